Source: an optimization exercise on an open RTL-to-GDS flow (aim: small area). Production flows keep margins and buffers that such runs may drop. Where RTL was checked, it was by simulation tests only, not by an equivalence proof against the original. Runs are listed by start time; runs that overlapped did not see each other's results, and the first one shown may already differ from the original design. Not every run is shown, and edits may drop behaviour that the tests do not exercise. Only the layout flow was run in runs 1, 8 and 17; the RTL was not checked for function there. The clock cells of runs 14 to 18 come from the design's own scripts or RTL, not from TritonCTS. No driver is modelled on the clock port, so clock power and skew are understated where the tree is cut down; a real chip needs a root buffer or a tree. Power figures rest on the tool's default switching activity, not on a simulated workload.

**flow/design.v**
```verilog
	module secondsClock(input clk, input rst, output reg new_clk, output rise, output fall);
	assign rise = ~new_clk;
	assign fall = new_clk;
	always @(posedge clk) begin	
			if (rst) begin
				new_clk <= 0;
			end else begin
				new_clk <= ~new_clk;
			end
	end
endmodule
module sevenSeg(input [3:0]A, output reg [0:6] Seg);
	always @(A) begin		
		case (A)  
			0: begin                
				Seg = 7'b0000001;       
				end
			1: begin                
				Seg = 7'b1001111;       
				end
			2: begin               
				Seg = 7'b0010010;
				end
			3: begin                
				Seg = 7'b0000110;
				end
			4: begin                
				Seg = 7'b1001100;
				end
			5: begin
				Seg = 7'b0100100;
				end
			6: begin   
				Seg = 7'b0100000;
				end
			7: begin
				Seg = 7'b0001111;
				end
			8: begin
				Seg = 7'b0000000;
				end
			9: begin
				Seg = 7'b0000100;
				end
			10: begin  
				Seg = 7'b0000100;
				end
			11: begin  
				Seg = 7'b1111111;
				end
			default: begin
				Seg = 7'b1111111;
				end
		endcase
	end
endmodule 	
module ovenClock(input clk, rst, onOff, output reg[3:0]minuteCountVal1, output reg[3:0]minuteCountVal2, output reg[3:0]hourCountVal1, output reg[3:0]hourCountVal2);
	wire clock;
	wire rise, fall;
	secondsClock clock1(clk, rst, clock, rise, fall);
	always @ (posedge clk) begin 
		if (rst) begin
			minuteCountVal1 <= 0;
			minuteCountVal2 <= 0;
			hourCountVal1 <= 0;
			hourCountVal2 <= 0;
		end else if (rise) begin
			if(minuteCountVal1 == 9) begin  
				minuteCountVal1 <= 0;
				if(minuteCountVal2 == 5) begin  
					minuteCountVal1 <= 0;
					minuteCountVal2 <= 0;
					if(hourCountVal2 == 2 && hourCountVal2 == 4) begin  
						hourCountVal2 <= 0;
						hourCountVal1 <= 0;
					end
					if(hourCountVal1 == 9) begin   
						hourCountVal1 <= 0;
						hourCountVal2 <= hourCountVal2 + 1;
					end else begin
						hourCountVal1 <= hourCountVal1 + 1;  
					end
				end else begin
					minuteCountVal2 <= minuteCountVal2 + 1;  
				end
			end else begin
				minuteCountVal1 <= minuteCountVal1 + 1;  
			end
		end
	end	
endmodule 
	module temp_input(input clk, rst, onOff, input [1:0] btn, input [3:0]sw, output reg [3:0]hex0, hex1, hex2, hex3);
	reg [2:0]state;  
	wire clock;
	wire rise, fall;
	secondsClock clock2(clk, rst, clock, rise, fall);
	always @(posedge clk) begin
		if (rst) begin
			hex3 <= 0;
			hex2 <= 0;
			hex1 <= 0;
			hex0 <= 0;
			state <= 0;
		end else if (fall) begin
		if(onOff == 0) begin
			hex3 <= 0;  
			hex2 <= 0; 
			hex1 <= 0;
			hex0 <= 0;
			state = 0;
		end
		if (state == 0) begin 
			hex0 <= (sw[3] * 4) + (sw[2] * 3) + (sw[1] * 2) + (sw[0] * 1);  
			if (btn[0] ==0 ) begin
				state <= 1;
			end
		end else if (state == 1) begin
			hex1 <= (sw[3] * 4) + (sw[2] * 3) + (sw[1] * 2) + (sw[0] * 1);  
			if (btn[0] == 0) begin
				state <= 2;
			end
		end else if (state == 2) begin
			hex2 <= (sw[3] * 3) + (sw[2] * 2) + (sw[1] * 1);  
			if (btn[1] == 0) begin  
				hex3 <= 0;  
				hex2 <= 0; 
				hex1 <= 0;
				hex0 <= 0;
				state <= 3;
			end
		end else if (state == 3) begin
			hex0 <= (sw[3] * 4) + (sw[2] * 3) + (sw[1] * 2) + (sw[0] * 1);  
			if (btn[0] == 0) begin
				state <= 4;
			end
		end else if (state == 4) begin 
			hex1 <= (sw[3] * 4) + (sw[2] * 3) + (sw[1] * 2) + (sw[0] * 1);  
			if (btn[0] == 0) begin
				state <= 5;
			end
		end else if (state == 5) begin
			hex2 <= (sw[3] * 4) + (sw[2] * 3) + (sw[1] * 2) + (sw[0] * 1);  
			if (btn[0] == 0) begin
				state <= 6;
			end
		end else if (state == 6) begin
			hex3 <= (sw[2] * 3) + (sw[1] * 2) + (sw[0] * 1);  
		end
		end
	end
endmodule 
module bakingState(input clk, input rst, input [1:0]state, input[9:0] timerVal, input [9:0]inputTemp, output reg[3:0] tempVal0, tempVal1, tempVal2, tempVal3, output reg readyLight);
	reg[9:0] currentTemp;  
	reg[9:0] counter;  
	reg[1:0] timerComplete;  
	wire clock;
	wire rise, fall;
	secondsClock clock4(clk, rst, clock, rise, fall);
	always @ (posedge clk) begin 
		if (rst) begin
			currentTemp <= 65;
			counter <= 0;
			timerComplete <= 0;
			readyLight <= 0;
			tempVal0 <= 0;
			tempVal1 <= 0;
			tempVal2 <= 0;
			tempVal3 <= 0;
		end else if (rise) begin
		if(state == 2) begin  
			if(currentTemp == inputTemp) begin  
				if(counter < timerVal) begin  
					counter = counter + 1;
				end else if(timerComplete == 0) begin	 
					timerComplete = 1;  
				end
				tempVal3 = ((timerVal - counter) / 60) / 10;  
				tempVal2 = ((timerVal - counter) / 60) % 10;  
				tempVal1 = ((timerVal - counter) % 60) / 10;  
				tempVal0 = ((timerVal - counter) % 60) % 10;  
				readyLight <= 1;  
			end
			if(timerComplete == 0 && currentTemp != inputTemp) begin
				if (currentTemp + 2 >= inputTemp) begin  
					currentTemp <= inputTemp;
				end else if (currentTemp < inputTemp) begin  
					currentTemp <= currentTemp + 2;
				end
				tempVal0 <= currentTemp % 10;  
				tempVal1 <= (currentTemp / 10) % 10;
				tempVal2 <= (currentTemp / 100) % 10;
				tempVal3 <= 11;
			end else if(timerComplete == 1) begin  
				if(currentTemp - 2 <= 65) begin  
						currentTemp <= 65;
				end else if(currentTemp > 65) begin  
					readyLight <= 0;  
					currentTemp <= currentTemp - 2;
				end 
				tempVal0 <= currentTemp % 10;  
				tempVal1 <= (currentTemp / 10) % 10;
				tempVal2 <= (currentTemp / 100) % 10;
				tempVal3 <= 11;
			end
		end 
		end
	end
endmodule 
module FinalProject(input [3:0] in, input [1:0]pushButton, input clk, input rst, input onOff, output [0:6] Hex0, Hex1, Hex2, Hex3, Hex4, Hex5, output readyLed);
	reg [1:0]state;  
	reg [3:0]hexVal0, hexVal1, hexVal2, hexVal3, hexVal4, hexVal5;  
	wire clock;
	wire rise, fall;
	secondsClock clock1(clk, rst, clock, rise, fall);
	wire[3:0] minuteCountVal1;  
	wire[3:0] minuteCountVal2;
	wire[3:0] hourCountVal1;
	wire[3:0] hourCountVal2;
	ovenClock ovenClk(clk, rst, onOff, minuteCountVal1, minuteCountVal2, hourCountVal1, hourCountVal2);  
	wire[3:0] hex0;  
	wire[3:0] hex1;
	wire[3:0] hex2;
	wire[3:0] hex3;
	reg[9:0] tempVal;
	reg[9:0] timerVal;
	temp_input tmp_in(clk, rst, onOff, pushButton[1:0], in[3:0], hex0, hex1, hex2, hex3);  
	wire[3:0] tempHex0;  
	wire[3:0] tempHex1;
	wire[3:0] tempHex2;
	wire[3:0] tempHex3;
	bakingState bake(clk, rst, state[1:0], timerVal, tempVal, tempHex0, tempHex1, tempHex2, tempHex3, readyLed);  
	always @(posedge clk) begin
		if (rst) begin
			hexVal0 <= 11;
			hexVal1 <= 11;
			hexVal2 <= 11;
			hexVal3 <= 11;
			hexVal4 <= 11;
			hexVal5 <= 11;
			tempVal <= 0;
			timerVal <= 0;
			state <= 0;
		end else if (fall) begin
		if(onOff == 0) begin  
			hexVal0 <= minuteCountVal1;
			hexVal1 <= minuteCountVal2;
			hexVal2 <= hourCountVal1;
			hexVal3 <= hourCountVal2;
			hexVal4 <= 11;  
			hexVal5 <= 11;
			state = 0;
		end else begin
			if(state == 0) begin  
				hexVal0 <= hex0;
				hexVal1 <= hex1;
				hexVal2 <= hex2;
				hexVal3 <= 11;
				hexVal4 <= 11;
				hexVal5 <= 11;
				if(pushButton[1] == 0) begin  
					tempVal <= hex0 + (hex1 * 10) + (hex2 * 100);  
					state <= 1;
				end
			end else if (state == 1) begin  
				hexVal0 <= hex0;
				hexVal1 <= hex1;
				hexVal2 <= hex2;
				hexVal3 <= hex3;
				hexVal4 <= 11;
				hexVal5 <= 11;
				if(pushButton[1] == 0) begin  
					timerVal <= (hex0 + (hex1 * 10) + (hex2 * 60) + ((hex3 * 10) * 60));  
					state <= 2;
				end
			end else if (state == 2) begin  
				hexVal0 <= tempHex0;
				hexVal1 <= tempHex1;
				hexVal2 <= tempHex2;
				hexVal3 <= tempHex3;
				hexVal4 <= 11;
				hexVal5 <= 11;
			end
		end
		end
	end
	sevenSeg Seg0(hexVal0, Hex0);  
	sevenSeg Seg1(hexVal1, Hex1); 
	sevenSeg Seg2(hexVal2, Hex2);
	sevenSeg Seg3(hexVal3, Hex3); 
	sevenSeg Seg4(hexVal4, Hex4); 
	sevenSeg Seg5(hexVal5, Hex5);
endmodule
```
**flow/run.sh**
```bash
#!/bin/bash
# synth_recipe.tcl (not shown) runs the flow's synth.tcl, then flattens the netlist and writes it again
# the make line also repeats each setting of config.mk as NAME=value (left out here)
make -C /OpenROAD-flow-scripts/flow DESIGN_CONFIG=/design/flow/config.mk WORK_HOME=/design/flow/orfs CLKGATE_MAP_FILE= SYNTH_SCRIPT=/design/flow/synth_recipe.tcl finish
```
**flow/config.mk**
```make
export PLATFORM = sky130hd
export DESIGN_NAME = FinalProject
export DESIGN_NICKNAME = FinalProject
export VERILOG_FILES = /design/flow/design.v
export SDC_FILE = /design/flow/constraint.sdc
export NUM_CORES = 8
export LEC_CHECK = 0
export CAP_MARGIN = 20
export CORE_MARGIN = 2
export CORE_UTILIZATION = 40
export SLEW_MARGIN = 20
```
**flow/constraint.sdc**
```tcl
create_clock -name core_clock -period 100.0 [get_ports {clk}]
set_input_delay 20.0000 -clock core_clock [delete_from_list [all_inputs] [get_ports {clk}]]
set_output_delay 20.0000 -clock core_clock [all_outputs]
set_load 0.01 [all_outputs]
```
==> results of run 1 <==
[kinds of logic (layout without fill, tap and decap cells)]
family                     after synthesis  after routing  share of synthesized area [%]
AOI/OAI and AO/OA                      509            509                           24.8
xor gates and xnor gates                95             95                           6.18
adders and majority gates              163            163                           16.3
buffers and inverters                  214            204                           6.54
DFF                                    144            144                           21.1
muxes                                   53             53                           3.93
other                                    1             14                         0.0274
and+or+nand+nor                        592            592                           21.2
[registers in the layout (all words and copies together), names as in the netlist, 7 cells and up]
name / cells
Hex3: 7
Hex2: 7
Hex0: 7
timerVal: 10
tempVal: 10
Hex1: 7
bake.counter: 10
bake.currentTemp: 10
[routing by layer]
metal,GRT usage (%),up-vias,wire length [microns]
met5,0,-,13
met4,4.09,2,414
met3,2.48,33,1290
met2,31.6,259,16000
met1,26.6,5787,16700
li1,-,6318,-
[area by class of cell]
| class | count | area (sq um) | share of cell area (%) |
|---|---|---|---|
| Multi-Input combinational cell | 1426 | 9980 | 66.9 |
| Sequential cell | 144 | 2880 | 19.3 |
| Tap cell | 448 | 561 | 3.75 |
| Timing Repair Buffer | 53 | 488 | 3.27 |
| Inverter | 119 | 447 | 2.99 |
| Clock buffer | 17 | 425 | 2.85 |
| Clock inverter | 15 | 144 | 0.964 |
[final timing paths]
check	endpoint	slack (ns)	depth (start not counted)
setup / recovery	Hex2[3]	77.05	11
hold reg to reg	bake.clock4.new_clk	0.41	1
hold / removal	bake.clock4.new_clk	0.41	1
setup reg to reg	bake.tempVal3[0]	90.36	37
[critical path, delay by kind of cell]
family                     cells  cell delay [ns]
AOI/OAI and AO/OA              5             1.10
adders and majority gates      1             0.35
buffers and inverters          3             1.15
and+or+nand+nor                2             0.60
[cell usage in the layout (no fill, tap or decap), types with 8 or more instances in the layout]
cell and count:
nor2_1 209, a21oi_1 146, dfxtp_1 144, ha_1 134, nand2_1 128, inv_1 115
o21ai_0 97, xnor2_1 62, nor3_1 53, mux2i_1 47, a211oi_1 42, nand3_1 39
clkdlybuf4s50_1 36, xor2_1 32, a21o_1 30, nor2b_1 28, fa_1 26, nand2b_1 23
or3_1 19, o22ai_1 19, clkbuf_16 17, buf_4 17, a31oi_1 16, conb_1 14
nor4_1 12, o211ai_1 12, o21a_1 11, nand4_1 11, and3_1 10, and2_1 9
o211a_1 8, a22o_1 8
[metrics by stage]
step	hold WS (ns)	instances	worst slack (ns)	util, %	power [uW]
final	0.410	2222	77.05	44.4	139
after global routing	0.410	2222	76.80	44.4	145
after CTS	0.407	2222	77.07	44.4	140
after detailed placement	0.399	2190	76.61	42.7	78.4
after global placement	0.395	2190	76.70	42.7	78.2
after floorplan	0.386	1784	77.42	-	72.4
[cells in the mapped netlist (7+ instances only)]
| cell | instances | area share, % |
|---|---|---|
| o21ai_0 | 97 | 3.5 |
| and2_1 | 9 | 0.41 |
| o31ai_1 | 7 | 0.38 |
| a32oi_1 | 7 | 0.45 |
| ha_1 | 134 | 12 |
| nand2_1 | 128 | 3.5 |
| nor2b_1 | 28 | 1.3 |
| o211ai_1 | 12 | 0.66 |
| dfxtp_1 | 144 | 21 |
| o21a_1 | 11 | 0.60 |
| buf_4 | 15 | 0.82 |
| nor3_1 | 53 | 1.9 |
| nand4_1 | 11 | 0.50 |
| a22o_1 | 8 | 0.51 |
| nor2_1 | 209 | 5.7 |
| inv_1 | 115 | 3.2 |
| nand2b_1 | 23 | 1.1 |
| buf_2 | 10 | 0.37 |
| a21o_1 | 30 | 1.6 |
| a211oi_1 | 43 | 2.4 |
| mux2i_1 | 47 | 3.4 |
| fa_1 | 26 | 3.8 |
| and3_1 | 10 | 0.46 |
| a22oi_1 | 7 | 0.38 |
| nor4_1 | 12 | 0.55 |
| o22ai_1 | 19 | 0.87 |
| or3_1 | 19 | 0.87 |
| nand3_1 | 39 | 1.4 |
| nand3b_1 | 7 | 0.38 |
| xnor2_1 | 62 | 4.0 |
| xor2_1 | 32 | 2.0 |
| o211a_1 | 8 | 0.59 |
| buf_1 | 14 | 0.38 |
| clkbuf_1 | 53 | 1.5 |
| a31oi_1 | 16 | 0.73 |
| a21oi_1 | 146 | 5.3 |
| a311oi_1 | 7 | 0.45 |
[where the power goes]
part	internal, uW	switching, uW	total, uW
sequential	60.1	1.38	61.5
combinational	6.87	8.71	15.6
clock	33.1	28.8	61.9
total	100	38.9	139
==> reports/metrics.yaml, run 1 <==
status: "timing/DRC/antenna clean"
worst_path_largest_cell_delay_ns: 0.69
ys_seq_elements: 144
syn-cell-area_sq_um: 13700
ios: 52
ctsHoldBuffers: 0
dp_hpwl_microns: 26100
insertion_delay_ns: 0.43
grt_max_degree: 65
vias_per_cell: 5.58
startpoint: "onOff"
avgSynthCellArea_sq_um: 7.73
critical_path.slowest_cell: "a211oi_1"
tns_ns: 0
crit_chain: "clkdlybuf4s50_1 -> buf_4 -> nand2b_1 -> o21ai_2 -> buf_4 -> a211oi_1 -> a211oi_1 -> ha_1 -> or3_1 -> o21ai_0 -> a21oi_1"
maxSlewViolCount: 0
n_antenna_cell: 0
cp.required_ns: 100.29
antenna_found_initial: 1
ant_nets: 0
synth-main-ff-cell: "dfxtp_1"
clock-sinks: 144
yosys_warnings: 6
nFillCells: 3419
grt_pass1_vias: 11334
numCtsBuffers: 17
ys_seq_area_share_pct: 21.1
drc: 0
place.gp.congestion: 0.854
rsz0062_at_grt: "no"
crit_fanout: 46
htreeDepth: 4
initial_core_util_pct: 40.7
via_count: 12399
avgRoutedWirePerCell_microns: 15.5
root_buffer: "clkbuf_16"
tightest_slew_ns: 1.01
vdd_drop_max_mv: 0.00999
fin_area_sq_um: 14900
hp-start: "bake.clock4.new_clk"
post_cts_resized: 0
nets: 1930
p_leak_uw: 0.00612
finalHoldViolCount: 0
timing.final.crit_share_pct: 22.9
clk_pin_slew_ns: 0.07
fin_worst_skew_ns: 0.0139
synth_cell_type_count: 103
setup_viol: 0
area_growth_pct: 9.07
max_freq_mhz: 43.6
clockBufferDepth: 2
placed_area_sq_um: 14400
power_density_nw_per_um2: 9.31
wl_microns: 34400
end_kind: "register"
die_h_microns: 189
crit_path_start_kind: "input port"
maxCapViolCount: 0
netlist_instances: 1771
dr.pass1.iters: 5
drive_gt1_share_pct: 5.47
row_count: 67
grtUsageTotal_pct: 19.1
slew_headroom_pct: 32.8
finalCriticalPeriod_ns: 22.95
cts_tree: "built"
die_w_microns: 189
synth_edf_count: 0
grt_pass1_wl_microns: 57200
reg2reg_from: "timerVal[1]"
port_buffers: 37
die_area_sq_um: 35700
worstHoldPathType: "register to register"
drt_iter0_markers: 810
critPathArrivalTime_ns: 23.23
coreArea_sq_um: 33600
timing_worst_setup_path_type: "input port to register"
synth_async_sr_flop_share_pct: 0
overflow: 0
post_cts_buffers: 0
==> inputs of run 2 (changes only) <==
==> flow/design.v (replaced) <==
module sevenSeg(input [3:0] A, output [0:6] Seg);
  localparam [111:0] TBL = {7'b1111111, 7'b1111111, 7'b1111111, 7'b1111111, 7'b1111111,
                            7'b0000100, 7'b0000100, 7'b0000000, 7'b0001111, 7'b0100000,
                            7'b0100100, 7'b1001100, 7'b0000110, 7'b0010010, 7'b1001111,
                            7'b0000001};
  assign Seg = TBL[A * 7 +: 7];
endmodule
module FinalProject(input [3:0] in, input [1:0] pushButton, input clk, input rst, input onOff,
                    output [0:6] Hex0, Hex1, Hex2, Hex3, Hex4, Hex5, output readyLed);
  localparam [3:0] BL = 4'd15;   
  reg p;
  always @(posedge clk) p <= ~rst & ~p;
  reg [3:0] m1, h1, h2;
  reg [2:0] m2;
  wire m1e = m1[3] & m1[0];    
  wire m2e = m2[2] & m2[0];    
  wire h1e = h1[3] & h1[0];    
  wire [3:0] m1n = {(m1[3] & ~m1[0]) | (m1[2] & m1[1] & m1[0]), m1[2] ^ (m1[1] & m1[0]),
                    ~m1[3] & (m1[1] ^ m1[0]), ~m1[0]};
  wire [3:0] h1n = {(h1[3] & ~h1[0]) | (h1[2] & h1[1] & h1[0]), h1[2] ^ (h1[1] & h1[0]),
                    ~h1[3] & (h1[1] ^ h1[0]), ~h1[0]};
  wire [2:0] m2n = {(m2[2] & ~m2[0]) | (m2[1] & m2[0]), ~m2[2] & (m2[1] ^ m2[0]), ~m2[0]};
  wire [3:0] h2n = {h2[3] ^ (h2[2] & h2[1] & h2[0]), h2[2] ^ (h2[1] & h2[0]), h2[1] ^ h2[0], ~h2[0]};
  always @(posedge clk)
    if (rst) begin m1 <= 0; m2 <= 0; h1 <= 0; h2 <= 0; end
    else if (!p) begin
      m1 <= m1n;
      if (m1e) begin
        m2 <= m2n;
        if (m2e) begin
          h1 <= h1n;
          if (h1e) h2 <= h2n;
        end
      end
    end
  wire b0 = ~pushButton[0], b1 = ~pushButton[1];
  wire [2:0] f3 = {in[2] & (in[1] | in[0]), in[2] ? ~(in[1] ^ in[0]) : in[1], in[2] ^ in[0]};
  wire [2:0] f2 = {in[3] & (in[2] | in[1]), in[3] ? ~(in[2] ^ in[1]) : in[2], in[3] ^ in[1]};
  wire [3:0] fsw = {in[3] & f3[2], in[3] ^ f3[2], f3[1], f3[0]};    
  reg [1:0] S;                    
  reg [3:0] hv0, hv1, hv2, hv3;   
  reg [11:0] X;                   
  reg [2:0] ith; reg [3:0] itt, itu;    
  reg [2:0] cth; reg [3:0] ctt, ctu;    
  reg Ca; reg [3:0] Cb; reg [2:0] Cc; reg [3:0] Cd;   
  reg tc, rdy;
  assign readyLed = rdy;
  wire [3:0] val = X[3:0];
  wire [2:0] ts = X[6:4];
  wire z = X[7];
  wire [3:0] w = X[11:8];
  wire [2:0] hv3z = hv3[3] ? 3'd0 : hv3[2:0];
  wire [3:0] H0 = w[0] ? val : hv0;
  wire [3:0] H1 = w[1] ? val : (z ? 4'd0 : hv1);
  wire [3:0] H2 = w[2] ? val : (z ? 4'd0 : hv2);
  wire [2:0] H3 = w[3] ? val[2:0] : (z ? 3'd0 : hv3z);
  reg [11:0] Xe;
  always @* begin
    if (!onOff) Xe = {4'b0001, 1'b1, 2'b00, b0, fsw};
    else case (ts)
      3'd0: Xe = {4'b0001, 1'b0, 2'b00, b0, fsw};
      3'd1: Xe = {4'b0010, 1'b0, b0 ? 3'd2 : 3'd1, fsw};
      3'd2: Xe = b1 ? {4'b0001, 1'b1, 3'd3, 4'd0} : {4'b0100, 1'b0, 3'd2, 1'b0, f2};
      3'd3: Xe = {4'b0001, 1'b0, b0 ? 3'd4 : 3'd3, fsw};
      3'd4: Xe = {4'b0010, 1'b0, b0 ? 3'd5 : 3'd4, fsw};
      3'd5: Xe = {4'b0100, 1'b0, b0 ? 3'd6 : 3'd5, fsw};
      default: Xe = {4'b1000, 1'b0, 3'd6, 1'b0, f3};
    endcase
  end
  wire [2:0] ithn; wire [3:0] ittn, Dn; wire [11:0] Tload;
  m_norm u_norm(H0, H1, H2, H3, ithn, ittn, Dn, Tload);
  wire Ta = X[11]; wire [3:0] Tb = X[10:7]; wire [2:0] Tc = X[6:4]; wire [3:0] Td = X[3:0];
  wire tA, nb; wire [3:0] tB, tD; wire [2:0] tC;
  m_sub u_sub(X, Ca, Cb, Cc, Cd, tA, tB, tC, tD, nb);
  wire cz0 = Cd[3] & Cd[0], cz1 = cz0 & Cc[2] & Cc[0], cz2 = cz1 & Cb[3] & Cb[0];
  wire [3:0] Cdi = {(Cd[3] & ~Cd[0]) | (Cd[2] & Cd[1] & Cd[0]), Cd[2] ^ (Cd[1] & Cd[0]),
                    ~Cd[3] & (Cd[1] ^ Cd[0]), ~Cd[0]};
  wire [2:0] Cci = {(Cc[2] & ~Cc[0]) | (Cc[1] & Cc[0]), ~Cc[2] & (Cc[1] ^ Cc[0]), ~Cc[0]};
  wire [3:0] Cbi = {(Cb[3] & ~Cb[0]) | (Cb[2] & Cb[1] & Cb[0]), Cb[2] ^ (Cb[1] & Cb[0]),
                    ~Cb[3] & (Cb[1] ^ Cb[0]), ~Cb[0]};
  wire eq = {cth, ctt, ctu} == {ith, itt, itu};
  wire cnt = eq & nb;
  wire tcn = tc | (eq & ~nb);
  wire tdisp = cnt & ~tc;
  wire [2:0] qh; wire [3:0] qt, qu; wire reach, le67, lt2;
  m_temp u_temp(cth, ith, ctt, ctu, itt, itu, tcn, qh, qt, qu, reach, le67, lt2);
  always @(posedge clk)
    if (rst) begin
      S <= 0; hv0 <= BL; hv1 <= BL; hv2 <= BL; hv3 <= BL;
      X <= {4'b0001, 1'b1, 3'd0, 4'd0};
      {Ca, Cb, Cc, Cd} <= 0; cth <= 0; ctt <= 6; ctu <= 5; tc <= 0;
    end else if (p) begin
      if (!onOff) begin
        hv0 <= m1; hv1 <= {1'b0, m2}; hv2 <= h1; hv3 <= h2; S <= 0; X <= Xe;
      end else case (S)
        2'd0: begin
          hv0 <= H0; hv1 <= H1; hv2 <= H2; hv3 <= BL; X <= Xe;
          if (b1) begin ith <= ithn; itt <= ittn; itu <= Dn; S <= 2'd1; end
        end
        2'd1: begin
          hv0 <= H0; hv1 <= H1; hv2 <= H2; hv3 <= {1'b0, H3};
          if (b1) begin X <= Tload; S <= 2'd2; end
          else X <= Xe;
        end
        default: begin
          if (tdisp) begin hv0 <= tD; hv1 <= {1'b0, tC}; hv2 <= tB; hv3 <= {3'b0, tA}; end
          else begin hv0 <= ctu; hv1 <= ctt; hv2 <= {1'b0, cth}; hv3 <= BL; end
        end
      endcase
      if (S == 2'd2) begin
        tc <= tcn;
        if (cnt) begin
          Cd <= Cdi;
          if (cz0) Cc <= Cci;
          if (cz1) Cb <= Cbi;
          if (cz2) Ca <= ~Ca;
        end
        if (~tcn) begin
          if (~eq) begin
            if (reach) begin cth <= ith; ctt <= itt; ctu <= itu; end
            else begin cth <= qh; ctt <= qt; ctu <= qu; end
          end
        end else begin
          if (le67 & ~lt2) begin cth <= 0; ctt <= 6; ctu <= 5; end
          else if (~le67) begin cth <= qh; ctt <= qt; ctu <= qu; end
        end
      end
    end
  always @(posedge clk)
    if (rst) rdy <= 0;
    else if (!p && S == 2'd2) begin
      if (tcn & ~le67) rdy <= 0;
      else if (eq) rdy <= 1;
    end
  sevenSeg Seg0(hv0, Hex0);
  sevenSeg Seg1(hv1, Hex1);
  sevenSeg Seg2(hv2, Hex2);
  sevenSeg Seg3(hv3, Hex3);
  assign Hex4 = 7'b1111111;
  assign Hex5 = 7'b1111111;
endmodule
module m_norm(input [3:0] H0, H1, H2, input [2:0] H3, output [2:0] ithn, output [3:0] ittn, output [3:0] Dn, output [11:0] Tload);
  function [4:0] add4(input [3:0] a, input [3:0] b, input ci);
    reg c; integer i;
    begin c = ci;
      for (i = 0; i < 4; i = i + 1) begin add4[i] = a[i] ^ b[i] ^ c; c = (a[i] & b[i]) | (c & (a[i] ^ b[i])); end
      add4[4] = c;
    end
  endfunction
  function [3:0] add3(input [2:0] a, input [2:0] b, input ci);
    reg c; integer i;
    begin c = ci;
      for (i = 0; i < 3; i = i + 1) begin add3[i] = a[i] ^ b[i] ^ c; c = (a[i] & b[i]) | (c & (a[i] ^ b[i])); end
      add3[3] = c;
    end
  endfunction
  wire c0 = H0[3] & H0[1];
  assign Dn = {H0[3] & ~H0[1], H0[2], H0[1] & ~H0[3], H0[0]};
  wire c1, t10, c2;
  wire [2:0] Cdn, An;
  wire [3:0] Bn;
  assign c1 = (H1[1] & H1[2]) | (H1[3]) | (H1[0] & H1[2] & c0);
  assign Cdn[0] = (H1[0] & ~c0) | (~H1[0] & c0);
  assign Cdn[1] = (H1[0] & ~H1[1] & ~H1[2] & ~H1[3] & c0) | (~H1[0] & H1[1] & ~H1[2] & ~H1[3]) | (H1[0] & H1[1] & H1[2] & c0) | (~H1[0] & ~H1[1] & H1[3]) | (H1[0] & H1[3] & ~c0) | (H1[0] & H1[1] & ~H1[2] & ~c0);
  assign Cdn[2] = (~H1[1] & H1[2] & ~c0) | (H1[1] & H1[3]) | (H1[0] & H1[1] & ~H1[2] & c0) | (~H1[0] & ~H1[1] & H1[2]) | (H1[0] & H1[3] & c0);
  assign t10 = (H1[0] & H1[3] & c0) | (H1[1] & H1[3]);
  assign ittn[0] = (H1[0] & ~c0) | (~H1[0] & c0);
  assign ittn[1] = ~((~H1[1] & ~c0) | (H1[3]) | (~H1[0] & ~H1[1]) | (H1[0] & H1[1] & c0));
  assign ittn[2] = (H1[2] & ~c0) | (H1[0] & H1[1] & ~H1[2] & c0) | (~H1[1] & H1[2]) | (~H1[0] & H1[2]);
  assign ittn[3] = (~H1[0] & ~H1[1] & H1[3]) | (H1[0] & H1[1] & H1[2] & c0) | (H1[0] & H1[3] & ~c0);
  assign c2 = (H2[0] & H2[3] & c1) | (H2[1] & H2[3]);
  assign Bn[0] = (H2[0] & ~c1) | (~H2[0] & c1);
  assign Bn[1] = ~((~H2[1] & ~c1) | (H2[3]) | (~H2[0] & ~H2[1]) | (H2[0] & H2[1] & c1));
  assign Bn[2] = (H2[2] & ~c1) | (H2[0] & H2[1] & ~H2[2] & c1) | (~H2[1] & H2[2]) | (~H2[0] & H2[2]);
  assign Bn[3] = (~H2[0] & ~H2[1] & H2[3]) | (H2[0] & H2[1] & H2[2] & c1) | (H2[0] & H2[3] & ~c1);
  assign ithn[0] = (H2[0] & ~t10) | (~H2[0] & t10);
  assign ithn[1] = (H2[1] & ~t10) | (H2[0] & ~H2[1] & t10) | (~H2[0] & H2[1]);
  assign ithn[2] = (H2[2]) | (H2[0] & H2[1] & t10);
  assign An[0] = (H3[0] & ~c2) | (~H3[0] & c2);
  assign An[1] = (H3[1] & ~c2) | (H3[0] & ~H3[1] & c2) | (~H3[0] & H3[1]);
  assign An[2] = (H3[2]) | (H3[0] & H3[1] & c2);
  wire g424, g248, g72, g496;
  assign g424 = ~((~Bn[2] & ~Bn[3]) | (~Bn[1] & Bn[2]) | (~Bn[0] & Bn[1]) | (~Dn[2] & ~Dn[3] & ~Cdn[0] & ~Cdn[1] & ~Cdn[2] & Bn[2]));
  assign g248 = ~((~Bn[2] & ~Bn[3]) | (~Dn[3] & ~Cdn[0] & ~Cdn[1] & ~Cdn[2] & ~Bn[0] & ~Bn[1] & Bn[2]));
  assign g72 = ~((~Cdn[0] & ~Cdn[1] & ~Cdn[2] & ~Bn[1] & ~Bn[2] & ~Bn[3]) | (~Bn[0] & ~Bn[1] & ~Bn[2] & ~Bn[3]) | (~Dn[1] & ~Dn[2] & ~Dn[3] & ~Cdn[1] & ~Cdn[2] & ~Bn[1] & ~Bn[2] & ~Bn[3]));
  assign g496 = (Dn[1] & Dn[2] & Cdn[0] & Bn[3]) | (Dn[3] & Cdn[0] & Bn[3]) | (Cdn[1] & Bn[3]) | (Cdn[2] & Bn[3]) | (Bn[0] & Bn[3]);
  wire [2:0] k;
  assign k[0] = (An[1] & ~An[2] & ~g248) | (~An[0] & An[1] & ~g496) | (An[0] & ~An[1] & ~An[2] & g424) | (An[0] & ~An[1] & An[2] & g72) | (~An[0] & An[1] & ~An[2]);
  assign k[1] = (~An[1] & An[2]) | (~An[0] & An[2] & ~g496) | (An[0] & An[1] & ~An[2] & g248);
  assign k[2] = ~((~An[2]) | (~An[1]) | (~An[0] & ~g496));
  wire [2:0] LD2, LC; wire [3:0] LB; wire K4;
  assign LD2[0] = (k[0] & ~k[1]) | (~k[0] & k[1]);
  assign LD2[1] = (k[0] & ~k[1]) | (k[2]);
  assign LD2[2] = (k[0] & k[1]);
  assign LC[0] = (k[0] & ~k[1]) | (~k[0] & k[1]);
  assign LC[1] = 1'b0;
  assign LC[2] = ~((~k[0] & ~k[1] & ~k[2]));
  assign LB[0] = (~k[0] & k[1]) | (k[2]);
  assign LB[1] = (k[0] & ~k[1]);
  assign LB[2] = (~k[0] & k[1]);
  assign LB[3] = (k[0] & k[1]);
  assign K4 = (k[2]);
  wire e0, e1, e2;
  wire [2:0] TD3, TC; wire [3:0] TB;
  wire [3:0] sWD = add3(Dn[3:1], LD2, 1'b0);
  wire [3:0] sWC = add3(Cdn, LC, e0);
  wire [4:0] sWB = add4(Bn, LB, e1);
  assign e0 = ~((~sWD[2] & ~sWD[3]) | (~sWD[0] & ~sWD[1] & ~sWD[3]));
  assign TD3[0] = (sWD[3]) | (sWD[0] & ~sWD[2]) | (~sWD[0] & sWD[1] & sWD[2]);
  assign TD3[1] = ~((~sWD[1] & ~sWD[3]) | (~sWD[0] & sWD[2]));
  assign TD3[2] = (~sWD[0] & ~sWD[1] & sWD[2]);
  assign e1 = (sWC[1] & sWC[2]) | (sWC[3]);
  assign TC[0] = (sWC[0]);
  assign TC[1] = (~sWC[1] & sWC[3]) | (sWC[1] & ~sWC[2] & ~sWC[3]);
  assign TC[2] = (sWC[1] & sWC[3]) | (~sWC[1] & sWC[2]);
  assign e2 = ~((~sWB[3] & ~sWB[4]) | (~sWB[1] & ~sWB[2] & sWB[3]));
  assign TB[0] = (sWB[0]);
  assign TB[1] = (sWB[1] & ~sWB[3] & ~sWB[4]) | (~sWB[1] & sWB[2] & sWB[3]) | (~sWB[1] & sWB[4]);
  assign TB[2] = (sWB[2] & ~sWB[3]) | (sWB[1] & sWB[2]) | (~sWB[1] & sWB[4]);
  assign TB[3] = (~sWB[1] & ~sWB[2] & sWB[3]) | (sWB[1] & sWB[4]);
  assign Tload = {An[0] ^ K4 ^ e2, TB, TC, TD3, Dn[0]};
endmodule
module m_sub(input [11:0] X, input Ca, input [3:0] Cb, input [2:0] Cc, input [3:0] Cd, output tA, output [3:0] tB, output [2:0] tC, output [3:0] tD, output nb);
  function [4:0] add4(input [3:0] a, input [3:0] b, input ci);
    reg c; integer i;
    begin c = ci;
      for (i = 0; i < 4; i = i + 1) begin add4[i] = a[i] ^ b[i] ^ c; c = (a[i] & b[i]) | (c & (a[i] ^ b[i])); end
      add4[4] = c;
    end
  endfunction
  function [3:0] add3(input [2:0] a, input [2:0] b, input ci);
    reg c; integer i;
    begin c = ci;
      for (i = 0; i < 3; i = i + 1) begin add3[i] = a[i] ^ b[i] ^ c; c = (a[i] & b[i]) | (c & (a[i] ^ b[i])); end
      add3[3] = c;
    end
  endfunction
  wire Ta = X[11]; wire [3:0] Tb = X[10:7]; wire [2:0] Tc = X[6:4]; wire [3:0] Td = X[3:0];
  wire [4:0] sD = add4(Td, ~Cd, 1'b0);
  wire bD = ~sD[4];
  wire [3:0] sC = add3(Tc, ~Cc, ~bD);
  wire bC = ~sC[3];
  wire [4:0] sB = add4(Tb, ~Cb, ~bC);
  wire bB = ~sB[4];
  assign tD[0] = (sD[0]);
  assign tD[1] = (sD[1] & ~bD) | (~sD[1] & bD);
  assign tD[2] = (sD[2] & ~bD) | (~sD[1] & sD[2]) | (sD[1] & ~sD[2] & bD);
  assign tD[3] = (sD[3] & ~bD) | (sD[1] & sD[2] & sD[3]);
  assign tC[0] = (sC[0]);
  assign tC[1] = (sC[1] & ~bC) | (~sC[1] & bC);
  assign tC[2] = ~((~sC[2]) | (~sC[1] & bC));
  assign tB[0] = (sB[0]);
  assign tB[1] = (sB[1] & ~bB) | (~sB[1] & bB);
  assign tB[2] = (sB[2] & ~bB) | (~sB[1] & sB[2]) | (sB[1] & ~sB[2] & bB);
  assign tB[3] = (sB[3] & ~bB) | (sB[1] & sB[2] & sB[3]);
  assign tA = Ta ^ Ca ^ bB;
  assign nb = ~((~Ta & (Ca | bB)) | (Ca & bB));
endmodule
module m_temp(input [2:0] cth, ith, input [3:0] ctt, ctu, itt, itu, input dn,
              output [2:0] qh, output [3:0] qt, qu, output reach, le67, lt2);
  wire cu, ct2;
  assign cu = (ctu[3] & ~dn) | (~ctu[1] & ~ctu[2] & ~ctu[3] & dn);
  assign qu[0] = (ctu[0]);
  assign qu[1] = ~((ctu[1]) | (ctu[3] & ~dn) | (~ctu[2] & ~ctu[3] & dn));
  assign qu[2] = (ctu[1] & ~ctu[2] & ~dn) | (~ctu[1] & ctu[2] & ~dn) | (ctu[1] & ctu[2] & dn) | (ctu[3] & dn);
  assign qu[3] = (~ctu[1] & ~ctu[2] & ~ctu[3] & dn) | (ctu[1] & ctu[2] & ~dn);
  assign ct2 = (~ctt[0] & ~ctt[1] & ~ctt[2] & ~ctt[3] & cu & dn) | (ctt[0] & ctt[3] & cu & ~dn);
  assign qt[0] = (ctt[0] & ~cu) | (~ctt[0] & cu);
  assign qt[1] = (ctt[1] & ~cu) | (ctt[0] & ~ctt[1] & ~ctt[3] & cu & ~dn) | (~ctt[0] & ctt[1] & ~dn) | (ctt[0] & ctt[1] & dn) | (~ctt[0] & ~ctt[1] & ctt[2] & cu & dn) | (~ctt[0] & ctt[3] & cu & dn);
  assign qt[2] = (ctt[2] & ~cu) | (ctt[0] & ctt[1] & ~ctt[2] & cu & ~dn) | (~ctt[0] & ctt[3] & cu & dn) | (~ctt[0] & ctt[2] & ~dn) | (ctt[0] & ctt[2] & dn) | (ctt[0] & ~ctt[1] & ctt[2]) | (~ctt[0] & ctt[1] & ctt[2]);
  assign qt[3] = (ctt[3] & ~cu) | (~ctt[0] & ~ctt[1] & ~ctt[2] & ~ctt[3] & cu & dn) | (ctt[0] & ctt[1] & ctt[2] & cu & ~dn) | (~ctt[0] & ctt[3] & ~dn) | (ctt[0] & ctt[3] & dn);
  assign qh[0] = (cth[0] & ~ct2) | (~cth[0] & ct2);
  assign qh[1] = (cth[1] & ~ct2) | (cth[0] & ~cth[1] & ct2 & ~dn) | (~cth[0] & cth[1] & ~dn) | (~cth[0] & ~cth[1] & ct2 & dn) | (cth[0] & cth[1] & dn);
  assign qh[2] = ~((~cth[2] & ~ct2) | (cth[0] & cth[1] & cth[2] & ct2 & ~dn) | (~cth[0] & ~cth[1] & cth[2] & ct2 & dn) | (~cth[0] & ~cth[2] & ~dn) | (cth[0] & ~cth[1] & ~cth[2]) | (cth[1] & ~cth[2] & dn));
  assign le67 = ~((ctu[3] & ctt[1] & ctt[2]) | (ctt[0] & ctt[1] & ctt[2]) | (ctt[3]) | (cth[0]) | (cth[1]) | (cth[2]));
  assign lt2 = (~ctu[1] & ~ctu[2] & ~ctu[3] & ~ctt[0] & ~ctt[1] & ~ctt[2] & ~ctt[3] & ~cth[0] & ~cth[1] & ~cth[2]);
  wire [10:0] qv = {qh, qt, qu}, iv = {ith, itt, itu};
  reg c; integer i;
  always @* begin
    c = 1'b1;
    for (i = 0; i < 11; i = i + 1) c = (qv[i] & ~iv[i]) | (c & (qv[i] | ~iv[i]));
  end
  assign reach = c;
endmodule
==> reports/metrics.yaml, run 2 <==
regToRegSetupSlack_ns: 91.35  # +0.99 ns
synth-main-ff-cell: "dfxtp_1"
dp_hpwl_microns: 14700  # -44%
yosys.area_share.adder_pct: 11.6  # -4.7 points
synth_edf_count: 11  # +11
grt_max_degree: 52  # -20%
root_buffer: "clkbuf_16"
crit_chain: "inv_1 -> ha_1 -> or2_2 -> a21oi_1 -> nor2_1 -> clkdlybuf4s50_1"
ys_seq_elements: 82  # -43%
rsz0062_at_grt: "no"
reg2reg_from: "X[9]"
synth-simple-area-share_pct: 24.4  # +3.2 points
synth-compound-area-share_pct: 24.1  # -0.69 points
yosysTopAreaCellShare_pct: 19.2  # -1.9 points
clk_pin_slew_ns: 0.06  # about the same
row_count: 49  # -27%
antenna_found_initial: 0  # -1
synth_most_common_cell: "nand2_1"
ctsHoldBuffers: 0  # unchanged
ys_seq_area_share_pct: 23.7  # +2.6 points
reg2reg_to: "X[11]"
setup_viol: 0  # unchanged
initial_core_util_pct: 40.9  # +0.19 points
nets: 1067  # -45%
max_freq_mhz: 45.3  # +3.9%
htreeDepth: 3  # -1
drc: 0  # unchanged
switching_share_pct: 30.3  # +2.3 points
overflow: 0  # unchanged
n_antenna_cell: 0  # unchanged
tns_ns: 0  # unchanged
post_cts_buffers: 0  # unchanged
layout_commonest_cell: "nand2_1"
reg2regPathDepth: 38  # +2.7%
grt_pass1_vias: 6406  # -43%
status: "timing/DRC/antenna clean"
insertion_delay_ns: 0.35  # -0.08 ns
p_total_uw: 90.4  # -35%
wl_microns: 20200  # -41%
grtUsageTotal_pct: 20.9  # +1.8 points
die_w_microns: 140  # -26%
via_count: 7042  # -43%
synth_async_sr_flop_share_pct: 0  # unchanged
ant_nets: 0  # unchanged
clkPwrFrac_pct: 38.3  # -6.3 points
power_density_nw_per_um2: 11.2  # +20%
place.gp.congestion: 0.919  # +7.6%
final_cell_mix: "nand2_1, nor2_1, a21oi_1"
synth_xor_area_share_pct: 5.09  # -1.1 points
critPathArrivalTime_ns: 2.08  # -21.15 ns
end_kind: "output pin"
crit_fanout: 5  # -89%
avgRoutedWirePerCell_microns: 16.3  # +5.4%
clockBufferDepth: 2  # unchanged
power.share.combinational_pct: 21.1  # +9.9 points
area_growth_pct: 9.38
synth_commonest_cells: "nand2_1, nor2_1, a21oi_1, o21ai_0, dfxtp_1"
drive_gt1_share_pct: 4.76  # -0.71 points
coreArea_sq_um: 18100  # -46%
synth_top_family_by_area: "simple AND/OR/NAND/NOR gates"
synthMuxAreaShare_pct: 2.82  # -1.1 points
synthTopCellsByArea: "dfxtp_1, ha_1, nand2_1, a21oi_1, nor2_1"
timing_worst_setup_path_type: "register to output pin"
timing.final.crit_share_pct: 22.1  # -0.86 points
finalHoldViolCount: 0  # unchanged
syn-cell-area_sq_um: 7400  # -46%
fin_cells: 1237  # -44%
avgSynthCellArea_sq_um: 7.32  # -5.3%
dr.pass1.iters: 21  # +16
grt_pass1_wl_microns: 33400  # -42%
worst_path_largest_cell_delay_ns: 0.49  # -0.20 ns
clock-sinks: 82  # -43%
critical_path.slowest_cell: "clkdlybuf4s50_1"
vias_per_cell: 5.69  # +2.0%
port_buffers: 37  # unchanged
netlist_instances: 1011  # -43%
min_path_cells: 2  # +1
numCtsBuffers: 9  # -8
fin_area_sq_um: 8090  # -46%
p_leak_uw: 0.00311  # -49%
finalCriticalPeriod_ns: 22.08  # -0.865 ns
tightest_slew_ns: 0.915  # -0.0919 ns
seqPwrFrac_pct: 40.5  # -3.7 points
placed_cells: 1221  # -44%
worstHoldPathType: "register to register"
yosys_warnings: 4  # -2
post_cts_resized: 0  # unchanged
placed_area_sq_um: 7780  # -46%
die_area_sq_um: 19600  # -45%
slew_headroom_pct: 39.0  # +6.2 points
ios: 52  # unchanged
vdd_drop_max_mv: 0.00776  # -22%
largest_register_ffs: 12
p_switching_uw: 27.4  # -30%
fin_worst_skew_ns: 0.00787  # -0.00604 ns
maxSlewViolCount: 0  # unchanged
die_h_microns: 140  # -26%
maxCapViolCount: 0  # unchanged
drt_iter0_markers: 547  # -32%
intPower_uw: 63.0  # -37%
synth.largest_area_cell: "dfxtp_1"
cp.required_ns: 80.00  # -20.29 ns
crit_path_start_kind: "register"
cts_tree: "built"
top_register: "X"
synth_cell_type_count: 75  # -27%
run 2: changes by cell type in the layout (fill, tap and decap cells not counted), sizes merged, moves of 25 or more:
cell / before / now
xnor2: 62 / 33
mux2i: 47 / 13
nor3: 57 / 25
a21oi: 148 / 84
nor2: 209 / 109
dfxtp: 144 / 71
ha: 134 / 37
inv: 125 / 65
o21ai: 104 / 77
a21o: 30 / 5
a211oi: 45 / 3
run 2: logic make-up after synthesis:
kind of cell               Yosys count
and+or+nand+nor                    386
DFF                                 82
buffers and inverters              141
muxes                               20
other                                1
AOI/OAI and AO/OA                  280
adders and majority gates           58
xor gates and xnor gates            43
run 2: worst max-delay path by stage:
stage | start | endpoint | slack (ns) | cells past startpoint
floorplan | onOff | ith[0] | 78.28 | 5
global placement | pushButton[1] | X[4] | 78.08 | 9
detailed placement | pushButton[1] | X[2] | 78.10 | 7
CTS | hv0[1] | Hex0[3] | 77.90 | 6
global route | hv0[1] | Hex0[0] | 77.75 | 6
finish | hv0[1] | Hex0[3] | 77.92 | 6
run 2: power groups by stage:
stage | clock network (uW) | logic, uW | registers (uW)
detailed placement | 0 | 19.0 | 37.4
floorplan | 0 | 14.4 | 35.9
finish | 34.7 | 19.1 | 36.7
global route | 36.9 | 21.6 | 36.9
CTS | 35.3 | 19.1 | 36.6
global placement | 0 | 19.0 | 37.4
run 2: per-layer routing:
layer,share of wire [%],vias up,global-route usage [%],wire (microns)
li1,-,3502,-,-
met1,48,3296,29.9,9780
met2,43,219,32.0,8750
met3,6.0,25,3.35,1210
met4,2.3,0,7.34,460
met5,0,-,0,0
run 2: layout make-up:
| class | instances | area, sq um |
|---|---|---|
| Fill cell | 1862 | 9990 |
| Sequential cell | 82 | 1750 |
| Inverter | 64 | 240 |
| Clock buffer | 13 | 293 |
| Timing Repair Buffer | 45 | 420 |
| Multi-Input combinational cell | 801 | 5090 |
| Clock inverter | 3 | 16.3 |
| Tap cell | 229 | 287 |
run 2: worst max-delay path, delay by kind of cell, from the launching register on:
family / cells / cell delay [ns]
adder cells (fa/ha/maj): 1 / 0.20
buffers and inverters: 2 / 0.63
AND/OR/NAND/NOR: 2 / 0.33
AO/OA/AOI/OAI: 1 / 0.14
flip-flops: 1 / 0.43
run 2: per-stage QoR:
| stage | hold slack [ns] | setup slack (ns) | utilization [%] |
|---|---|---|---|
| after CTS | 0.473 | 77.90 | 44.8 |
| final | 0.472 | 77.92 | 44.8 |
| after global placement | 0.460 | 78.08 | 43.0 |
| after global routing | 0.494 | 77.75 | 44.8 |
| after floorplan | 0.445 | 78.28 | - |
| after detailed placement | 0.464 | 78.10 | 43.0 |
==> inputs of run 3 (changes only) <==
==> flow/design.v (replaced) <==
module sevenSeg(input [3:0] A, output [0:6] Seg);
  localparam [111:0] TBL = {7'b1111111, 7'b1111111, 7'b1111111, 7'b1111111, 7'b1111111,
                            7'b0000100, 7'b0000100, 7'b0000000, 7'b0001111, 7'b0100000,
                            7'b0100100, 7'b1001100, 7'b0000110, 7'b0010010, 7'b1001111,
                            7'b0000001};
  assign Seg = TBL[A * 7 +: 7];
endmodule
module FinalProject(input [3:0] in, input [1:0] pushButton, input clk, input rst, input onOff,
                    output [0:6] Hex0, Hex1, Hex2, Hex3, Hex4, Hex5, output readyLed);
  localparam [3:0] BL = 4'd15;   
  reg p;
  always @(posedge clk) p <= ~rst & ~p;
  wire [3:0] m1, h1, h2; wire [2:0] m2;
  m_tod u_tod(clk, rst, p, m1, m2, h1, h2);
  wire b0 = ~pushButton[0], b1 = ~pushButton[1];
  reg [1:0] S;                    
  reg [3:0] hv0, hv1, hv2, hv3;   
  reg [11:0] X;                   
  reg [2:0] ith; reg [3:0] itt, itu;    
  reg [2:0] cth; reg [3:0] ctt, ctu;    
  reg NA; reg [3:0] NB; reg [2:0] NC; reg [3:0] ND;   
  reg tc, rdy;
  assign readyLed = rdy;
  wire [3:0] H0, H1, H2; wire [2:0] H3; wire [11:0] Xe;
  m_entry u_entry(X, hv0, hv1, hv2, hv3, onOff, b0, b1, in, H0, H1, H2, H3, Xe);
  wire [2:0] ithn; wire [3:0] ittn, Dn; wire [11:0] Rn, Lk;
  m_norm u_norm(H0, H1, H2, H3, ithn, ittn, Dn, Rn, Lk);
  wire [11:0] sum; wire co;
  m_add u_add(S[1] ? X : Rn, S[1] ? {NA, NB, NC, ND} : Lk, sum, co);
  wire tA = sum[11]; wire [3:0] tB = sum[10:7]; wire [2:0] tC = sum[6:4]; wire [3:0] tD = sum[3:0];
  wire nb = co;
  wire nz0 = ~|ND, nz1 = nz0 & ~|NC, nz2 = nz1 & ~|NB;
  wire [3:0] NDd, NBd; wire [2:0] NCd;
  assign NDd[0] = (~ND[0]);
  assign NDd[1] = (~ND[0] & ND[3]) | (ND[0] & ND[1]) | (~ND[0] & ~ND[1] & ND[2]);
  assign NDd[2] = (~ND[0] & ND[3]) | (ND[0] & ND[2]) | (ND[1] & ND[2]);
  assign NDd[3] = (~ND[0] & ~ND[1] & ~ND[2] & ~ND[3]) | (ND[0] & ND[3]);
  assign NCd[0] = (~NC[0]);
  assign NCd[1] = (NC[0] & NC[1]) | (~NC[0] & NC[2]);
  assign NCd[2] = (~NC[0] & ~NC[1] & ~NC[2]) | (NC[0] & NC[2]);
  assign NBd[0] = (~NB[0]);
  assign NBd[1] = (~NB[0] & NB[3]) | (NB[0] & NB[1]) | (~NB[0] & ~NB[1] & NB[2]);
  assign NBd[2] = (~NB[0] & NB[3]) | (NB[0] & NB[2]) | (NB[1] & NB[2]);
  assign NBd[3] = (~NB[0] & ~NB[1] & ~NB[2] & ~NB[3]) | (NB[0] & NB[3]);
  wire eq = {cth, ctt, ctu} == {ith, itt, itu};
  wire cnt = eq & nb;
  wire tcn = tc | (eq & ~nb);
  wire tdisp = cnt & ~tc;
  wire [2:0] qh; wire [3:0] qt, qu; wire reach, le67, lt2;
  m_temp u_temp(cth, ith, ctt, ctu, itt, itu, tcn, qh, qt, qu, reach, le67, lt2);
  always @(posedge clk)
    if (rst) begin
      S <= 0; hv0 <= BL; hv1 <= BL; hv2 <= BL; hv3 <= BL;
      X <= {4'b0001, 1'b1, 3'd0, 4'd0};
      NA <= 1; NB <= 9; NC <= 5; ND <= 9; cth <= 0; ctt <= 6; ctu <= 5; tc <= 0;
    end else if (p) begin
      if (!onOff) begin
        hv0 <= m1; hv1 <= {1'b0, m2}; hv2 <= h1; hv3 <= h2; S <= 0; X <= Xe;
      end else case (S)
        2'd0: begin
          hv0 <= H0; hv1 <= H1; hv2 <= H2; hv3 <= BL; X <= Xe;
          if (b1) begin ith <= ithn; itt <= ittn; itu <= Dn; S <= 2'd1; end
        end
        2'd1: begin
          hv0 <= H0; hv1 <= H1; hv2 <= H2; hv3 <= {1'b0, H3};
          if (b1) begin X <= sum; S <= 2'd2; end
          else X <= Xe;
        end
        default: begin
          if (tdisp) begin hv0 <= tD; hv1 <= {1'b0, tC}; hv2 <= tB; hv3 <= {3'b0, tA}; end
          else begin hv0 <= ctu; hv1 <= ctt; hv2 <= {1'b0, cth}; hv3 <= BL; end
        end
      endcase
      if (S == 2'd2) begin
        tc <= tcn;
        if (cnt) begin
          ND <= NDd;
          if (nz0) NC <= NCd;
          if (nz1) NB <= NBd;
          if (nz2) NA <= ~NA;
        end
        if (~tcn) begin
          if (~eq) begin
            if (reach) begin cth <= ith; ctt <= itt; ctu <= itu; end
            else begin cth <= qh; ctt <= qt; ctu <= qu; end
          end
        end else begin
          if (le67 & ~lt2) begin cth <= 0; ctt <= 6; ctu <= 5; end
          else if (~le67) begin cth <= qh; ctt <= qt; ctu <= qu; end
        end
      end
    end
  always @(posedge clk)
    if (rst) rdy <= 0;
    else if (!p && S == 2'd2) begin
      if (tcn & ~le67) rdy <= 0;
      else if (eq) rdy <= 1;
    end
  segDC Seg0(hv0, Hex0);
  segDC Seg1(hv1, Hex1);
  segDC Seg2(hv2, Hex2);
  sevenSeg Seg3(hv3, Hex3);
  assign Hex4 = 7'b1111111;
  assign Hex5 = 7'b1111111;
endmodule
module m_tod(input clk, rst, p, output reg [3:0] m1, output reg [2:0] m2, output reg [3:0] h1, h2);
  wire m1e = m1[3] & m1[0];    
  wire m2e = m2[2] & m2[0];    
  wire h1e = h1[3] & h1[0];    
  wire [3:0] m1n = {(m1[3] & ~m1[0]) | (m1[2] & m1[1] & m1[0]), m1[2] ^ (m1[1] & m1[0]),
                    ~m1[3] & (m1[1] ^ m1[0]), ~m1[0]};
  wire [3:0] h1n = {(h1[3] & ~h1[0]) | (h1[2] & h1[1] & h1[0]), h1[2] ^ (h1[1] & h1[0]),
                    ~h1[3] & (h1[1] ^ h1[0]), ~h1[0]};
  wire [2:0] m2n = {(m2[2] & ~m2[0]) | (m2[1] & m2[0]), ~m2[2] & (m2[1] ^ m2[0]), ~m2[0]};
  wire [3:0] h2n = {h2[3] ^ (h2[2] & h2[1] & h2[0]), h2[2] ^ (h2[1] & h2[0]), h2[1] ^ h2[0], ~h2[0]};
  always @(posedge clk)
    if (rst) begin m1 <= 0; m2 <= 0; h1 <= 0; h2 <= 0; end
    else if (!p) begin
      m1 <= m1n;
      if (m1e) begin
        m2 <= m2n;
        if (m2e) begin
          h1 <= h1n;
          if (h1e) h2 <= h2n;
        end
      end
    end
endmodule
module m_entry(input [11:0] X, input [3:0] hv0, hv1, hv2, hv3, input onOff, b0, b1, input [3:0] in, output [3:0] H0, H1, H2, output [2:0] H3, output reg [11:0] Xe);
  wire [2:0] f3 = {in[2] & (in[1] | in[0]), in[2] ? ~(in[1] ^ in[0]) : in[1], in[2] ^ in[0]};
  wire [2:0] f2 = {in[3] & (in[2] | in[1]), in[3] ? ~(in[2] ^ in[1]) : in[2], in[3] ^ in[1]};
  wire [3:0] fsw = {in[3] & f3[2], in[3] ^ f3[2], f3[1], f3[0]};    
  wire [3:0] val = X[3:0];
  wire [2:0] ts = X[6:4];
  wire z = X[7];
  wire [3:0] w = X[11:8];
  wire [2:0] hv3z = hv3[3] ? 3'd0 : hv3[2:0];
  assign H0 = w[0] ? val : hv0;
  assign H1 = w[1] ? val : (z ? 4'd0 : hv1);
  assign H2 = w[2] ? val : (z ? 4'd0 : hv2);
  assign H3 = w[3] ? val[2:0] : (z ? 3'd0 : hv3z);
  always @* begin
    if (!onOff) Xe = {4'b0001, 1'b1, 2'b00, b0, fsw};
    else case (ts)
      3'd0: Xe = {4'b0001, 1'b0, 2'b00, b0, fsw};
      3'd1: Xe = {4'b0010, 1'b0, b0 ? 3'd2 : 3'd1, fsw};
      3'd2: Xe = b1 ? {4'b0001, 1'b1, 3'd3, 4'd0} : {4'b0100, 1'b0, 3'd2, 1'b0, f2};
      3'd3: Xe = {4'b0001, 1'b0, b0 ? 3'd4 : 3'd3, fsw};
      3'd4: Xe = {4'b0010, 1'b0, b0 ? 3'd5 : 3'd4, fsw};
      3'd5: Xe = {4'b0100, 1'b0, b0 ? 3'd6 : 3'd5, fsw};
      default: Xe = {4'b1000, 1'b0, 3'd6, 1'b0, f3};
    endcase
  end
endmodule
module m_norm(input [3:0] H0, H1, H2, input [2:0] H3, output [2:0] ithn, output [3:0] ittn, output [3:0] Dn, output [11:0] Rn, output [11:0] Lk);
  wire c0 = H0[3] & H0[1];
  assign Dn = {H0[3] & ~H0[1], H0[2], H0[1] & ~H0[3], H0[0]};
  wire c1, t10, c2;
  wire [2:0] Cdn, An;
  wire [3:0] Bn;
  assign c1 = (H1[1] & H1[2]) | (H1[3]) | (H1[0] & H1[2] & c0);
  assign Cdn[0] = (H1[0] & ~c0) | (~H1[0] & c0);
  assign Cdn[1] = (H1[0] & ~H1[1] & ~H1[2] & ~H1[3] & c0) | (~H1[0] & H1[1] & ~H1[2] & ~H1[3]) | (H1[0] & H1[1] & H1[2] & c0) | (~H1[0] & ~H1[1] & H1[3]) | (H1[0] & H1[3] & ~c0) | (H1[0] & H1[1] & ~H1[2] & ~c0);
  assign Cdn[2] = (~H1[1] & H1[2] & ~c0) | (H1[1] & H1[3]) | (H1[0] & H1[1] & ~H1[2] & c0) | (~H1[0] & ~H1[1] & H1[2]) | (H1[0] & H1[3] & c0);
  assign t10 = (H1[0] & H1[3] & c0) | (H1[1] & H1[3]);
  assign ittn[0] = (H1[0] & ~c0) | (~H1[0] & c0);
  assign ittn[1] = ~((~H1[1] & ~c0) | (H1[3]) | (~H1[0] & ~H1[1]) | (H1[0] & H1[1] & c0));
  assign ittn[2] = (H1[2] & ~c0) | (H1[0] & H1[1] & ~H1[2] & c0) | (~H1[1] & H1[2]) | (~H1[0] & H1[2]);
  assign ittn[3] = (~H1[0] & ~H1[1] & H1[3]) | (H1[0] & H1[1] & H1[2] & c0) | (H1[0] & H1[3] & ~c0);
  assign c2 = (H2[0] & H2[3] & c1) | (H2[1] & H2[3]);
  assign Bn[0] = (H2[0] & ~c1) | (~H2[0] & c1);
  assign Bn[1] = ~((~H2[1] & ~c1) | (H2[3]) | (~H2[0] & ~H2[1]) | (H2[0] & H2[1] & c1));
  assign Bn[2] = (H2[2] & ~c1) | (H2[0] & H2[1] & ~H2[2] & c1) | (~H2[1] & H2[2]) | (~H2[0] & H2[2]);
  assign Bn[3] = (~H2[0] & ~H2[1] & H2[3]) | (H2[0] & H2[1] & H2[2] & c1) | (H2[0] & H2[3] & ~c1);
  assign ithn[0] = (H2[0] & ~t10) | (~H2[0] & t10);
  assign ithn[1] = (H2[1] & ~t10) | (H2[0] & ~H2[1] & t10) | (~H2[0] & H2[1]);
  assign ithn[2] = (H2[2]) | (H2[0] & H2[1] & t10);
  assign An[0] = (H3[0] & ~c2) | (~H3[0] & c2);
  assign An[1] = (H3[1] & ~c2) | (H3[0] & ~H3[1] & c2) | (~H3[0] & H3[1]);
  assign An[2] = (H3[2]) | (H3[0] & H3[1] & c2);
  wire g424, g248, g72, g496;
  assign g424 = ~((~Bn[2] & ~Bn[3]) | (~Bn[1] & Bn[2]) | (~Bn[0] & Bn[1]) | (~Dn[2] & ~Dn[3] & ~Cdn[0] & ~Cdn[1] & ~Cdn[2] & Bn[2]));
  assign g248 = ~((~Bn[2] & ~Bn[3]) | (~Dn[3] & ~Cdn[0] & ~Cdn[1] & ~Cdn[2] & ~Bn[0] & ~Bn[1] & Bn[2]));
  assign g72 = ~((~Cdn[0] & ~Cdn[1] & ~Cdn[2] & ~Bn[1] & ~Bn[2] & ~Bn[3]) | (~Bn[0] & ~Bn[1] & ~Bn[2] & ~Bn[3]) | (~Dn[1] & ~Dn[2] & ~Dn[3] & ~Cdn[1] & ~Cdn[2] & ~Bn[1] & ~Bn[2] & ~Bn[3]));
  assign g496 = (Dn[1] & Dn[2] & Cdn[0] & Bn[3]) | (Dn[3] & Cdn[0] & Bn[3]) | (Cdn[1] & Bn[3]) | (Cdn[2] & Bn[3]) | (Bn[0] & Bn[3]);
  wire [2:0] k;
  assign k[0] = (An[1] & ~An[2] & ~g248) | (~An[0] & An[1] & ~g496) | (An[0] & ~An[1] & ~An[2] & g424) | (An[0] & ~An[1] & An[2] & g72) | (~An[0] & An[1] & ~An[2]);
  assign k[1] = (~An[1] & An[2]) | (~An[0] & An[2] & ~g496) | (An[0] & An[1] & ~An[2] & g248);
  assign k[2] = ~((~An[2]) | (~An[1]) | (~An[0] & ~g496));
  assign Lk[0] = 1'b0;
  assign Lk[1] = (k[0] & ~k[1]) | (~k[0] & k[1]);
  assign Lk[2] = (k[0] & ~k[1]) | (k[2]);
  assign Lk[3] = (k[0] & k[1]);
  assign Lk[4] = (k[0] & ~k[1]) | (~k[0] & k[1]);
  assign Lk[5] = 1'b0;
  assign Lk[6] = ~((~k[0] & ~k[1] & ~k[2]));
  assign Lk[7] = (~k[0] & k[1]) | (k[2]);
  assign Lk[8] = (k[0] & ~k[1]);
  assign Lk[9] = (~k[0] & k[1]);
  assign Lk[10] = (k[0] & k[1]);
  assign Lk[11] = (k[2]);
  assign Rn = {An[0], Bn, Cdn, Dn};
endmodule
module m_add(input [11:0] a, input [11:0] b, output [11:0] s, output co);
  function [4:0] add4(input [3:0] a, input [3:0] b, input ci);
    reg c; integer i;
    begin c = ci;
      for (i = 0; i < 4; i = i + 1) begin add4[i] = a[i] ^ b[i] ^ c; c = (a[i] & b[i]) | (c & (a[i] ^ b[i])); end
      add4[4] = c;
    end
  endfunction
  function [3:0] add3(input [2:0] a, input [2:0] b, input ci);
    reg c; integer i;
    begin c = ci;
      for (i = 0; i < 3; i = i + 1) begin add3[i] = a[i] ^ b[i] ^ c; c = (a[i] & b[i]) | (c & (a[i] ^ b[i])); end
      add3[3] = c;
    end
  endfunction
  wire [4:0] xD = add4(a[3:0], b[3:0], 1'b0);
  wire c1, c2, c3;
  assign c1 = ~((~xD[3] & ~xD[4]) | (~xD[1] & ~xD[2] & xD[3]));
  assign s[0] = (xD[0]);
  assign s[1] = (xD[1] & ~xD[3] & ~xD[4]) | (~xD[1] & xD[2] & xD[3]) | (~xD[1] & xD[4]);
  assign s[2] = (xD[2] & ~xD[3]) | (xD[1] & xD[2]) | (~xD[1] & xD[4]);
  assign s[3] = (~xD[1] & ~xD[2] & xD[3]) | (xD[1] & xD[4]);
  wire [3:0] xC = add3(a[6:4], b[6:4], c1);
  assign c2 = (xC[1] & xC[2]) | (xC[3]);
  assign s[4+0] = (xC[0]);
  assign s[4+1] = (~xC[1] & xC[3]) | (xC[1] & ~xC[2] & ~xC[3]);
  assign s[4+2] = (xC[1] & xC[3]) | (~xC[1] & xC[2]);
  wire [4:0] xB = add4(a[10:7], b[10:7], c2);
  assign c3 = ~((~xB[3] & ~xB[4]) | (~xB[1] & ~xB[2] & xB[3]));
  assign s[7+0] = (xB[0]);
  assign s[7+1] = (xB[1] & ~xB[3] & ~xB[4]) | (~xB[1] & xB[2] & xB[3]) | (~xB[1] & xB[4]);
  assign s[7+2] = (xB[2] & ~xB[3]) | (xB[1] & xB[2]) | (~xB[1] & xB[4]);
  assign s[7+3] = (~xB[1] & ~xB[2] & xB[3]) | (xB[1] & xB[4]);
  assign s[11] = a[11] ^ b[11] ^ c3;
  assign co = (a[11] & b[11]) | (c3 & (a[11] | b[11]));
endmodule
module m_temp(input [2:0] cth, ith, input [3:0] ctt, ctu, itt, itu, input dn,
              output [2:0] qh, output [3:0] qt, qu, output reach, le67, lt2);
  wire cu, ct2;
  assign cu = (ctu[3] & ~dn) | (~ctu[1] & ~ctu[2] & ~ctu[3] & dn);
  assign qu[0] = (ctu[0]);
  assign qu[1] = ~((ctu[1]) | (ctu[3] & ~dn) | (~ctu[2] & ~ctu[3] & dn));
  assign qu[2] = (ctu[1] & ~ctu[2] & ~dn) | (~ctu[1] & ctu[2] & ~dn) | (ctu[1] & ctu[2] & dn) | (ctu[3] & dn);
  assign qu[3] = (~ctu[1] & ~ctu[2] & ~ctu[3] & dn) | (ctu[1] & ctu[2] & ~dn);
  assign ct2 = (~ctt[0] & ~ctt[1] & ~ctt[2] & ~ctt[3] & cu & dn) | (ctt[0] & ctt[3] & cu & ~dn);
  assign qt[0] = (ctt[0] & ~cu) | (~ctt[0] & cu);
  assign qt[1] = (ctt[1] & ~cu) | (ctt[0] & ~ctt[1] & ~ctt[3] & cu & ~dn) | (~ctt[0] & ctt[1] & ~dn) | (ctt[0] & ctt[1] & dn) | (~ctt[0] & ~ctt[1] & ctt[2] & cu & dn) | (~ctt[0] & ctt[3] & cu & dn);
  assign qt[2] = (ctt[2] & ~cu) | (ctt[0] & ctt[1] & ~ctt[2] & cu & ~dn) | (~ctt[0] & ctt[3] & cu & dn) | (~ctt[0] & ctt[2] & ~dn) | (ctt[0] & ctt[2] & dn) | (ctt[0] & ~ctt[1] & ctt[2]) | (~ctt[0] & ctt[1] & ctt[2]);
  assign qt[3] = (ctt[3] & ~cu) | (~ctt[0] & ~ctt[1] & ~ctt[2] & ~ctt[3] & cu & dn) | (ctt[0] & ctt[1] & ctt[2] & cu & ~dn) | (~ctt[0] & ctt[3] & ~dn) | (ctt[0] & ctt[3] & dn);
  assign qh[0] = (cth[0] & ~ct2) | (~cth[0] & ct2);
  assign qh[1] = (cth[1] & ~ct2) | (cth[0] & ~cth[1] & ct2 & ~dn) | (~cth[0] & cth[1] & ~dn) | (~cth[0] & ~cth[1] & ct2 & dn) | (cth[0] & cth[1] & dn);
  assign qh[2] = ~((~cth[2] & ~ct2) | (cth[0] & cth[1] & cth[2] & ct2 & ~dn) | (~cth[0] & ~cth[1] & cth[2] & ct2 & dn) | (~cth[0] & ~cth[2] & ~dn) | (cth[0] & ~cth[1] & ~cth[2]) | (cth[1] & ~cth[2] & dn));
  assign le67 = ~((ctu[3] & ctt[1] & ctt[2]) | (ctt[0] & ctt[1] & ctt[2]) | (ctt[3]) | (cth[0]) | (cth[1]) | (cth[2]));
  assign lt2 = (~ctu[1] & ~ctu[2] & ~ctu[3] & ~ctt[0] & ~ctt[1] & ~ctt[2] & ~ctt[3] & ~cth[0] & ~cth[1] & ~cth[2]);
  wire [10:0] qv = {qh, qt, qu}, iv = {ith, itt, itu};
  reg c; integer i;
  always @* begin
    c = 1'b1;
    for (i = 0; i < 11; i = i + 1) c = (qv[i] & ~iv[i]) | (c & (qv[i] | ~iv[i]));
  end
  assign reach = c;
endmodule
module segDC(input [3:0] A, output [0:6] Seg);
  assign Seg[0] = (A[0] & ~A[1] & ~A[2] & ~A[3]) | (~A[0] & ~A[1] & A[2]) | (A[2] & A[3]);
  assign Seg[1] = ~((~A[2]) | (~A[0] & ~A[1]) | (A[0] & A[1] & ~A[3]));
  assign Seg[2] = (~A[0] & A[1] & ~A[2] & ~A[3]) | (A[2] & A[3]);
  assign Seg[3] = (A[0] & ~A[1] & ~A[2] & ~A[3]) | (~A[0] & ~A[1] & A[2]) | (A[0] & A[1] & A[2]);
  assign Seg[4] = (A[0]) | (~A[1] & A[2]) | (A[1] & A[3]);
  assign Seg[5] = (A[0] & ~A[2] & ~A[3]) | (A[1] & ~A[2] & ~A[3]) | (A[0] & A[1]);
  assign Seg[6] = (~A[1] & ~A[2] & ~A[3]) | (A[0] & A[1] & A[2]);
endmodule
--- a/flow/config.mk
+++ b/flow/config.mk
@@ -9,3 +9,4 @@
 export CORE_MARGIN = 2
 export CORE_UTILIZATION = 40
+export CTS_BUF_LIST = sky130_fd_sc_hd__clkbuf_8
 export SLEW_MARGIN = 20
==> reports/metrics.yaml, run 3 <==
initial_core_util_pct: 40.7  # -0.22 points
ys_seq_area_share_pct: 25.1  # +1.4 points
setup_viol: 0  # unchanged
met2_usage_pct: 35.0  # +3.0 points
finalHoldViolCount: 0  # unchanged
use_met3_pct: 3.17  # -0.18 points
layout_commonest_cell: "nand2_1"
numCtsBuffers: 9  # unchanged
ctsHoldBuffers: 0  # unchanged
regToRegSetupSlack_ns: 87.41  # -3.94 ns
overflow: 0  # unchanged
antenna_found_initial: 0  # unchanged
vdd_drop_max_mv: 0.00587  # -24%
coreArea_sq_um: 17200  # -5.0%
critical_path.slowest_cell: "clkdlybuf4s50_1"
worstHoldPathType: "register to register"
fin_worst_skew_ns: 0.00835  # +0.000486 ns
cp.required_ns: 80.00  # about the same
status: "timing/DRC/antenna clean"
max_freq_mhz: 45.4  # +0.15%
syn-cell-area_sq_um: 6990  # -5.5%
grtUsageTotal_pct: 21.4  # +0.45 points
wl_microns: 19300  # -4.4%
slew_headroom_pct: 33.4  # -5.6 points
whs_ns: 0.477  # +0.00546 ns
drc: 0  # unchanged
drt_iter0_markers: 388  # -29%
avgRoutedWirePerCell_microns: 16.7  # +2.4%
maxSlewViolCount: 0  # unchanged
post_cts_buffers: 0  # unchanged
critPathArrivalTime_ns: 2.05  # -0.03 ns
clockBufferDepth: 2  # unchanged
die_area_sq_um: 18500  # -5.4%
synth.largest_area_cell: "dfxtp_1"
ant_nets: 0  # unchanged
clk_pin_slew_ns: 0.08  # +0.02 ns
post_cts_resized: 0  # unchanged
p_leak_uw: 0.00288  # -7.4%
grt_pass1_vias: 5816  # -9.2%
top_register: "X"
crit_fanout: 6  # +1
end_kind: "output pin"
final_cell_mix: "nand2_1, nor2_1, a21oi_1"
insertion_delay_ns: 0.39  # +0.04 ns
n_antenna_cell: 0  # unchanged
root_buffer: "clkbuf_8"
crit_cells: 6  # unchanged
yosysTopAreaCellShare_pct: 20.3  # +1.1 points
hp-start: "NC[0]"
crit_chain: "inv_1 -> ha_1 -> or2_2 -> a21oi_1 -> nor2_1 -> clkdlybuf4s50_1"
die_w_microns: 136  # -2.7%
nets: 962  # -9.8%
netlist_instances: 944  # -6.6%
synth_async_sr_flop_share_pct: 0  # unchanged
area_growth_pct: 7.96
tightest_slew_ns: 0.990  # +0.0755 ns
yosys_warnings: 5  # +1
dr.pass1.iters: 6  # -71%
reg2reg_from: "X[8]"
largest_register_ffs: 12  # unchanged
cts_tree: "built"
reg2reg_to: "ctt[0]"
rsz0062_at_grt: "no"
dp_hpwl_microns: 14200  # -3.6%
timing_worst_setup_path_type: "register to output pin"
htreeDepth: 3  # unchanged
synthTopCellsByArea: "dfxtp_1, nand2_1, a21oi_1, mux2i_1, o21ai_0"
vias_per_cell: 5.63  # -1.1%
grt_max_degree: 55  # +5.8%
reg2regPathDepth: 46  # +21%
place.gp.congestion: 0.921  # +0.32%
synth_commonest_cells: "nand2_1, nor2_1, a21oi_1, o21ai_0, dfxtp_1"
row_count: 48  # -2.0%
power_density_nw_per_um2: 11.0  # -1.8%
timing.final.crit_share_pct: 22.0  # -0.033 points
port_buffers: 37  # unchanged
use_met1_pct: 28.8  # -1.1 points
grt_pass1_wl_microns: 31100  # -6.9%
tns_ns: 0  # unchanged
synth_most_common_cell: "nand2_1"
avgSynthCellArea_sq_um: 7.41  # +1.2%
clock-sinks: 82  # unchanged
synth-main-ff-cell: "dfxtp_1"
ys_seq_elements: 82  # unchanged
worst_path_largest_cell_delay_ns: 0.49  # about the same
min_path_cells: 2  # unchanged
crit_buf_inv: 2  # unchanged
busiest_layer: "met2"
cp_top_family: "buffers and inverters"
maxCapViolCount: 0  # unchanged
synth_edf_count: 11  # unchanged
ios: 52  # unchanged
die_h_microns: 136  # -2.7%
synth_cell_type_count: 77  # +2.7%
crit_path_start_kind: "register"
via_count: 6502  # -7.7%
drive_gt1_share_pct: 5.81  # +1.0 points
finalCriticalPeriod_ns: 22.05  # -0.0332 ns
min_to: "NC[0]"
-- run 3: cell type report --
class	count	area (sq um)
Clock buffer	9	124
Sequential cell	82	1750
Clock inverter	7	87.6
Inverter	46	173
Fill cell	1788	9630
Timing Repair Buffer	45	425
Multi-Input combinational cell	741	4700
Tap cell	225	282
-- run 3: power by group --
group	total [uW]	switching (uW)	internal [uW]
Combinational	18.1	10.2	7.93
Clock	27.4	13.5	13.9
Sequential	37.3	2.80	34.5
-- run 3: metal layers --
metal | vias to the layer above | share of wire [%]
met4 | 0 | 2.4
met2 | 143 | 47
met5 | - | 0
met1 | 3046 | 47
met3 | 26 | 3.9
li1 | 3287 | -
-- run 3: per-stage QoR --
stage          total power (uW)  std cells  instance area [sq um]  utilization [%]  setup slack [ns]
6_report                   82.8       1155                   7550             43.9             77.95
5_1_grt                    86.5       1155                   7550             43.9             77.78
4_1_cts                    83.2       1155                   7540             43.9             77.65
3_5_place_dp               56.0       1139                   7330             42.7             77.24
3_3_place_gp               55.9       1139                   7330             42.7             77.29
2_1_floorplan              50.0        957                   7040                -             77.98
-- run 3: cells by family (layout without fill, tap and decap cells) --
kind of cell / after synthesis / in the layout / share of synthesized area [%]
buf+inv: 134 / 107 / 8.65
compound gates: 267 / 267 / 24.7
xor+xnor: 33 / 33 / 4.56
flops: 82 / 82 / 25.1
simple gates: 347 / 347 / 23.2
other cells: 1 / 14 / 0.0536
fa+ha+maj: 32 / 32 / 6.77
mux: 48 / 48 / 7.05
-- run 3: worst register-to-register path, delay by kind of cell (launching register included) --
kind / cells / cell delay, ns
AOI/OAI and AO/OA: 13 / 3.78
and+or+nand+nor: 8 / 1.48
xor gates and xnor gates: 2 / 0.41
buffers and inverters: 8 / 0.75
DFF: 1 / 0.64
muxes: 3 / 1.23
adders and majority gates: 12 / 4.24
-- run 3: how the worst max path moves through the flow --
stage / from / endpoint / slack (ns)
6_report: hv3[1] / Hex3[3] / 77.95
5_1_grt: hv3[3] / Hex3[6] / 77.78
4_1_cts: onOff / itt[0] / 77.65
3_5_place_dp: onOff / itt[0] / 77.24
3_3_place_gp: onOff / itt[0] / 77.29
2_1_floorplan: onOff / ith[0] / 77.98
==> inputs of run 4 (changes only) <==
==> flow/flow/run.sh (new file) <==
#!/bin/bash
# Own layout flow: the standard ORFS flow, with
#  - synthesis re-run with an area-oriented ABC script and without Yosys's full-adder extraction
#    (same passes before ABC, so the same registers; their instance names are then set to the
#    standard synthesis's, paired by the net on their Q pin),
#  - port buffers of the smallest buffer cell.
# Every tool's output goes to a log file in this folder.
set -uo pipefail
here=$PWD
R=$here/orfs/results/$FLOW_PLATFORM/FinalProject/base
# 1. standard synthesis (reference for the register names; also the fallback netlist)
bash standard.sh synth > std_synth.log 2>&1 || { echo "standard synthesis failed"; exit 1; }
cp $R/1_2_yosys.v std_1_2_yosys.v
# 2. own synthesis
mkdir -p own
sed -e '/# Technology mapping of adders/,/# Technology mapping of latches/{/# Technology mapping of latches/!d}' \
    -e "s#log_cmd abc {\*}\$abc_args#log_cmd abc -script $here/flow/area.abc {*}\$lib_args {*}\$lib_dont_use_args#" \
    $FLOW_HOME/scripts/synth.tcl > own/synth_core.tcl
sed "s#source \$::env(SCRIPTS_DIR)/synth.tcl#source $here/own/synth_core.tcl#" synth_recipe.tcl > own/synth.tcl
if grep -q "flow/area.abc" own/synth_core.tcl && ! grep -q "extract_fa" own/synth_core.tcl && grep -q "own/synth_core.tcl" own/synth.tcl; then
  make -C $FLOW_HOME DESIGN_CONFIG=$FLOW_CONFIG WORK_HOME=$here/own/orfs CLKGATE_MAP_FILE= \
    SYNTH_SCRIPT=$here/own/synth.tcl $here/own/orfs/results/$FLOW_PLATFORM/FinalProject/base/1_2_yosys.v > own_synth.log 2>&1 \
  && python3 flow/fixnames.py std_1_2_yosys.v own/orfs/results/$FLOW_PLATFORM/FinalProject/base/1_2_yosys.v own_1_2_yosys.v > fixnames.log 2>&1 \
  && { cp own_1_2_yosys.v $R/1_2_yosys.v; rm -f $R/1_synth.odb $R/1_synth.sdc; echo "using own synthesis" >> fixnames.log; } \
  || echo "own synthesis not used" >> fixnames.log
else
  echo "own synthesis script not built; using the standard one" >> fixnames.log
fi
# 3. the rest of the standard flow
export BUFFER_PORTS_ARGS="-buffer_cell sky130_fd_sc_hd__buf_1"
bash standard.sh finish > std_finish.log 2>&1 || { echo "flow failed"; tail -20 std_finish.log; exit 1; }
ls -l out/ > out.log
==> flow/flow/area.abc (new file) <==
strash
ifraig
scorr
dc2
strash
&get -n
&dch -f
&nf -R 1000 -p -F 8 -A 4
&put
==> flow/flow/fixnames.py (new file) <==
#!/usr/bin/env python3
"""Give the registers of our own synthesis the instance names the standard synthesis gave them.
usage: fixnames.py STD_NETLIST OWN_NETLIST OUT_NETLIST
Registers are paired by the net on their Q pin. Auto-named objects (_123_) of our netlist are
renamed to _o123_ first, so that the standard names cannot collide with them.
Exits with status 1 if the registers (names, cell types) cannot be paired one to one."""
import re, sys

FF = re.compile(r'^\s*(sky130_fd_sc_hd__\w*df\w*)\s+(\\\S+\s|\S+)\s*\((.*?)\);', re.M | re.S)

def regs(text):
    out = {}
    for m in FF.finditer(text):
        cell, inst, pins = m.group(1), m.group(2).strip(), m.group(3)
        q = re.search(r'\.Q\((.*?)\)\s*(,|$)', pins, re.S)
        if not q:
            sys.exit('no Q pin on ' + inst)
        out[q.group(1).strip()] = (inst, cell)
    return out

std = open(sys.argv[1]).read()
own = open(sys.argv[2]).read()
own = re.sub(r'(?<![\w$\\])_(\d+)_(?![\w$])', r'_o\1_', own)
rs, ro = regs(std), regs(own)
if set(rs) != set(ro):
    sys.exit('register Q nets differ: %s' % sorted(set(rs) ^ set(ro))[:10])
for q, (inst, cell) in rs.items():
    oinst, ocell = ro[q]
    if ocell != cell:
        sys.exit('cell type differs for %s: %s vs %s' % (q, cell, ocell))
    if oinst != inst:
        pat = re.compile(r'(sky130_fd_sc_hd__\w+\s+)' + re.escape(oinst) + (r'(?=\s)' if not oinst.startswith('\\') else r''))
        own, n = pat.subn(lambda m: m.group(1) + inst + (' ' if inst.startswith('\\') and not oinst.startswith('\\') else ''), own, count=1)
        if n != 1:
            sys.exit('could not rename ' + oinst)
# check
r2 = regs(own)
for q, (inst, cell) in rs.items():
    if r2[q] != (inst, cell):
        sys.exit('rename check failed for %s: %s vs %s' % (q, r2[q], (inst, cell)))
open(sys.argv[3], 'w').write(own)
print('registers paired:', len(rs))
==> flow/standard.sh (new file) <==
#!/bin/bash
# synth_recipe.tcl (not shown) runs the flow's synth.tcl, then flattens the netlist and writes it again
# the make line also repeats each setting of config.mk as NAME=value (left out here)
make -C /OpenROAD-flow-scripts/flow DESIGN_CONFIG=/design/flow/config.mk WORK_HOME=/design/flow/orfs CLKGATE_MAP_FILE= SYNTH_SCRIPT=/design/flow/synth_recipe.tcl "${@:-finish}"
removed: flow/run.sh
==> reports/metrics.yaml, run 4 <==
vdd_drop_max_mv: 0.00731  # +25%
htreeDepth: 3  # unchanged
post_cts_resized: 0  # unchanged
finalHoldViolCount: 0  # unchanged
yosys_warnings: 5  # unchanged
dr.pass1.iters: 5  # -1
clock-sinks: 82  # unchanged
end_kind: "output pin"
antenna_found_initial: 0  # unchanged
slew_headroom_pct: 41.0  # +7.6 points
cts_tree: "built"
post_cts_buffers: 0  # unchanged
overflow: 0  # unchanged
fin_worst_skew_ns: 0.0101  # +0.00175 ns
finalCriticalPeriod_ns: 21.77  # -0.274 ns
clockBufferDepth: 2  # unchanged
drive_gt1_share_pct: 2.78  # -3.0 points
fin_util_pct: 44.7  # +0.78 points
root_buffer: "clkbuf_8"
maxSlewViolCount: 0  # unchanged
p_leak_uw: 0.00222  # -23%
layout_commonest_cell: "a21oi_1"
nets: 866  # -10%
power_density_nw_per_um2: 13.6  # +24%
cp.required_ns: 80.00  # about the same
ctsHoldBuffers: 0  # unchanged
n_antenna_cell: 0  # unchanged
port_buffers: 37  # unchanged
drc: 0  # unchanged
rsz0062_at_grt: "no"
crit_fanout: 8  # +2
numCtsBuffers: 9  # unchanged
largest_register_ffs: 12  # unchanged
status: "timing/DRC/antenna clean"
grt_pass1_vias: 5502  # -5.4%
worstHoldPathType: "register to register"
timing_worst_setup_path_type: "register to output pin"
grt_pass1_wl_microns: 28500  # -8.1%
critPathArrivalTime_ns: 1.77  # -0.28 ns
maxCapViolCount: 0  # unchanged
row_count: 44  # -8.3%
netlist_instances: 803  # -15%
whs_ns: 0.486  # +0.00903 ns
fin_cells: 1046  # -9.4%
placed_cells: 1029  # -9.7%
clk_pin_slew_ns: 0.09  # about the same
tightest_slew_ns: 0.873  # -0.117 ns
area_growth_pct: 10.3
drt_iter0_markers: 626  # +61%
max_freq_mhz: 45.9  # +1.3%
wl_microns: 17400  # -10%
placed_area_sq_um: 6190  # -16%
ios: 52  # unchanged
coreArea_sq_um: 14400  # -16%
die_area_sq_um: 15500  # -16%
final_cell_mix: "a21oi_1, nor2_1, o21ai_0"
initial_core_util_pct: 40.6  # -0.15 points
avgSynthCellArea_sq_um: 7.26  # -2.0%
top_register: "X"
crit_path_start_kind: "register"
syn-cell-area_sq_um: 5830  # -17%
die_h_microns: 125  # -8.4%
ant_nets: 0  # unchanged
grtUsageTotal_pct: 22.4  # +1.1 points
via_count: 6019  # -7.4%
place.gp.congestion: 0.918  # -0.42%
avgRoutedWirePerCell_microns: 16.6  # -0.64%
setup_viol: 0  # unchanged
timing.final.crit_share_pct: 21.8  # -0.27 points
fin_area_sq_um: 6430  # -15%
tns_ns: 0  # unchanged
vias_per_cell: 5.75  # +2.2%
dp_hpwl_microns: 12600  # -11%
grt_max_degree: 74  # +35%
insertion_delay_ns: 0.38  # about the same
die_w_microns: 125  # -8.4%
[run 4: worst max-delay path, stage by stage, from the launching register on]
cell	delay (ns)
dfxtp_1	0.40
nand2_1	0.12
clkinv_1	0.09
o21ai_0	0.43
o21ai_0	0.19
buf_1	0.17
[run 4: layout make-up]
| cell class | instances | area [sq um] |
|---|---|---|
| clock inverter | 6 | 95.1 |
| sequential | 82 | 1750 |
| fill | 1530 | 7940 |
| timing repair buffer | 44 | 193 |
| clock buffer | 10 | 138 |
| tap | 184 | 230 |
| inverter | 38 | 143 |
| multi-input combinational | 682 | 3880 |
[run 4: path summary, 6_finish.rpt]
path,end,start,cells past startpoint,slack (ns)
hold reg to reg,NA,NA,2,0.49
hold / removal,NA,NA,2,0.49
setup reg to reg,ctu[1],X[8],55,86.50
setup / recovery,Hex3[6],hv3[0],5,78.23
[run 4: power breakdown]
| group | switching [uW] | internal [uW] | leakage, uW | total [uW] |
|---|---|---|---|---|
| clock | 13.6 | 15.1 | 0.000118 | 28.6 |
| combinational | 14.1 | 7.55 | 0.00142 | 21.7 |
| sequential | 2.60 | 34.6 | 0.000682 | 37.2 |
[run 4: layer usage]
layer / routed length, microns / part of all wire (%) / global-route usage [%] / vias up
li1: - / - / - / 3041
met1: 8410 / 48 / 32.1 / 2733
met2: 7370 / 42 / 33.3 / 211
met3: 1200 / 6.9 / 5.63 / 34
met4: 398 / 2.3 / 6.48 / 0
met5: 0 / 0 / 0 / -
[run 4: per-stage QoR]
stage	total power (uW)	setup WS (ns)
2_1_floorplan	52.3	78.33
3_3_place_gp	59.0	78.14
3_5_place_dp	59.1	78.14
5_1_grt	92.4	78.02
4_1_cts	87.8	78.20
6_report	87.5	78.23
==> inputs of run 5 (changes only) <==
--- a/flow/flow/run.sh
+++ b/flow/flow/run.sh
@@ -29,4 +29,5 @@
 # 3. the rest of the standard flow
 export BUFFER_PORTS_ARGS="-buffer_cell sky130_fd_sc_hd__buf_1"
+export CTS_ARGS="-sink_clustering_enable -repair_clock_nets -dont_use_dummy_load -sink_clustering_size 30 -sink_clustering_max_diameter 100 -buf_list sky130_fd_sc_hd__clkbuf_8"
 bash standard.sh finish > std_finish.log 2>&1 || { echo "flow failed"; tail -20 std_finish.log; exit 1; }
 ls -l out/ > out.log
--- a/flow/config.mk
+++ b/flow/config.mk
@@ -6,7 +6,6 @@
 export NUM_CORES = 8
 export LEC_CHECK = 0
-export CAP_MARGIN = 20
+export CAP_MARGIN = 0
 export CORE_MARGIN = 2
 export CORE_UTILIZATION = 40
-export CTS_BUF_LIST = sky130_fd_sc_hd__clkbuf_8
-export SLEW_MARGIN = 20
+export SLEW_MARGIN = 0
==> reports/metrics.yaml, run 5 <==
numCtsBuffers: 9  # unchanged
p_leak_uw: 0.00216  # -2.6%
tightest_slew_ns: 1.11  # +0.238 ns
initial_core_util_pct: 40.6  # unchanged
avgRoutedWirePerCell_microns: 16.8  # +0.83%
fin_area_sq_um: 6310  # -1.8%
n_antenna_cell: 0  # unchanged
insertion_delay_ns: 0.39  # about the same
post_cts_resized: 0  # unchanged
placed_area_sq_um: 6190  # unchanged
slew_headroom_pct: 25.9  # -15 points
status: "timing/DRC/antenna clean"
post_cts_buffers: 0  # unchanged
port_buffers: 37  # unchanged
timing.final.ws_setup_ns: 78.22  # -0.00790 ns
finalHoldViolCount: 0  # unchanged
crit_path_start_kind: "register"
reg2reg_from: "hv1[0]"
timing_worst_setup_path_type: "register to output pin"
cts_tree: "built"
wl_microns: 17400  # about the same
maxSlewViolCount: 0  # unchanged
clkPwrFrac_pct: 24.8  # -7.9 points
antenna_found_initial: 0  # unchanged
root_buffer: "clkbuf_8"
cp.required_ns: 80.00  # about the same
tns_ns: 0  # unchanged
row_count: 44  # unchanged
ant_nets: 0  # unchanged
nets: 865  # -0.12%
min_to: "ND[2]"
nFillCells: 1537  # +0.46%
layout_commonest_cell: "a21oi_1"
p_switching_uw: 28.2  # -7.1%
netlist_instances: 803  # unchanged
die_area_sq_um: 15500  # unchanged
htreeDepth: 3  # unchanged
avgSynthCellArea_sq_um: 7.26  # unchanged
drc: 0  # unchanged
reg2reg_to: "ctu[1]"
die_w_microns: 125  # unchanged
ctsHoldBuffers: 0  # unchanged
vdd_drop_max_mv: 0.00653  # -11%
clock-sinks: 82  # unchanged
seqPwrFrac_pct: 47.5  # +5.0 points
top_register: "X"
drt_iter0_markers: 649  # +3.7%
reg2regPathDepth: 56  # +1.8%
whs_ns: 0.486  # -0.000640 ns
max_freq_mhz: 45.9  # about the same
timing.final.crit_share_pct: 21.8  # about the same
dr.pass1.iters: 5  # unchanged
setup_viol: 0  # unchanged
die_h_microns: 125  # unchanged
crit_fanout: 8  # unchanged
ios: 52  # unchanged
fin_util_pct: 43.9  # -0.81 points
vias_per_cell: 5.79  # +0.55%
final_cell_mix: "a21oi_1, nor2_1, o21ai_0"
grt_max_degree: 74  # unchanged
critPathArrivalTime_ns: 1.78  # about the same
grtUsageTotal_pct: 22.5  # +0.055 points
rsz0062_at_grt: "no"
drive_gt1_share_pct: 1.87  # -0.91 points
worstHoldPathType: "register to register"
overflow: 0  # unchanged
end_kind: "output pin"
regToRegSetupSlack_ns: 86.48  # -0.02 ns
post-place-ws_ns: 78.14  # unchanged
syn-cell-area_sq_um: 5830  # unchanged
intPower_uw: 50.2  # -12%
via_count: 6006  # -0.22%
dp_hpwl_microns: 12600  # unchanged
grt_pass1_vias: 5480  # -0.40%
coreArea_sq_um: 14400  # unchanged
hp-start: "ND[2]"
place.gp.congestion: 0.918  # unchanged
clk_pin_slew_ns: 0.07  # -0.02 ns
power_density_nw_per_um2: 12.4  # -8.8%
finalCriticalPeriod_ns: 21.78  # +0.00790 ns
maxCapViolCount: 0  # unchanged
fin_worst_skew_ns: 0.0215  # +0.0114 ns
clockBufferDepth: 2  # unchanged
yosys_warnings: 5  # unchanged
min_path_cells: 2  # unchanged
switching_share_pct: 35.9  # +1.3 points
grt_pass1_wl_microns: 28600  # about the same
largest_register_ffs: 12  # unchanged
power.share.combinational_pct: 27.7  # +2.9 points
area_growth_pct: 8.29
==> run 5: cell types whose count changed in the layout (fill, tap and decap cells not counted), sizes merged <==
cell	previous run	this run
bufinv	2	0
clkbuf	12	10
clkinv	39	38
inv	3	0
==> run 5: power by group through the flow <==
stage	combinational (uW)	sequential, uW	clock (uW)
finish	21.7	37.2	19.4
global placement	21.1	37.9	0
detailed placement	21.2	37.9	0
CTS	21.3	37.1	20.1
global route	24.0	37.5	21.3
floorplan	15.2	37.0	0
==> run 5: how the worst max path moves through the flow <==
stage | startpoint | depth (start not counted) | slack [ns] | endpoint
6_report | hv3[0] | 5 | 78.22 | Hex3[6]
5_1_grt | hv3[0] | 5 | 78.03 | Hex3[1]
4_1_cts | hv3[0] | 5 | 78.21 | Hex3[6]
3_5_place_dp | onOff | 8 | 78.14 | X[0]
3_3_place_gp | onOff | 8 | 78.14 | X[0]
2_1_floorplan | pushButton[1] | 2 | 78.33 | ith[0]
==> run 5: critical path: stages (launching register included) <==
cell      delay, ns
dfxtp_1        0.40
nand2_1        0.12
clkinv_1       0.09
o21ai_0        0.44
o21ai_0        0.19
buf_1          0.17
==> run 5: per-layer routing <==
layer / part of all wire (%) / vias to the layer above / track usage, %
met5: 0 / - / 0
met4: 2.1 / 0 / 6.94
met3: 6.8 / 32 / 4.64
met2: 43 / 202 / 33.9
met1: 48 / 2747 / 32.2
li1: - / 3025 / -
==> run 5: per-stage QoR <==
stage / total power (uW) / std cells
final: 78.4 / 1038
after global routing: 82.8 / 1038
after CTS: 78.5 / 1038
after detailed placement: 59.1 / 1029
after global placement: 59.0 / 1029
after floorplan: 52.3 / 816
==> run 5: layout make-up <==
class | instances | area (sq um) | share of cell area, %
clock buffer | 9 | 124 | 1.96
inverter | 38 | 143 | 2.26
multi-input combinational | 682 | 3880 | 61.4
sequential | 82 | 1750 | 27.8
tap | 184 | 230 | 3.65
timing repair buffer | 43 | 185 | 2.93
==> inputs of run 6 (changes only) <==
--- a/flow/config.mk
+++ b/flow/config.mk
@@ -8,4 +8,6 @@
 export CAP_MARGIN = 0
 export CORE_MARGIN = 2
-export CORE_UTILIZATION = 40
+export CORE_UTILIZATION = 70
+export GPL_TIMING_DRIVEN = 0
+export PLACE_DENSITY = 0.85
 export SLEW_MARGIN = 0
==> reports/metrics.yaml, run 6 <==
drive_gt1_share_pct: 3.24  # +1.4 points
wl_met3_microns: 1530  # +30%
crit_chain: "clkbuf_2 -> clkinv_1 -> o21ai_1 -> nor2_1 -> a32oi_1 -> a21oi_1"
grtUsageTotal_pct: 36.0  # +13 points
top_register: "X"
routed.top_layer: "met4"
clk_pin_slew_ns: 0.07  # about the same
vias_per_cell: 6.51  # +13%
end_kind: "register"
crit_cells: 6  # +1
coreArea_sq_um: 8130  # -43%
p_total_uw: 78.0  # -0.40%
critical_path.slowest_cell: "o21ai_1"
numCtsBuffers: 9  # unchanged
ant_nets: 0  # unchanged
drt_iter0_markers: 691  # +6.5%
timing.final.crit_share_pct: 22.5  # +0.70 points
intPower_uw: 50.5  # +0.63%
die_area_sq_um: 9070  # -42%
maxCapViolCount: 0  # unchanged
final_cell_mix: "a21oi_1, nor2_1, o21ai_0"
p_switching_uw: 27.5  # -2.2%
avgSynthCellArea_sq_um: 7.26  # unchanged
nFillCells: 642  # -58%
power_density_nw_per_um2: 12.4  # -0.22%
port_buffers: 37  # unchanged
die_h_microns: 95.2  # -24%
placed_cells: 959  # -6.8%
overflow: 0  # unchanged
avgRoutedWirePerCell_microns: 16.9  # +0.98%
antenna_found_initial: 0  # unchanged
fin_cells: 968  # -6.7%
finalCriticalPeriod_ns: 22.48  # +0.700 ns
netlist_instances: 803  # unchanged
status: "timing/DRC/antenna clean"
grt_pass1_wl_microns: 25600  # -10%
timing_worst_setup_path_type: "input port to register"
via_count: 6302  # +4.9%
tns_ns: 0  # unchanged
dr.pass1.iters: 7  # +2
row_count: 33  # -25%
cp-endpoint: "X[0]"
crit_buf_inv: 2  # unchanged
ctsHoldBuffers: 0  # unchanged
fin_util_pct: 77.4  # +34 points
seqPwrFrac_pct: 47.6  # about the same
grt_max_degree: 53  # -28%
crit_path_start_kind: "input port"
reg2reg_to: "ctu[1]"
critPathArrivalTime_ns: 22.72  # +20.94 ns
wl_met2_microns: 7520  # +0.67%
power.share.combinational_pct: 28.0  # +0.3 points
crit_fanout: 38  # +30
layout_commonest_cell: "a21oi_1"
reg2regPathDepth: 56  # unchanged
ios: 52  # unchanged
worst_path_largest_cell_delay_ns: 0.92  # +0.48 ns
dp_hpwl_microns: 12100  # -4.5%
vdd_drop_max_mv: 0.00727  # +11%
cts_tree: "built"
htreeDepth: 3  # unchanged
post_cts_resized: 0  # unchanged
startpoint: "onOff"
p_leak_uw: 0.00220  # +1.9%
reg2reg_from: "hv1[0]"
worstHoldPathType: "register to register"
maxSlewViolCount: 0  # unchanged
fin_worst_skew_ns: 0.0234  # +0.00185 ns
placed_area_sq_um: 6170  # -0.30%
n_antenna_cell: 0  # unchanged
place.gp.congestion: 0.926  # +0.94%
setup_viol: 0  # unchanged
largest_register_ffs: 12  # unchanged
hp-start: "ND[2]"
post_cts_buffers: 0  # unchanged
grt_pass1_vias: 5409  # -1.3%
clockBufferDepth: 2  # unchanged
switching_share_pct: 35.3  # -0.66 points
drc: 0  # unchanged
initial_core_util_pct: 71.6  # +31 points
insertion_delay_ns: 0.37  # -0.02 ns
syn-cell-area_sq_um: 5830  # unchanged
cp_top_family: "compound AO/OA/AOI/OAI gates"
tightest_slew_ns: 1.21  # +0.0950 ns
die_w_microns: 95.2  # -24%
regToRegSetupSlack_ns: 86.21  # -0.27 ns
cp.required_ns: 100.24  # +20.24 ns
slew_headroom_pct: 19.6  # -6.3 points
wirelength_met1_microns: 6630  # -21%
finalHoldViolCount: 0  # unchanged
nets: 874  # +1.0%
yosys_warnings: 5  # unchanged
root_buffer: "clkbuf_8"
area_growth_pct: 8.10
clock-sinks: 82  # unchanged
wl_microns: 16400  # -5.8%
rsz0062_at_grt: "no"
clkPwrFrac_pct: 24.4  # -0.4 points
max_freq_mhz: 44.5  # -3.1%
fin_area_sq_um: 6300  # -0.18%
-- run 6: how the worst min path moves through the flow --
stage	to	slack, ns	cells after the start
after detailed placement	ND[2]	0.48	2
after floorplan	ND[1]	0.44	2
after CTS	ND[2]	0.49	2
final	ND[2]	0.48	2
after global routing	NA	0.52	2
after global placement	ND[2]	0.47	2
-- run 6: tightest hold or removal path, stage by stage, from the launching register on --
cell and delay (ns):
dfxtp_1 0.33, nand2_1 0.06, a21oi_1 0.05
-- run 6: final cells by class --
cell class | instances | area [sq um] | area share (%)
Inverter | 38 | 143 | 2.26
Clock buffer | 9 | 124 | 1.97
Sequential cell | 82 | 1750 | 27.8
Timing Repair Buffer | 38 | 161 | 2.56
Buffer | 14 | 105 | 1.67
Multi-Input combinational cell | 682 | 3880 | 61.6
Tap cell | 105 | 131 | 2.09
-- run 6: metal layers --
layer / GRT usage [%] / vias up
met5: 0 / -
met4: 17.0 / 0
met3: 4.58 / 60
met2: 58.3 / 361
met1: 47.5 / 2836
li1: - / 3045
-- run 6: per-stage QoR --
step	setup slack (ns)	hold WS [ns]
floorplan	78.33	0.444
global placement	76.00	0.469
detailed placement	76.13	0.476
CTS	76.47	0.486
global route	77.43	0.516
finish	77.52	0.481
-- run 6: power by group through the flow --
stage	Clock (uW)	Sequential, uW	Combinational (uW)
2_1_floorplan	0	37.0	15.2
3_3_place_gp	0	37.7	20.3
3_5_place_dp	0	37.8	21.0
4_1_cts	18.8	37.1	21.1
5_1_grt	19.9	37.4	24.0
6_report	19.0	37.2	21.8
==> inputs of run 7 (changes only) <==
--- a/flow/config.mk
+++ b/flow/config.mk
@@ -8,6 +8,5 @@
 export CAP_MARGIN = 0
 export CORE_MARGIN = 2
-export CORE_UTILIZATION = 70
+export CORE_UTILIZATION = 40
 export GPL_TIMING_DRIVEN = 0
-export PLACE_DENSITY = 0.85
 export SLEW_MARGIN = 0
==> reports/metrics.yaml, run 7 <==
status: "timing/DRC/antenna clean"
cp.required_ns: 100.25  # about the same
grt_pass1_wl_microns: 27400  # +7.2%
post_cts_buffers: 0  # unchanged
wl_met2_microns: 7310  # -2.9%
post_cts_resized: 0  # unchanged
slew_headroom_pct: 16.7  # -2.9 points
avgRoutedWirePerCell_microns: 16.2  # -4.4%
timing.final.crit_share_pct: 22.4  # -0.036 points
worst_path_largest_cell_delay_ns: 0.90  # -0.02 ns
overflow: 0  # unchanged
timing_worst_setup_path_type: "input port to register"
n_antenna_cell: 0  # unchanged
ant_nets: 0  # unchanged
die_h_microns: 125  # +31%
timing.final.ws_setup_ns: 77.55  # +0.0359 ns
worstHoldPathType: "register to register"
cts_tree: "built"
tightest_slew_ns: 1.25  # +0.0436 ns
p_leak_uw: 0.00220  # unchanged
fin_worst_skew_ns: 0.0397  # +0.0163 ns
wl_met3_microns: 1090  # -29%
largest_register_ffs: 12  # unchanged
area_growth_pct: 9.79
layout_commonest_cell: "a21oi_1"
fin_cells: 1047  # +8.2%
final_cell_mix: "a21oi_1, nor2_1, o21ai_0"
port_buffers: 37  # unchanged
crit_path_start_kind: "input port"
whs_ns: 0.481  # +0.000294 ns
drc: 0  # unchanged
ios: 52  # unchanged
vias_per_cell: 5.72  # -12%
post-place-ws_ns: 75.96  # -0.162 ns
die_w_microns: 125  # +31%
placed_cells: 1038  # +8.2%
finalHoldViolCount: 0  # unchanged
rsz0062_at_grt: "no"
insertion_delay_ns: 0.38  # about the same
clk_pin_slew_ns: 0.07  # about the same
maxCapViolCount: 0  # unchanged
wirelength_met1_microns: 8320  # +26%
nets: 874  # unchanged
ctsHoldBuffers: 0  # unchanged
netlist_instances: 803  # unchanged
crit_fanout: 38  # unchanged
wl_microns: 16900  # +3.4%
max_freq_mhz: 44.6  # +0.16%
coreArea_sq_um: 14400  # +77%
numCtsBuffers: 9  # unchanged
initial_core_util_pct: 40.6  # -31 points
dr.pass1.iters: 5  # -2
clock-sinks: 82  # unchanged
place.gp.congestion: 0.870  # -6.1%
yosys_warnings: 5  # unchanged
critPathArrivalTime_ns: 22.70  # -0.02 ns
avgSynthCellArea_sq_um: 7.26  # unchanged
tns_ns: 0  # unchanged
clockBufferDepth: 2  # unchanged
power_density_nw_per_um2: 12.2  # -1.2%
antenna_found_initial: 0  # unchanged
crit_buf_inv: 2  # unchanged
htreeDepth: 3  # unchanged
syn-cell-area_sq_um: 5830  # unchanged
cp_top_family: "buffers and inverters"
grtUsageTotal_pct: 21.7  # -14 points
setup_viol: 0  # unchanged
maxSlewViolCount: 0  # unchanged
crit_chain: "clkbuf_2 -> clkinv_1 -> o21ai_1 -> nor2_1 -> a32oi_1 -> a21oi_1"
top_register: "X"
via_count: 5994  # -4.9%
finalCriticalPeriod_ns: 22.45  # -0.0359 ns
die_area_sq_um: 15500  # +71%
critical_path.slowest_cell: "o21ai_1"
vdd_drop_max_mv: 0.00734  # +0.93%
drive_gt1_share_pct: 3.24  # unchanged
row_count: 44  # +33%
root_buffer: "clkbuf_8"
routed.top_layer: "met4"
end_kind: "register"
grt_max_degree: 50  # -5.7%
dp_hpwl_microns: 12500  # +3.4%
grt_pass1_vias: 5272  # -2.5%
drt_iter0_markers: 630  # -8.8%
[run 7: cell counts in the layout (fill, tap and decap cells not counted)]
Identical to the previous run, type by type.
[run 7: through the flow]
stage          total power (uW)  utilization [%]  area, sq um
6_report                   78.3             44.5         6400
5_1_grt                    82.8             44.5         6400
2_1_floorplan              52.3                -         5880
4_1_cts                    78.6             44.5         6390
3_5_place_dp               59.2             43.6         6270
3_3_place_gp               59.1             43.5         6240
[run 7: area by class of cell]
cell class              instances  area (sq um)
clock buffers                   9           124
fillers                      1503          7970
flip-flops and latches         82          1750
repair buffers                 38           161
inverters                      38           143
well taps                     184           230
multi-input cells             682          3880
plain buffers                  14           105
[run 7: where the power goes]
part           total (uW)  switching [uW]  internal (uW)
registers            37.3            2.64           34.6
clock network        19.4            11.4           8.05
logic                21.6            13.8           7.83
[run 7: tightest hold or removal path, stage by stage, from the launching register on]
cell	delay, ns
dfxtp_1	0.32
nand2_1	0.06
a21oi_1	0.05
[run 7: path summary, 6_finish.rpt]
path | startpoint | end | slack [ns] | cells after the start
worst min-delay path | ND[2] | ND[2] | 0.48 | 2
worst min register to register | ND[2] | ND[2] | 0.48 | 2
worst max register to register | hv1[0] | ctu[1] | 86.49 | 56
worst max-delay path | onOff | X[0] | 77.55 | 6
[run 7: layer usage]
metal  vias up  GRT usage (%)
li1       3041              -
met1      2726           31.6
met2       211           32.7
met3        16           4.34
met4         0           5.55
met5         -              0
==> inputs of run 8 (changes only) <==
--- a/flow/design.v
+++ b/flow/design.v
@@ -52,5 +52,5 @@
     if (rst) begin
       S <= 0; hv0 <= BL; hv1 <= BL; hv2 <= BL; hv3 <= BL;
-      X <= {4'b0001, 1'b1, 3'd0, 4'd0};
+      X <= {4'b0000, 1'b1, 3'd0, 4'd0};
       NA <= 1; NB <= 9; NC <= 5; ND <= 9; cth <= 0; ctt <= 6; ctu <= 5; tc <= 0;
     end else if (p) begin
@@ -127,29 +127,27 @@
     end
 endmodule
-module m_entry(input [11:0] X, input [3:0] hv0, hv1, hv2, hv3, input onOff, b0, b1, input [3:0] in, output [3:0] H0, H1, H2, output [2:0] H3, output reg [11:0] Xe);
+module m_entry(input [11:0] X, input [3:0] hv0, hv1, hv2, hv3, input onOff, b0, b1, input [3:0] in, output [3:0] H0, H1, H2, output [2:0] H3, output [11:0] Xe);
   wire [2:0] f3 = {in[2] & (in[1] | in[0]), in[2] ? ~(in[1] ^ in[0]) : in[1], in[2] ^ in[0]};
   wire [2:0] f2 = {in[3] & (in[2] | in[1]), in[3] ? ~(in[2] ^ in[1]) : in[2], in[3] ^ in[1]};
   wire [3:0] fsw = {in[3] & f3[2], in[3] ^ f3[2], f3[1], f3[0]};    
   wire [3:0] val = X[3:0];
-  wire [2:0] ts = X[6:4];
+  wire [1:0] idx = X[5:4];
+  wire tmr = X[6];
   wire z = X[7];
-  wire [3:0] w = X[11:8];
+  wire [1:0] ip = X[9:8];
   wire [2:0] hv3z = hv3[3] ? 3'd0 : hv3[2:0];
-  assign H0 = w[0] ? val : hv0;
-  assign H1 = w[1] ? val : (z ? 4'd0 : hv1);
-  assign H2 = w[2] ? val : (z ? 4'd0 : hv2);
-  assign H3 = w[3] ? val[2:0] : (z ? 3'd0 : hv3z);
-  always @* begin
-    if (!onOff) Xe = {4'b0001, 1'b1, 2'b00, b0, fsw};
-    else case (ts)
-      3'd0: Xe = {4'b0001, 1'b0, 2'b00, b0, fsw};
-      3'd1: Xe = {4'b0010, 1'b0, b0 ? 3'd2 : 3'd1, fsw};
-      3'd2: Xe = b1 ? {4'b0001, 1'b1, 3'd3, 4'd0} : {4'b0100, 1'b0, 3'd2, 1'b0, f2};
-      3'd3: Xe = {4'b0001, 1'b0, b0 ? 3'd4 : 3'd3, fsw};
-      3'd4: Xe = {4'b0010, 1'b0, b0 ? 3'd5 : 3'd4, fsw};
-      3'd5: Xe = {4'b0100, 1'b0, b0 ? 3'd6 : 3'd5, fsw};
-      default: Xe = {4'b1000, 1'b0, 3'd6, 1'b0, f3};
-    endcase
-  end
+  assign H0 = (ip == 2'd0) ? val : (z ? 4'd0 : hv0);
+  assign H1 = (ip == 2'd1) ? val : (z ? 4'd0 : hv1);
+  assign H2 = (ip == 2'd2) ? val : (z ? 4'd0 : hv2);
+  assign H3 = (ip == 2'd3) ? val[2:0] : (z ? 3'd0 : hv3z);
+  wire t2 = ~tmr & idx[1];               
+  wire t3 = tmr & idx[1] & idx[0];       
+  wire rs = ~onOff | (t2 & b1);          
+  wire adv = b0 & ~t2 & ~t3;
+  wire [1:0] idxn = ~onOff ? {1'b0, b0} : (t2 & b1) ? 2'd0 : {idx[1] ^ (adv & idx[0]), idx[0] ^ adv};
+  wire tmrn = onOff & (tmr | (t2 & b1));
+  wire [3:0] valn = ~onOff ? fsw : t2 ? (b1 ? 4'd0 : {1'b0, f2}) : t3 ? {1'b0, f3} : fsw;
+  wire [1:0] ipn = rs ? 2'd0 : idx;
+  assign Xe = {ipn, ipn, rs, tmrn, idxn, valn};
 endmodule
 module m_norm(input [3:0] H0, H1, H2, input [2:0] H3, output [2:0] ithn, output [3:0] ittn, output [3:0] Dn, output [11:0] Rn, output [11:0] Lk);
--- a/flow/flow/run.sh
+++ b/flow/flow/run.sh
@@ -29,5 +29,5 @@
 # 3. the rest of the standard flow
 export BUFFER_PORTS_ARGS="-buffer_cell sky130_fd_sc_hd__buf_1"
-export CTS_ARGS="-sink_clustering_enable -repair_clock_nets -dont_use_dummy_load -sink_clustering_size 30 -sink_clustering_max_diameter 100 -buf_list sky130_fd_sc_hd__clkbuf_8"
+export CTS_ARGS="-sink_clustering_enable -repair_clock_nets -dont_use_dummy_load -buf_list sky130_fd_sc_hd__clkbuf_8"
 bash standard.sh finish > std_finish.log 2>&1 || { echo "flow failed"; tail -20 std_finish.log; exit 1; }
 ls -l out/ > out.log
==> flow/flow/area.abc (replaced) <==
strash
ifraig
scorr
dc2
strash
balance -l
resub -K 6 -l
rewrite -l
resub -K 6 -N 2 -l
refactor -l
resub -K 8 -l
balance -l
resub -K 8 -N 2 -l
rewrite -l
resub -K 10 -l
rewrite -z -l
resub -K 10 -N 2 -l
balance -l
resub -K 12 -l
refactor -z -l
resub -K 12 -N 2 -l
rewrite -z -l
balance -l
dch -f
balance -l
resub -K 6 -l
rewrite -l
resub -K 6 -N 2 -l
refactor -l
resub -K 8 -l
balance -l
resub -K 8 -N 2 -l
rewrite -l
resub -K 10 -l
rewrite -z -l
resub -K 10 -N 2 -l
balance -l
resub -K 12 -l
refactor -z -l
resub -K 12 -N 2 -l
rewrite -z -l
balance -l
dch -f
amap -m -F 4 -A 8
strash
dch -f
amap -m -F 4 -A 8
topo
--- a/flow/config.mk
+++ b/flow/config.mk
@@ -9,4 +9,3 @@
 export CORE_MARGIN = 2
 export CORE_UTILIZATION = 40
-export GPL_TIMING_DRIVEN = 0
 export SLEW_MARGIN = 0
==> reports/metrics.yaml, run 8 <==
grtUsageTotal_pct: 23.5  # +1.8 points
critPathArrivalTime_ns: 1.86  # -20.84 ns
seqPwrFrac_pct: 49.0  # +1.4 points
overflow: 0  # unchanged
intPower_uw: 47.9  # -5.1%
avgSynthCellArea_sq_um: 6.80  # -6.3%
ctsHoldBuffers: 0  # unchanged
syn-cell-area_sq_um: 5500  # -5.6%
row_count: 42  # -4.5%
initial_core_util_pct: 41.2  # +0.66 points
nets: 876  # +0.23%
final_cell_mix: "nor2_1, clkinv_1, o21ai_0"
die_area_sq_um: 14700  # -5.4%
die_w_microns: 121  # -2.8%
ios: 52  # unchanged
post_cts_buffers: 0  # unchanged
antenna_found_initial: 0  # unchanged
layout_commonest_cell: "nor2_1"
maxSlewViolCount: 0  # unchanged
ant_nets: 0  # unchanged
worstHoldPathType: "register to register"
grt_max_degree: 37  # -26%
vias_per_cell: 5.82  # +1.6%
p_switching_uw: 24.2  # -13%
tns_ns: 0  # unchanged
clk_pin_slew_ns: 0.07  # about the same
drc: 0  # unchanged
cts_tree: "built"
netlist_instances: 809  # +0.75%
status: "timing/DRC/antenna clean"
drt_iter0_markers: 609  # -3.3%
insertion_delay_ns: 0.36  # -0.02 ns
dp_hpwl_microns: 12800  # +2.7%
largest_register_ffs: 12  # unchanged
root_buffer: "clkbuf_8"
nFillCells: 1458  # -3.0%
n_antenna_cell: 0  # unchanged
switching_share_pct: 33.5  # -2.0 points
fin_worst_skew_ns: 0.0170  # -0.0227 ns
met2_usage_pct: 38.2  # +5.5 points
finalHoldViolCount: 0  # unchanged
p_leak_uw: 0.00197  # -10%
clock-sinks: 82  # unchanged
htreeDepth: 3  # unchanged
p_total_uw: 72.1  # -7.9%
top_register: "X"
placed_area_sq_um: 5890  # -6.1%
maxCapViolCount: 0  # unchanged
crit_path_start_kind: "register"
max_freq_mhz: 45.7  # +2.7%
timing.final.crit_share_pct: 21.9  # -0.58 points
end_kind: "output pin"
numCtsBuffers: 9  # unchanged
dr.pass1.iters: 7  # +2
slew_headroom_pct: 56.1  # +39 points
rsz0062_at_grt: "no"
crit_fanout: 6  # -84%
clockBufferDepth: 2  # unchanged
port_buffers: 37  # unchanged
place.gp.congestion: 0.932  # +7.1%
post-place-ws_ns: 77.89  # +1.93 ns
tightest_slew_ns: 0.659  # -0.591 ns
grt_pass1_vias: 5306  # +0.64%
fin_util_pct: 45.0  # +0.51 points
use_met3_pct: 2.49  # -1.8 points
timing_worst_setup_path_type: "register to output pin"
power.share.combinational_pct: 24.2  # -3.4 points
vdd_drop_max_mv: 0.00706  # -3.9%
clkPwrFrac_pct: 26.8  # +2.0 points
die_h_microns: 121  # -2.8%
wl_microns: 17100  # +0.88%
finalCriticalPeriod_ns: 21.86  # -0.583 ns
coreArea_sq_um: 13300  # -7.1%
busiest_layer: "met2"
grt_pass1_wl_microns: 27100  # -1.4%
fin_area_sq_um: 6010  # -6.0%
timing.final.ws_setup_ns: 78.14  # +0.583 ns
power_density_nw_per_um2: 12.0  # -2.0%
yosys_warnings: 4  # -1
area_growth_pct: 9.28
post_cts_resized: 0  # unchanged
setup_viol: 0  # unchanged
avgRoutedWirePerCell_microns: 16.4  # +1.5%
via_count: 6054  # +1.0%
use_met1_pct: 32.1  # +0.53 points
cp.required_ns: 80.00  # -20.25 ns
drive_gt1_share_pct: 2.43  # -0.82 points
## run 8: layout make-up
class                   instances  area (sq um)  share of cell area [%]
inverters                     111           417                    6.93
well taps                     176           220                    3.66
flip-flops and latches         82          1750                    29.1
repair buffers                 48           223                    3.71
clock buffers                   9           124                    2.06
multi-input cells             615          3280                    54.5
## run 8: worst paths after layout
check / startpoint / end / slack, ns / cells after the start
setup / recovery: hv3[1] / Hex3[0] / 78.14 / 6
hold / removal: u_tod.h2[3] / u_tod.h2[3] / 0.45 / 1
setup reg to reg: X[8] / ctt[0] / 86.97 / 67
hold reg to reg: u_tod.h2[3] / u_tod.h2[3] / 0.45 / 1
## run 8: worst max-delay path: stages (launching register included)
cell and delay (ns):
dfxtp_1 0.40, clkinv_1 0.19, o22ai_1 0.29, a21oi_1 0.11, o21ai_0 0.22, o21a_1 0.16
buf_1 0.14
## run 8: power groups by stage
stage	Clock, uW	Combinational [uW]	Sequential [uW]
after floorplan	0	12.1	36.0
after global placement	0	17.2	36.1
after detailed placement	0	17.2	36.1
after CTS	19.8	17.2	35.3
after global routing	21.0	19.3	35.5
final	19.3	17.5	35.3
## run 8: metrics by stage
step	hold slack (ns)	std cells
2_1_floorplan	0.421	822
3_3_place_gp	0.438	1032
4_1_cts	0.458	1041
6_report	0.454	1041
3_5_place_dp	0.448	1032
5_1_grt	0.474	1041
## run 8: layer usage
| layer | share of wire [%] | vias up | wire (microns) |
|---|---|---|---|
| met2 | 46 | 233 | 7850 |
| met4 | 2.5 | 0 | 433 |
| li1 | - | 3090 | - |
| met3 | 5.6 | 33 | 959 |
| met5 | 0 | - | 0 |
| met1 | 46 | 2698 | 7840 |
==> inputs of run 9 (changes only) <==
--- a/flow/design.v
+++ b/flow/design.v
@@ -14,5 +14,5 @@
   m_tod u_tod(clk, rst, p, m1, m2, h1, h2);
   wire b0 = ~pushButton[0], b1 = ~pushButton[1];
-  reg [1:0] S;                    
+  reg s1;                         
   reg [3:0] hv0, hv1, hv2, hv3;   
   reg [11:0] X;                   
@@ -20,12 +20,14 @@
   reg [2:0] cth; reg [3:0] ctt, ctu;    
   reg NA; reg [3:0] NB; reg [2:0] NC; reg [3:0] ND;   
-  reg tc, rdy;
+  reg rdy;
   assign readyLed = rdy;
   wire [3:0] H0, H1, H2; wire [2:0] H3; wire [11:0] Xe;
+  wire S2 = ~(X[11] & X[10]);
+  wire S0 = ~S2 & ~s1, S1 = ~S2 & s1;
   m_entry u_entry(X, hv0, hv1, hv2, hv3, onOff, b0, b1, in, H0, H1, H2, H3, Xe);
   wire [2:0] ithn; wire [3:0] ittn, Dn; wire [11:0] Rn, Lk;
   m_norm u_norm(H0, H1, H2, H3, ithn, ittn, Dn, Rn, Lk);
   wire [11:0] sum; wire co;
-  m_add u_add(S[1] ? X : Rn, S[1] ? {NA, NB, NC, ND} : Lk, sum, co);
+  m_add u_add(S2 ? X : Rn, S2 ? {NA, NB, NC, ND} : Lk, sum, co);
   wire tA = sum[11]; wire [3:0] tB = sum[10:7]; wire [2:0] tC = sum[6:4]; wire [3:0] tD = sum[3:0];
   wire nb = co;
@@ -43,4 +45,5 @@
   assign NBd[2] = (~NB[0] & NB[3]) | (NB[0] & NB[2]) | (NB[1] & NB[2]);
   assign NBd[3] = (~NB[0] & ~NB[1] & ~NB[2] & ~NB[3]) | (NB[0] & NB[3]);
+  wire tc = ND[3] & ND[2];
   wire eq = {cth, ctt, ctu} == {ith, itt, itu};
   wire cnt = eq & nb;
@@ -51,29 +54,25 @@
   always @(posedge clk)
     if (rst) begin
-      S <= 0; hv0 <= BL; hv1 <= BL; hv2 <= BL; hv3 <= BL;
-      X <= {4'b0000, 1'b1, 3'd0, 4'd0};
-      NA <= 1; NB <= 9; NC <= 5; ND <= 9; cth <= 0; ctt <= 6; ctu <= 5; tc <= 0;
+      s1 <= 0; hv0 <= BL; hv1 <= BL; hv2 <= BL; hv3 <= BL;
+      X <= {2'b11, 2'b00, 1'b1, 3'd0, 4'd0};
+      NA <= 1; NB <= 9; NC <= 5; ND <= 9; cth <= 0; ctt <= 6; ctu <= 5;
     end else if (p) begin
       if (!onOff) begin
-        hv0 <= m1; hv1 <= {1'b0, m2}; hv2 <= h1; hv3 <= h2; S <= 0; X <= Xe;
-      end else case (S)
-        2'd0: begin
+        hv0 <= m1; hv1 <= {1'b0, m2}; hv2 <= h1; hv3 <= h2; s1 <= 0; X <= Xe;
+      end else if (S0) begin
           hv0 <= H0; hv1 <= H1; hv2 <= H2; hv3 <= BL; X <= Xe;
-          if (b1) begin ith <= ithn; itt <= ittn; itu <= Dn; S <= 2'd1; end
-        end
-        2'd1: begin
+          if (b1) begin ith <= ithn; itt <= ittn; itu <= Dn; s1 <= 1; end
+      end else if (S1) begin
           hv0 <= H0; hv1 <= H1; hv2 <= H2; hv3 <= {1'b0, H3};
-          if (b1) begin X <= sum; S <= 2'd2; end
+          if (b1) X <= sum;
           else X <= Xe;
-        end
-        default: begin
+      end else begin
           if (tdisp) begin hv0 <= tD; hv1 <= {1'b0, tC}; hv2 <= tB; hv3 <= {3'b0, tA}; end
           else begin hv0 <= ctu; hv1 <= ctt; hv2 <= {1'b0, cth}; hv3 <= BL; end
-        end
-      endcase
-      if (S == 2'd2) begin
-        tc <= tcn;
+      end
+      if (S2) begin
+        if (tcn) ND <= 4'd12;
+        else if (cnt) ND <= NDd;
         if (cnt) begin
-          ND <= NDd;
           if (nz0) NC <= NCd;
           if (nz1) NB <= NBd;
@@ -93,5 +92,5 @@
   always @(posedge clk)
     if (rst) rdy <= 0;
-    else if (!p && S == 2'd2) begin
+    else if (!p && S2) begin
       if (tcn & ~le67) rdy <= 0;
       else if (eq) rdy <= 1;
@@ -149,5 +148,5 @@
   wire [3:0] valn = ~onOff ? fsw : t2 ? (b1 ? 4'd0 : {1'b0, f2}) : t3 ? {1'b0, f3} : fsw;
   wire [1:0] ipn = rs ? 2'd0 : idx;
-  assign Xe = {ipn, ipn, rs, tmrn, idxn, valn};
+  assign Xe = {2'b11, ipn, rs, tmrn, idxn, valn};
 endmodule
 module m_norm(input [3:0] H0, H1, H2, input [2:0] H3, output [2:0] ithn, output [3:0] ittn, output [3:0] Dn, output [11:0] Rn, output [11:0] Lk);
==> reports/metrics.yaml, run 9 <==
status: "timing/DRC/antenna clean"
cp_top_family: "buffers and inverters"
timing.final.crit_share_pct: 21.8  # -0.030 points
p_switching_uw: 37.0  # +53%
seqPwrFrac_pct: 40.4  # -8.6 points
dr.pass1.iters: 6  # -1
reg2reg_to: "ctu[2]"
cts_tree: "built"
slew_headroom_pct: 24.7  # -31 points
regToRegSetupSlack_ns: 87.61  # +0.64 ns
p_leak_uw: 0.00194  # -1.5%
grt_max_degree: 37  # unchanged
insertion_delay_ns: 0.38  # +0.02 ns
final_cell_mix: "clkinv_1, nor2_1, o21ai_0"
avgRoutedWirePerCell_microns: 17.1  # +4.2%
use_met3_pct: 6.65  # +4.2 points
die_area_sq_um: 14600  # -0.91%
min_to: "u_tod.h2[3]"
hp-start: "u_tod.h2[3]"
place.gp.congestion: 0.978  # +4.9%
coreArea_sq_um: 13300  # -0.39%
switching_share_pct: 41.5  # +7.9 points
antenna_found_initial: 0  # unchanged
vias_per_cell: 5.93  # +2.0%
nets: 865  # -1.3%
crit_fanout: 14  # +8
syn-cell-area_sq_um: 5450  # -0.93%
crit_path_start_kind: "input port"
tightest_slew_ns: 1.12  # +0.464 ns
netlist_instances: 803  # -0.74%
initial_core_util_pct: 41.0  # -0.22 points
die_w_microns: 121  # -0.45%
clk_pin_slew_ns: 0.08  # about the same
grtUsageTotal_pct: 24.4  # +0.92 points
top_register: "X"
busiest_layer: "met2"
avgSynthCellArea_sq_um: 6.79  # -0.19%
dp_hpwl_microns: 13300  # +3.7%
power.share.combinational_pct: 37.8  # +14 points
reg2regPathDepth: 67  # unchanged
drt_iter0_markers: 623  # +2.3%
min_path_cells: 1  # unchanged
via_count: 6107  # +0.88%
drc: 0  # unchanged
post_cts_resized: 0  # unchanged
tns_ns: 0  # unchanged
placed_area_sq_um: 5800  # -1.5%
root_buffer: "clkbuf_8"
fin_worst_skew_ns: 0.0262  # +0.00923 ns
intPower_uw: 52.2  # +9.0%
clockBufferDepth: 2  # unchanged
clkPwrFrac_pct: 21.8  # -5.0 points
cp.required_ns: 100.29  # +20.29 ns
ios: 52  # unchanged
area_growth_pct: 8.68
maxSlewViolCount: 0  # unchanged
ctsHoldBuffers: 0  # unchanged
clock-sinks: 80  # -2.4%
numCtsBuffers: 9  # unchanged
layout_commonest_cell: "clkinv_1"
grt_pass1_vias: 5294  # -0.23%
end_kind: "register"
port_buffers: 37  # unchanged
timing_worst_setup_path_type: "input port to register"
critical_path.slowest_cell: "nor2_1"
n_antenna_cell: 0  # unchanged
die_h_microns: 121  # -0.45%
wl_microns: 17600  # +3.1%
max_freq_mhz: 45.8  # +0.14%
reg2reg_from: "X[8]"
setup_viol: 0  # unchanged
overflow: 0  # unchanged
yosys_warnings: 4  # unchanged
maxCapViolCount: 0  # unchanged
drive_gt1_share_pct: 1.87  # -0.55 points
power_density_nw_per_um2: 15.1  # +26%
worstHoldPathType: "register to register"
vdd_drop_max_mv: 0.00571  # -19%
rsz0062_at_grt: "no"
crit_chain: "buf_1 -> clkinv_1 -> nor3_1 -> buf_4 -> nor2_1 -> clkinv_1 -> o21ai_0 -> o21ai_0 -> a21oi_1"
finalHoldViolCount: 0  # unchanged
htreeDepth: 3  # unchanged
worst_path_largest_cell_delay_ns: 0.55  # +0.15 ns
met2_usage_pct: 37.0  # -1.2 points
largest_register_ffs: 12  # unchanged
row_count: 42  # unchanged
critPathArrivalTime_ns: 22.13  # +20.27 ns
grt_pass1_wl_microns: 27800  # +2.9%
ant_nets: 0  # unchanged
fin_area_sq_um: 5920  # -1.5%
crit_cells: 9  # +3
finalCriticalPeriod_ns: 21.83  # -0.0303 ns
post_cts_buffers: 0  # unchanged
fin_util_pct: 44.5  # -0.49 points
use_met1_pct: 33.7  # +1.6 points
crit_buf_inv: 4  # +2
run 9: worst max-delay path by stage:
stage	startpoint	end	slack (ns)
2_1_floorplan	onOff	ith[0]	77.93
4_1_cts	onOff	X[3]	78.25
3_3_place_gp	onOff	X[3]	77.93
3_5_place_dp	onOff	ith[0]	77.89
5_1_grt	onOff	X[3]	77.98
6_report	onOff	X[3]	78.17
run 9: layer usage:
metal  wire length (microns)  vias to the layer above
met5                       0                        -
met4                     383                        0
met3                    1470                       30
met2                    7700                      268
met1                    8040                     2763
li1                        -                     3046
run 9: power groups by stage:
stage,clock (uW),sequential (uW),combinational [uW]
after global routing,21.2,36.3,37.1
after global placement,0,36.8,32.9
after CTS,19.8,36.0,32.9
final,19.5,36.0,33.8
after floorplan,0,36.1,23.3
after detailed placement,0,36.7,32.7
run 9: per-stage QoR:
stage	hold slack [ns]	power (uW)	cells	setup WS [ns]
2_1_floorplan	0.421	59.5	816	77.93
3_3_place_gp	0.430	69.7	1021	77.93
3_5_place_dp	0.442	69.4	1021	77.89
4_1_cts	0.453	88.7	1030	78.25
5_1_grt	0.483	94.6	1030	77.98
6_report	0.449	89.3	1030	78.17
run 9: layout make-up:
class                           instances  area, sq um
Clock buffer                            9          124
Fill cell                            1437         7370
Inverter                              128          480
Multi-Input combinational cell        594         3200
Sequential cell                        80         1710
Tap cell                              176          220
Timing Repair Buffer                   43          185
==> inputs of run 10 (changes only) <==
==> flow/flow/run.sh (replaced) <==
#!/bin/bash
# Own layout flow: the standard ORFS flow, with
#  - synthesis re-run with area-oriented ABC scripts (the smallest result is kept) and without
#    Yosys's full-adder extraction: the same passes before ABC, so the same registers; their
#    instance names are then set to the standard synthesis's, paired by the net on their Q pin,
#  - constant outputs driven by tie cells of their own instead of buffers of one tie cell,
#  - port buffers of the smallest buffer cell, and a clock tree without dummy loads.
# Every tool's output goes to a log file in this folder.
set -uo pipefail
here=$PWD
P=$FLOW_PLATFORM
R=$here/orfs/results/$P/FinalProject/base
# 1. standard synthesis (reference for the register names; also the fallback netlist)
bash standard.sh synth > std_synth.log 2>&1 || { echo "standard synthesis failed"; exit 1; }
cp $R/1_2_yosys.v std_1_2_yosys.v
# 2. own synthesis, one run per ABC script
mkdir -p own
sed -e '/# Technology mapping of adders/,/# Technology mapping of latches/{/# Technology mapping of latches/!d}' \
    -e 's#log_cmd abc {\*}\$abc_args#log_cmd abc -script $::env(OWN_ABC_SCRIPT) {*}$lib_args {*}$lib_dont_use_args#' \
    $FLOW_HOME/scripts/synth.tcl > own/synth_core.tcl
sed "s#source \$::env(SCRIPTS_DIR)/synth.tcl#source $here/own/synth_core.tcl#" synth_recipe.tcl > own/synth.tcl
best=""; best_area=""
if grep -q "OWN_ABC_SCRIPT" own/synth_core.tcl && ! grep -q "extract_fa" own/synth_core.tcl && grep -q "own/synth_core.tcl" own/synth.tcl; then
  for s in flow/abc_*.script; do
    n=$(basename $s .script)
    OWN_ABC_SCRIPT=$here/$s make -C $FLOW_HOME DESIGN_CONFIG=$FLOW_CONFIG WORK_HOME=$here/own/$n CLKGATE_MAP_FILE= \
      SYNTH_SCRIPT=$here/own/synth.tcl $here/own/$n/results/$P/FinalProject/base/1_2_yosys.v > own_synth_$n.log 2>&1 &
  done
  wait
  for s in flow/abc_*.script; do
    n=$(basename $s .script)
    v=own/$n/results/$P/FinalProject/base/1_2_yosys.v
    a=$(grep -o "Chip area for module .*: [0-9.]*" own/$n/reports/$P/FinalProject/base/synth_stat.txt 2>/dev/null | awk '{print $NF}')
    [ -f "$v" ] && [ -n "$a" ] || continue
    python3 flow/fixnames.py std_1_2_yosys.v $v own_$n.v > fixnames_$n.log 2>&1 || continue
    echo "$n $a" >> own_areas.log
    if [ -z "$best" ] || awk "BEGIN{exit !($a < $best_area)}"; then best=$n; best_area=$a; fi
  done
fi
if [ -n "$best" ]; then
  python3 flow/tiefix.py own_$best.v own_1_2_yosys.v > tiefix.log 2>&1 || cp own_$best.v own_1_2_yosys.v
  cp own_1_2_yosys.v $R/1_2_yosys.v; rm -f $R/1_synth.odb $R/1_synth.sdc
  echo "using own synthesis $best ($best_area)" >> own_areas.log
else
  echo "own synthesis not used" >> own_areas.log
fi
# 3. the rest of the standard flow
export BUFFER_PORTS_ARGS="-buffer_cell sky130_fd_sc_hd__buf_1"
export CTS_ARGS="-sink_clustering_enable -repair_clock_nets -dont_use_dummy_load -buf_list sky130_fd_sc_hd__clkbuf_8"
bash standard.sh finish > std_finish.log 2>&1 || { echo "flow failed"; tail -20 std_finish.log; exit 1; }
ls -l out/ > out.log
==> flow/flow/abc_a.script (new file) <==
strash
ifraig
scorr
dc2
strash
balance -l
resub -K 6 -l
rewrite -l
resub -K 6 -N 2 -l
refactor -l
resub -K 8 -l
balance -l
resub -K 8 -N 2 -l
rewrite -l
resub -K 10 -l
rewrite -z -l
resub -K 10 -N 2 -l
balance -l
resub -K 12 -l
refactor -z -l
resub -K 12 -N 2 -l
rewrite -z -l
balance -l
dch -f
balance -l
resub -K 6 -l
rewrite -l
resub -K 6 -N 2 -l
refactor -l
resub -K 8 -l
balance -l
resub -K 8 -N 2 -l
rewrite -l
resub -K 10 -l
rewrite -z -l
resub -K 10 -N 2 -l
balance -l
resub -K 12 -l
refactor -z -l
resub -K 12 -N 2 -l
rewrite -z -l
balance -l
dch -f
amap -m -F 4 -A 8
strash
dch -f
amap -m -F 4 -A 8
topo
==> flow/flow/abc_b.script (new file) <==
strash
ifraig
scorr
dc2
strash
balance -l
resub -K 6 -l
rewrite -l
resub -K 6 -N 2 -l
refactor -l
resub -K 8 -l
balance -l
resub -K 8 -N 2 -l
rewrite -l
resub -K 10 -l
rewrite -z -l
resub -K 10 -N 2 -l
balance -l
resub -K 12 -l
refactor -z -l
resub -K 12 -N 2 -l
rewrite -z -l
balance -l
dch -f
balance -l
resub -K 6 -l
rewrite -l
resub -K 6 -N 2 -l
refactor -l
resub -K 8 -l
balance -l
resub -K 8 -N 2 -l
rewrite -l
resub -K 10 -l
rewrite -z -l
resub -K 10 -N 2 -l
balance -l
resub -K 12 -l
refactor -z -l
resub -K 12 -N 2 -l
rewrite -z -l
balance -l
dch -f
amap -m -F 4 -A 8
strash
dch -f
amap -m -F 4 -A 8
strash
dch -f
amap -m -F 4 -A 8
topo
==> flow/flow/abc_c.script (new file) <==
strash
ifraig
scorr
dc2
strash
balance -l
resub -K 6 -l
rewrite -l
resub -K 6 -N 2 -l
refactor -l
resub -K 8 -l
balance -l
resub -K 8 -N 2 -l
rewrite -l
resub -K 10 -l
rewrite -z -l
resub -K 10 -N 2 -l
balance -l
resub -K 12 -l
refactor -z -l
resub -K 12 -N 2 -l
rewrite -z -l
balance -l
dch -f
balance -l
resub -K 6 -l
rewrite -l
resub -K 6 -N 2 -l
refactor -l
resub -K 8 -l
balance -l
resub -K 8 -N 2 -l
rewrite -l
resub -K 10 -l
rewrite -z -l
resub -K 10 -N 2 -l
balance -l
resub -K 12 -l
refactor -z -l
resub -K 12 -N 2 -l
rewrite -z -l
balance -l
dch -f
amap -m -F 4 -A 8
topo
==> flow/flow/tiefix.py (new file) <==
#!/usr/bin/env python3
"""Replace buffers that only pass a tie cell's constant to an output by tie cells of their own.
usage: tiefix.py IN_NETLIST OUT_NETLIST"""
import re, sys
txt = open(sys.argv[1]).read()
CELL = re.compile(r'^(\s*)(sky130_fd_sc_hd__\w+)\s+(\\\S+\s|\S+)\s*\((.*?)\);\n', re.M | re.S)
cells = [(m.start(), m.end(), m.group(2), m.group(3).strip(), dict((p, n.strip()) for p, n in re.findall(r'\.(\w+)\((.*?)\)\s*(?=,|$)', m.group(4), re.S))) for m in CELL.finditer(txt)]
const = {}
for s, e, typ, inst, pins in cells:
    if typ == 'sky130_fd_sc_hd__conb_1':
        for p in ('HI', 'LO'):
            if p in pins and pins[p]: const[pins[p]] = (p, inst)
repl = {}
n = 0
for s, e, typ, inst, pins in cells:
    if re.match(r'sky130_fd_sc_hd__(buf|clkbuf)_\d+$', typ) and pins.get('A') in const:
        pol, _ = const[pins['A']]
        repl[(s, e)] = '  sky130_fd_sc_hd__conb_1 tiefix_%d (\n    .%s(%s)\n  );\n' % (n, pol, pins['X'])
        n += 1
# drop tie cells whose outputs no longer have loads
out = []
last = 0
for s, e, typ, inst, pins in cells:
    out.append(txt[last:s])
    out.append(repl.get((s, e), txt[s:e]))
    last = e
out.append(txt[last:])
txt2 = ''.join(out)
for net, (pol, inst) in const.items():
    uses = len(re.findall(r'\(\s*' + re.escape(net) + r'\s*\)', txt2))
    if uses == 1:   # only the tie cell's own pin
        txt2 = re.sub(r'^\s*sky130_fd_sc_hd__conb_1\s+' + re.escape(inst) + r'\s*\(.*?\);\n', '', txt2, flags=re.M | re.S)
open(sys.argv[2], 'w').write(txt2)
print('buffers replaced by tie cells:', n)
--- a/flow/config.mk
+++ b/flow/config.mk
@@ -9,3 +9,4 @@
 export CORE_MARGIN = 2
 export CORE_UTILIZATION = 40
+export GPL_TIMING_DRIVEN = 0
 export SLEW_MARGIN = 0
removed: flow/flow/area.abc
==> reports/metrics.yaml, run 10 <==
clk_pin_slew_ns: 0.08  # about the same
crit_fanout: 12  # -2
initial_core_util_pct: 40.8  # -0.14 points
port_buffers: 37  # unchanged
p_switching_uw: 36.4  # -1.5%
wl_microns: 18500  # +5.2%
via_count: 6236  # +2.1%
fin_worst_skew_ns: 0.0264  # +0.000151 ns
area_growth_pct: 9.34
final_cell_mix: "clkinv_1, nor2_1, o21ai_0"
finalCriticalPeriod_ns: 22.24  # +0.407 ns
placed_cells: 1009  # -1.2%
dp_hpwl_microns: 13900  # +4.8%
switching_share_pct: 41.3  # -0.21 points
regToRegSetupSlack_ns: 86.44  # -1.17 ns
n_antenna_cell: 0  # unchanged
fin_cells: 1018  # -1.2%
power_density_nw_per_um2: 15.0  # -0.49%
reg2regPathDepth: 66  # -1.5%
layout_commonest_cell: "clkinv_1"
post-place-ws_ns: 77.42  # -0.475 ns
htreeDepth: 3  # unchanged
die_w_microns: 120  # -0.55%
drt_iter0_markers: 543  # -13%
maxCapViolCount: 0  # unchanged
hp-start: "u_tod.h2[3]"
timing_worst_setup_path_type: "input port to register"
timing.final.crit_share_pct: 22.2  # +0.41 points
clkPwrFrac_pct: 22.0  # +0.2 points
tns_ns: 0  # unchanged
coreArea_sq_um: 13200  # -0.79%
drive_gt1_share_pct: 1.54  # -0.33 points
end_kind: "register"
intPower_uw: 51.9  # -0.66%
avgRoutedWirePerCell_microns: 18.2  # +6.4%
maxSlewViolCount: 0  # unchanged
ctsHoldBuffers: 0  # unchanged
antenna_found_initial: 0  # unchanged
ant_nets: 0  # unchanged
vdd_drop_max_mv: 0.00756  # +32%
place.gp.congestion: 1.03  # +5.1%
p_leak_uw: 0.00190  # -2.1%
vias_per_cell: 6.13  # +3.3%
insertion_delay_ns: 0.38  # about the same
dr.pass1.iters: 6  # unchanged
yosys_warnings: 4  # unchanged
max_freq_mhz: 45.0  # -1.8%
seqPwrFrac_pct: 40.8  # +0.4 points
grt_pass1_wl_microns: 29700  # +6.9%
root_buffer: "clkbuf_8"
reg2reg_to: "ctt[1]"
min_to: "u_tod.h2[3]"
power.share.combinational_pct: 37.2  # -0.6 points
min_path_cells: 1  # unchanged
critPathArrivalTime_ns: 22.23  # +0.10 ns
slew_headroom_pct: 19.6  # -5.1 points
cts_tree: "built"
fin_area_sq_um: 5890  # -0.53%
netlist_instances: 795  # -1.0%
largest_register_ffs: 12  # unchanged
top_register: "X"
cp.required_ns: 99.99  # -0.30 ns
setup_viol: 0  # unchanged
whs_ns: 0.451  # +0.00132 ns
finalHoldViolCount: 0  # unchanged
clockBufferDepth: 2  # unchanged
grt_pass1_vias: 5694  # +7.6%
status: "timing/DRC/antenna clean"
nets: 853  # -1.4%
post_cts_buffers: 0  # unchanged
timing.final.ws_setup_ns: 77.76  # -0.407 ns
ios: 52  # unchanged
numCtsBuffers: 9  # unchanged
syn-cell-area_sq_um: 5390  # -1.1%
reg2reg_from: "X[9]"
drc: 0  # unchanged
rsz0062_at_grt: "no"
row_count: 42  # unchanged
die_h_microns: 120  # -0.55%
placed_area_sq_um: 5770  # -0.54%
crit_path_start_kind: "input port"
grt_max_degree: 39  # +5.4%
die_area_sq_um: 14400  # -1.1%
overflow: 0  # unchanged
avgSynthCellArea_sq_um: 6.78  # -0.13%
worstHoldPathType: "register to register"
tightest_slew_ns: 1.20  # +0.0765 ns
post_cts_resized: 0  # unchanged
clock-sinks: 80  # unchanged
grtUsageTotal_pct: 26.4  # +1.9 points
-- run 10: how the worst max path moves through the flow --
stage / endpoint / slack (ns) / cells after the start / start
detailed placement: ith[1] / 77.42 / 7 / onOff
global placement: X[3] / 76.11 / 8 / onOff
global route: itt[0] / 77.50 / 7 / onOff
floorplan: ith[0] / 77.78 / 5 / onOff
CTS: itt[0] / 77.79 / 7 / onOff
finish: itt[0] / 77.76 / 7 / onOff
-- run 10: area by class of cell --
cell class | count | area [sq um]
clock buffer | 9 | 124
fill | 1400 | 7300
inverter | 124 | 465
multi-input combinational | 591 | 3220
sequential | 80 | 1710
tap | 176 | 220
timing repair buffer | 38 | 151
-- run 10: per-layer routing --
layer | routed length (microns) | GRT usage (%) | vias up
met5 | 0 | 0 | -
met4 | 546 | 12.4 | 0
met3 | 1190 | 3.37 | 43
met2 | 8430 | 42.0 | 255
met1 | 8350 | 35.3 | 2904
li1 | - | - | 3034
-- run 10: per-stage QoR --
stage | power, uW | utilization (%)
CTS | 88.0 | 44.7
floorplan | 58.6 | -
finish | 88.3 | 44.7
global route | 93.8 | 44.7
detailed placement | 68.6 | 43.7
global placement | 67.9 | 43.6
-- run 10: power by group through the flow --
stage | clock (uW) | combinational [uW] | sequential (uW)
3_3_place_gp | 0 | 31.2 | 36.7
6_report | 19.4 | 32.9 | 36.1
4_1_cts | 19.9 | 32.0 | 36.0
2_1_floorplan | 0 | 22.5 | 36.1
3_5_place_dp | 0 | 31.9 | 36.8
5_1_grt | 21.1 | 36.4 | 36.3
-- run 10: critical path: stages --
cell	delay, ns
buf_1	0.25
clkinv_1	0.36
nor3_2	0.50
buf_6	0.24
a21oi_1	0.08
nor3_1	0.24
and3_1	0.55
==> inputs of run 11 (changes only) <==
==> flow/flow/abc_H1.script (new file) <==
strash
ifraig
scorr
dc2
strash
balance -l
resub -K 6 -l
rewrite -l
resub -K 6 -N 2 -l
refactor -l
resub -K 8 -l
balance -l
resub -K 8 -N 2 -l
rewrite -l
resub -K 10 -l
rewrite -z -l
resub -K 10 -N 2 -l
balance -l
resub -K 12 -l
refactor -z -l
resub -K 12 -N 2 -l
rewrite -z -l
balance -l
dch -f
balance -l
resub -K 6 -l
rewrite -l
resub -K 6 -N 2 -l
refactor -l
resub -K 8 -l
balance -l
resub -K 8 -N 2 -l
rewrite -l
resub -K 10 -l
rewrite -z -l
resub -K 10 -N 2 -l
balance -l
resub -K 12 -l
refactor -z -l
resub -K 12 -N 2 -l
rewrite -z -l
balance -l
dch -f
amap -m -F 4 -A 8
strash
dch -f
amap -m -F 4 -A 8
topo
==> flow/flow/abc_I1.script (new file) <==
strash
ifraig
scorr
dc2
strash
balance -l
resub -K 6 -l
rewrite -l
resub -K 6 -N 2 -l
refactor -l
resub -K 8 -l
balance -l
resub -K 8 -N 2 -l
rewrite -l
resub -K 10 -l
rewrite -z -l
resub -K 10 -N 2 -l
balance -l
resub -K 12 -l
refactor -z -l
resub -K 12 -N 2 -l
rewrite -z -l
balance -l
dch -f
balance -l
resub -K 6 -l
rewrite -l
resub -K 6 -N 2 -l
refactor -l
resub -K 8 -l
balance -l
resub -K 8 -N 2 -l
rewrite -l
resub -K 10 -l
rewrite -z -l
resub -K 10 -N 2 -l
balance -l
resub -K 12 -l
refactor -z -l
resub -K 12 -N 2 -l
rewrite -z -l
balance -l
dch -f
amap -m -F 4 -A 8
strash
dch -f
amap -m -F 4 -A 8
strash
dch -f
amap -m -F 4 -A 8
topo
==> flow/flow/abc_J1.script (new file) <==
strash
ifraig
scorr
dc2
strash
balance -l
resub -K 6 -l
rewrite -l
resub -K 6 -N 2 -l
refactor -l
resub -K 8 -l
balance -l
resub -K 8 -N 2 -l
rewrite -l
resub -K 10 -l
rewrite -z -l
resub -K 10 -N 2 -l
balance -l
resub -K 12 -l
refactor -z -l
resub -K 12 -N 2 -l
rewrite -z -l
balance -l
dch -f
balance -l
resub -K 6 -l
rewrite -l
resub -K 6 -N 2 -l
refactor -l
resub -K 8 -l
balance -l
resub -K 8 -N 2 -l
rewrite -l
resub -K 10 -l
rewrite -z -l
resub -K 10 -N 2 -l
balance -l
resub -K 12 -l
refactor -z -l
resub -K 12 -N 2 -l
rewrite -z -l
balance -l
dch -f
amap -m -F 4 -A 8
strash
dch -f
amap -m -F 4 -A 8
strash
dch
amap -m -F 4 -A 8
topo
==> flow/flow/abc_J5.script (new file) <==
strash
ifraig
scorr
dc2
strash
balance -l
resub -K 6 -l
rewrite -l
resub -K 6 -N 2 -l
refactor -l
resub -K 8 -l
balance -l
resub -K 8 -N 2 -l
rewrite -l
resub -K 10 -l
rewrite -z -l
resub -K 10 -N 2 -l
balance -l
resub -K 12 -l
refactor -z -l
resub -K 12 -N 2 -l
rewrite -z -l
balance -l
dch -f
balance -l
resub -K 6 -l
rewrite -l
resub -K 6 -N 2 -l
refactor -l
resub -K 8 -l
balance -l
resub -K 8 -N 2 -l
rewrite -l
resub -K 10 -l
rewrite -z -l
resub -K 10 -N 2 -l
balance -l
resub -K 12 -l
refactor -z -l
resub -K 12 -N 2 -l
rewrite -z -l
balance -l
dch -f
amap -m -F 4 -A 8
strash
&get -n
&dch -f
&put
amap -m -F 4 -A 8
topo
==> flow/flow/abc_J8.script (new file) <==
strash
ifraig
scorr
dc2
strash
balance -l
resub -K 6 -l
rewrite -l
resub -K 6 -N 2 -l
refactor -l
resub -K 8 -l
balance -l
resub -K 8 -N 2 -l
rewrite -l
resub -K 10 -l
rewrite -z -l
resub -K 10 -N 2 -l
balance -l
resub -K 12 -l
refactor -z -l
resub -K 12 -N 2 -l
rewrite -z -l
balance -l
dch -f
balance -l
resub -K 6 -l
rewrite -l
resub -K 6 -N 2 -l
refactor -l
resub -K 8 -l
balance -l
resub -K 8 -N 2 -l
rewrite -l
resub -K 10 -l
rewrite -z -l
resub -K 10 -N 2 -l
balance -l
resub -K 12 -l
refactor -z -l
resub -K 12 -N 2 -l
rewrite -z -l
balance -l
dch -f
amap -F 4 -A 8
strash
dch -f
amap -m -F 4 -A 8
strash
dch -f
amap -F 4 -A 8
topo
removed: flow/flow/abc_a.script
removed: flow/flow/abc_b.script
removed: flow/flow/abc_c.script
==> reports/metrics.yaml, run 11 <==
port_buffers: 37  # unchanged
netlist_instances: 791  # -0.50%
grt_max_degree: 38  # -2.6%
maxCapViolCount: 0  # unchanged
post-place-ws_ns: 77.49  # +0.0793 ns
vias_per_cell: 6.03  # -1.6%
crit_fanout: 37  # +25
fin_area_sq_um: 5860  # -0.49%
die_h_microns: 120  # -0.26%
wirelength_met1_microns: 8220  # -1.5%
crit_cells: 4  # -3
hp-start: "NA"
syn-cell-area_sq_um: 5360  # -0.53%
critPathArrivalTime_ns: 22.39  # +0.16 ns
routed.top_layer: "met4"
slew_headroom_pct: 18.8  # -0.76 points
timing.final.crit_share_pct: 22.2  # -0.061 points
dr.pass1.iters: 8  # +2
wl_met2_microns: 8510  # +0.98%
ff_latch_area_sq_um: 1710  # unchanged
vdd_drop_max_mv: 0.00623  # -18%
wl_met3_microns: 1200  # +1.1%
fin_worst_skew_ns: 0.0286  # +0.00227 ns
post_cts_resized: 0  # unchanged
clkPwrFrac_pct: 21.7  # -0.3 points
drt_iter0_markers: 638  # +17%
grtUsageTotal_pct: 26.3  # -0.033 points
drive_gt1_share_pct: 1.55  # +0.0074 points
min_path_cells: 2  # +1
p_leak_uw: 0.00194  # +1.8%
numCtsBuffers: 9  # unchanged
insertion_delay_ns: 0.38  # about the same
largest_register_ffs: 12  # unchanged
area_growth_pct: 9.39  # about the same
clock-sinks: 80  # unchanged
timing.final.ws_setup_ns: 77.82  # +0.0611 ns
timing_worst_setup_path_type: "input port to register"
layout_commonest_cell: "nor2_1"
finalCriticalPeriod_ns: 22.18  # -0.0611 ns
startpoint: "rst"
intPower_uw: 51.9  # about the same
status: "timing/DRC/antenna clean"
cp.required_ns: 100.21  # +0.22 ns
die_w_microns: 120  # -0.26%
seqPwrFrac_pct: 41.3  # +0.5 points
power_density_nw_per_um2: 15.0  # -0.29%
reg2regPathDepth: 65  # -1.5%
coreArea_sq_um: 13100  # -0.40%
critical_path.slowest_cell: "clkinv_1"
grt_pass1_wl_microns: 29400  # -1.2%
finalHoldViolCount: 0  # unchanged
tns_ns: 0  # unchanged
setup_viol: 0  # unchanged
crit_path_start_kind: "input port"
maxSlewViolCount: 0  # unchanged
overflow: 0  # unchanged
row_count: 42  # unchanged
crit_buf_inv: 2  # -1
worstHoldPathType: "register to register"
clk_pin_slew_ns: 0.07  # about the same
ios: 52  # unchanged
drc: 0  # unchanged
place.gp.congestion: 0.958  # -6.8%
worst_path_largest_cell_delay_ns: 1.19  # +0.64 ns
p_switching_uw: 35.8  # -1.8%
ant_nets: 0  # unchanged
final_cell_mix: "nor2_1, clkinv_1, o21ai_0"
wl_microns: 18600  # +0.45%
nFillCells: 1393  # -0.50%
via_count: 6114  # -2.0%
die_area_sq_um: 14300  # -0.52%
switching_share_pct: 40.8  # -0.44 points
yosys_warnings: 4  # unchanged
rsz0062_at_grt: "no"
grt_pass1_vias: 5533  # -2.8%
top_register: "X"
avgRoutedWirePerCell_microns: 18.3  # +0.84%
cp_top_family: "buffers and inverters"
nets: 849  # -0.47%
cts_tree: "built"
crit_chain: "buf_2 -> clkinv_1 -> o21ai_0 -> a21oi_1"
multiInputGateArea_sq_um: 3210  # -0.31%
root_buffer: "clkbuf_8"
whs_ns: 0.480  # +0.0291 ns
clockBufferDepth: 2  # unchanged
initial_core_util_pct: 40.8  # -0.056 points
n_antenna_cell: 0  # unchanged
post_cts_buffers: 0  # unchanged
htreeDepth: 3  # unchanged
fin_util_pct: 44.6  # about the same
power.share.combinational_pct: 37.0  # -0.2 points
placed_area_sq_um: 5740  # -0.50%
max_freq_mhz: 45.1  # +0.28%
ctsHoldBuffers: 0  # unchanged
dp_hpwl_microns: 14000  # +0.74%
tightest_slew_ns: 1.21  # +0.0113 ns
antenna_found_initial: 0  # unchanged
avgSynthCellArea_sq_um: 6.77  # about the same
reg2reg_from: "X[9]"
end_kind: "register"
==> run 11: cell types whose count changed in the layout (fill, tap and decap cells not counted), sizes merged, moves of 4 or more <==
cell,before,now
a21oi,60,55
o21a,10,6
clkinv,124,119
nand2,60,67
o22ai,53,57
==> run 11: power groups by stage <==
| stage | Combinational (uW) | Clock (uW) | Sequential [uW] |
|---|---|---|---|
| floorplan | 22.4 | 0 | 36.1 |
| global route | 35.9 | 21.3 | 36.4 |
| global placement | 31.0 | 0 | 36.8 |
| detailed placement | 31.7 | 0 | 36.9 |
| finish | 32.4 | 19.0 | 36.2 |
| CTS | 31.8 | 19.6 | 36.1 |
==> run 11: area by class of cell <==
type	count	area share, %
multi-input cells	592	54.7
repair buffers	38	2.58
well taps	176	3.76
flip-flops and latches	80	29.2
inverters	119	7.62
clock buffers	9	2.11
==> run 11: worst reg2reg max path: cells and delay by family (launching register included) <==
family | cells | cell delay [ns]
DFF | 1 | 0.45
buffers and inverters | 7 | 1.23
and+or+nand+nor | 28 | 5.28
AOI/OAI and AO/OA | 30 | 5.85
==> run 11: metrics by stage <==
step | instances | total power, uW
after floorplan | 791 | 58.5
after global placement | 1004 | 67.8
after detailed placement | 1005 | 68.5
after CTS | 1014 | 87.6
after global routing | 1014 | 93.5
final | 1014 | 87.7
==> run 11: worst paths after layout <==
kind / end / slack [ns]
max: X[2] / 77.82
max reg2reg: ctu[1] / 87.14
min: NA / 0.48
min reg2reg: NA / 0.48
==> run 11: per-layer routing <==
layer,track usage [%],up-vias
met3,3.37,42
met1,35.3,2819
met2,42.2,250
met5,0,-
met4,12.1,0
li1,-,3003
==> inputs of run 12 (changes only) <==
--- a/flow/flow/run.sh
+++ b/flow/flow/run.sh
@@ -48,4 +48,5 @@
 export BUFFER_PORTS_ARGS="-buffer_cell sky130_fd_sc_hd__buf_1"
 export CTS_ARGS="-sink_clustering_enable -repair_clock_nets -dont_use_dummy_load -buf_list sky130_fd_sc_hd__clkbuf_8"
+[ -f flow/cts_args.txt ] && export CTS_ARGS="$(cat flow/cts_args.txt)"
 bash standard.sh finish > std_finish.log 2>&1 || { echo "flow failed"; tail -20 std_finish.log; exit 1; }
 ls -l out/ > out.log
==> flow/flow/cts_args.txt (new file) <==
-sink_clustering_enable -dont_use_dummy_load -root_buf sky130_fd_sc_hd__clkbuf_8 -buf_list sky130_fd_sc_hd__clkbuf_4
--- a/flow/config.mk
+++ b/flow/config.mk
@@ -8,5 +8,6 @@
 export CAP_MARGIN = 0
 export CORE_MARGIN = 2
-export CORE_UTILIZATION = 40
+export CORE_UTILIZATION = 70
 export GPL_TIMING_DRIVEN = 0
+export PLACE_DENSITY = 0.85
 export SLEW_MARGIN = 0
removed: flow/flow/abc_H1.script
removed: flow/flow/abc_J5.script
removed: flow/flow/abc_J8.script
==> reports/metrics.yaml, run 12 <==
grt_pass1_wl_microns: 28500  # -3.2%
drt_iter0_markers: 945  # +48%
die_area_sq_um: 8370  # -42%
p_leak_uw: 0.00194  # unchanged
min_to: "u_tod.h2[3]"
htreeDepth: 3  # unchanged
avgRoutedWirePerCell_microns: 18.8  # +2.7%
post_cts_resized: 0  # unchanged
clock-sinks: 80  # unchanged
crit_fanout: 15  # -59%
clkPwrFrac_pct: 21.7  # about the same
regToRegSetupSlack_ns: 86.61  # -0.53 ns
timing_worst_setup_path_type: "input port to register"
nFillCells: 565  # -59%
ios: 52  # unchanged
final_cell_mix: "nor2_1, clkinv_1, o21ai_0"
antenna_found_initial: 0  # unchanged
seqPwrFrac_pct: 41.0  # -0.3 points
wl_microns: 17600  # -5.1%
port_buffers: 37  # unchanged
crit_path_start_kind: "input port"
post_cts_buffers: 0  # unchanged
reg2reg_from: "X[9]"
finalCriticalPeriod_ns: 22.27  # +0.0967 ns
fin_worst_skew_ns: 0.0169  # -0.0117 ns
post-place-ws_ns: 77.52  # +0.0204 ns
ant_nets: 0  # unchanged
maxSlewViolCount: 0  # unchanged
tightest_slew_ns: 1.25  # +0.0413 ns
place.gp.congestion: 1.12  # +17%
netlist_instances: 791  # unchanged
row_count: 31  # -26%
layout_commonest_cell: "nor2_1"
tns_ns: 0  # unchanged
top_register: "X"
root_buffer: "clkbuf_8"
ff_latch_area_sq_um: 1710  # unchanged
status: "timing/DRC/antenna clean"
coreArea_sq_um: 7330  # -44%
worstHoldPathType: "register to register"
die_h_microns: 91.5  # -24%
clk_pin_slew_ns: 0.09  # +0.02 ns
timing.final.ws_setup_ns: 77.73  # -0.0967 ns
via_count: 6581  # +7.6%
vdd_drop_max_mv: 0.0122  # +96%
switching_share_pct: 41.1  # +0.29 points
reg2reg_to: "ctu[2]"
vias_per_cell: 7.02  # +16%
grt_pass1_vias: 6016  # +8.7%
setup_viol: 0  # unchanged
syn-cell-area_sq_um: 5360  # unchanged
drive_gt1_share_pct: 1.55  # unchanged
intPower_uw: 51.9  # about the same
power_density_nw_per_um2: 15.3  # +2.2%
n_antenna_cell: 0  # unchanged
initial_core_util_pct: 73.1  # +32 points
reg2regPathDepth: 68  # +4.6%
clockBufferDepth: 2  # unchanged
rsz0062_at_grt: "no"
finalHoldViolCount: 0  # unchanged
grt_max_degree: 38  # unchanged
die_w_microns: 91.5  # -24%
hp-start: "u_tod.h2[3]"
overflow: 0  # unchanged
p_switching_uw: 36.2  # +1.3%
cp.required_ns: 100.26  # +0.05 ns
min_path_cells: 1  # -1
maxCapViolCount: 0  # unchanged
yosys_warnings: 4  # unchanged
slew_headroom_pct: 16.2  # -2.6 points
cts_tree: "built"
power.share.combinational_pct: 37.3  # +0.3 points
insertion_delay_ns: 0.35  # -0.03 ns
multiInputGateArea_sq_um: 3210  # unchanged
drc: 0  # unchanged
area_growth_pct: 7.59
timing.final.crit_share_pct: 22.3  # +0.097 points
grtUsageTotal_pct: 42.2  # +16 points
max_freq_mhz: 44.9  # -0.43%
critPathArrivalTime_ns: 22.54  # +0.15 ns
dr.pass1.iters: 9  # +1
avgSynthCellArea_sq_um: 6.77  # unchanged
largest_register_ffs: 12  # unchanged
ctsHoldBuffers: 0  # unchanged
dp_hpwl_microns: 13000  # -7.2%
end_kind: "register"
nets: 849  # unchanged
numCtsBuffers: 9  # unchanged
[run 12: cell counts in the layout (fill, tap and decap cells not counted)]
No cell type changed its count.
[run 12: power groups by stage]
stage / clock network (uW) / registers (uW) / logic, uW
after floorplan: 0 / 36.1 / 22.4
after global placement: 0 / 36.6 / 29.5
after detailed placement: 0 / 36.7 / 31.0
after CTS: 19.0 / 36.0 / 31.2
after global routing: 19.8 / 36.2 / 35.5
final: 19.1 / 36.1 / 32.9
[run 12: worst max path at each step]
stage / slack, ns / start / cells past startpoint / end
2_1_floorplan: 77.73 / onOff / 5 / ith[0]
3_3_place_gp: 76.08 / onOff / 8 / X[3]
3_5_place_dp: 77.52 / onOff / 7 / itt[1]
4_1_cts: 77.88 / onOff / 7 / itu[2]
5_1_grt: 77.58 / onOff / 7 / X[3]
6_report: 77.73 / onOff / 7 / X[4]
[run 12: final cells by class]
| class | instances | area share, % |
|---|---|---|
| Sequential cell | 80 | 29.7 |
| Tap cell | 99 | 2.15 |
| Timing Repair Buffer | 38 | 2.63 |
| Clock buffer | 9 | 2.15 |
| Inverter | 119 | 7.75 |
| Multi-Input combinational cell | 592 | 55.6 |
[run 12: metrics by stage]
| stage | util, % | area, sq um | std cells | power (uW) | hold WS, ns |
|---|---|---|---|---|---|
| 4_1_cts | 78.6 | 5770 | 937 | 86.2 | 0.476 |
| 5_1_grt | 78.6 | 5770 | 937 | 91.5 | 0.513 |
| 6_report | 78.6 | 5770 | 937 | 88.1 | 0.482 |
| 2_1_floorplan | - | 5360 | 791 | 58.5 | 0.421 |
| 3_5_place_dp | 77.0 | 5640 | 928 | 67.7 | 0.462 |
| 3_3_place_gp | 76.7 | 5620 | 927 | 66.1 | 0.433 |
[run 12: worst max-delay path, stage by stage]
cell	delay (ns)
buf_1	0.31
nor2_1	0.38
nor2_1	0.87
clkinv_1	0.48
o21ai_0	0.21
o21ai_0	0.11
a21oi_1	0.17
[run 12: metal layers]
metal,GRT usage [%],part of all wire [%],vias to the layer above
li1,-,-,3008
met1,53.0,36,2880
met2,68.8,43,562
met3,8.13,14,131
met4,21.7,6.3,0
met5,0,0,-
==> inputs of run 13 (changes only) <==
==> flow/flow/abc_dsA.script (new file) <==
strash
ifraig
scorr
dc2
strash
balance -l
resub -K 6 -l
rewrite -l
resub -K 6 -N 2 -l
refactor -l
resub -K 8 -l
balance -l
resub -K 8 -N 2 -l
rewrite -l
resub -K 10 -l
rewrite -z -l
resub -K 10 -N 2 -l
balance -l
resub -K 12 -l
refactor -z -l
resub -K 12 -N 2 -l
rewrite -z -l
balance -l
&get -n
&deepsyn -I 1 -J 100 -S 3
&put
balance -l
resub -K 6 -l
rewrite -l
resub -K 6 -N 2 -l
refactor -l
resub -K 8 -l
balance -l
resub -K 8 -N 2 -l
rewrite -l
resub -K 10 -l
rewrite -z -l
resub -K 10 -N 2 -l
balance -l
resub -K 12 -l
refactor -z -l
resub -K 12 -N 2 -l
rewrite -z -l
balance -l
&get -n
&deepsyn -I 1 -J 100 -S 5
&put
balance -l
resub -K 6 -l
rewrite -l
resub -K 6 -N 2 -l
refactor -l
resub -K 8 -l
balance -l
resub -K 8 -N 2 -l
rewrite -l
resub -K 10 -l
rewrite -z -l
resub -K 10 -N 2 -l
balance -l
resub -K 12 -l
refactor -z -l
resub -K 12 -N 2 -l
rewrite -z -l
balance -l
&get -n
&deepsyn -I 1 -J 100 -S 9
&put
balance -l
resub -K 6 -l
rewrite -l
resub -K 6 -N 2 -l
refactor -l
resub -K 8 -l
balance -l
resub -K 8 -N 2 -l
rewrite -l
resub -K 10 -l
rewrite -z -l
resub -K 10 -N 2 -l
balance -l
resub -K 12 -l
refactor -z -l
resub -K 12 -N 2 -l
rewrite -z -l
balance -l
&get -n
&deepsyn -I 1 -J 100 -S 12
&put
balance -l
resub -K 6 -l
rewrite -l
resub -K 6 -N 2 -l
refactor -l
resub -K 8 -l
balance -l
resub -K 8 -N 2 -l
rewrite -l
resub -K 10 -l
rewrite -z -l
resub -K 10 -N 2 -l
balance -l
resub -K 12 -l
refactor -z -l
resub -K 12 -N 2 -l
rewrite -z -l
balance -l
&get -n
&deepsyn -I 1 -J 100 -S 15
&put
balance -l
resub -K 6 -l
rewrite -l
resub -K 6 -N 2 -l
refactor -l
resub -K 8 -l
balance -l
resub -K 8 -N 2 -l
rewrite -l
resub -K 10 -l
rewrite -z -l
resub -K 10 -N 2 -l
balance -l
resub -K 12 -l
refactor -z -l
resub -K 12 -N 2 -l
rewrite -z -l
balance -l
dch -f
amap -m -F 4 -A 8
strash
dch -f
amap -m -F 4 -A 8
topo
==> flow/flow/abc_dsB.script (new file) <==
strash
ifraig
scorr
dc2
strash
balance -l
resub -K 6 -l
rewrite -l
resub -K 6 -N 2 -l
refactor -l
resub -K 8 -l
balance -l
resub -K 8 -N 2 -l
rewrite -l
resub -K 10 -l
rewrite -z -l
resub -K 10 -N 2 -l
balance -l
resub -K 12 -l
refactor -z -l
resub -K 12 -N 2 -l
rewrite -z -l
balance -l
&get -n
&deepsyn -I 1 -J 100 -S 11
&put
balance -l
resub -K 6 -l
rewrite -l
resub -K 6 -N 2 -l
refactor -l
resub -K 8 -l
balance -l
resub -K 8 -N 2 -l
rewrite -l
resub -K 10 -l
rewrite -z -l
resub -K 10 -N 2 -l
balance -l
resub -K 12 -l
refactor -z -l
resub -K 12 -N 2 -l
rewrite -z -l
balance -l
&get -n
&deepsyn -I 1 -J 100 -S 17
&put
balance -l
resub -K 6 -l
rewrite -l
resub -K 6 -N 2 -l
refactor -l
resub -K 8 -l
balance -l
resub -K 8 -N 2 -l
rewrite -l
resub -K 10 -l
rewrite -z -l
resub -K 10 -N 2 -l
balance -l
resub -K 12 -l
refactor -z -l
resub -K 12 -N 2 -l
rewrite -z -l
balance -l
&get -n
&deepsyn -I 1 -J 100 -S 23
&put
balance -l
resub -K 6 -l
rewrite -l
resub -K 6 -N 2 -l
refactor -l
resub -K 8 -l
balance -l
resub -K 8 -N 2 -l
rewrite -l
resub -K 10 -l
rewrite -z -l
resub -K 10 -N 2 -l
balance -l
resub -K 12 -l
refactor -z -l
resub -K 12 -N 2 -l
rewrite -z -l
balance -l
dch -f
amap -m -F 4 -A 8
strash
dch -f
amap -m -F 4 -A 8
topo
==> flow/flow/abc_dsC.script (new file) <==
strash
ifraig
scorr
dc2
strash
balance -l
resub -K 6 -l
rewrite -l
resub -K 6 -N 2 -l
refactor -l
resub -K 8 -l
balance -l
resub -K 8 -N 2 -l
rewrite -l
resub -K 10 -l
rewrite -z -l
resub -K 10 -N 2 -l
balance -l
resub -K 12 -l
refactor -z -l
resub -K 12 -N 2 -l
rewrite -z -l
balance -l
&get -n
&deepsyn -I 1 -J 100 -S 3
&put
balance -l
resub -K 6 -l
rewrite -l
resub -K 6 -N 2 -l
refactor -l
resub -K 8 -l
balance -l
resub -K 8 -N 2 -l
rewrite -l
resub -K 10 -l
rewrite -z -l
resub -K 10 -N 2 -l
balance -l
resub -K 12 -l
refactor -z -l
resub -K 12 -N 2 -l
rewrite -z -l
balance -l
&get -n
&deepsyn -I 1 -J 100 -S 5
&put
balance -l
resub -K 6 -l
rewrite -l
resub -K 6 -N 2 -l
refactor -l
resub -K 8 -l
balance -l
resub -K 8 -N 2 -l
rewrite -l
resub -K 10 -l
rewrite -z -l
resub -K 10 -N 2 -l
balance -l
resub -K 12 -l
refactor -z -l
resub -K 12 -N 2 -l
rewrite -z -l
balance -l
&get -n
&deepsyn -I 1 -J 100 -S 9
&put
balance -l
resub -K 6 -l
rewrite -l
resub -K 6 -N 2 -l
refactor -l
resub -K 8 -l
balance -l
resub -K 8 -N 2 -l
rewrite -l
resub -K 10 -l
rewrite -z -l
resub -K 10 -N 2 -l
balance -l
resub -K 12 -l
refactor -z -l
resub -K 12 -N 2 -l
rewrite -z -l
balance -l
dch -f
amap -m -F 4 -A 8
strash
dch -f
amap -m -F 4 -A 8
topo
==> flow/flow/abc_dsD.script (new file) <==
strash
ifraig
scorr
dc2
strash
balance -l
resub -K 6 -l
rewrite -l
resub -K 6 -N 2 -l
refactor -l
resub -K 8 -l
balance -l
resub -K 8 -N 2 -l
rewrite -l
resub -K 10 -l
rewrite -z -l
resub -K 10 -N 2 -l
balance -l
resub -K 12 -l
refactor -z -l
resub -K 12 -N 2 -l
rewrite -z -l
balance -l
&get -n
&deepsyn -I 1 -J 100 -S 13
&put
balance -l
resub -K 6 -l
rewrite -l
resub -K 6 -N 2 -l
refactor -l
resub -K 8 -l
balance -l
resub -K 8 -N 2 -l
rewrite -l
resub -K 10 -l
rewrite -z -l
resub -K 10 -N 2 -l
balance -l
resub -K 12 -l
refactor -z -l
resub -K 12 -N 2 -l
rewrite -z -l
balance -l
&get -n
&deepsyn -I 1 -J 100 -S 27
&put
balance -l
resub -K 6 -l
rewrite -l
resub -K 6 -N 2 -l
refactor -l
resub -K 8 -l
balance -l
resub -K 8 -N 2 -l
rewrite -l
resub -K 10 -l
rewrite -z -l
resub -K 10 -N 2 -l
balance -l
resub -K 12 -l
refactor -z -l
resub -K 12 -N 2 -l
rewrite -z -l
balance -l
dch -f
amap -m -F 4 -A 8
strash
dch -f
amap -m -F 4 -A 8
topo
==> flow/flow/abc_dsE.script (new file) <==
strash
ifraig
scorr
dc2
strash
balance -l
resub -K 6 -l
rewrite -l
resub -K 6 -N 2 -l
refactor -l
resub -K 8 -l
balance -l
resub -K 8 -N 2 -l
rewrite -l
resub -K 10 -l
rewrite -z -l
resub -K 10 -N 2 -l
balance -l
resub -K 12 -l
refactor -z -l
resub -K 12 -N 2 -l
rewrite -z -l
balance -l
&get -n
&deepsyn -I 1 -J 100 -S 31
&put
balance -l
resub -K 6 -l
rewrite -l
resub -K 6 -N 2 -l
refactor -l
resub -K 8 -l
balance -l
resub -K 8 -N 2 -l
rewrite -l
resub -K 10 -l
rewrite -z -l
resub -K 10 -N 2 -l
balance -l
resub -K 12 -l
refactor -z -l
resub -K 12 -N 2 -l
rewrite -z -l
balance -l
&get -n
&deepsyn -I 1 -J 100 -S 37
&put
balance -l
resub -K 6 -l
rewrite -l
resub -K 6 -N 2 -l
refactor -l
resub -K 8 -l
balance -l
resub -K 8 -N 2 -l
rewrite -l
resub -K 10 -l
rewrite -z -l
resub -K 10 -N 2 -l
balance -l
resub -K 12 -l
refactor -z -l
resub -K 12 -N 2 -l
rewrite -z -l
balance -l
&get -n
&deepsyn -I 1 -J 100 -S 41
&put
balance -l
resub -K 6 -l
rewrite -l
resub -K 6 -N 2 -l
refactor -l
resub -K 8 -l
balance -l
resub -K 8 -N 2 -l
rewrite -l
resub -K 10 -l
rewrite -z -l
resub -K 10 -N 2 -l
balance -l
resub -K 12 -l
refactor -z -l
resub -K 12 -N 2 -l
rewrite -z -l
balance -l
&get -n
&deepsyn -I 1 -J 100 -S 43
&put
balance -l
resub -K 6 -l
rewrite -l
resub -K 6 -N 2 -l
refactor -l
resub -K 8 -l
balance -l
resub -K 8 -N 2 -l
rewrite -l
resub -K 10 -l
rewrite -z -l
resub -K 10 -N 2 -l
balance -l
resub -K 12 -l
refactor -z -l
resub -K 12 -N 2 -l
rewrite -z -l
balance -l
&get -n
&deepsyn -I 1 -J 100 -S 47
&put
balance -l
resub -K 6 -l
rewrite -l
resub -K 6 -N 2 -l
refactor -l
resub -K 8 -l
balance -l
resub -K 8 -N 2 -l
rewrite -l
resub -K 10 -l
rewrite -z -l
resub -K 10 -N 2 -l
balance -l
resub -K 12 -l
refactor -z -l
resub -K 12 -N 2 -l
rewrite -z -l
balance -l
dch -f
amap -m -F 4 -A 8
strash
dch -f
amap -m -F 4 -A 8
topo
==> flow/flow/abc_dsF.script (new file) <==
strash
ifraig
scorr
dc2
strash
balance -l
resub -K 6 -l
rewrite -l
resub -K 6 -N 2 -l
refactor -l
resub -K 8 -l
balance -l
resub -K 8 -N 2 -l
rewrite -l
resub -K 10 -l
rewrite -z -l
resub -K 10 -N 2 -l
balance -l
resub -K 12 -l
refactor -z -l
resub -K 12 -N 2 -l
rewrite -z -l
balance -l
&get -n
&deepsyn -I 1 -J 100 -S 2
&put
balance -l
resub -K 6 -l
rewrite -l
resub -K 6 -N 2 -l
refactor -l
resub -K 8 -l
balance -l
resub -K 8 -N 2 -l
rewrite -l
resub -K 10 -l
rewrite -z -l
resub -K 10 -N 2 -l
balance -l
resub -K 12 -l
refactor -z -l
resub -K 12 -N 2 -l
rewrite -z -l
balance -l
&get -n
&deepsyn -I 1 -J 100 -S 4
&put
balance -l
resub -K 6 -l
rewrite -l
resub -K 6 -N 2 -l
refactor -l
resub -K 8 -l
balance -l
resub -K 8 -N 2 -l
rewrite -l
resub -K 10 -l
rewrite -z -l
resub -K 10 -N 2 -l
balance -l
resub -K 12 -l
refactor -z -l
resub -K 12 -N 2 -l
rewrite -z -l
balance -l
&get -n
&deepsyn -I 1 -J 100 -S 6
&put
balance -l
resub -K 6 -l
rewrite -l
resub -K 6 -N 2 -l
refactor -l
resub -K 8 -l
balance -l
resub -K 8 -N 2 -l
rewrite -l
resub -K 10 -l
rewrite -z -l
resub -K 10 -N 2 -l
balance -l
resub -K 12 -l
refactor -z -l
resub -K 12 -N 2 -l
rewrite -z -l
balance -l
&get -n
&deepsyn -I 1 -J 100 -S 8
&put
balance -l
resub -K 6 -l
rewrite -l
resub -K 6 -N 2 -l
refactor -l
resub -K 8 -l
balance -l
resub -K 8 -N 2 -l
rewrite -l
resub -K 10 -l
rewrite -z -l
resub -K 10 -N 2 -l
balance -l
resub -K 12 -l
refactor -z -l
resub -K 12 -N 2 -l
rewrite -z -l
balance -l
dch -f
amap -m -F 4 -A 8
strash
dch -f
amap -m -F 4 -A 8
topo
--- a/flow/config.mk
+++ b/flow/config.mk
@@ -8,6 +8,5 @@
 export CAP_MARGIN = 0
 export CORE_MARGIN = 2
-export CORE_UTILIZATION = 70
+export CORE_UTILIZATION = 40
 export GPL_TIMING_DRIVEN = 0
-export PLACE_DENSITY = 0.85
 export SLEW_MARGIN = 0
removed: flow/flow/abc_I1.script
removed: flow/flow/cts_args.txt
==> reports/metrics.yaml, run 13 <==
status: "timing/DRC/antenna clean"
intPower_uw: 46.0  # -11%
dp_hpwl_microns: 13500  # +3.6%
clockBufferDepth: 2  # unchanged
ant_nets: 0  # unchanged
drive_gt1_share_pct: 1.47  # -0.084 points
startpoint: "rst"
cp-endpoint: "X[5]"
end_kind: "register"
initial_core_util_pct: 41.0  # -32 points
ff_latch_area_sq_um: 1710  # unchanged
layout_commonest_cell: "nor2_1"
crit_path_start_kind: "input port"
n_antenna_cell: 0  # unchanged
vdd_drop_max_mv: 0.00834  # -32%
fin_cells: 990  # +5.7%
die_h_microns: 118  # +29%
cts_tree: "built"
insertion_delay_ns: 0.38  # +0.03 ns
die_w_microns: 118  # +29%
clk_pin_slew_ns: 0.07  # -0.02 ns
top_register: "X"
ios: 52  # unchanged
avgSynthCellArea_sq_um: 6.73  # -0.70%
ctsHoldBuffers: 0  # unchanged
max_freq_mhz: 42.9  # -4.4%
root_buffer: "clkbuf_8"
drc: 0  # unchanged
die_area_sq_um: 13900  # +66%
grt_pass1_vias: 5325  # -11%
syn-cell-area_sq_um: 5180  # -3.3%
post_cts_buffers: 0  # unchanged
via_count: 5919  # -10%
rsz0062_at_grt: "no"
grt_max_degree: 22  # -42%
grt_pass1_wl_microns: 27300  # -4.0%
crit_path_frequent_cell: "nor2_1"
final_cell_mix: "nor2_1, clkinv_1, o21ai_0"
htreeDepth: 3  # unchanged
placed_area_sq_um: 5570  # -1.3%
reg2reg_from: "X[9]"
power_density_nw_per_um2: 12.0  # -22%
slew_headroom_pct: 18.9  # +2.7 points
crit_fanout: 21  # +6
whs_ns: 0.477  # -0.00571 ns
placed_cells: 981  # +5.7%
switching_share_pct: 32.6  # -8.5 points
row_count: 41  # +32%
clock-sinks: 80  # unchanged
wl_microns: 17400  # -1.3%
place.gp.congestion: 0.940  # -16%
finalHoldViolCount: 0  # unchanged
grtUsageTotal_pct: 24.9  # -17 points
power.share.combinational_pct: 20.7  # -17 points
critPathArrivalTime_ns: 23.57  # +1.03 ns
finalCriticalPeriod_ns: 23.31  # +1.03 ns
largest_register_ffs: 12  # unchanged
overflow: 0  # unchanged
fin_area_sq_um: 5690  # -1.3%
yosys_warnings: 4  # unchanged
timing_worst_setup_path_type: "input port to register"
critical_path.slowest_cell: "nor2_1"
regToRegSetupSlack_ns: 87.05  # +0.44 ns
tns_ns: 0  # unchanged
setup_viol: 0  # unchanged
clkPwrFrac_pct: 28.2  # +6.5 points
reg2reg_to: "ctt[0]"
nFillCells: 1354  # +140%
maxSlewViolCount: 0  # unchanged
crit_chain: "buf_1 -> buf_8 -> nor2_1 -> clkinv_1 -> or3_1 -> nor2_1 -> nor4_1 -> o21ai_0 -> clkinv_1 -> nand2_1 -> nor2_1 -> a221o_1"
area_growth_pct: 9.86
p_switching_uw: 22.2  # -39%
tightest_slew_ns: 1.20  # -0.0485 ns
vias_per_cell: 5.98  # -15%
dr.pass1.iters: 8  # -1
worst_path_largest_cell_delay_ns: 0.56  # -0.31 ns
avgRoutedWirePerCell_microns: 17.6  # -6.6%
antenna_found_initial: 0  # unchanged
cp.required_ns: 100.27  # about the same
worstHoldPathType: "register to register"
drt_iter0_markers: 532  # -44%
p_leak_uw: 0.00182  # -5.9%
maxCapViolCount: 0  # unchanged
nets: 829  # -2.4%
multiInputGateArea_sq_um: 3010  # -6.2%
netlist_instances: 770  # -2.7%
numCtsBuffers: 9  # unchanged
seqPwrFrac_pct: 51.1  # +10 points
coreArea_sq_um: 12600  # +72%
post_cts_resized: 0  # unchanged
fin_worst_skew_ns: 0.0180  # +0.00105 ns
port_buffers: 37  # unchanged
reg2regPathDepth: 71  # +4.4%
timing.final.crit_share_pct: 23.3  # +1.0 points
run 13: cell types whose count changed in the layout (fill, tap and decap cells not counted), sizes merged, moves of 4 or more:
| cell | change |
|---|---|
| nand3 | -9 |
| nor3 | +10 |
| a21boi | +4 |
| a211oi | +6 |
| o21ai | -21 |
| nor2 | +11 |
| a222oi | -11 |
| clkinv | +4 |
run 13: critical path: cells and delay by family:
family / cells / cell delay, ns
AO/OA/AOI/OAI: 2 / 0.81
buffers and inverters: 4 / 1.10
AND/OR/NAND/NOR: 6 / 1.64
run 13: worst min path at each step:
stage | slack (ns) | to | cells after the start | startpoint
6_report | 0.48 | s1 | 2 | s1
2_1_floorplan | 0.43 | u_tod.h2[3] | 2 | u_tod.h2[3]
4_1_cts | 0.47 | s1 | 2 | s1
3_3_place_gp | 0.45 | s1 | 2 | s1
5_1_grt | 0.50 | u_tod.h2[3] | 2 | u_tod.h2[3]
3_5_place_dp | 0.46 | s1 | 2 | s1
run 13: metal layers:
layer  track usage, %  vias up  wire length, microns
li1                 -     2872                     -
met1             31.0     2750                  7300
met2             41.9      251                  8390
met3             5.86       46                  1240
met4             9.26        0                   483
met5                0        -                     0
run 13: area by class of cell:
cell class                 instances  area share [%]
multi-input combinational        567            52.9
timing repair buffer              39            2.97
sequential                        80            30.1
inverter                         123            8.11
clock buffer                       9            2.18
tap                              172            3.78
run 13: power groups by stage:
stage	clock network, uW	registers (uW)	logic [uW]
6_report	19.2	34.9	14.1
5_1_grt	21.1	35.0	15.4
4_1_cts	19.9	34.8	13.8
3_5_place_dp	0	35.6	13.8
3_3_place_gp	0	35.5	13.4
2_1_floorplan	0	35.2	9.37
run 13: through the flow:
stage          power, uW  worst slack (ns)  util (%)
2_1_floorplan       44.6             77.90         -
3_3_place_gp        49.0             76.07      43.9
3_5_place_dp        49.4             76.41      44.1
4_1_cts             68.6             76.80      45.1
5_1_grt             71.5             76.51      45.1
6_report            68.2             76.70      45.1
==> inputs of run 14 (changes only) <==
--- a/flow/flow/run.sh
+++ b/flow/flow/run.sh
@@ -49,4 +49,20 @@
 export CTS_ARGS="-sink_clustering_enable -repair_clock_nets -dont_use_dummy_load -buf_list sky130_fd_sc_hd__clkbuf_8"
 [ -f flow/cts_args.txt ] && export CTS_ARGS="$(cat flow/cts_args.txt)"
+# clock tree by hand (flow/clocktree.tcl): the fewest leaf buffers whose estimated clock-pin
+# slew stays well under the limit; without one, the standard clock tree synthesis runs
+if [ -f flow/clocktree.tcl ]; then
+  bash standard.sh place > std_place.log 2>&1 || { echo "placement failed"; tail -20 std_place.log; exit 1; }
+  for K in 5 6 7 8 10 12; do
+    ( cd $R && PLATFORM_DIR=$FLOW_HOME/platforms/$P CT_NBUF=$K CT_CELL=sky130_fd_sc_hd__clkbuf_8 \
+      CT_ROOT=sky130_fd_sc_hd__clkbuf_8 CT_IN=3_place.odb CT_SDC=3_place.sdc CT_OUT=$here/ct_$K.odb \
+      openroad -no_init -exit $here/flow/clocktree.tcl ) > clocktree_$K.log 2>&1 || continue
+    sl=$(grep "max clock pin slew" clocktree_$K.log | awk '{print $NF}')
+    if [ -n "$sl" ] && [ -f ct_$K.odb ] && awk "BEGIN{exit !($sl <= 0.110)}"; then
+      cp ct_$K.odb $R/4_1_cts.odb; cp $R/3_place.sdc $R/4_cts.sdc
+      echo "clock tree by hand: $K leaf buffers, estimated slew $sl" >> clocktree.log
+      break
+    fi
+  done
+fi
 bash standard.sh finish > std_finish.log 2>&1 || { echo "flow failed"; tail -20 std_finish.log; exit 1; }
 ls -l out/ > out.log
==> flow/flow/clocktree.tcl (new file) <==
# Clock tree built by hand: the clock port drives one root buffer, which drives CT_NBUF leaf
# buffers, each driving the clock pins of one group of registers. The groups come from
# recursive bisection of the register positions, so they are compact and of equal size.
# env: CT_NBUF, CT_CELL (leaf), CT_ROOT (root), CT_IN, CT_SDC, CT_OUT, PLATFORM_DIR
set P $::env(PLATFORM_DIR)
read_liberty $P/lib/sky130_fd_sc_hd__tt_025C_1v80.lib
read_db $::env(CT_IN)
read_sdc $::env(CT_SDC)
source $P/setRC.tcl
set nbuf $::env(CT_NBUF)
set db [ord::get_db]
set block [ord::get_db_block]
set clk [$block findNet clk]
set leafm [$db findMaster $::env(CT_CELL)]
set rootm [$db findMaster $::env(CT_ROOT)]
set sinks {}
foreach it [$clk getITerms] {
  set bb [[$it getInst] getBBox]
  lappend sinks [list $it [expr {([$bb xMin] + [$bb xMax]) / 2}] [expr {([$bb yMin] + [$bb yMax]) / 2}]]
}
puts "clock sinks: [llength $sinks]"
proc bisect {sinks k} {
  if {$k <= 1} { return [list $sinks] }
  set xs {}; set ys {}
  foreach s $sinks { lappend xs [lindex $s 1]; lappend ys [lindex $s 2] }
  set xs [lsort -integer $xs]; set ys [lsort -integer $ys]
  set dx [expr {[lindex $xs end] - [lindex $xs 0]}]
  set dy [expr {[lindex $ys end] - [lindex $ys 0]}]
  set idx [expr {$dx >= $dy ? 1 : 2}]
  set sorted [lsort -integer -index $idx $sinks]
  set k1 [expr {$k / 2}]; set k2 [expr {$k - $k1}]
  set n1 [expr {int(round(double([llength $sorted]) * $k1 / $k))}]
  set a [lrange $sorted 0 [expr {$n1 - 1}]]
  set b [lrange $sorted $n1 end]
  return [concat [bisect $a $k1] [bisect $b $k2]]
}
set groups [bisect $sinks $nbuf]
set rinst [odb::dbInst_create $block $rootm "clkbuf_man_root"]
set rnet [odb::dbNet_create $block "clknet_man_root"]
$rnet setSigType CLOCK
[$rinst findITerm A] connect $clk
[$rinst findITerm X] connect $rnet
set sx 0; set sy 0; set k 0
foreach g $groups {
  set gx 0; set gy 0
  foreach s $g { set gx [expr {$gx + [lindex $s 1]}]; set gy [expr {$gy + [lindex $s 2]}] }
  set gx [expr {$gx / [llength $g]}]; set gy [expr {$gy / [llength $g]}]
  set sx [expr {$sx + $gx}]; set sy [expr {$sy + $gy}]
  set inst [odb::dbInst_create $block $leafm "clkbuf_man_$k"]
  set net [odb::dbNet_create $block "clknet_man_$k"]
  $net setSigType CLOCK
  [$inst findITerm A] connect $rnet
  [$inst findITerm X] connect $net
  $inst setLocation $gx $gy
  $inst setPlacementStatus PLACED
  foreach s $g { set it [lindex $s 0]; $it disconnect; $it connect $net }
  puts "group $k: [llength $g] sinks"
  incr k
}
$rinst setLocation [expr {$sx / $nbuf}] [expr {$sy / $nbuf}]
$rinst setPlacementStatus PLACED
detailed_placement
check_placement -verbose
set_propagated_clock [all_clocks]
estimate_parasitics -placement
set mx 0
foreach pin [get_pins -hierarchical */CLK] {
  set s [get_property $pin slew_max]
  if {$s > $mx} {set mx $s}
}
puts "max clock pin slew (placement estimate): $mx"
report_clock_skew
report_checks -path_delay min -format full_clock_expanded -group_path_count 1
report_check_types -max_slew -max_capacitance -violators
write_db $::env(CT_OUT)
removed: flow/flow/abc_dsA.script
removed: flow/flow/abc_dsB.script
removed: flow/flow/abc_dsC.script
removed: flow/flow/abc_dsD.script
removed: flow/flow/abc_dsE.script
removed: flow/flow/abc_dsF.script
==> reports/metrics.yaml, run 14 <==
status: "timing/DRC/antenna clean"
crit_buf_inv: 2  # -2
timing_worst_setup_path_type: "input port to register"
drive_gt1_share_pct: 1.32  # -0.15 points
setup_viol: 0  # unchanged
ios: 52  # unchanged
reg2reg_from: "X[9]"
ant_nets: 0  # unchanged
insertion_delay_ns: 0.38  # about the same
cp_top_family: "buffers and inverters"
maxCapViolCount: 0  # unchanged
cp.required_ns: 100.24  # -0.03 ns
n_antenna_cell: 0  # unchanged
grtUsageTotal_pct: 25.4  # +0.43 points
die_area_sq_um: 14300  # +3.3%
largest_register_ffs: 12  # unchanged
layout_commonest_cell: "nor2_1"
max_freq_mhz: 45.2  # +5.3%
vdd_drop_max_mv: 0.00936  # +12%
nets: 847  # +2.2%
hp-start: "u_tod.h2[3]"
fin_area_sq_um: 5830  # +2.5%
end_kind: "register"
power_density_nw_per_um2: 14.8  # +23%
grt_max_degree: 38  # +73%
crit_chain: "buf_2 -> clkinv_1 -> o21ai_0 -> a21oi_1"
finalCriticalPeriod_ns: 22.13  # -1.18 ns
grt_pass1_wl_microns: 29400  # +7.6%
area_growth_pct: 8.87
tightest_slew_ns: 1.18  # -0.0187 ns
die_h_microns: 120  # +1.7%
maxSlewViolCount: 0  # unchanged
clk_pin_slew_ns: 0.09  # +0.02 ns
avgSynthCellArea_sq_um: 6.77  # +0.71%
vias_per_cell: 6.03  # +0.82%
critical_path.slowest_cell: "clkinv_1"
critPathArrivalTime_ns: 22.36  # -1.21 ns
netlist_instances: 791  # +2.7%
overflow: 0  # unchanged
crit_fanout: 37  # +76%
top_register: "X"
finalHoldViolCount: 0  # unchanged
fin_util_pct: 44.4  # -0.68 points
grt_pass1_vias: 5545  # +4.1%
coreArea_sq_um: 13100  # +4.1%
fin_worst_skew_ns: 0.0142  # -0.00383 ns
placed_area_sq_um: 5740  # +3.1%
startpoint: "rst"
initial_core_util_pct: 40.8  # -0.26 points
place.gp.congestion: 0.958  # +1.9%
final_cell_mix: "nor2_1, clkinv_1, o21ai_0"
yosys_warnings: 4  # unchanged
row_count: 42  # +2.4%
antenna_found_initial: 0  # unchanged
drt_iter0_markers: 637  # +20%
syn-cell-area_sq_um: 5360  # +3.5%
whs_ns: 0.476  # -0.000839 ns
avgRoutedWirePerCell_microns: 18.4  # +4.4%
p_total_uw: 86.2  # +26%
worstHoldPathType: "register to register"
port_buffers: 37  # unchanged
wl_microns: 18600  # +6.7%
dr.pass1.iters: 7  # -1
die_w_microns: 120  # +1.7%
p_leak_uw: 0.00192  # +5.5%
crit_path_start_kind: "input port"
slew_headroom_pct: 20.6  # +1.6 points
drc: 0  # unchanged
via_count: 6100  # +3.1%
rsz0062_at_grt: "no"
tns_ns: 0  # unchanged
dp_hpwl_microns: 14000  # +4.0%
timing.final.crit_share_pct: 22.1  # -1.2 points
regToRegSetupSlack_ns: 87.10  # +0.05 ns
worst_path_largest_cell_delay_ns: 1.18  # +0.62 ns
-- run 14: final cells by class --
class | count | area (sq um)
tap | 176 | 220
inverter | 119 | 447
sequential | 80 | 1710
fill | 1385 | 7300
multi-input combinational | 592 | 3210
timing repair buffer | 38 | 151
buffer | 7 | 96.3
-- run 14: final timing paths --
check | cells past startpoint | to
max | 4 | X[2]
min | 1 | u_tod.h2[3]
max reg2reg | 67 | ctu[1]
min reg2reg | 1 | u_tod.h2[3]
-- run 14: worst reg2reg max path: cells and delay by family (launching register included) --
kind                   cells  cell delay [ns]
DFF                        1             0.47
AOI/OAI and AO/OA         29             5.27
and+or+nand+nor           30             5.77
buffers and inverters      8             1.37
-- run 14: where the power goes --
part | internal (uW) | switching (uW)
logic | 9.63 | 22.9
registers | 34.2 | 2.01
clock network | 6.34 | 11.1
-- run 14: layer usage --
layer	up-vias	track usage (%)	wire length (microns)
met5	-	0	0
li1	3004	-	-
met2	251	41.8	8490
met4	0	9.04	678
met1	2802	35.0	8250
met3	43	1.85	1160
-- run 14: stage by stage --
stage	instances	worst slack (ns)
3_5_place_dp	1005	77.49
3_3_place_gp	1004	76.06
2_1_floorplan	791	77.73
5_1_grt	1012	77.65
6_report	1012	77.87
==> inputs of run 15 (changes only) <==
--- a/flow/flow/run.sh
+++ b/flow/flow/run.sh
@@ -22,8 +22,10 @@
 best=""; best_area=""
 if grep -q "OWN_ABC_SCRIPT" own/synth_core.tcl && ! grep -q "extract_fa" own/synth_core.tcl && grep -q "own/synth_core.tcl" own/synth.tcl; then
+  i=0
   for s in flow/abc_*.script; do
     n=$(basename $s .script)
     OWN_ABC_SCRIPT=$here/$s make -C $FLOW_HOME DESIGN_CONFIG=$FLOW_CONFIG WORK_HOME=$here/own/$n CLKGATE_MAP_FILE= \
       SYNTH_SCRIPT=$here/own/synth.tcl $here/own/$n/results/$P/FinalProject/base/1_2_yosys.v > own_synth_$n.log 2>&1 &
+    i=$((i + 1)); [ $((i % ${NUM_CORES:-8})) -eq 0 ] && wait
   done
   wait
==> flow/flow/abc_ds00.script (new file) <==
strash
ifraig
scorr
dc2
strash
balance -l
resub -K 6 -l
rewrite -l
resub -K 6 -N 2 -l
refactor -l
resub -K 8 -l
balance -l
resub -K 8 -N 2 -l
rewrite -l
resub -K 10 -l
rewrite -z -l
resub -K 10 -N 2 -l
balance -l
resub -K 12 -l
refactor -z -l
resub -K 12 -N 2 -l
rewrite -z -l
balance -l
&get -n
&deepsyn -I 1 -J 100 -S 3
&put
balance -l
resub -K 6 -l
rewrite -l
resub -K 6 -N 2 -l
refactor -l
resub -K 8 -l
balance -l
resub -K 8 -N 2 -l
rewrite -l
resub -K 10 -l
rewrite -z -l
resub -K 10 -N 2 -l
balance -l
resub -K 12 -l
refactor -z -l
resub -K 12 -N 2 -l
rewrite -z -l
balance -l
&get -n
&deepsyn -I 1 -J 100 -S 5
&put
balance -l
resub -K 6 -l
rewrite -l
resub -K 6 -N 2 -l
refactor -l
resub -K 8 -l
balance -l
resub -K 8 -N 2 -l
rewrite -l
resub -K 10 -l
rewrite -z -l
resub -K 10 -N 2 -l
balance -l
resub -K 12 -l
refactor -z -l
resub -K 12 -N 2 -l
rewrite -z -l
balance -l
&get -n
&deepsyn -I 1 -J 100 -S 9
&put
balance -l
resub -K 6 -l
rewrite -l
resub -K 6 -N 2 -l
refactor -l
resub -K 8 -l
balance -l
resub -K 8 -N 2 -l
rewrite -l
resub -K 10 -l
rewrite -z -l
resub -K 10 -N 2 -l
balance -l
resub -K 12 -l
refactor -z -l
resub -K 12 -N 2 -l
rewrite -z -l
balance -l
&get -n
&deepsyn -I 1 -J 100 -S 12
&put
balance -l
resub -K 6 -l
rewrite -l
resub -K 6 -N 2 -l
refactor -l
resub -K 8 -l
balance -l
resub -K 8 -N 2 -l
rewrite -l
resub -K 10 -l
rewrite -z -l
resub -K 10 -N 2 -l
balance -l
resub -K 12 -l
refactor -z -l
resub -K 12 -N 2 -l
rewrite -z -l
balance -l
&get -n
&deepsyn -I 1 -J 100 -S 15
&put
balance -l
resub -K 6 -l
rewrite -l
resub -K 6 -N 2 -l
refactor -l
resub -K 8 -l
balance -l
resub -K 8 -N 2 -l
rewrite -l
resub -K 10 -l
rewrite -z -l
resub -K 10 -N 2 -l
balance -l
resub -K 12 -l
refactor -z -l
resub -K 12 -N 2 -l
rewrite -z -l
balance -l
dch -f
amap -m -F 4 -A 8
strash
dch -f
amap -m -F 4 -A 8
topo
==> flow/flow/abc_ds01.script (new file) <==
strash
ifraig
scorr
dc2
strash
balance -l
resub -K 6 -l
rewrite -l
resub -K 6 -N 2 -l
refactor -l
resub -K 8 -l
balance -l
resub -K 8 -N 2 -l
rewrite -l
resub -K 10 -l
rewrite -z -l
resub -K 10 -N 2 -l
balance -l
resub -K 12 -l
refactor -z -l
resub -K 12 -N 2 -l
rewrite -z -l
balance -l
&get -n
&deepsyn -I 1 -J 100 -S 11
&put
balance -l
resub -K 6 -l
rewrite -l
resub -K 6 -N 2 -l
refactor -l
resub -K 8 -l
balance -l
resub -K 8 -N 2 -l
rewrite -l
resub -K 10 -l
rewrite -z -l
resub -K 10 -N 2 -l
balance -l
resub -K 12 -l
refactor -z -l
resub -K 12 -N 2 -l
rewrite -z -l
balance -l
&get -n
&deepsyn -I 1 -J 100 -S 17
&put
balance -l
resub -K 6 -l
rewrite -l
resub -K 6 -N 2 -l
refactor -l
resub -K 8 -l
balance -l
resub -K 8 -N 2 -l
rewrite -l
resub -K 10 -l
rewrite -z -l
resub -K 10 -N 2 -l
balance -l
resub -K 12 -l
refactor -z -l
resub -K 12 -N 2 -l
rewrite -z -l
balance -l
&get -n
&deepsyn -I 1 -J 100 -S 23
&put
balance -l
resub -K 6 -l
rewrite -l
resub -K 6 -N 2 -l
refactor -l
resub -K 8 -l
balance -l
resub -K 8 -N 2 -l
rewrite -l
resub -K 10 -l
rewrite -z -l
resub -K 10 -N 2 -l
balance -l
resub -K 12 -l
refactor -z -l
resub -K 12 -N 2 -l
rewrite -z -l
balance -l
dch -f
amap -m -F 4 -A 8
strash
dch -f
amap -m -F 4 -A 8
topo
==> flow/flow/abc_ds02.script (new file) <==
strash
ifraig
scorr
dc2
strash
balance -l
resub -K 6 -l
rewrite -l
resub -K 6 -N 2 -l
refactor -l
resub -K 8 -l
balance -l
resub -K 8 -N 2 -l
rewrite -l
resub -K 10 -l
rewrite -z -l
resub -K 10 -N 2 -l
balance -l
resub -K 12 -l
refactor -z -l
resub -K 12 -N 2 -l
rewrite -z -l
balance -l
&get -n
&deepsyn -I 1 -J 100 -S 3
&put
balance -l
resub -K 6 -l
rewrite -l
resub -K 6 -N 2 -l
refactor -l
resub -K 8 -l
balance -l
resub -K 8 -N 2 -l
rewrite -l
resub -K 10 -l
rewrite -z -l
resub -K 10 -N 2 -l
balance -l
resub -K 12 -l
refactor -z -l
resub -K 12 -N 2 -l
rewrite -z -l
balance -l
&get -n
&deepsyn -I 1 -J 100 -S 5
&put
balance -l
resub -K 6 -l
rewrite -l
resub -K 6 -N 2 -l
refactor -l
resub -K 8 -l
balance -l
resub -K 8 -N 2 -l
rewrite -l
resub -K 10 -l
rewrite -z -l
resub -K 10 -N 2 -l
balance -l
resub -K 12 -l
refactor -z -l
resub -K 12 -N 2 -l
rewrite -z -l
balance -l
&get -n
&deepsyn -I 1 -J 100 -S 9
&put
balance -l
resub -K 6 -l
rewrite -l
resub -K 6 -N 2 -l
refactor -l
resub -K 8 -l
balance -l
resub -K 8 -N 2 -l
rewrite -l
resub -K 10 -l
rewrite -z -l
resub -K 10 -N 2 -l
balance -l
resub -K 12 -l
refactor -z -l
resub -K 12 -N 2 -l
rewrite -z -l
balance -l
dch -f
amap -m -F 4 -A 8
strash
dch -f
amap -m -F 4 -A 8
topo
==> flow/flow/abc_ds03.script (new file) <==
strash
ifraig
scorr
dc2
strash
balance -l
resub -K 6 -l
rewrite -l
resub -K 6 -N 2 -l
refactor -l
resub -K 8 -l
balance -l
resub -K 8 -N 2 -l
rewrite -l
resub -K 10 -l
rewrite -z -l
resub -K 10 -N 2 -l
balance -l
resub -K 12 -l
refactor -z -l
resub -K 12 -N 2 -l
rewrite -z -l
balance -l
&get -n
&deepsyn -I 1 -J 100 -S 13
&put
balance -l
resub -K 6 -l
rewrite -l
resub -K 6 -N 2 -l
refactor -l
resub -K 8 -l
balance -l
resub -K 8 -N 2 -l
rewrite -l
resub -K 10 -l
rewrite -z -l
resub -K 10 -N 2 -l
balance -l
resub -K 12 -l
refactor -z -l
resub -K 12 -N 2 -l
rewrite -z -l
balance -l
&get -n
&deepsyn -I 1 -J 100 -S 27
&put
balance -l
resub -K 6 -l
rewrite -l
resub -K 6 -N 2 -l
refactor -l
resub -K 8 -l
balance -l
resub -K 8 -N 2 -l
rewrite -l
resub -K 10 -l
rewrite -z -l
resub -K 10 -N 2 -l
balance -l
resub -K 12 -l
refactor -z -l
resub -K 12 -N 2 -l
rewrite -z -l
balance -l
dch -f
amap -m -F 4 -A 8
strash
dch -f
amap -m -F 4 -A 8
topo
==> flow/flow/abc_ds04.script (new file) <==
strash
ifraig
scorr
dc2
strash
balance -l
resub -K 6 -l
rewrite -l
resub -K 6 -N 2 -l
refactor -l
resub -K 8 -l
balance -l
resub -K 8 -N 2 -l
rewrite -l
resub -K 10 -l
rewrite -z -l
resub -K 10 -N 2 -l
balance -l
resub -K 12 -l
refactor -z -l
resub -K 12 -N 2 -l
rewrite -z -l
balance -l
&get -n
&deepsyn -I 1 -J 100 -S 31
&put
balance -l
resub -K 6 -l
rewrite -l
resub -K 6 -N 2 -l
refactor -l
resub -K 8 -l
balance -l
resub -K 8 -N 2 -l
rewrite -l
resub -K 10 -l
rewrite -z -l
resub -K 10 -N 2 -l
balance -l
resub -K 12 -l
refactor -z -l
resub -K 12 -N 2 -l
rewrite -z -l
balance -l
&get -n
&deepsyn -I 1 -J 100 -S 37
&put
balance -l
resub -K 6 -l
rewrite -l
resub -K 6 -N 2 -l
refactor -l
resub -K 8 -l
balance -l
resub -K 8 -N 2 -l
rewrite -l
resub -K 10 -l
rewrite -z -l
resub -K 10 -N 2 -l
balance -l
resub -K 12 -l
refactor -z -l
resub -K 12 -N 2 -l
rewrite -z -l
balance -l
&get -n
&deepsyn -I 1 -J 100 -S 41
&put
balance -l
resub -K 6 -l
rewrite -l
resub -K 6 -N 2 -l
refactor -l
resub -K 8 -l
balance -l
resub -K 8 -N 2 -l
rewrite -l
resub -K 10 -l
rewrite -z -l
resub -K 10 -N 2 -l
balance -l
resub -K 12 -l
refactor -z -l
resub -K 12 -N 2 -l
rewrite -z -l
balance -l
&get -n
&deepsyn -I 1 -J 100 -S 43
&put
balance -l
resub -K 6 -l
rewrite -l
resub -K 6 -N 2 -l
refactor -l
resub -K 8 -l
balance -l
resub -K 8 -N 2 -l
rewrite -l
resub -K 10 -l
rewrite -z -l
resub -K 10 -N 2 -l
balance -l
resub -K 12 -l
refactor -z -l
resub -K 12 -N 2 -l
rewrite -z -l
balance -l
&get -n
&deepsyn -I 1 -J 100 -S 47
&put
balance -l
resub -K 6 -l
rewrite -l
resub -K 6 -N 2 -l
refactor -l
resub -K 8 -l
balance -l
resub -K 8 -N 2 -l
rewrite -l
resub -K 10 -l
rewrite -z -l
resub -K 10 -N 2 -l
balance -l
resub -K 12 -l
refactor -z -l
resub -K 12 -N 2 -l
rewrite -z -l
balance -l
dch -f
amap -m -F 4 -A 8
strash
dch -f
amap -m -F 4 -A 8
topo
==> flow/flow/abc_ds05.script (new file) <==
strash
ifraig
scorr
dc2
strash
balance -l
resub -K 6 -l
rewrite -l
resub -K 6 -N 2 -l
refactor -l
resub -K 8 -l
balance -l
resub -K 8 -N 2 -l
rewrite -l
resub -K 10 -l
rewrite -z -l
resub -K 10 -N 2 -l
balance -l
resub -K 12 -l
refactor -z -l
resub -K 12 -N 2 -l
rewrite -z -l
balance -l
&get -n
&deepsyn -I 1 -J 100 -S 2
&put
balance -l
resub -K 6 -l
rewrite -l
resub -K 6 -N 2 -l
refactor -l
resub -K 8 -l
balance -l
resub -K 8 -N 2 -l
rewrite -l
resub -K 10 -l
rewrite -z -l
resub -K 10 -N 2 -l
balance -l
resub -K 12 -l
refactor -z -l
resub -K 12 -N 2 -l
rewrite -z -l
balance -l
&get -n
&deepsyn -I 1 -J 100 -S 4
&put
balance -l
resub -K 6 -l
rewrite -l
resub -K 6 -N 2 -l
refactor -l
resub -K 8 -l
balance -l
resub -K 8 -N 2 -l
rewrite -l
resub -K 10 -l
rewrite -z -l
resub -K 10 -N 2 -l
balance -l
resub -K 12 -l
refactor -z -l
resub -K 12 -N 2 -l
rewrite -z -l
balance -l
&get -n
&deepsyn -I 1 -J 100 -S 6
&put
balance -l
resub -K 6 -l
rewrite -l
resub -K 6 -N 2 -l
refactor -l
resub -K 8 -l
balance -l
resub -K 8 -N 2 -l
rewrite -l
resub -K 10 -l
rewrite -z -l
resub -K 10 -N 2 -l
balance -l
resub -K 12 -l
refactor -z -l
resub -K 12 -N 2 -l
rewrite -z -l
balance -l
&get -n
&deepsyn -I 1 -J 100 -S 8
&put
balance -l
resub -K 6 -l
rewrite -l
resub -K 6 -N 2 -l
refactor -l
resub -K 8 -l
balance -l
resub -K 8 -N 2 -l
rewrite -l
resub -K 10 -l
rewrite -z -l
resub -K 10 -N 2 -l
balance -l
resub -K 12 -l
refactor -z -l
resub -K 12 -N 2 -l
rewrite -z -l
balance -l
dch -f
amap -m -F 4 -A 8
strash
dch -f
amap -m -F 4 -A 8
topo
==> flow/flow/abc_ds06.script (new file) <==
strash
ifraig
scorr
dc2
strash
balance -l
resub -K 6 -l
rewrite -l
resub -K 6 -N 2 -l
refactor -l
resub -K 8 -l
balance -l
resub -K 8 -N 2 -l
rewrite -l
resub -K 10 -l
rewrite -z -l
resub -K 10 -N 2 -l
balance -l
resub -K 12 -l
refactor -z -l
resub -K 12 -N 2 -l
rewrite -z -l
balance -l
&get -n
&deepsyn -I 1 -J 100 -S 19
&put
balance -l
resub -K 6 -l
rewrite -l
resub -K 6 -N 2 -l
refactor -l
resub -K 8 -l
balance -l
resub -K 8 -N 2 -l
rewrite -l
resub -K 10 -l
rewrite -z -l
resub -K 10 -N 2 -l
balance -l
resub -K 12 -l
refactor -z -l
resub -K 12 -N 2 -l
rewrite -z -l
balance -l
&get -n
&deepsyn -I 1 -J 100 -S 29
&put
balance -l
resub -K 6 -l
rewrite -l
resub -K 6 -N 2 -l
refactor -l
resub -K 8 -l
balance -l
resub -K 8 -N 2 -l
rewrite -l
resub -K 10 -l
rewrite -z -l
resub -K 10 -N 2 -l
balance -l
resub -K 12 -l
refactor -z -l
resub -K 12 -N 2 -l
rewrite -z -l
balance -l
&get -n
&deepsyn -I 1 -J 100 -S 39
&put
balance -l
resub -K 6 -l
rewrite -l
resub -K 6 -N 2 -l
refactor -l
resub -K 8 -l
balance -l
resub -K 8 -N 2 -l
rewrite -l
resub -K 10 -l
rewrite -z -l
resub -K 10 -N 2 -l
balance -l
resub -K 12 -l
refactor -z -l
resub -K 12 -N 2 -l
rewrite -z -l
balance -l
dch -f
amap -m -F 4 -A 8
strash
dch -f
amap -m -F 4 -A 8
topo
==> flow/flow/abc_ds07.script (new file) <==
strash
ifraig
scorr
dc2
strash
balance -l
resub -K 6 -l
rewrite -l
resub -K 6 -N 2 -l
refactor -l
resub -K 8 -l
balance -l
resub -K 8 -N 2 -l
rewrite -l
resub -K 10 -l
rewrite -z -l
resub -K 10 -N 2 -l
balance -l
resub -K 12 -l
refactor -z -l
resub -K 12 -N 2 -l
rewrite -z -l
balance -l
&get -n
&deepsyn -I 1 -J 100 -S 51
&put
balance -l
resub -K 6 -l
rewrite -l
resub -K 6 -N 2 -l
refactor -l
resub -K 8 -l
balance -l
resub -K 8 -N 2 -l
rewrite -l
resub -K 10 -l
rewrite -z -l
resub -K 10 -N 2 -l
balance -l
resub -K 12 -l
refactor -z -l
resub -K 12 -N 2 -l
rewrite -z -l
balance -l
&get -n
&deepsyn -I 1 -J 100 -S 53
&put
balance -l
resub -K 6 -l
rewrite -l
resub -K 6 -N 2 -l
refactor -l
resub -K 8 -l
balance -l
resub -K 8 -N 2 -l
rewrite -l
resub -K 10 -l
rewrite -z -l
resub -K 10 -N 2 -l
balance -l
resub -K 12 -l
refactor -z -l
resub -K 12 -N 2 -l
rewrite -z -l
balance -l
&get -n
&deepsyn -I 1 -J 100 -S 57
&put
balance -l
resub -K 6 -l
rewrite -l
resub -K 6 -N 2 -l
refactor -l
resub -K 8 -l
balance -l
resub -K 8 -N 2 -l
rewrite -l
resub -K 10 -l
rewrite -z -l
resub -K 10 -N 2 -l
balance -l
resub -K 12 -l
refactor -z -l
resub -K 12 -N 2 -l
rewrite -z -l
balance -l
dch -f
amap -m -F 4 -A 8
strash
dch -f
amap -m -F 4 -A 8
topo
==> flow/flow/abc_ds08.script (new file) <==
strash
ifraig
scorr
dc2
strash
balance -l
resub -K 6 -l
rewrite -l
resub -K 6 -N 2 -l
refactor -l
resub -K 8 -l
balance -l
resub -K 8 -N 2 -l
rewrite -l
resub -K 10 -l
rewrite -z -l
resub -K 10 -N 2 -l
balance -l
resub -K 12 -l
refactor -z -l
resub -K 12 -N 2 -l
rewrite -z -l
balance -l
&get -n
&deepsyn -I 1 -J 100 -S 61
&put
balance -l
resub -K 6 -l
rewrite -l
resub -K 6 -N 2 -l
refactor -l
resub -K 8 -l
balance -l
resub -K 8 -N 2 -l
rewrite -l
resub -K 10 -l
rewrite -z -l
resub -K 10 -N 2 -l
balance -l
resub -K 12 -l
refactor -z -l
resub -K 12 -N 2 -l
rewrite -z -l
balance -l
&get -n
&deepsyn -I 1 -J 100 -S 67
&put
balance -l
resub -K 6 -l
rewrite -l
resub -K 6 -N 2 -l
refactor -l
resub -K 8 -l
balance -l
resub -K 8 -N 2 -l
rewrite -l
resub -K 10 -l
rewrite -z -l
resub -K 10 -N 2 -l
balance -l
resub -K 12 -l
refactor -z -l
resub -K 12 -N 2 -l
rewrite -z -l
balance -l
&get -n
&deepsyn -I 1 -J 100 -S 71
&put
balance -l
resub -K 6 -l
rewrite -l
resub -K 6 -N 2 -l
refactor -l
resub -K 8 -l
balance -l
resub -K 8 -N 2 -l
rewrite -l
resub -K 10 -l
rewrite -z -l
resub -K 10 -N 2 -l
balance -l
resub -K 12 -l
refactor -z -l
resub -K 12 -N 2 -l
rewrite -z -l
balance -l
dch -f
amap -m -F 4 -A 8
strash
dch -f
amap -m -F 4 -A 8
topo
==> flow/flow/abc_ds09.script (new file) <==
strash
ifraig
scorr
dc2
strash
balance -l
resub -K 6 -l
rewrite -l
resub -K 6 -N 2 -l
refactor -l
resub -K 8 -l
balance -l
resub -K 8 -N 2 -l
rewrite -l
resub -K 10 -l
rewrite -z -l
resub -K 10 -N 2 -l
balance -l
resub -K 12 -l
refactor -z -l
resub -K 12 -N 2 -l
rewrite -z -l
balance -l
&get -n
&deepsyn -I 1 -J 100 -S 73
&put
balance -l
resub -K 6 -l
rewrite -l
resub -K 6 -N 2 -l
refactor -l
resub -K 8 -l
balance -l
resub -K 8 -N 2 -l
rewrite -l
resub -K 10 -l
rewrite -z -l
resub -K 10 -N 2 -l
balance -l
resub -K 12 -l
refactor -z -l
resub -K 12 -N 2 -l
rewrite -z -l
balance -l
&get -n
&deepsyn -I 1 -J 100 -S 79
&put
balance -l
resub -K 6 -l
rewrite -l
resub -K 6 -N 2 -l
refactor -l
resub -K 8 -l
balance -l
resub -K 8 -N 2 -l
rewrite -l
resub -K 10 -l
rewrite -z -l
resub -K 10 -N 2 -l
balance -l
resub -K 12 -l
refactor -z -l
resub -K 12 -N 2 -l
rewrite -z -l
balance -l
&get -n
&deepsyn -I 1 -J 100 -S 83
&put
balance -l
resub -K 6 -l
rewrite -l
resub -K 6 -N 2 -l
refactor -l
resub -K 8 -l
balance -l
resub -K 8 -N 2 -l
rewrite -l
resub -K 10 -l
rewrite -z -l
resub -K 10 -N 2 -l
balance -l
resub -K 12 -l
refactor -z -l
resub -K 12 -N 2 -l
rewrite -z -l
balance -l
dch -f
amap -m -F 4 -A 8
strash
dch -f
amap -m -F 4 -A 8
topo
==> flow/flow/abc_ds10.script (new file) <==
strash
ifraig
scorr
dc2
strash
balance -l
resub -K 6 -l
rewrite -l
resub -K 6 -N 2 -l
refactor -l
resub -K 8 -l
balance -l
resub -K 8 -N 2 -l
rewrite -l
resub -K 10 -l
rewrite -z -l
resub -K 10 -N 2 -l
balance -l
resub -K 12 -l
refactor -z -l
resub -K 12 -N 2 -l
rewrite -z -l
balance -l
&get -n
&deepsyn -I 1 -J 100 -S 89
&put
balance -l
resub -K 6 -l
rewrite -l
resub -K 6 -N 2 -l
refactor -l
resub -K 8 -l
balance -l
resub -K 8 -N 2 -l
rewrite -l
resub -K 10 -l
rewrite -z -l
resub -K 10 -N 2 -l
balance -l
resub -K 12 -l
refactor -z -l
resub -K 12 -N 2 -l
rewrite -z -l
balance -l
&get -n
&deepsyn -I 1 -J 100 -S 97
&put
balance -l
resub -K 6 -l
rewrite -l
resub -K 6 -N 2 -l
refactor -l
resub -K 8 -l
balance -l
resub -K 8 -N 2 -l
rewrite -l
resub -K 10 -l
rewrite -z -l
resub -K 10 -N 2 -l
balance -l
resub -K 12 -l
refactor -z -l
resub -K 12 -N 2 -l
rewrite -z -l
balance -l
&get -n
&deepsyn -I 1 -J 100 -S 1
&put
balance -l
resub -K 6 -l
rewrite -l
resub -K 6 -N 2 -l
refactor -l
resub -K 8 -l
balance -l
resub -K 8 -N 2 -l
rewrite -l
resub -K 10 -l
rewrite -z -l
resub -K 10 -N 2 -l
balance -l
resub -K 12 -l
refactor -z -l
resub -K 12 -N 2 -l
rewrite -z -l
balance -l
dch -f
amap -m -F 4 -A 8
strash
dch -f
amap -m -F 4 -A 8
topo
==> flow/flow/abc_ds11.script (new file) <==
strash
ifraig
scorr
dc2
strash
balance -l
resub -K 6 -l
rewrite -l
resub -K 6 -N 2 -l
refactor -l
resub -K 8 -l
balance -l
resub -K 8 -N 2 -l
rewrite -l
resub -K 10 -l
rewrite -z -l
resub -K 10 -N 2 -l
balance -l
resub -K 12 -l
refactor -z -l
resub -K 12 -N 2 -l
rewrite -z -l
balance -l
&get -n
&deepsyn -I 1 -J 100 -S 14
&put
balance -l
resub -K 6 -l
rewrite -l
resub -K 6 -N 2 -l
refactor -l
resub -K 8 -l
balance -l
resub -K 8 -N 2 -l
rewrite -l
resub -K 10 -l
rewrite -z -l
resub -K 10 -N 2 -l
balance -l
resub -K 12 -l
refactor -z -l
resub -K 12 -N 2 -l
rewrite -z -l
balance -l
&get -n
&deepsyn -I 1 -J 100 -S 18
&put
balance -l
resub -K 6 -l
rewrite -l
resub -K 6 -N 2 -l
refactor -l
resub -K 8 -l
balance -l
resub -K 8 -N 2 -l
rewrite -l
resub -K 10 -l
rewrite -z -l
resub -K 10 -N 2 -l
balance -l
resub -K 12 -l
refactor -z -l
resub -K 12 -N 2 -l
rewrite -z -l
balance -l
&get -n
&deepsyn -I 1 -J 100 -S 22
&put
balance -l
resub -K 6 -l
rewrite -l
resub -K 6 -N 2 -l
refactor -l
resub -K 8 -l
balance -l
resub -K 8 -N 2 -l
rewrite -l
resub -K 10 -l
rewrite -z -l
resub -K 10 -N 2 -l
balance -l
resub -K 12 -l
refactor -z -l
resub -K 12 -N 2 -l
rewrite -z -l
balance -l
dch -f
amap -m -F 4 -A 8
strash
dch -f
amap -m -F 4 -A 8
topo
==> flow/flow/abc_ds12.script (new file) <==
strash
ifraig
scorr
dc2
strash
balance -l
resub -K 6 -l
rewrite -l
resub -K 6 -N 2 -l
refactor -l
resub -K 8 -l
balance -l
resub -K 8 -N 2 -l
rewrite -l
resub -K 10 -l
rewrite -z -l
resub -K 10 -N 2 -l
balance -l
resub -K 12 -l
refactor -z -l
resub -K 12 -N 2 -l
rewrite -z -l
balance -l
&get -n
&deepsyn -I 1 -J 100 -S 26
&put
balance -l
resub -K 6 -l
rewrite -l
resub -K 6 -N 2 -l
refactor -l
resub -K 8 -l
balance -l
resub -K 8 -N 2 -l
rewrite -l
resub -K 10 -l
rewrite -z -l
resub -K 10 -N 2 -l
balance -l
resub -K 12 -l
refactor -z -l
resub -K 12 -N 2 -l
rewrite -z -l
balance -l
&get -n
&deepsyn -I 1 -J 100 -S 34
&put
balance -l
resub -K 6 -l
rewrite -l
resub -K 6 -N 2 -l
refactor -l
resub -K 8 -l
balance -l
resub -K 8 -N 2 -l
rewrite -l
resub -K 10 -l
rewrite -z -l
resub -K 10 -N 2 -l
balance -l
resub -K 12 -l
refactor -z -l
resub -K 12 -N 2 -l
rewrite -z -l
balance -l
&get -n
&deepsyn -I 1 -J 100 -S 38
&put
balance -l
resub -K 6 -l
rewrite -l
resub -K 6 -N 2 -l
refactor -l
resub -K 8 -l
balance -l
resub -K 8 -N 2 -l
rewrite -l
resub -K 10 -l
rewrite -z -l
resub -K 10 -N 2 -l
balance -l
resub -K 12 -l
refactor -z -l
resub -K 12 -N 2 -l
rewrite -z -l
balance -l
dch -f
amap -m -F 4 -A 8
strash
dch -f
amap -m -F 4 -A 8
topo
==> reports/metrics.yaml, run 15 <==
top_register: "X"
maxSlewViolCount: 0  # unchanged
netlist_instances: 770  # -2.7%
status: "timing/DRC/antenna clean"
overflow: 0  # unchanged
ant_nets: 0  # unchanged
crit_fanout: 21  # -43%
crit_path_start_kind: "input port"
drt_iter0_markers: 553  # -13%
setup_viol: 0  # unchanged
die_w_microns: 118  # -1.6%
coreArea_sq_um: 12600  # -3.9%
grt_max_degree: 22  # -42%
timing_worst_setup_path_type: "input port to register"
wl_microns: 17300  # -6.8%
n_antenna_cell: 0  # unchanged
row_count: 41  # -2.4%
dp_hpwl_microns: 13500  # -3.8%
worstHoldPathType: "register to register"
post-place-ws_ns: 76.41  # -1.08 ns
clk_pin_slew_ns: 0.10  # about the same
fin_worst_skew_ns: 0.0123  # -0.00183 ns
timing.final.ws_setup_ns: 76.68  # -1.19 ns
p_switching_uw: 21.7  # -40%
final_cell_mix: "nor2_1, clkinv_1, o21ai_0"
die_h_microns: 118  # -1.6%
ios: 52  # unchanged
die_area_sq_um: 13900  # -3.2%
dr.pass1.iters: 5  # -2
initial_core_util_pct: 41.0  # +0.26 points
power.share.combinational_pct: 21.4  # -16 points
tns_ns: 0  # unchanged
vias_per_cell: 5.96  # -1.1%
timing.final.crit_share_pct: 23.3  # +1.2 points
drive_gt1_share_pct: 1.23  # -0.090 points
grt_pass1_wl_microns: 27100  # -7.9%
max_freq_mhz: 42.9  # -5.1%
p_total_uw: 66.0  # -23%
drc: 0  # unchanged
vdd_drop_max_mv: 0.00518  # -45%
seqPwrFrac_pct: 52.8  # +11 points
cp.required_ns: 100.26  # +0.02 ns
syn-cell-area_sq_um: 5180  # -3.3%
yosys_warnings: 4  # unchanged
finalCriticalPeriod_ns: 23.32  # +1.19 ns
critPathArrivalTime_ns: 23.58  # +1.22 ns
slew_headroom_pct: 20.0  # -0.52 points
power_density_nw_per_um2: 11.7  # -21%
rsz0062_at_grt: "no"
layout_commonest_cell: "nor2_1"
intPower_uw: 44.3  # -12%
via_count: 5889  # -3.5%
port_buffers: 37  # unchanged
grt_pass1_vias: 5274  # -4.9%
end_kind: "register"
nets: 827  # -2.4%
insertion_delay_ns: 0.36  # -0.02 ns
switching_share_pct: 32.9  # -8.9 points
clkPwrFrac_pct: 25.8  # +5.6 points
avgRoutedWirePerCell_microns: 17.5  # -4.5%
finalHoldViolCount: 0  # unchanged
place.gp.congestion: 0.940  # -1.9%
largest_register_ffs: 12  # unchanged
area_growth_pct: 9.32
p_leak_uw: 0.00181  # -5.9%
avgSynthCellArea_sq_um: 6.73  # -0.70%
tightest_slew_ns: 1.19  # +0.00264 ns
grtUsageTotal_pct: 23.7  # -1.7 points
antenna_found_initial: 0  # unchanged
maxCapViolCount: 0  # unchanged
==> run 15: stage by stage <==
| stage | cells | area [sq um] | utilization [%] | hold WS, ns |
|---|---|---|---|---|
| detailed placement | 981 | 5570 | 44.1 | 0.460 |
| finish | 988 | 5660 | 44.9 | 0.480 |
| global route | 988 | 5660 | 44.9 | 0.509 |
| floorplan | 770 | 5180 | - | 0.434 |
| global placement | 979 | 5530 | 43.9 | 0.449 |
==> run 15: worst paths after layout <==
kind,end,slack (ns),startpoint,cells past startpoint
max,X[5],76.68,rst,12
min,s1,0.48,s1,2
max reg2reg,ctu[1],86.97,X[9],73
min reg2reg,s1,0.48,s1,2
==> run 15: area by class of cell <==
cell class / count / area (sq um)
Buffer: 7 / 96.3
Fill cell: 1354 / 6960
Inverter: 123 / 462
Multi-Input combinational cell: 567 / 3010
Sequential cell: 80 / 1710
Tap cell: 172 / 215
Timing Repair Buffer: 39 / 169
==> run 15: metal layers <==
metal | GRT usage [%] | wire, microns | share of wire, %
met1 | 31.3 | 7420 | 43
met2 | 41.6 | 8270 | 48
met3 | 1.89 | 1100 | 6.4
met4 | 6.25 | 527 | 3.0
met5 | 0 | 0 | 0
==> run 15: critical path, stage by stage <==
cell and delay, ns:
buf_1 0.28, buf_8 0.27, nor2_1 0.13, clkinv_1 0.39, or3_1 0.53, nor2_1 0.55, nor4_1 0.18, o21ai_0 0.56
clkinv_1 0.18, nand2_1 0.18, nor2_1 0.06, a221o_1 0.26
==> run 15: power groups by stage <==
| stage | Combinational, uW | Clock (uW) | Sequential [uW] |
|---|---|---|---|
| after floorplan | 9.37 | 0 | 35.2 |
| after global placement | 13.4 | 0 | 35.5 |
| after detailed placement | 13.8 | 0 | 35.6 |
| after global routing | 15.4 | 18.4 | 35.0 |
| final | 14.2 | 17.0 | 34.9 |
==> inputs of run 16 (changes only) <==
--- a/flow/flow/run.sh
+++ b/flow/flow/run.sh
@@ -55,12 +55,13 @@
 if [ -f flow/clocktree.tcl ]; then
   bash standard.sh place > std_place.log 2>&1 || { echo "placement failed"; tail -20 std_place.log; exit 1; }
-  for K in 5 6 7 8 10 12; do
-    ( cd $R && PLATFORM_DIR=$FLOW_HOME/platforms/$P CT_NBUF=$K CT_CELL=sky130_fd_sc_hd__clkbuf_8 \
-      CT_ROOT=sky130_fd_sc_hd__clkbuf_8 CT_IN=3_place.odb CT_SDC=3_place.sdc CT_OUT=$here/ct_$K.odb \
-      openroad -no_init -exit $here/flow/clocktree.tcl ) > clocktree_$K.log 2>&1 || continue
-    sl=$(grep "max clock pin slew" clocktree_$K.log | awk '{print $NF}')
-    if [ -n "$sl" ] && [ -f ct_$K.odb ] && awk "BEGIN{exit !($sl <= 0.110)}"; then
-      cp ct_$K.odb $R/4_1_cts.odb; cp $R/3_place.sdc $R/4_cts.sdc
-      echo "clock tree by hand: $K leaf buffers, estimated slew $sl" >> clocktree.log
+  for KC in 5:8 10:4 6:8 12:4 7:8 8:8 10:8 12:8; do
+    K=${KC%:*}
+    ( cd $R && PLATFORM_DIR=$FLOW_HOME/platforms/$P CT_NBUF=$K CT_CELL=sky130_fd_sc_hd__clkbuf_${KC#*:} \
+      CT_ROOT=sky130_fd_sc_hd__clkbuf_8 CT_IN=3_place.odb CT_SDC=3_place.sdc CT_OUT=$here/ct_${K}_${KC#*:}.odb \
+      openroad -no_init -exit $here/flow/clocktree.tcl ) > clocktree_${K}_${KC#*:}.log 2>&1 || continue
+    sl=$(grep "max clock pin slew" clocktree_${K}_${KC#*:}.log | awk '{print $NF}')
+    if [ -n "$sl" ] && [ -f ct_${K}_${KC#*:}.odb ] && awk "BEGIN{exit !($sl <= 0.110)}"; then
+      cp ct_${K}_${KC#*:}.odb $R/4_1_cts.odb; cp $R/3_place.sdc $R/4_cts.sdc
+      echo "clock tree by hand: $K leaf buffers clkbuf_${KC#*:}, estimated slew $sl" >> clocktree.log
       break
     fi
==> flow/flow/abc_ds13.script (new file) <==
strash
ifraig
scorr
dc2
strash
balance -l
resub -K 6 -l
rewrite -l
resub -K 6 -N 2 -l
refactor -l
resub -K 8 -l
balance -l
resub -K 8 -N 2 -l
rewrite -l
resub -K 10 -l
rewrite -z -l
resub -K 10 -N 2 -l
balance -l
resub -K 12 -l
refactor -z -l
resub -K 12 -N 2 -l
rewrite -z -l
balance -l
&get -n
&deepsyn -I 1 -J 100 -S 13
&put
balance -l
resub -K 6 -l
rewrite -l
resub -K 6 -N 2 -l
refactor -l
resub -K 8 -l
balance -l
resub -K 8 -N 2 -l
rewrite -l
resub -K 10 -l
rewrite -z -l
resub -K 10 -N 2 -l
balance -l
resub -K 12 -l
refactor -z -l
resub -K 12 -N 2 -l
rewrite -z -l
balance -l
&get -n
&deepsyn -I 1 -J 100 -S 28
&put
balance -l
resub -K 6 -l
rewrite -l
resub -K 6 -N 2 -l
refactor -l
resub -K 8 -l
balance -l
resub -K 8 -N 2 -l
rewrite -l
resub -K 10 -l
rewrite -z -l
resub -K 10 -N 2 -l
balance -l
resub -K 12 -l
refactor -z -l
resub -K 12 -N 2 -l
rewrite -z -l
balance -l
dch -f
amap -m -F 4 -A 8
strash
dch -f
amap -m -F 4 -A 8
topo
==> flow/flow/abc_ds14.script (new file) <==
strash
ifraig
scorr
dc2
strash
balance -l
resub -K 6 -l
rewrite -l
resub -K 6 -N 2 -l
refactor -l
resub -K 8 -l
balance -l
resub -K 8 -N 2 -l
rewrite -l
resub -K 10 -l
rewrite -z -l
resub -K 10 -N 2 -l
balance -l
resub -K 12 -l
refactor -z -l
resub -K 12 -N 2 -l
rewrite -z -l
balance -l
&get -n
&deepsyn -I 1 -J 100 -S 13
&put
balance -l
resub -K 6 -l
rewrite -l
resub -K 6 -N 2 -l
refactor -l
resub -K 8 -l
balance -l
resub -K 8 -N 2 -l
rewrite -l
resub -K 10 -l
rewrite -z -l
resub -K 10 -N 2 -l
balance -l
resub -K 12 -l
refactor -z -l
resub -K 12 -N 2 -l
rewrite -z -l
balance -l
&get -n
&deepsyn -I 1 -J 100 -S 29
&put
balance -l
resub -K 6 -l
rewrite -l
resub -K 6 -N 2 -l
refactor -l
resub -K 8 -l
balance -l
resub -K 8 -N 2 -l
rewrite -l
resub -K 10 -l
rewrite -z -l
resub -K 10 -N 2 -l
balance -l
resub -K 12 -l
refactor -z -l
resub -K 12 -N 2 -l
rewrite -z -l
balance -l
&get -n
&deepsyn -I 1 -J 100 -S 7
&put
balance -l
resub -K 6 -l
rewrite -l
resub -K 6 -N 2 -l
refactor -l
resub -K 8 -l
balance -l
resub -K 8 -N 2 -l
rewrite -l
resub -K 10 -l
rewrite -z -l
resub -K 10 -N 2 -l
balance -l
resub -K 12 -l
refactor -z -l
resub -K 12 -N 2 -l
rewrite -z -l
balance -l
dch -f
amap -m -F 4 -A 8
strash
dch -f
amap -m -F 4 -A 8
topo
==> flow/flow/abc_ds15.script (new file) <==
strash
ifraig
scorr
dc2
strash
balance -l
resub -K 6 -l
rewrite -l
resub -K 6 -N 2 -l
refactor -l
resub -K 8 -l
balance -l
resub -K 8 -N 2 -l
rewrite -l
resub -K 10 -l
rewrite -z -l
resub -K 10 -N 2 -l
balance -l
resub -K 12 -l
refactor -z -l
resub -K 12 -N 2 -l
rewrite -z -l
balance -l
&get -n
&deepsyn -I 1 -J 100 -S 24
&put
balance -l
resub -K 6 -l
rewrite -l
resub -K 6 -N 2 -l
refactor -l
resub -K 8 -l
balance -l
resub -K 8 -N 2 -l
rewrite -l
resub -K 10 -l
rewrite -z -l
resub -K 10 -N 2 -l
balance -l
resub -K 12 -l
refactor -z -l
resub -K 12 -N 2 -l
rewrite -z -l
balance -l
&get -n
&deepsyn -I 1 -J 100 -S 44
&put
balance -l
resub -K 6 -l
rewrite -l
resub -K 6 -N 2 -l
refactor -l
resub -K 8 -l
balance -l
resub -K 8 -N 2 -l
rewrite -l
resub -K 10 -l
rewrite -z -l
resub -K 10 -N 2 -l
balance -l
resub -K 12 -l
refactor -z -l
resub -K 12 -N 2 -l
rewrite -z -l
balance -l
&get -n
&deepsyn -I 1 -J 100 -S 64
&put
balance -l
resub -K 6 -l
rewrite -l
resub -K 6 -N 2 -l
refactor -l
resub -K 8 -l
balance -l
resub -K 8 -N 2 -l
rewrite -l
resub -K 10 -l
rewrite -z -l
resub -K 10 -N 2 -l
balance -l
resub -K 12 -l
refactor -z -l
resub -K 12 -N 2 -l
rewrite -z -l
balance -l
dch -f
amap -m -F 4 -A 8
strash
dch -f
amap -m -F 4 -A 8
topo
==> flow/flow/abc_ds16.script (new file) <==
strash
ifraig
scorr
dc2
strash
balance -l
resub -K 6 -l
rewrite -l
resub -K 6 -N 2 -l
refactor -l
resub -K 8 -l
balance -l
resub -K 8 -N 2 -l
rewrite -l
resub -K 10 -l
rewrite -z -l
resub -K 10 -N 2 -l
balance -l
resub -K 12 -l
refactor -z -l
resub -K 12 -N 2 -l
rewrite -z -l
balance -l
&get -n
&deepsyn -I 1 -J 100 -S 33
&put
balance -l
resub -K 6 -l
rewrite -l
resub -K 6 -N 2 -l
refactor -l
resub -K 8 -l
balance -l
resub -K 8 -N 2 -l
rewrite -l
resub -K 10 -l
rewrite -z -l
resub -K 10 -N 2 -l
balance -l
resub -K 12 -l
refactor -z -l
resub -K 12 -N 2 -l
rewrite -z -l
balance -l
&get -n
&deepsyn -I 1 -J 100 -S 55
&put
balance -l
resub -K 6 -l
rewrite -l
resub -K 6 -N 2 -l
refactor -l
resub -K 8 -l
balance -l
resub -K 8 -N 2 -l
rewrite -l
resub -K 10 -l
rewrite -z -l
resub -K 10 -N 2 -l
balance -l
resub -K 12 -l
refactor -z -l
resub -K 12 -N 2 -l
rewrite -z -l
balance -l
&get -n
&deepsyn -I 1 -J 100 -S 77
&put
balance -l
resub -K 6 -l
rewrite -l
resub -K 6 -N 2 -l
refactor -l
resub -K 8 -l
balance -l
resub -K 8 -N 2 -l
rewrite -l
resub -K 10 -l
rewrite -z -l
resub -K 10 -N 2 -l
balance -l
resub -K 12 -l
refactor -z -l
resub -K 12 -N 2 -l
rewrite -z -l
balance -l
dch -f
amap -m -F 4 -A 8
strash
dch -f
amap -m -F 4 -A 8
topo
==> flow/flow/abc_ds17.script (new file) <==
strash
ifraig
scorr
dc2
strash
balance -l
resub -K 6 -l
rewrite -l
resub -K 6 -N 2 -l
refactor -l
resub -K 8 -l
balance -l
resub -K 8 -N 2 -l
rewrite -l
resub -K 10 -l
rewrite -z -l
resub -K 10 -N 2 -l
balance -l
resub -K 12 -l
refactor -z -l
resub -K 12 -N 2 -l
rewrite -z -l
balance -l
&get -n
&deepsyn -I 1 -J 100 -S 10
&put
balance -l
resub -K 6 -l
rewrite -l
resub -K 6 -N 2 -l
refactor -l
resub -K 8 -l
balance -l
resub -K 8 -N 2 -l
rewrite -l
resub -K 10 -l
rewrite -z -l
resub -K 10 -N 2 -l
balance -l
resub -K 12 -l
refactor -z -l
resub -K 12 -N 2 -l
rewrite -z -l
balance -l
&get -n
&deepsyn -I 1 -J 100 -S 20
&put
balance -l
resub -K 6 -l
rewrite -l
resub -K 6 -N 2 -l
refactor -l
resub -K 8 -l
balance -l
resub -K 8 -N 2 -l
rewrite -l
resub -K 10 -l
rewrite -z -l
resub -K 10 -N 2 -l
balance -l
resub -K 12 -l
refactor -z -l
resub -K 12 -N 2 -l
rewrite -z -l
balance -l
&get -n
&deepsyn -I 1 -J 100 -S 30
&put
balance -l
resub -K 6 -l
rewrite -l
resub -K 6 -N 2 -l
refactor -l
resub -K 8 -l
balance -l
resub -K 8 -N 2 -l
rewrite -l
resub -K 10 -l
rewrite -z -l
resub -K 10 -N 2 -l
balance -l
resub -K 12 -l
refactor -z -l
resub -K 12 -N 2 -l
rewrite -z -l
balance -l
dch -f
amap -m -F 4 -A 8
strash
dch -f
amap -m -F 4 -A 8
topo
==> flow/flow/abc_ds18.script (new file) <==
strash
ifraig
scorr
dc2
strash
balance -l
resub -K 6 -l
rewrite -l
resub -K 6 -N 2 -l
refactor -l
resub -K 8 -l
balance -l
resub -K 8 -N 2 -l
rewrite -l
resub -K 10 -l
rewrite -z -l
resub -K 10 -N 2 -l
balance -l
resub -K 12 -l
refactor -z -l
resub -K 12 -N 2 -l
rewrite -z -l
balance -l
&get -n
&deepsyn -I 1 -J 100 -S 16
&put
balance -l
resub -K 6 -l
rewrite -l
resub -K 6 -N 2 -l
refactor -l
resub -K 8 -l
balance -l
resub -K 8 -N 2 -l
rewrite -l
resub -K 10 -l
rewrite -z -l
resub -K 10 -N 2 -l
balance -l
resub -K 12 -l
refactor -z -l
resub -K 12 -N 2 -l
rewrite -z -l
balance -l
&get -n
&deepsyn -I 1 -J 100 -S 32
&put
balance -l
resub -K 6 -l
rewrite -l
resub -K 6 -N 2 -l
refactor -l
resub -K 8 -l
balance -l
resub -K 8 -N 2 -l
rewrite -l
resub -K 10 -l
rewrite -z -l
resub -K 10 -N 2 -l
balance -l
resub -K 12 -l
refactor -z -l
resub -K 12 -N 2 -l
rewrite -z -l
balance -l
&get -n
&deepsyn -I 1 -J 100 -S 48
&put
balance -l
resub -K 6 -l
rewrite -l
resub -K 6 -N 2 -l
refactor -l
resub -K 8 -l
balance -l
resub -K 8 -N 2 -l
rewrite -l
resub -K 10 -l
rewrite -z -l
resub -K 10 -N 2 -l
balance -l
resub -K 12 -l
refactor -z -l
resub -K 12 -N 2 -l
rewrite -z -l
balance -l
dch -f
amap -m -F 4 -A 8
strash
dch -f
amap -m -F 4 -A 8
topo
==> flow/flow/abc_ds19.script (new file) <==
strash
ifraig
scorr
dc2
strash
balance -l
resub -K 6 -l
rewrite -l
resub -K 6 -N 2 -l
refactor -l
resub -K 8 -l
balance -l
resub -K 8 -N 2 -l
rewrite -l
resub -K 10 -l
rewrite -z -l
resub -K 10 -N 2 -l
balance -l
resub -K 12 -l
refactor -z -l
resub -K 12 -N 2 -l
rewrite -z -l
balance -l
&get -n
&deepsyn -I 1 -J 100 -S 42
&put
balance -l
resub -K 6 -l
rewrite -l
resub -K 6 -N 2 -l
refactor -l
resub -K 8 -l
balance -l
resub -K 8 -N 2 -l
rewrite -l
resub -K 10 -l
rewrite -z -l
resub -K 10 -N 2 -l
balance -l
resub -K 12 -l
refactor -z -l
resub -K 12 -N 2 -l
rewrite -z -l
balance -l
&get -n
&deepsyn -I 1 -J 100 -S 84
&put
balance -l
resub -K 6 -l
rewrite -l
resub -K 6 -N 2 -l
refactor -l
resub -K 8 -l
balance -l
resub -K 8 -N 2 -l
rewrite -l
resub -K 10 -l
rewrite -z -l
resub -K 10 -N 2 -l
balance -l
resub -K 12 -l
refactor -z -l
resub -K 12 -N 2 -l
rewrite -z -l
balance -l
dch -f
amap -m -F 4 -A 8
strash
dch -f
amap -m -F 4 -A 8
topo
==> flow/flow/abc_ds20.script (new file) <==
strash
ifraig
scorr
dc2
strash
balance -l
resub -K 6 -l
rewrite -l
resub -K 6 -N 2 -l
refactor -l
resub -K 8 -l
balance -l
resub -K 8 -N 2 -l
rewrite -l
resub -K 10 -l
rewrite -z -l
resub -K 10 -N 2 -l
balance -l
resub -K 12 -l
refactor -z -l
resub -K 12 -N 2 -l
rewrite -z -l
balance -l
&get -n
&deepsyn -I 1 -J 100 -S 25
&put
balance -l
resub -K 6 -l
rewrite -l
resub -K 6 -N 2 -l
refactor -l
resub -K 8 -l
balance -l
resub -K 8 -N 2 -l
rewrite -l
resub -K 10 -l
rewrite -z -l
resub -K 10 -N 2 -l
balance -l
resub -K 12 -l
refactor -z -l
resub -K 12 -N 2 -l
rewrite -z -l
balance -l
&get -n
&deepsyn -I 1 -J 100 -S 50
&put
balance -l
resub -K 6 -l
rewrite -l
resub -K 6 -N 2 -l
refactor -l
resub -K 8 -l
balance -l
resub -K 8 -N 2 -l
rewrite -l
resub -K 10 -l
rewrite -z -l
resub -K 10 -N 2 -l
balance -l
resub -K 12 -l
refactor -z -l
resub -K 12 -N 2 -l
rewrite -z -l
balance -l
&get -n
&deepsyn -I 1 -J 100 -S 75
&put
balance -l
resub -K 6 -l
rewrite -l
resub -K 6 -N 2 -l
refactor -l
resub -K 8 -l
balance -l
resub -K 8 -N 2 -l
rewrite -l
resub -K 10 -l
rewrite -z -l
resub -K 10 -N 2 -l
balance -l
resub -K 12 -l
refactor -z -l
resub -K 12 -N 2 -l
rewrite -z -l
balance -l
dch -f
amap -m -F 4 -A 8
strash
dch -f
amap -m -F 4 -A 8
topo
==> flow/flow/abc_ds21.script (new file) <==
strash
ifraig
scorr
dc2
strash
balance -l
resub -K 6 -l
rewrite -l
resub -K 6 -N 2 -l
refactor -l
resub -K 8 -l
balance -l
resub -K 8 -N 2 -l
rewrite -l
resub -K 10 -l
rewrite -z -l
resub -K 10 -N 2 -l
balance -l
resub -K 12 -l
refactor -z -l
resub -K 12 -N 2 -l
rewrite -z -l
balance -l
&get -n
&deepsyn -I 1 -J 100 -S 36
&put
balance -l
resub -K 6 -l
rewrite -l
resub -K 6 -N 2 -l
refactor -l
resub -K 8 -l
balance -l
resub -K 8 -N 2 -l
rewrite -l
resub -K 10 -l
rewrite -z -l
resub -K 10 -N 2 -l
balance -l
resub -K 12 -l
refactor -z -l
resub -K 12 -N 2 -l
rewrite -z -l
balance -l
&get -n
&deepsyn -I 1 -J 100 -S 72
&put
balance -l
resub -K 6 -l
rewrite -l
resub -K 6 -N 2 -l
refactor -l
resub -K 8 -l
balance -l
resub -K 8 -N 2 -l
rewrite -l
resub -K 10 -l
rewrite -z -l
resub -K 10 -N 2 -l
balance -l
resub -K 12 -l
refactor -z -l
resub -K 12 -N 2 -l
rewrite -z -l
balance -l
dch -f
amap -m -F 4 -A 8
strash
dch -f
amap -m -F 4 -A 8
topo
==> flow/flow/abc_ds22.script (new file) <==
strash
ifraig
scorr
dc2
strash
balance -l
resub -K 6 -l
rewrite -l
resub -K 6 -N 2 -l
refactor -l
resub -K 8 -l
balance -l
resub -K 8 -N 2 -l
rewrite -l
resub -K 10 -l
rewrite -z -l
resub -K 10 -N 2 -l
balance -l
resub -K 12 -l
refactor -z -l
resub -K 12 -N 2 -l
rewrite -z -l
balance -l
&get -n
&deepsyn -I 1 -J 100 -S 45
&put
balance -l
resub -K 6 -l
rewrite -l
resub -K 6 -N 2 -l
refactor -l
resub -K 8 -l
balance -l
resub -K 8 -N 2 -l
rewrite -l
resub -K 10 -l
rewrite -z -l
resub -K 10 -N 2 -l
balance -l
resub -K 12 -l
refactor -z -l
resub -K 12 -N 2 -l
rewrite -z -l
balance -l
&get -n
&deepsyn -I 1 -J 100 -S 90
&put
balance -l
resub -K 6 -l
rewrite -l
resub -K 6 -N 2 -l
refactor -l
resub -K 8 -l
balance -l
resub -K 8 -N 2 -l
rewrite -l
resub -K 10 -l
rewrite -z -l
resub -K 10 -N 2 -l
balance -l
resub -K 12 -l
refactor -z -l
resub -K 12 -N 2 -l
rewrite -z -l
balance -l
&get -n
&deepsyn -I 1 -J 100 -S 15
&put
balance -l
resub -K 6 -l
rewrite -l
resub -K 6 -N 2 -l
refactor -l
resub -K 8 -l
balance -l
resub -K 8 -N 2 -l
rewrite -l
resub -K 10 -l
rewrite -z -l
resub -K 10 -N 2 -l
balance -l
resub -K 12 -l
refactor -z -l
resub -K 12 -N 2 -l
rewrite -z -l
balance -l
dch -f
amap -m -F 4 -A 8
strash
dch -f
amap -m -F 4 -A 8
topo
==> flow/flow/abc_ds23.script (new file) <==
strash
ifraig
scorr
dc2
strash
balance -l
resub -K 6 -l
rewrite -l
resub -K 6 -N 2 -l
refactor -l
resub -K 8 -l
balance -l
resub -K 8 -N 2 -l
rewrite -l
resub -K 10 -l
rewrite -z -l
resub -K 10 -N 2 -l
balance -l
resub -K 12 -l
refactor -z -l
resub -K 12 -N 2 -l
rewrite -z -l
balance -l
&get -n
&deepsyn -I 1 -J 100 -S 58
&put
balance -l
resub -K 6 -l
rewrite -l
resub -K 6 -N 2 -l
refactor -l
resub -K 8 -l
balance -l
resub -K 8 -N 2 -l
rewrite -l
resub -K 10 -l
rewrite -z -l
resub -K 10 -N 2 -l
balance -l
resub -K 12 -l
refactor -z -l
resub -K 12 -N 2 -l
rewrite -z -l
balance -l
&get -n
&deepsyn -I 1 -J 100 -S 62
&put
balance -l
resub -K 6 -l
rewrite -l
resub -K 6 -N 2 -l
refactor -l
resub -K 8 -l
balance -l
resub -K 8 -N 2 -l
rewrite -l
resub -K 10 -l
rewrite -z -l
resub -K 10 -N 2 -l
balance -l
resub -K 12 -l
refactor -z -l
resub -K 12 -N 2 -l
rewrite -z -l
balance -l
&get -n
&deepsyn -I 1 -J 100 -S 66
&put
balance -l
resub -K 6 -l
rewrite -l
resub -K 6 -N 2 -l
refactor -l
resub -K 8 -l
balance -l
resub -K 8 -N 2 -l
rewrite -l
resub -K 10 -l
rewrite -z -l
resub -K 10 -N 2 -l
balance -l
resub -K 12 -l
refactor -z -l
resub -K 12 -N 2 -l
rewrite -z -l
balance -l
dch -f
amap -m -F 4 -A 8
strash
dch -f
amap -m -F 4 -A 8
topo
==> reports/metrics.yaml, run 16 <==
wl_microns: 18000  # +3.8%
fin_worst_skew_ns: 0.0190  # +0.00663 ns
overflow: 0  # unchanged
status: "timing/DRC/antenna clean"
top_register: "X"
slew_headroom_pct: 8.98  # -11 points
tns_ns: 0  # unchanged
insertion_delay_ns: 0.38  # +0.02 ns
p_leak_uw: 0.00180  # -0.15%
power_density_nw_per_um2: 12.7  # +9.2%
ios: 52  # unchanged
yosys_warnings: 4  # unchanged
netlist_instances: 753  # -2.2%
avgRoutedWirePerCell_microns: 18.6  # +5.8%
final_cell_mix: "clkinv_1, nor2_1, o21ai_0"
via_count: 5780  # -1.9%
crit_fanout: 23  # +9.5%
placed_cells: 962  # -1.9%
die_w_microns: 118  # about the same
end_kind: "register"
nets: 808  # -2.3%
drt_iter0_markers: 586  # +6.0%
regToRegSetupSlack_ns: 88.33  # +1.36 ns
grtUsageTotal_pct: 25.4  # +1.7 points
place.gp.congestion: 0.949  # +0.95%
antenna_found_initial: 0  # unchanged
timing.final.ws_setup_ns: 76.58  # -0.106 ns
initial_core_util_pct: 41.0  # -0.069 points
coreArea_sq_um: 12600  # unchanged
drc: 0  # unchanged
maxSlewViolCount: 0  # unchanged
port_buffers: 37  # unchanged
post-place-ws_ns: 76.25  # -0.163 ns
grt_pass1_wl_microns: 28900  # +6.7%
critPathArrivalTime_ns: 23.68  # +0.10 ns
whs_ns: 0.492  # +0.0121 ns
fin_cells: 969  # -1.9%
timing_worst_setup_path_type: "input port to register"
max_freq_mhz: 42.7  # -0.45%
clk_pin_slew_ns: 0.11  # about the same
layout_commonest_cell: "clkinv_1"
largest_register_ffs: 12  # unchanged
grt_pass1_vias: 5489  # +4.1%
area_growth_pct: 8.81
finalCriticalPeriod_ns: 23.42  # +0.106 ns
row_count: 41  # unchanged
setup_viol: 0  # unchanged
worstHoldPathType: "register to register"
timing.final.crit_share_pct: 23.4  # +0.11 points
dr.pass1.iters: 6  # +1
grt_max_degree: 30  # +36%
avgSynthCellArea_sq_um: 6.87  # +2.1%
die_h_microns: 118  # about the same
rsz0062_at_grt: "no"
vias_per_cell: 5.96  # about the same
die_area_sq_um: 13900  # -0.16%
maxCapViolCount: 0  # unchanged
vdd_drop_max_mv: 0.00968  # +87%
finalHoldViolCount: 0  # unchanged
tightest_slew_ns: 1.37  # +0.178 ns
crit_path_start_kind: "input port"
drive_gt1_share_pct: 1.00  # -0.22 points
syn-cell-area_sq_um: 5170  # -0.17%
cp.required_ns: 100.26  # about the same
dp_hpwl_microns: 14000  # +3.3%
ant_nets: 0  # unchanged
n_antenna_cell: 0  # unchanged
[run 16: critical path, cell delays in order]
cell and delay, ns:
buf_1 0.97, clkinv_1 1.14, nand2_1 0.41, clkinv_1 0.17
nand3_1 0.23, clkinv_1 0.27, a222oi_1 0.34, o31ai_1 0.12
[run 16: path summary, 6_finish.rpt]
kind / start / to / cells past startpoint
setup / recovery: rst / ctu[3] / 8
hold / removal: NC[2] / register / 2
setup reg to reg: X[8] / ctu[2] / 59
hold reg to reg: NC[2] / register / 2
[run 16: area by class of cell]
type	count	area, sq um
fill	1373	6990
timing repair buffer	37	139
multi-input combinational	550	3000
sequential	80	1710
tap	172	215
inverter	123	462
buffer	7	96.3
[run 16: through the flow]
step                power, uW  utilization (%)  instance area (sq um)
finish                   71.6             44.6                   5630
global route             75.0             44.6                   5630
detailed placement       54.5             43.8                   5530
global placement         54.2             43.8                   5530
floorplan                48.4                -                   5170
[run 16: report_power, final]
group	switching (uW)	internal, uW
registers	1.25	33.7
logic	13.3	5.91
clock network	11.1	6.34
total	25.7	46.0
[run 16: layer usage]
metal,vias up,wire [microns],track usage (%)
met3,46,1150,2.96
met5,-,0,0
li1,2829,-,-
met2,207,8720,45.1
met4,0,645,8.36
met1,2698,7460,31.9
==> inputs of run 17 (changes only) <==
--- a/flow/design.v
+++ b/flow/design.v
@@ -253,11 +253,11 @@
   assign le67 = ~((ctu[3] & ctt[1] & ctt[2]) | (ctt[0] & ctt[1] & ctt[2]) | (ctt[3]) | (cth[0]) | (cth[1]) | (cth[2]));
   assign lt2 = (~ctu[1] & ~ctu[2] & ~ctu[3] & ~ctt[0] & ~ctt[1] & ~ctt[2] & ~ctt[3] & ~cth[0] & ~cth[1] & ~cth[2]);
-  wire [10:0] qv = {qh, qt, qu}, iv = {ith, itt, itu};
-  reg c; integer i;
-  always @* begin
-    c = 1'b1;
-    for (i = 0; i < 11; i = i + 1) c = (qv[i] & ~iv[i]) | (c & (qv[i] | ~iv[i]));
-  end
-  assign reach = c;
+  wire geu, gtt, eqt, gth, eqh;
+  assign geu = ~((~qu[3] & itu[3]) | (~qu[0] & ~qu[1] & ~qu[2] & ~qu[3] & itu[0]) | (~qu[0] & itu[0] & itu[3]) | (~qu[1] & ~qu[2] & ~qu[3] & itu[1]) | (~qu[2] & ~qu[3] & itu[2]) | (~qu[1] & qu[2] & itu[1] & itu[2]) | (~qu[0] & ~qu[1] & qu[2] & itu[0] & itu[2]) | (~qu[0] & qu[1] & ~qu[2] & itu[0] & itu[1]) | (~qu[0] & qu[2] & itu[0] & itu[1] & itu[2]));
+  assign gtt = (qt[0] & ~itt[0] & ~itt[1] & ~itt[2] & ~itt[3]) | (qt[1] & ~itt[1] & ~itt[2] & ~itt[3]) | (qt[2] & ~itt[2] & ~itt[3]) | (qt[3] & ~itt[3]) | (qt[0] & qt[3] & ~itt[0]) | (qt[1] & qt[2] & ~itt[1] & ~itt[3]) | (qt[0] & qt[1] & qt[2] & ~itt[0] & ~itt[3]) | (qt[0] & qt[2] & ~itt[0] & ~itt[1] & ~itt[3]) | (qt[0] & qt[1] & ~itt[0] & ~itt[2] & ~itt[3]);
+  assign eqt = ~((qt[0] & ~itt[0]) | (qt[1] & ~itt[1]) | (qt[2] & ~itt[2]) | (qt[3] & ~itt[3]) | (~qt[0] & itt[0]) | (~qt[1] & itt[1]) | (~qt[2] & itt[2]) | (~qt[3] & itt[3]));
+  assign gth = (qh[0] & ~ith[0] & ~ith[1] & ~ith[2]) | (qh[1] & ~ith[1] & ~ith[2]) | (qh[2] & ~ith[2]) | (qh[0] & qh[1] & ~ith[0] & ~ith[2]) | (qh[0] & qh[2] & ~ith[0] & ~ith[1]) | (qh[1] & qh[2] & ~ith[1]) | (qh[0] & qh[1] & qh[2] & ~ith[0]);
+  assign eqh = ~((qh[0] & ~ith[0]) | (qh[1] & ~ith[1]) | (qh[2] & ~ith[2]) | (~qh[0] & ith[0]) | (~qh[1] & ith[1]) | (~qh[2] & ith[2]));
+  assign reach = gth | (eqh & (gtt | (eqt & geu)));
 endmodule
 module segDC(input [3:0] A, output [0:6] Seg);
==> reports/metrics.yaml, run 17 <==
top_register: "X"
tns_ns: 0  # unchanged
max_freq_mhz: 42.6  # -0.22%
ant_nets: 0  # unchanged
final_cell_mix: "clkinv_1, nor2_1, o21ai_0"
p_leak_uw: 0.00182  # +0.65%
vdd_drop_max_mv: 0.00943  # -2.6%
fin_util_pct: 44.6  # about the same
tightest_slew_ns: 1.09  # -0.279 ns
hp-start: "u_tod.h2[3]"
maxCapViolCount: 0  # unchanged
crit_path_start_kind: "input port"
min_path_cells: 1  # -1
min_to: "u_tod.h2[3]"
coreArea_sq_um: 12700  # +0.41%
reg2reg_from: "X[9]"
post-place-ws_ns: 75.28  # -0.974 ns
setup_viol: 0  # unchanged
grt_pass1_wl_microns: 28700  # -0.52%
slew_headroom_pct: 27.3  # +18 points
n_antenna_cell: 0  # unchanged
critPathArrivalTime_ns: 23.75  # +0.07 ns
timing_worst_setup_path_type: "input port to register"
nets: 827  # +2.4%
ios: 52  # unchanged
reg2regPathDepth: 65  # +10%
largest_register_ffs: 12  # unchanged
wl_met2_microns: 8830  # +1.2%
routed.top_layer: "met4"
row_count: 41  # unchanged
placed_area_sq_um: 5560  # +0.57%
status: "timing/DRC/antenna clean"
insertion_delay_ns: 0.40  # +0.02 ns
dr.pass1.iters: 6  # unchanged
wl_met3_microns: 1260  # +9.8%
worstHoldPathType: "register to register"
timing.final.ws_setup_ns: 76.53  # -0.0511 ns
nFillCells: 1383  # +0.73%
rsz0062_at_grt: "no"
via_count: 5937  # +2.7%
place.gp.congestion: 1.02  # +7.8%
drc: 0  # unchanged
initial_core_util_pct: 41.0  # about the same
wl_microns: 18500  # +2.7%
regToRegSetupSlack_ns: 87.45  # -0.88 ns
die_area_sq_um: 13900  # +0.43%
avgRoutedWirePerCell_microns: 18.7  # +0.68%
netlist_instances: 767  # +1.9%
clk_pin_slew_ns: 0.09  # -0.02 ns
overflow: 0  # unchanged
drive_gt1_share_pct: 1.72  # +0.71 points
grt_max_degree: 30  # unchanged
grtUsageTotal_pct: 25.6  # +0.20 points
dp_hpwl_microns: 14700  # +5.7%
yosys_warnings: 3  # -1
timing.final.crit_share_pct: 23.5  # +0.051 points
syn-cell-area_sq_um: 5190  # +0.44%
finalCriticalPeriod_ns: 23.47  # +0.0511 ns
power_density_nw_per_um2: 12.3  # -3.2%
finalHoldViolCount: 0  # unchanged
area_growth_pct: 8.82  # about the same
antenna_found_initial: 0  # unchanged
crit_fanout: 29  # +26%
vias_per_cell: 6.01  # +0.74%
port_buffers: 37  # unchanged
avgSynthCellArea_sq_um: 6.77  # -1.4%
grt_pass1_vias: 5340  # -2.7%
fin_area_sq_um: 5650  # +0.44%
wirelength_met1_microns: 7740  # +3.7%
die_w_microns: 118  # +0.21%
maxSlewViolCount: 0  # unchanged
whs_ns: 0.463  # -0.0289 ns
reg2reg_to: "ctt[1]"
drt_iter0_markers: 651  # +11%
die_h_microns: 118  # +0.21%
cp.required_ns: 100.28  # +0.02 ns
layout_commonest_cell: "clkinv_1"
fin_worst_skew_ns: 0.0177  # -0.00124 ns
end_kind: "register"
==> run 17: worst max path at each step <==
| stage | depth (start not counted) | from | to |
|---|---|---|---|
| 2_1_floorplan | 11 | rst | X[4] |
| 3_3_place_gp | 10 | rst | X[9] |
| 3_5_place_dp | 10 | rst | X[9] |
| 5_1_grt | 10 | rst | X[9] |
| 6_report | 12 | rst | X[4] |
==> run 17: through the flow <==
| step | std cells | power (uW) |
|---|---|---|
| floorplan | 767 | 46.8 |
| global placement | 976 | 52.7 |
| detailed placement | 977 | 52.9 |
| global route | 988 | 72.9 |
| finish | 988 | 69.6 |
==> run 17: power by group <==
part	internal, uW	switching (uW)	total [uW]
Combinational	5.15	12.4	17.6
Sequential	33.7	1.33	35.0
Clock	5.58	11.4	17.0
==> run 17: worst max-delay path, cell delays in order <==
cell and delay, ns:
clkbuf_2 0.51, clkinv_1 0.67, nand2_1 0.62, nor2_1 0.26
nor2_1 0.46, clkinv_1 0.15, nor2_1 0.34, nor2_1 0.17
nor2_1 0.22, nand2_1 0.12, o22ai_1 0.11, o21ai_0 0.09
==> run 17: metal layers <==
metal / GRT usage (%) / up-vias
met5: 0 / -
met4: 7.61 / 0
met3: 1.99 / 34
met2: 45.5 / 271
met1: 33.1 / 2736
li1: - / 2896
==> run 17: final cells by class <==
type	count	area (sq um)	share of cell area, %
buffer	11	88.8	1.57
inverter	134	503	8.90
multi-input combinational	553	2980	52.8
sequential	80	1710	30.3
tap	172	215	3.81
timing repair buffer	38	151	2.68
==> inputs of run 18 (changes only) <==
--- a/flow/design.v
+++ b/flow/design.v
@@ -59,5 +59,5 @@
     end else if (p) begin
       if (!onOff) begin
-        hv0 <= m1; hv1 <= {1'b0, m2}; hv2 <= h1; hv3 <= h2; s1 <= 0; X <= Xe;
+        hv0 <= m1; hv1 <= {1'b0, m2}; hv2 <= h1; hv3 <= h2 | {4{h2[3] & (h2[2] | (h2[1] & h2[0]))}}; s1 <= 0; X <= Xe;
       end else if (S0) begin
           hv0 <= H0; hv1 <= H1; hv2 <= H2; hv3 <= BL; X <= Xe;
@@ -99,5 +99,5 @@
   segDC Seg1(hv1, Hex1);
   segDC Seg2(hv2, Hex2);
-  sevenSeg Seg3(hv3, Hex3);
+  segDC Seg3(hv3, Hex3);
   assign Hex4 = 7'b1111111;
   assign Hex5 = 7'b1111111;
@@ -253,11 +253,11 @@
   assign le67 = ~((ctu[3] & ctt[1] & ctt[2]) | (ctt[0] & ctt[1] & ctt[2]) | (ctt[3]) | (cth[0]) | (cth[1]) | (cth[2]));
   assign lt2 = (~ctu[1] & ~ctu[2] & ~ctu[3] & ~ctt[0] & ~ctt[1] & ~ctt[2] & ~ctt[3] & ~cth[0] & ~cth[1] & ~cth[2]);
-  wire geu, gtt, eqt, gth, eqh;
-  assign geu = ~((~qu[3] & itu[3]) | (~qu[0] & ~qu[1] & ~qu[2] & ~qu[3] & itu[0]) | (~qu[0] & itu[0] & itu[3]) | (~qu[1] & ~qu[2] & ~qu[3] & itu[1]) | (~qu[2] & ~qu[3] & itu[2]) | (~qu[1] & qu[2] & itu[1] & itu[2]) | (~qu[0] & ~qu[1] & qu[2] & itu[0] & itu[2]) | (~qu[0] & qu[1] & ~qu[2] & itu[0] & itu[1]) | (~qu[0] & qu[2] & itu[0] & itu[1] & itu[2]));
-  assign gtt = (qt[0] & ~itt[0] & ~itt[1] & ~itt[2] & ~itt[3]) | (qt[1] & ~itt[1] & ~itt[2] & ~itt[3]) | (qt[2] & ~itt[2] & ~itt[3]) | (qt[3] & ~itt[3]) | (qt[0] & qt[3] & ~itt[0]) | (qt[1] & qt[2] & ~itt[1] & ~itt[3]) | (qt[0] & qt[1] & qt[2] & ~itt[0] & ~itt[3]) | (qt[0] & qt[2] & ~itt[0] & ~itt[1] & ~itt[3]) | (qt[0] & qt[1] & ~itt[0] & ~itt[2] & ~itt[3]);
-  assign eqt = ~((qt[0] & ~itt[0]) | (qt[1] & ~itt[1]) | (qt[2] & ~itt[2]) | (qt[3] & ~itt[3]) | (~qt[0] & itt[0]) | (~qt[1] & itt[1]) | (~qt[2] & itt[2]) | (~qt[3] & itt[3]));
-  assign gth = (qh[0] & ~ith[0] & ~ith[1] & ~ith[2]) | (qh[1] & ~ith[1] & ~ith[2]) | (qh[2] & ~ith[2]) | (qh[0] & qh[1] & ~ith[0] & ~ith[2]) | (qh[0] & qh[2] & ~ith[0] & ~ith[1]) | (qh[1] & qh[2] & ~ith[1]) | (qh[0] & qh[1] & qh[2] & ~ith[0]);
-  assign eqh = ~((qh[0] & ~ith[0]) | (qh[1] & ~ith[1]) | (qh[2] & ~ith[2]) | (~qh[0] & ith[0]) | (~qh[1] & ith[1]) | (~qh[2] & ith[2]));
-  assign reach = gth | (eqh & (gtt | (eqt & geu)));
+  wire [10:0] qv = {qh, qt, qu}, iv = {ith, itt, itu};
+  reg c; integer i;
+  always @* begin
+    c = 1'b1;
+    for (i = 0; i < 11; i = i + 1) c = (qv[i] & ~iv[i]) | (c & (qv[i] | ~iv[i]));
+  end
+  assign reach = c;
 endmodule
 module segDC(input [3:0] A, output [0:6] Seg);
==> reports/metrics.yaml, run 18 <==
ff_latch_area_sq_um: 1710  # unchanged
cp.required_ns: 100.24  # -0.04 ns
whs_ns: 0.459  # -0.00394 ns
initial_core_util_pct: 40.9  # -0.084 points
nets: 811  # -1.9%
placed_cells: 965  # -1.2%
largest_register_ffs: 12  # unchanged
crit_chain: "clkbuf_2 -> clkinv_1 -> nand2_1 -> nor3_1 -> nand3_1 -> clkinv_1 -> nor4_1 -> a21oi_1 -> or3_1 -> o21ai_0 -> o221ai_1"
critical_path.slowest_cell: "clkinv_1"
crit_path_start_kind: "input port"
wl_microns: 17700  # -4.2%
end_kind: "register"
maxCapViolCount: 0  # unchanged
timing.final.crit_share_pct: 24.0  # +0.55 points
finalHoldViolCount: 0  # unchanged
yosys_warnings: 4  # +1
fin_cells: 972  # -1.6%
worst_path_largest_cell_delay_ns: 0.77  # +0.10 ns
post-place-ws_ns: 74.83  # -0.448 ns
grt_max_degree: 24  # -20%
n_antenna_cell: 0  # unchanged
setup_viol: 0  # unchanged
netlist_instances: 755  # -1.6%
nFillCells: 1318  # -4.7%
ant_nets: 0  # unchanged
slew_headroom_pct: 36.5  # +9.2 points
via_count: 5925  # -0.20%
max_freq_mhz: 41.6  # -2.3%
fin_worst_skew_ns: 0.0124  # -0.00536 ns
layout_commonest_cell: "clkinv_1"
vdd_drop_max_mv: 0.00861  # -8.6%
clk_pin_slew_ns: 0.10  # about the same
finalCriticalPeriod_ns: 24.03  # +0.553 ns
die_w_microns: 117  # -0.49%
die_h_microns: 117  # -0.49%
antenna_found_initial: 0  # unchanged
regToRegSetupSlack_ns: 87.03  # -0.42 ns
fin_util_pct: 44.6  # about the same
syn-cell-area_sq_um: 5140  # -1.0%
grt_pass1_vias: 5344  # +0.075%
final_cell_mix: "clkinv_1, nor2_1, o21ai_0"
port_buffers: 37  # unchanged
tns_ns: 0  # unchanged
rsz0062_at_grt: "no"
p_leak_uw: 0.00177  # -2.6%
crit_fanout: 23  # -21%
power_density_nw_per_um2: 13.5  # +9.6%
grtUsageTotal_pct: 24.3  # -1.3 points
dp_hpwl_microns: 13700  # -6.9%
dr.pass1.iters: 8  # +2
min_to: "rdy"
area_growth_pct: 8.93
avgSynthCellArea_sq_um: 6.81  # +0.56%
ios: 52  # unchanged
avgRoutedWirePerCell_microns: 18.2  # -2.6%
maxSlewViolCount: 0  # unchanged
timing_worst_setup_path_type: "input port to register"
timing.final.ws_setup_ns: 75.97  # -0.553 ns
top_register: "X"
drt_iter0_markers: 581  # -11%
grt_pass1_wl_microns: 27700  # -3.5%
coreArea_sq_um: 12600  # -0.81%
drive_gt1_share_pct: 1.13  # -0.59 points
vias_per_cell: 6.10  # +1.4%
place.gp.congestion: 0.910  # -11%
tightest_slew_ns: 0.944  # -0.142 ns
drc: 0  # unchanged
die_area_sq_um: 13800  # -0.98%
reg2regPathDepth: 57  # -12%
status: "timing/DRC/antenna clean"
multiInputGateArea_sq_um: 2970  # -0.34%
crit_path_frequent_cell: "clkinv_1"
overflow: 0  # unchanged
min_path_cells: 2  # +1
reg2reg_from: "X[8]"
insertion_delay_ns: 0.37  # -0.03 ns
reg2reg_to: "ctu[2]"
worstHoldPathType: "register to register"
row_count: 41  # unchanged
hp-start: "rdy"
critPathArrivalTime_ns: 24.26  # +0.51 ns
[run 18: how the worst max path moves through the flow]
stage | slack [ns] | endpoint | startpoint
global placement | 74.96 | X[4] | rst
global route | 75.70 | X[4] | rst
floorplan | 77.70 | X[4] | rst
finish | 75.97 | X[4] | rst
detailed placement | 74.83 | X[4] | rst
[run 18: where the power goes]
group          switching (uW)  internal (uW)
logic                    16.2           6.78
registers                1.37           33.9
clock network            11.1           6.35
[run 18: worst max-delay path, delay by kind of cell]
kind | cells | cell delay [ns]
AND/OR/NAND/NOR | 5 | 2.12
AO/OA/AOI/OAI | 3 | 0.46
buffers and inverters | 3 | 1.67
[run 18: final cells by class]
type / count / share of cell area, %
inverters: 122 / 8.18
multi-input cells: 553 / 53.1
well taps: 172 / 3.84
plain buffers: 7 / 1.72
flip-flops and latches: 80 / 30.6
repair buffers: 38 / 2.64
[run 18: through the flow]
step	instance area (sq um)	total power, uW
after floorplan	5140	51.0
after global placement	5500	57.7
after detailed placement	5500	58.2
after global routing	5600	79.2
final	5600	75.6
[run 18: metal layers]
layer  GRT usage, %  wire length (microns)  part of all wire (%)
met3           1.61                   1100                   6.2
met4           8.36                    655                   3.7
met5              0                      0                     0
met1           32.6                   7700                    44
met2           41.4                   8220                    46

[what the ideal ports hide]
No port has a modelled driver above. Below, the same layouts with a new extraction and two added sets of constraints.
Step 1, drivers: a clkbuf_16 drives clk and a buf_2 each remaining input, both assumed.
Step 2 also shifts input and output timing later by t, the mid clock arrival at the registers, as if the neighbouring blocks saw the same clock.
a / b / c = ideal / step 1 / step 2; a / b = the first two.
run | t, ns | setup slack, ns | clock arrival spread, ns
run 1 | 0.469 | 77.054 / 77.075 / 76.606 | 0.014 / 0.014
run 2 | 0.391 | 77.919 / 77.876 / 78.025 | 0.008 / 0.008
run 3 | 0.422 | 77.952 / 77.913 / 77.551 | 0.009 / 0.009
run 4 | 0.410 | 78.227 / 78.191 / 78.040 | 0.010 / 0.010
run 5 | 0.413 | 78.219 / 78.182 / 78.032 | 0.022 / 0.022
run 6 | 0.393 | 77.519 / 77.527 / 77.134 | 0.023 / 0.024
run 7 | 0.398 | 77.555 / 77.568 / 77.170 | 0.040 / 0.040
run 8 | 0.392 | 78.138 / 78.101 / 77.789 | 0.017 / 0.018
run 9 | 0.404 | 78.168 / 78.187 / 77.782 | 0.027 / 0.027
run 10 | 0.400 | 77.761 / 77.770 / 77.369 | 0.026 / 0.027
run 11 | 0.399 | 77.822 / 77.835 / 77.436 | 0.028 / 0.028
run 12 | 0.373 | 77.725 / 77.734 / 77.361 | 0.017 / 0.017
run 13 | 0.401 | 76.695 / 76.707 / 76.306 | 0.018 / 0.018
run 14 | 0.407 | 77.874 / 77.886 / 77.479 | 0.014 / 0.015
run 15 | 0.393 | 76.683 / 76.699 / 76.306 | 0.013 / 0.013
run 16 | 0.405 | 76.576 / 76.576 / 76.171 | 0.019 / 0.019
run 17 | 0.424 | 76.525 / 76.535 / 76.111 | 0.018 / 0.018
run 18 | 0.400 | 75.973 / 75.988 / 75.588 | 0.014 / 0.014
After both steps every run listed still meets setup and hold. For run 1, which loses most, drivers alone change the setup slack by +0.021 ns; drivers and shift together by -0.448 ns.
